What follows belongs to an exercise in optimizing a design on an open flow for small area; a production flow would make more cautious choices. Where RTL was checked, it was by simulation tests only, not by an equivalence proof against the original. The runs stand in the order in which they began. Some may have run side by side, so a run need not build on the results above it, and the first need not be the original design. The series may have gaps, and a smaller design here may also do less where the tests do not look. The RTL of run 3 was laid out without a check of its function. No driver is modelled on the clock port, so clocking that relies on it looks cheaper here than on a real chip.

$ cat flow/config.mk
export PLATFORM = sky130hd
export DESIGN_NAME = simon_says_top
export DESIGN_NICKNAME = simon_says_top
export VERILOG_FILES = /design/flow/design.v
export SDC_FILE = /design/flow/constraint.sdc
export NUM_CORES = 4
export LEC_CHECK = 0
export CAP_MARGIN = 20
export CORE_MARGIN = 2
export CORE_UTILIZATION = 40
export PLACE_DENSITY = 0.6
export SLEW_MARGIN = 20
$ cat flow/constraint.sdc
create_clock -name core_clock -period 10.0 [get_ports {clk}]
set_input_delay 2.0000 -clock core_clock [delete_from_list [all_inputs] [get_ports {clk}]]
set_output_delay 2.0000 -clock core_clock [all_outputs]
set_load 0.01 [all_outputs]
$ cat flow/design.v
module clock_divider(
    input clk,               
    input reset,             
    output reg clk_1Hz,      
    output reg clk_2Hz,      
    output reg clk_3Hz,      
    output reg clk_10Hz      
);
    reg [26:0] counter_1Hz;
    reg [25:0] counter_2Hz;
    reg [24:0] counter_3Hz;
    reg [23:0] counter_10Hz;
    localparam COUNT_1HZ = 5_000;        
    localparam COUNT_2HZ = 2_500;        
    localparam COUNT_3HZ = 1_666;        
    localparam COUNT_10HZ = 500;         
    always @(posedge clk or posedge reset) begin
        if (reset) begin
            counter_1Hz <= 0;
            clk_1Hz <= 0;
        end else begin
            if (counter_1Hz == COUNT_1HZ - 1) begin
                counter_1Hz <= 0;
                clk_1Hz <= ~clk_1Hz;
            end else begin
                counter_1Hz <= counter_1Hz + 1;
            end
        end
    end
    always @(posedge clk or posedge reset) begin
        if (reset) begin
            counter_2Hz <= 0;
            clk_2Hz <= 0;
        end else begin
            if (counter_2Hz == COUNT_2HZ - 1) begin
                counter_2Hz <= 0;
                clk_2Hz <= ~clk_2Hz;
            end else begin
                counter_2Hz <= counter_2Hz + 1;
            end
        end
    end
    always @(posedge clk or posedge reset) begin
        if (reset) begin
            counter_3Hz <= 0;
            clk_3Hz <= 0;
        end else begin
            if (counter_3Hz == COUNT_3HZ - 1) begin
                counter_3Hz <= 0;
                clk_3Hz <= ~clk_3Hz;
            end else begin
                counter_3Hz <= counter_3Hz + 1;
            end
        end
    end
    always @(posedge clk or posedge reset) begin
        if (reset) begin
            counter_10Hz <= 0;
            clk_10Hz <= 0;
        end else begin
            if (counter_10Hz == COUNT_10HZ - 1) begin
                counter_10Hz <= 0;
                clk_10Hz <= ~clk_10Hz;
            end else begin
                counter_10Hz <= counter_10Hz + 1;
            end
        end
    end
endmodule
`timescale 1ns / 1ps
module keypad_controller(
    input clk_100MHz,
    input reset,                           
    input [3:0] row,                       
    output reg [3:0] col,                  
    output reg [3:0] dec_out               
    );
    parameter LAG = 10;                    
	reg [19:0] scan_timer;                 
	reg [1:0] col_select;                  
	always @(posedge clk_100MHz or posedge reset)
		if (reset) begin
			scan_timer <= 0;
			col_select <= 0;
		end
		else if(scan_timer == 99) begin    
			scan_timer <= 0;
			col_select <= col_select + 1;
		end
		else
			scan_timer <= scan_timer + 1;
	always @(posedge clk_100MHz or posedge reset)
		if (reset) begin
			col <= 4'b1111;
			dec_out <= 4'b1111;
		end
		else
		case(col_select)
			2'b00 :	begin
					   col <= 4'b0111;
					   if(scan_timer == LAG)
						  case(row)
						      4'b0111 :	dec_out <= 4'b0001;	 
						      4'b1011 :	dec_out <= 4'b0100;	 
						      4'b1101 :	dec_out <= 4'b0111;	 
						      4'b1110 :	dec_out <= 4'b0000;	 
						  endcase
					end
			2'b01 :	begin
					   col <= 4'b1011;
					   if(scan_timer == LAG)
						  case(row)    		
						      4'b0111 :	dec_out <= 4'b0010;	 
						      4'b1011 :	dec_out <= 4'b0101;	 
						      4'b1101 :	dec_out <= 4'b1000;	 
					          4'b1110 : dec_out <= 4'b1111;	 
			              endcase
			        end 
			2'b10 :	begin       
					   col <= 4'b1101;
					   if(scan_timer == LAG)
						  case(row)    		       
						      4'b0111 :	dec_out <= 4'b0011;	 
						      4'b1011 :	dec_out <= 4'b0110;	 
						      4'b1101 :	dec_out <= 4'b1001;	 
						      4'b1110 : dec_out <= 4'b1110;	 
						  endcase      
					end
			2'b11 :	begin
					   col <= 4'b1110;
					   if(scan_timer == LAG)
						  case(row)    
						      4'b0111 :	dec_out <= 4'b1010;	 
						      4'b1011 :	dec_out <= 4'b1011;	 
						      4'b1101 :	dec_out <= 4'b1100;	 
						      4'b1110 :	dec_out <= 4'b1101;	 
						  endcase      
					end
		endcase
endmodule
module game_controller(
    input clk,                       
    input reset,                     
    input select,                    
    input [15:0] switches,           
    input [3:0] keypad_value,        
    input clk_1Hz,                   
    input clk_2Hz,                   
    input clk_3Hz,                   
    input clk_10Hz,                  
    output reg player_clk,           
    output reg [15:0] sequence_leds, 
    output reg [15:0] game_over_leds, 
    output reg [15:0] current_leds,  
    output reg [2:0] current_round,  
    output reg [2:0] highest_round,  
    output reg [31:0] display_value, 
    output reg [1:0] game_state,     
    output reg says_showing,         
    output reg says_sequence_complete,  
    output reg says_times_odd,       
    output reg sequence_complete,    
    output reg input_valid,          
    output reg input_correct,        
    output reg game_over,            
    output reg display_mode,          
    output reg [15:0] debug_switch_toggled,
    output reg [15:0] debug_expected_toggle,
    output reg [15:0] debug_led_sequence_current,
    output reg [15:0] debug_switches,
    output reg [15:0] debug_player_switches,
    output reg [5:0]  debug_sequence_position
);
    localparam STATE_INIT = 2'b00;
    localparam STATE_SHOW_SEQUENCE = 2'b01;
    localparam STATE_PLAYER_INPUT = 2'b10;
    localparam STATE_GAME_OVER = 2'b11;
    localparam KEY_NONE = 4'd15;   
    localparam MAX_SEQUENCE_LENGTH = 5;
    localparam MAX_ROUND = 4'd10;           
    reg [15:0] led_sequence[0:MAX_SEQUENCE_LENGTH-1];
    reg [3:0] key_sequence[0:MAX_SEQUENCE_LENGTH-1];
    reg [5:0] sequence_length;             
    reg [5:0] sequence_position;           
    reg [3:0] says_count;                  
    reg [3:0] max_says_count;              
    reg says_displayed;                    
    reg [15:0] player_switches;            
    reg [15:0] switch_toggled;             
    reg [15:0] expected_toggle;            
    reg [3:0] player_key;                  
    reg player_key_pressed;                
    reg player_input_required;             
    reg [1:0] input_type[0:MAX_SEQUENCE_LENGTH-1];  
    reg input_step_completed;              
    reg [31:0] random_value;
    reg select_pressed;                    
    reg select_debounce;                   
    reg [19:0] select_counter;             
    reg player_clk_prev;
    always @(*) begin
        case (current_round)
            3'd1, 3'd2: player_clk = clk_1Hz;    
            3'd3, 3'd4: player_clk = clk_2Hz;    
            3'd5, 3'd6: player_clk = clk_3Hz;    
            3'd7: player_clk = clk_10Hz;         
            default: player_clk = clk_1Hz;
        endcase
    end
    always @(posedge clk or posedge reset) begin
        if (reset) begin
            random_value <= 32'hABCDEF01;  
        end else begin
            random_value <= {random_value[30:0], random_value[31] ^ random_value[27] ^ random_value[23] ^ random_value[19]};
        end
    end
    always @(posedge clk) begin
        player_clk_prev <= player_clk;
    end
    always @(posedge clk) begin
        debug_switch_toggled <= switch_toggled;
        debug_expected_toggle <= expected_toggle;
        debug_led_sequence_current <= (sequence_position < MAX_SEQUENCE_LENGTH) ? led_sequence[sequence_position[2:0]] : 16'h0000;
        debug_switches <= switches;
        debug_player_switches <= player_switches;
        debug_sequence_position <= sequence_position;
    end
    function [31:0] keypad_to_display;
        input [3:0] key;
        begin
            case (key)
                4'h0: keypad_to_display = 32'h00300000;  
                4'h1: keypad_to_display = 32'h00310000;  
                4'h2: keypad_to_display = 32'h00320000;  
                4'h3: keypad_to_display = 32'h00330000;  
                4'h4: keypad_to_display = 32'h00340000;  
                4'h5: keypad_to_display = 32'h00350000;  
                4'h6: keypad_to_display = 32'h00360000;  
                4'h7: keypad_to_display = 32'h00370000;  
                4'h8: keypad_to_display = 32'h00380000;  
                4'h9: keypad_to_display = 32'h00390000;  
                4'hA: keypad_to_display = 32'h00410000;  
                4'hB: keypad_to_display = 32'h00420000;  
                4'hC: keypad_to_display = 32'h00430000;  
                4'hD: keypad_to_display = 32'h00440000;  
                4'hE: keypad_to_display = 32'h00450000;  
                4'hF: keypad_to_display = 32'h00460000;  
                default: keypad_to_display = 32'h00200000;  
            endcase
        end
    endfunction
    reg        v_input_valid;
    reg [15:0] v_switch_toggled;
    reg [15:0] v_expected_toggle;
    reg [15:0] v_player_switches;
    reg [2:0]  v_current_round;
    reg [2:0]  v_highest_round;
    reg [1:0]  v_game_state;
    reg [5:0]  v_sequence_length;
    reg        n_input_valid_set, n_input_valid;
    reg        n_switch_toggled_set;
    reg        n_game_state_set;
    reg [1:0]  n_game_state;
    reg [1:0]  v_type;                 
    reg [15:0] v_led_step;             
    always @(posedge clk or posedge reset) begin
        if (reset) begin
            game_state <= STATE_INIT;
            sequence_leds <= 0;
            game_over_leds <= 0;
            current_leds <= 0;
            current_round <= 1;
            highest_round <= 1;
            display_value <= 0;
            says_showing <= 0;
            says_sequence_complete <= 0;
            says_times_odd <= 0;
            sequence_complete <= 0;
            input_valid <= 0;
            input_correct <= 0;
            game_over <= 0;
            display_mode <= 0;
            sequence_position <= 0;
            says_count <= 0;
            max_says_count <= 1;  
            says_displayed <= 0;
            player_switches <= 0;
            switch_toggled <= 0;
            expected_toggle <= 0;
            player_key <= KEY_NONE;
            player_key_pressed <= 0;
            player_input_required <= 0;
            input_step_completed <= 0;
            select_pressed <= 0;
            select_debounce <= 0;
            select_counter <= 0;
            sequence_length <= 6'd1;
            input_type[0] <= 2'd1; input_type[1] <= 2'd2; input_type[2] <= 2'd1;
            input_type[3] <= 2'd2; input_type[4] <= 2'd1;
            led_sequence[0] <= 16'h0002; key_sequence[0] <= 4'h0;
            led_sequence[1] <= 16'h0000; key_sequence[1] <= 4'h2;
            led_sequence[2] <= 16'h0020; key_sequence[2] <= 4'h0;
            led_sequence[3] <= 16'h0000; key_sequence[3] <= 4'hB;
            led_sequence[4] <= 16'h0080; key_sequence[4] <= 4'h0;
        end else begin
            v_input_valid = input_valid;
            v_switch_toggled = switch_toggled;
            v_expected_toggle = expected_toggle;
            v_player_switches = player_switches;
            v_current_round = current_round;
            v_highest_round = highest_round;
            v_game_state = game_state;
            v_sequence_length = sequence_length;
            n_input_valid_set = 0; n_input_valid = 0;
            n_switch_toggled_set = 0;
            n_game_state_set = 0; n_game_state = 0;
            v_type = (sequence_position < MAX_SEQUENCE_LENGTH && sequence_position < sequence_length) ?
                     input_type[sequence_position[2:0]] : 2'd0;
            v_led_step = (sequence_position < MAX_SEQUENCE_LENGTH) ? led_sequence[sequence_position[2:0]] : 16'h0000;
            if (select && !select_pressed && !select_debounce) begin
                select_debounce <= 1;
                select_counter <= 0;
            end
            if (select_debounce) begin
                if (select_counter >= 200) begin  
                    select_debounce <= 0;
                    if (select) begin
                        display_mode <= ~display_mode;
                    end
                end else begin
                    select_counter <= select_counter + 1;
                end
            end
            select_pressed <= select;
            case (game_state)
                STATE_INIT: begin
                    current_leds <= 0;
                    says_showing <= 0;
                    says_sequence_complete <= 0;
                    says_times_odd <= 0;
                    sequence_complete <= 0;
                    n_input_valid_set = 1; n_input_valid = 0;
                    input_correct <= 0;
                    game_over <= 0;
                    sequence_position <= 0;
                    says_count <= 0;
                    says_displayed <= 0;
                    player_input_required <= 0;
                    v_player_switches = switches;  
                    player_key <= KEY_NONE;
                    player_key_pressed <= 0;
                    n_switch_toggled_set = 1;
                    v_expected_toggle = 0;
                    input_step_completed <= 0;
                    max_says_count <= ((random_value[3:0] % 5) * 2) + 1;  
                    n_game_state_set = 1; n_game_state = STATE_SHOW_SEQUENCE;
                end
                STATE_SHOW_SEQUENCE: begin
                    if (!says_displayed) begin
                        says_showing <= 1;
                        display_value <= 32'h53415953;  
                        if (player_clk && !player_clk_prev) begin
                            says_count <= says_count + 1;
                            if (says_count >= max_says_count) begin
                                says_displayed <= 1;
                                says_sequence_complete <= 1;
                                says_times_odd <= (says_count % 2 == 1);
                                says_showing <= 0;
                                display_value <= 0;
                                sequence_position <= 0;
                            end
                        end
                    end else begin
                        says_showing <= 0;
                        if (player_clk && !player_clk_prev) begin
                            if (sequence_position < sequence_length) begin
                                if (v_type == 1) begin
                                    current_leds <= v_led_step;
                                    display_value <= 0;
                                end else begin
                                    current_leds <= 0;
                                    display_value <= keypad_to_display((sequence_position < MAX_SEQUENCE_LENGTH) ? key_sequence[sequence_position[2:0]] : 4'h0);
                                end
                                sequence_position <= sequence_position + 1;
                            end else begin
                                current_leds <= 0;
                                display_value <= {29'd0, current_round};
                                sequence_complete <= 1;
                                n_game_state_set = 1; n_game_state = STATE_PLAYER_INPUT;
                                sequence_position <= 0;
                                player_input_required <= 1;
                                v_player_switches = switches;  
                                player_key <= KEY_NONE;
                                player_key_pressed <= 0;
                                n_switch_toggled_set = 1;
                                v_expected_toggle = 0;
                                input_step_completed <= 0;
                            end
                        end
                    end
                end
                STATE_PLAYER_INPUT: begin
                    if (player_input_required) begin
                        if (!says_sequence_complete || (says_sequence_complete && !says_times_odd)) begin
                            if ((switches != player_switches) || player_key_pressed) begin
                                game_over <= 1;
                                n_game_state_set = 1; n_game_state = STATE_GAME_OVER;
                            end
                        end else begin
                            v_input_valid = 1;
                            if (v_type == 1) begin
                                if (switches != player_switches && !input_step_completed) begin
                                    v_switch_toggled = switches ^ player_switches;
                                    v_expected_toggle = v_led_step;
                                    if (v_switch_toggled == v_led_step) begin
                                        input_correct <= 1;
                                        input_step_completed <= 1;
                                    end else begin
                                        input_correct <= 0;
                                        game_over <= 1;
                                        n_game_state_set = 1; n_game_state = STATE_GAME_OVER;
                                    end
                                    v_player_switches = switches;
                                end else if (input_step_completed && (switches == player_switches)) begin
                                    sequence_position <= sequence_position + 1;
                                    input_step_completed <= 0;
                                    n_switch_toggled_set = 1;  
                                    n_input_valid_set = 1; n_input_valid = 0;
                                    input_correct <= 0;
                                end
                            end else if (v_type == 2) begin
                                if (!player_key_pressed && !input_step_completed) begin
                                    player_key_pressed <= 1;
                                    player_key <= keypad_value;
                                    if (keypad_value == ((sequence_position < MAX_SEQUENCE_LENGTH) ? key_sequence[sequence_position[2:0]] : 4'h0)) begin
                                        input_correct <= 1;
                                        input_step_completed <= 1;
                                    end else if (switches != player_switches) begin
                                        input_correct <= 0;
                                        game_over <= 1;
                                        n_game_state_set = 1; n_game_state = STATE_GAME_OVER;
                                    end else begin
                                        input_correct <= 0;
                                        game_over <= 1;
                                        n_game_state_set = 1; n_game_state = STATE_GAME_OVER;
                                    end
                                end else if (input_step_completed && player_key_pressed) begin
                                    sequence_position <= sequence_position + 1;
                                    input_step_completed <= 0;
                                    player_key_pressed <= 0;
                                    n_input_valid_set = 1; n_input_valid = 0;
                                    input_correct <= 0;
                                end
                            end
                            if (sequence_position >= sequence_length && !game_over) begin
                                player_input_required <= 0;  
                                if (v_current_round < MAX_ROUND) begin
                                    v_current_round = v_current_round + 1;
                                    if (v_current_round >= v_highest_round) begin
                                        v_highest_round = v_current_round + 1;
                                    end
                                end
                                if(v_current_round >= MAX_SEQUENCE_LENGTH) begin 
                                    generate_new_sequence(MAX_SEQUENCE_LENGTH, random_value); 
                                end else if (v_current_round % 3 == 0) begin
                                    generate_new_sequence(v_current_round + 1, random_value);
                                end else begin
                                    extend_sequence(v_current_round);
                                end
                                v_game_state = STATE_INIT;
                            end
                        end
                    end
                end
                STATE_GAME_OVER: begin
                    if (clk_2Hz) begin
                        game_over_leds <= 16'hFFFF;
                    end else begin
                        game_over_leds <= 16'h0000;
                    end
                    current_leds <= game_over_leds;
                end
                default: begin n_game_state_set = 1; n_game_state = STATE_INIT; end
            endcase
            input_valid <= n_input_valid_set ? n_input_valid : v_input_valid;
            switch_toggled <= n_switch_toggled_set ? 16'h0000 : v_switch_toggled;
            expected_toggle <= v_expected_toggle;
            player_switches <= v_player_switches;
            current_round <= v_current_round;
            highest_round <= v_highest_round;
            game_state <= n_game_state_set ? n_game_state : v_game_state;
        end
    end
    task generate_new_sequence;
        input [3:0] round;
        input [31:0] seed;
        integer i;
        reg [31:0] temp_random;
        begin
            sequence_length <= {2'b00, round};
            temp_random = seed;
            for (i = 0; i < MAX_SEQUENCE_LENGTH; i = i + 1) begin
                if (round <= 3) begin
                    if (temp_random[31] == 1) begin
                        input_type[i] <= 2'd1;
                        led_sequence[i] <= 16'h0001 << (temp_random[3:0] % 16);  
                        key_sequence[i] <= 4'h0;  
                    end else begin
                        input_type[i] <= 2'd2;
                        led_sequence[i] <= 16'h0000;  
                        key_sequence[i] <= temp_random[3:0] % 16;  
                    end
                end else begin
                    if (i % 2 == 0) begin
                        input_type[i] <= 2'd1;
                        led_sequence[i] <= 16'h0001 << (temp_random[3:0] % 16);  
                        key_sequence[i] <= 4'h0;  
                    end else begin
                        input_type[i] <= 2'd2;
                        led_sequence[i] <= 16'h0000;  
                        key_sequence[i] <= temp_random[3:0] % 16;  
                    end
                end
                temp_random = {temp_random[30:0], temp_random[31] ^ temp_random[21] ^ temp_random[1] ^ temp_random[0]};
            end
        end
    endtask
    task extend_sequence;
        input [3:0] round; 
        reg [31:0] temp_random;
        begin
            temp_random = random_value;
            if (v_sequence_length < MAX_SEQUENCE_LENGTH) begin
                if (round > 3 && temp_random[31] == 1) begin
                    input_type[v_sequence_length[2:0]] <= 2'd2;
                    led_sequence[v_sequence_length[2:0]] <= 16'h0000;  
                    key_sequence[v_sequence_length[2:0]] <= temp_random[3:0] % 16;  
                end else begin
                    input_type[v_sequence_length[2:0]] <= 2'd1;
                    led_sequence[v_sequence_length[2:0]] <= 16'h0001 << (temp_random[3:0] % 16);  
                    key_sequence[v_sequence_length[2:0]] <= 4'h0;  
                end
            end
            v_sequence_length = v_sequence_length + 1;
            sequence_length <= v_sequence_length;
        end
    endtask
endmodule
module seven_segment_controller(
    input clk,                       
    input reset,                     
    input display_mode,              
    input [31:0] display_value,      
    input says_showing,              
    input [2:0] current_round,       
    input [2:0] highest_round,       
    output reg [6:0] seg,            
    output reg [3:0] an              
);
    localparam CHAR_0 = 7'b1000000;
    localparam CHAR_1 = 7'b1111001;
    localparam CHAR_2 = 7'b0100100;
    localparam CHAR_3 = 7'b0110000;
    localparam CHAR_4 = 7'b0011001;
    localparam CHAR_5 = 7'b0010010;
    localparam CHAR_6 = 7'b0000010;
    localparam CHAR_7 = 7'b1111000;
    localparam CHAR_8 = 7'b0000000;
    localparam CHAR_9 = 7'b0010000;
    localparam CHAR_A = 7'b0001000;
    localparam CHAR_B = 7'b0000011;
    localparam CHAR_C = 7'b1000110;
    localparam CHAR_D = 7'b0100001;
    localparam CHAR_E = 7'b0000110;
    localparam CHAR_F = 7'b0001110;
    localparam CHAR_G = 7'b0010000;  
    localparam CHAR_H = 7'b0001001;
    localparam CHAR_I = 7'b1111001;  
    localparam CHAR_J = 7'b1100001;
    localparam CHAR_K = 7'b0001010;
    localparam CHAR_L = 7'b1000111;
    localparam CHAR_M = 7'b0101010;  
    localparam CHAR_N = 7'b0101011;  
    localparam CHAR_O = 7'b1000000;  
    localparam CHAR_P = 7'b0001100;
    localparam CHAR_Q = 7'b0011000;
    localparam CHAR_R = 7'b0101111;  
    localparam CHAR_S = 7'b0010010;  
    localparam CHAR_T = 7'b0000111;
    localparam CHAR_U = 7'b1000001;
    localparam CHAR_V = 7'b1100011;  
    localparam CHAR_W = 7'b1010101;  
    localparam CHAR_X = 7'b0001001;  
    localparam CHAR_Y = 7'b0010001;
    localparam CHAR_Z = 7'b0100100;  
    localparam CHAR_BLANK = 7'b1111111;
    reg [16:0] refresh_counter;       
    reg [1:0] digit_select;           
    reg [7:0] ascii_to_display[3:0];  
    reg [6:0] segments[3:0];          
    always @(posedge clk or posedge reset) begin
        if (reset) begin
            refresh_counter <= 0;
            digit_select <= 0;
        end else begin
            refresh_counter <= refresh_counter + 1;
            if (refresh_counter >= 100) begin  
                refresh_counter <= 0;
                digit_select <= digit_select + 1;
            end
        end
    end
    always @(posedge clk or posedge reset) begin
        if (reset) begin
            ascii_to_display[0] <= 8'h00;
            ascii_to_display[1] <= 8'h00;
            ascii_to_display[2] <= 8'h00;
            ascii_to_display[3] <= 8'h00;
        end else begin
            if (display_mode == 0) begin  
                if (says_showing) begin
                    ascii_to_display[3] <= display_value[31:24];  
                    ascii_to_display[2] <= display_value[23:16];  
                    ascii_to_display[1] <= display_value[15:8];   
                    ascii_to_display[0] <= display_value[7:0];    
                end else if (display_value != 0) begin
                    if (display_value >= 32'h20 && display_value <= 32'h7A) begin  
                        ascii_to_display[3] <= 8'h00;
                        ascii_to_display[2] <= 8'h00;
                        ascii_to_display[1] <= 8'h00;
                        ascii_to_display[0] <= display_value[15:8];  
                    end else begin
                        ascii_to_display[3] <= 8'h00;
                        ascii_to_display[2] <= 8'h00;
                        ascii_to_display[1] <= 8'h00;
                        ascii_to_display[0] <= 8'h30 + display_value[3:0];  
                    end
                end else begin
                    ascii_to_display[3] <= 8'h00;
                    ascii_to_display[2] <= 8'h00;
                    ascii_to_display[1] <= 8'h00;
                    ascii_to_display[0] <= 8'h00;
                end
            end else begin  
                ascii_to_display[3] <= 8'h00;
                ascii_to_display[2] <= 8'h00;
                ascii_to_display[1] <= 8'h00;
                ascii_to_display[0] <= 8'h30 + highest_round;  
            end
        end
    end
    always @(*) begin
        for (integer i = 0; i < 4; i = i + 1) begin
            case (ascii_to_display[i])
                8'h00: segments[i] = CHAR_BLANK;
                8'h30: segments[i] = CHAR_0;
                8'h31: segments[i] = CHAR_1;
                8'h32: segments[i] = CHAR_2;
                8'h33: segments[i] = CHAR_3;
                8'h34: segments[i] = CHAR_4;
                8'h35: segments[i] = CHAR_5;
                8'h36: segments[i] = CHAR_6;
                8'h37: segments[i] = CHAR_7;
                8'h38: segments[i] = CHAR_8;
                8'h39: segments[i] = CHAR_9;
                8'h41, 8'h61: segments[i] = CHAR_A;  
                8'h42, 8'h62: segments[i] = CHAR_B;  
                8'h43, 8'h63: segments[i] = CHAR_C;  
                8'h44, 8'h64: segments[i] = CHAR_D;  
                8'h45, 8'h65: segments[i] = CHAR_E;  
                8'h46, 8'h66: segments[i] = CHAR_F;  
                8'h47, 8'h67: segments[i] = CHAR_G;  
                8'h48, 8'h68: segments[i] = CHAR_H;  
                8'h49, 8'h69: segments[i] = CHAR_I;  
                8'h4A, 8'h6A: segments[i] = CHAR_J;  
                8'h4B, 8'h6B: segments[i] = CHAR_K;  
                8'h4C, 8'h6C: segments[i] = CHAR_L;  
                8'h4D, 8'h6D: segments[i] = CHAR_M;  
                8'h4E, 8'h6E: segments[i] = CHAR_N;  
                8'h4F, 8'h6F: segments[i] = CHAR_O;  
                8'h50, 8'h70: segments[i] = CHAR_P;  
                8'h51, 8'h71: segments[i] = CHAR_Q;  
                8'h52, 8'h72: segments[i] = CHAR_R;  
                8'h53, 8'h73: segments[i] = CHAR_S;  
                8'h54, 8'h74: segments[i] = CHAR_T;  
                8'h55, 8'h75: segments[i] = CHAR_U;  
                8'h56, 8'h76: segments[i] = CHAR_V;  
                8'h57, 8'h77: segments[i] = CHAR_W;  
                8'h58, 8'h78: segments[i] = CHAR_X;  
                8'h59, 8'h79: segments[i] = CHAR_Y;  
                8'h5A, 8'h7A: segments[i] = CHAR_Z;  
                default: segments[i] = CHAR_BLANK;
            endcase
        end
    end
    always @(*) begin
        case (digit_select)
            2'b00: begin
                an = 4'b1110;   
                seg = segments[0];
            end
            2'b01: begin
                an = 4'b1101;   
                seg = segments[1];
            end
            2'b10: begin
                an = 4'b1011;   
                seg = segments[2];
            end
            2'b11: begin
                an = 4'b0111;   
                seg = segments[3];
            end
        endcase
    end
endmodule
module simon_says_top(
    input clk,               
    input reset,             
    input select,            
    input [15:0] switches,   
    input [3:0] rows,    
    output [3:0] cols,   
    output [15:0] leds,      
    output [6:0] seg,        
    output [3:0] an          
);
    wire [15:0] sequence_leds;
    wire [15:0] game_over_leds;
    wire [15:0] current_leds;
    wire [2:0] current_round;
    wire [2:0] highest_round;
    wire [3:0] keypad_value;       
    wire keypad_valid;             
    wire [31:0] display_value;
    wire [1:0] game_state;         
    wire says_showing;
    wire says_sequence_complete;
    wire says_times_odd;
    wire sequence_complete;
    wire input_valid;
    wire input_correct;
    wire game_over;
    wire display_mode;            
    wire [15:0] debug_switch_toggled;
    wire [15:0] debug_expected_toggle;
    wire [15:0] debug_led_sequence_current;
    wire [15:0] debug_switches;
    wire [15:0] debug_player_switches;
    wire [5:0]  debug_sequence_position;
    wire clk_1Hz, clk_2Hz, clk_3Hz, clk_10Hz;
    wire player_clk;  
    wire [3:0] w_dec;
    clock_divider clock_div (
        .clk(clk),
        .reset(reset),
        .clk_1Hz(clk_1Hz),
        .clk_2Hz(clk_2Hz),
        .clk_3Hz(clk_3Hz),
        .clk_10Hz(clk_10Hz)
    );
    keypad_controller keypad_ctrl (
        .clk_100MHz(clk),
        .reset(reset),
        .row(rows),
		.col(cols),
        .dec_out(w_dec)
    );
    game_controller game_ctrl (
        .clk(clk),
        .reset(reset),
        .select(select),
        .switches(switches),
        .keypad_value(w_dec),
        .clk_1Hz(clk_1Hz),
        .clk_2Hz(clk_2Hz),
        .clk_3Hz(clk_3Hz),
        .clk_10Hz(clk_10Hz),
        .player_clk(player_clk),
        .sequence_leds(sequence_leds),
        .game_over_leds(game_over_leds),
        .current_leds(current_leds),
        .current_round(current_round),
        .highest_round(highest_round),
        .display_value(display_value),
        .game_state(game_state),
        .says_showing(says_showing),
        .says_sequence_complete(says_sequence_complete),
        .says_times_odd(says_times_odd),
        .sequence_complete(sequence_complete),
        .input_valid(input_valid),
        .input_correct(input_correct),
        .game_over(game_over),
        .display_mode(display_mode),
        .debug_switch_toggled(debug_switch_toggled),
        .debug_expected_toggle(debug_expected_toggle),
        .debug_led_sequence_current(debug_led_sequence_current),
        .debug_switches(debug_switches),
        .debug_player_switches(debug_player_switches),
        .debug_sequence_position(debug_sequence_position)
    );
    seven_segment_controller seg_ctrl (
        .clk(clk),
        .reset(reset),
        .display_mode(display_mode),
        .display_value(display_value),
        .says_showing(says_showing),
        .current_round(current_round),
        .highest_round(highest_round),
        .seg(seg),
        .an(an)
    );
    assign leds = current_leds;
endmodule
$ cat flow/run.sh
#!/bin/bash
# synth_recipe.tcl (not shown) runs the flow's synth.tcl, then flattens the netlist and writes it again
# the make line also repeats each setting of config.mk as NAME=value (left out here)
make -C /OpenROAD-flow-scripts/flow DESIGN_CONFIG=/design/flow/config.mk WORK_HOME=/design/flow/orfs CLKGATE_MAP_FILE= SYNTH_SCRIPT=/design/flow/synth_recipe.tcl finish
==> flow_metrics.py, run 1 <==
metrics = {
    "worst_setup_path": {
        "cp_top_family": "flip-flops",
        "rr_startpoint": "game_ctrl.current_round[0]",
        "critical_path_buf_inv_count": 1,
        "cp-start-kind": "flip-flop",
        "setup.worst_path.end_class": "primary output",
        "rrSetupSlack_ns": 5.37,
        "cp_cell_sequence": "mux2_2, o221ai_1, o21ai_0, o21ai_0, a21oi_1, a21oi_1, clkdlybuf4s50_1",
        "slowest_stage": "dfrtp_1",
        "critPathMaxStageDelay_ns": 0.92,
        "arrival_ns": 3.07,
        "reg2reg_depth": 13,
        "worstSetupPathType": "flip-flop to primary output",
        "critPathMaxFanout": 33,
        "cp.required_ns": 8.00,
        "worstReg2RegEnd": "game_ctrl.led_sequence[0][12]",
    },
    "sta": {
        "slew-limit-headroom": 0.318,
        "hold_viol_final": 0,
        "period_share": 0.507,
        "fin_worst_skew_ns": 0.0213,
        "layout_setup_ws_ns": 4.93,
        "finalMaxSlewViolations": 0,
        "tightest_slew_ns": 1.02,
        "min_period_ns": 5.07,
        "rsz0062_at_grt": "false",
        "fmax_mhz": 197,
        "final.setup.tns_ns": 0,
        "fin_hold_ws_ns": 0.352,
        "setup_violations": 0,
    },
    "yosys": {
        "synth_common_cells": "369 x dfrtp_1, 259 x nand2_1, 172 x o21ai_0, 170 x nor2_1, 113 x xnor2_1",
        "syn_area_per_cell_um2": 9.71,
        "synth_cells": 2245,
        "synth_top_area_cell": "dfrtp_1",
        "yosys-top-cells-area": "dfrtp_1 42%, ha_1 5.6%, dfstp_2 4.9%",
        "syn_area_um2": 21800,
        "ys.flop_type": "dfrtp_1",
        "synth_edf_count": 0,
        "ys_types": 97,
        "yosys_warnings": 9,
        "yosysMostFrequentCell": "dfrtp_1",
        "synth_top_area_share": 0.423,
        "ys_async_sr_fraction": 0.998,
        "ys_ff_latch": 411,
        "synth_seq_area_share": 0.474,
    },
    "route": {
        "postRouteAntennaNets": 0,
        "drt_iter0_drc": 1274,
        "drcViolationCount": 0,
        "viasPerCell": 5.67,
        "routed_wl_mm": 55.8,
        "firstDrtPassIters": 6,
        "wl_per_cell_um": 18.6,
        "num_vias": 17000,
    },
    "global_routing": {
        "grt_max_degree": 179,
        "overflow": 0,
        "antenna_found_initial": 0,
        "grt_pass1_vias": 16800,
        "grt_first_pass_wirelength_mm": 91.6,
        "grt_util_all_layers": 0.200,
    },
    "clocking": {
        "cts_sinks": 411,
        "numCtsBuffers": 46,
        "htree_num_levels": 2,
        "cts_setup_buffers": 0,
        "cts_tree": "built",
        "ctsResizeCount": 0,
        "ctsHoldBuffers": 0,
        "clk_latency_ns": 0.58,
        "clkSlewWorstSetupHoldPaths_ns": 0.06,
        "cts-root-buf": "clkbuf_16",
        "clockBufferDepth": 3,
    },
    "outcome": {
        "status": "no timing/DRC/antenna violations",
    },
    "floorplan": {
        "core_um2": 53800,
        "die-area_um2": 56400,
        "die_w_um": 237,
        "row_count": 85,
        "start_util": 0.405,
        "io_pins": 54,
        "fp.dieH_um": 237,
    },
    "cells_and_area": {
        "fillers": 5072,
        "diodes": 0,
        "multi_input_area_um2": 10800,
        "layout-drive-gt1-share": 0.0896,
        "final_util": 0.456,
        "nets": 2394,
        "syn2layout_area_growth_pct": 12.5,
        "seqCellArea_um2": 10300,
    },
    "placement": {
        "port_buffers": 53,
        "pre_cts_ws_ns": 5.10,
        "dp_hpwl_mm": 37.8,
        "place_congestion": 0.928,
    },
    "worst_hold_path": {
        "hold_start": "game_ctrl.random_value[24]",
        "min_path_type": "flip-flop to flip-flop",
        "hold_end": "game_ctrl.random_value[25]",
        "min_path_cells": 0,
    },
    "job": {
        "maxCapViolations": 0,
    },
}
## cells by family after synthesis
logic type | Yosys count | share of synthesized area
and+or+nand+nor | 777 | 0.175
muxes | 46 | 0.0246
buffers and inverters | 191 | 0.0359
xor gates and xnor gates | 167 | 0.0671
other | 1 | 0.000172
DFF | 411 | 0.474
adders and majority gates | 98 | 0.0562
AOI/OAI and AO/OA | 554 | 0.167
## cells in the final DEF (no fill, tap or decap), drive strengths merged, types with 7 or more instances in the layout
master           n
a21o            17
a21oi           87
a22o            20
a22oi           25
a31oi           47
a32oi           35
and2            28
and3            38
and4            12
buf             20
clkbuf          69
clkdlybuf4s50   53
clkinv          11
conb            10
dfrtp          369
dfstp           41
ha              98
inv             87
mux2            27
mux2i           19
nand2          261
nand2b          20
nand3           82
nand4           29
nor2           172
nor2b           14
nor3            37
nor4            33
nor4b            7
o211ai          24
o21ai          175
o22ai           14
o31ai           46
o41ai            8
or2             14
or3              7
xnor2          113
xor2            54
## registers in the layout (all words and copies together), names as in the netlist, 16 cells and up
| name | cells |
|---|---|
| game_ctrl.led_sequence | 80 |
| clock_div.counter_1Hz | 27 |
| game_ctrl.select_counter | 20 |
| seg_ctrl.refresh_counter | 17 |
| game_ctrl.key_sequence | 20 |
| game_ctrl.current_leds | 16 |
| game_ctrl.player_switches | 16 |
| clock_div.counter_10Hz | 24 |
| clock_div.counter_3Hz | 25 |
| clock_div.counter_2Hz | 26 |
| game_ctrl.random_value | 32 |
| keypad_ctrl.scan_timer | 20 |
## worst register-to-register path, delay by kind of cell (launching register included)
kind | cells | cell delay, ns
AO/OA/AOI/OAI | 5 | 1.90
adder cells (fa/ha/maj) | 3 | 0.85
buffers and inverters | 1 | 0.18
flip-flops | 1 | 0.69
AND/OR/NAND/NOR | 4 | 0.94
## how the worst max path moves through the flow
stage / startpoint / to / slack [ns] / cells after the start
6_report: seg_ctrl.ascii_to_display[2][2] / seg[2] / 4.93 / 7
5_1_grt: seg_ctrl.ascii_to_display[2][2] / seg[2] / 4.69 / 7
4_1_cts: seg_ctrl.ascii_to_display[2][2] / seg[2] / 4.90 / 7
3_5_place_dp: switches[11] / game_ctrl.player_switches[13] / 5.10 / 9
3_3_place_gp: switches[11] / game_ctrl.player_switches[12] / 5.14 / 9
2_1_floorplan: reset / clock_div.clk_10Hz / 2.51 / 1
## per-layer routing
layer,part of all wire,routed length [um],track usage
met5,0,0,0
met4,0.024,1320,0.0577
met3,0.058,3220,0.0377
met2,0.46,25600,0.317
met1,0.46,25700,0.279
## cell type report
cell class,count,area share
Timing Repair Buffer,73,0.0288
Clock inverter,16,0.00694
Clock buffer,69,0.0558
Multi-Input combinational cell,1652,0.438
Tap cell,696,0.0355
Sequential cell,411,0.421
Inverter,89,0.0138
## stage by stage
stage	cells	area (um^2)
3_3_place_gp	2920	23000
3_5_place_dp	2920	23000
6_report	3006	24500
2_1_floorplan	2254	21800
4_1_cts	3005	24500
5_1_grt	3006	24500
Power of run 1 is not shown: the default activity estimate is doubtful for this run.
==> run 2: changes to the inputs <==
==> flow/design.v (replaced) <==
module clock_divider(
    input clk,
    input reset,
    output reg clk_1Hz,
    output reg clk_2Hz,
    output reg clk_3Hz,
    output reg clk_10Hz,
    output reg [6:0] st,         
    output st_zero,
    output st_lag
);
    reg [2:0] b;
    reg [2:0] a;
    reg [10:0] c3;
    wire st_end = (st[6] & st[5] & st[1] & st[0]);    
    wire b_end  = b[2];                                
    wire a_end  = a[2];                                
    wire t10    = st_end & b_end;
    wire t2     = t10 & a_end;
    wire c3_end = c3[10] & c3[9] & c3[7] & c3[0];      
    assign st_zero = (st == 7'd0);
    assign st_lag  = (st == 7'd10);
    always @(posedge clk or posedge reset) begin
        if (reset) begin
            st <= 0; b <= 0; a <= 0; c3 <= 0;
            clk_1Hz <= 0; clk_2Hz <= 0; clk_3Hz <= 0; clk_10Hz <= 0;
        end else begin
            st <= st_end ? 7'd0 : st + 7'd1;
            if (st_end) b <= b_end ? 3'd0 : b + 3'd1;
            if (t10) begin
                a <= a_end ? 3'd0 : a + 3'd1;
                clk_10Hz <= ~clk_10Hz;
            end
            if (t2) begin
                clk_2Hz <= ~clk_2Hz;
                if (clk_2Hz) clk_1Hz <= ~clk_1Hz;
            end
            c3 <= c3_end ? 11'd0 : c3 + 11'd1;
            if (c3_end) clk_3Hz <= ~clk_3Hz;
        end
    end
endmodule
`timescale 1ns / 1ps
module keypad_controller(
    input clk_100MHz,
    input reset,
    input st_zero,
    input st_lag,
    input [3:0] row,
    output [3:0] col,
    output reg [3:0] dec_out
    );
    reg [1:0] ci;
    reg first;
    assign col = first ? 4'b1111 : ~(4'b1000 >> ci);
    always @(posedge clk_100MHz or posedge reset)
        if (reset) begin
            ci <= 2'd3;
            first <= 1'b1;
            dec_out <= 4'b1111;
        end else begin
            first <= 1'b0;
            if (st_zero) ci <= ci + 2'd1;
            if (st_lag)
                case ({ci, row})
                    6'b00_0111: dec_out <= 4'h1;
                    6'b00_1011: dec_out <= 4'h4;
                    6'b00_1101: dec_out <= 4'h7;
                    6'b00_1110: dec_out <= 4'h0;
                    6'b01_0111: dec_out <= 4'h2;
                    6'b01_1011: dec_out <= 4'h5;
                    6'b01_1101: dec_out <= 4'h8;
                    6'b01_1110: dec_out <= 4'hF;
                    6'b10_0111: dec_out <= 4'h3;
                    6'b10_1011: dec_out <= 4'h6;
                    6'b10_1101: dec_out <= 4'h9;
                    6'b10_1110: dec_out <= 4'hE;
                    6'b11_0111: dec_out <= 4'hA;
                    6'b11_1011: dec_out <= 4'hB;
                    6'b11_1101: dec_out <= 4'hC;
                    6'b11_1110: dec_out <= 4'hD;
                    default: ;
                endcase
        end
endmodule
module game_controller(
    input clk,
    input reset,
    input select,
    input [15:0] switches,
    input [3:0] keypad_value,
    input clk_1Hz,
    input clk_2Hz,
    input clk_3Hz,
    input clk_10Hz,
    output [15:0] leds,
    output [3:0] disp_code,          
    output [2:0] highest_round,
    output reg display_mode
);
    localparam S_INIT = 2'd0, S_SHOW = 2'd1, S_INPUT = 2'd2, S_OVER = 2'd3;
    reg [1:0] gs;
    reg [2:0] cr;
    reg won, wr;
    reg [3:0] r0, r1, r2, r3, r4;
    reg k0, k4;
    reg [2:0] P;
    reg [3:0] D;
    reg ss, cmp;
    reg [15:0] ps;
    reg [31:0] rnd;
    reg pclk_prev;
    reg gol, la;
    reg sp, db;
    reg [7:0] scnt;
    reg pclk;
    always @(*) begin
        case (cr)
            3'd1, 3'd2: pclk = clk_1Hz;
            3'd3, 3'd4: pclk = clk_2Hz;
            3'd5, 3'd6: pclk = clk_3Hz;
            3'd7:       pclk = clk_10Hz;
            default:    pclk = clk_1Hz;
        endcase
    end
    wire edge_p = pclk & ~pclk_prev;
    reg [2:0] L;
    always @(*) begin
        case (cr)
            3'd0: L = 3'd1;
            3'd1: L = wr ? 3'd2 : 3'd1;
            3'd2: L = wr ? 3'd3 : 3'd2;
            3'd3: L = 3'd4;
            default: L = 3'd5;
        endcase
    end
    wire lt3 = ~cr[2] & ~(cr[1] & cr[0]);
    reg [3:0] rP;
    reg kP;
    always @(*) begin
        case (P)
            3'd0: begin rP = r0; kP = k0 & lt3; end
            3'd1: begin rP = r1; kP = ~lt3; end
            3'd2: begin rP = r2; kP = 1'b0; end
            3'd3: begin rP = r3; kP = 1'b1; end
            default: begin rP = r4; kP = k4 & (cr == 3'd4); end
        endcase
    end
    wire [15:0] onehot = 16'd1 << rP;
    wire Pvalid = (P < L);
    wire [2:0] Pn = P + 3'd1;
    wire says_done = D[3] & D[2];
    wire show_led = (gs == S_SHOW) & says_done & (P != 3'd7) & ~kP;
    assign leds = {16{la}} | (show_led ? onehot : 16'd0);
    wire [2:0] crm1 = cr - 3'd1;
    reg [3:0] gcode;
    always @(*) begin
        case (gs)
            S_INIT: gcode = (won && crm1 != 0) ? {1'b0, crm1} : 4'd8;
            S_SHOW:
                if (!says_done)
                    gcode = ss ? 4'd9 : ((won && crm1 != 0) ? {1'b0, crm1} : 4'd8);
                else if (P == 3'd7)
                    gcode = 4'd8;
                else
                    gcode = kP ? 4'd0 : 4'd8;
            default: gcode = (cr != 0) ? {1'b0, cr} : 4'd8;
        endcase
    end
    assign disp_code = gcode;
    assign highest_round = cr + {2'b0, won};
    wire [31:0] S = rnd;
    wire f1 = S[31] ^ S[21] ^ S[1] ^ S[0];
    wire f2 = S[30] ^ S[20] ^ S[0] ^ f1;
    wire f3 = S[29] ^ S[19] ^ f1 ^ f2;
    wire f4 = S[28] ^ S[18] ^ f2 ^ f3;
    wire [2:0] n = cr + 3'd1;
    wire gen = (n == 3'd0) | (n == 3'd3) | n[2] & (n[1] | n[0]);
    reg [3:0] says_max;
    always @(*) begin
        case (S[3:0] % 5)
            0: says_max = 4'd1;
            1: says_max = 4'd3;
            2: says_max = 4'd5;
            3: says_max = 4'd7;
            default: says_max = 4'd9;
        endcase
    end
    wire sw_diff = (switches != ps);
    wire sw_match = ((switches ^ ps) == onehot);
    wire key_match = (keypad_value == rP);
    always @(posedge clk) begin
        pclk_prev <= pclk;
        gol <= (gs == S_OVER) & clk_2Hz;
    end
    wire sel_start = select & ~sp & ~db;
    wire sel_end = scnt[7] & scnt[6] & scnt[3];      
    always @(posedge clk or posedge reset) begin
        if (reset) begin
            sp <= 0; db <= 0; display_mode <= 0;
        end else begin
            sp <= select;
            if (sel_start) db <= 1'b1;
            else if (db & sel_end) begin
                db <= 1'b0;
                if (select) display_mode <= ~display_mode;
            end
        end
    end
    always @(posedge clk) begin
        if (sel_start) scnt <= 8'd0;
        else if (db & ~sel_end) scnt <= scnt + 8'd1;
    end
    always @(posedge clk or posedge reset) begin
        if (reset) begin
            rnd <= 32'hABCDEF01;
            gs <= S_INIT;
            cr <= 3'd1;
            won <= 1'b0;
            wr <= 1'b0;
            r0 <= 4'd1;
            k0 <= 1'b0;
            la <= 1'b0;
        end else begin
            rnd <= {rnd[30:0], rnd[31] ^ rnd[27] ^ rnd[23] ^ rnd[19]};
            la <= gol;
            case (gs)
                S_INIT: gs <= S_SHOW;
                S_SHOW: if (says_done & edge_p & ~(Pn < L)) gs <= S_INPUT;
                S_INPUT:
                    if (!Pvalid) begin
                        gs <= S_INIT;
                        cr <= n;
                        won <= 1'b1;
                        if (n == 3'd0) wr <= 1'b1;
                        if (gen) r0 <= S[3:0];
                        if (n == 3'd0) k0 <= ~S[31];
                    end else if (!kP) begin
                        if (!cmp && sw_diff && !sw_match) gs <= S_OVER;
                    end else begin
                        if (!cmp && !key_match) gs <= S_OVER;
                    end
                default: ;
            endcase
        end
    end
    always @(posedge clk) begin
        case (gs)
            S_INIT: begin
                P <= 3'd7;
                D <= says_max;
                ss <= 1'b0;
            end
            S_SHOW:
                if (!says_done) begin
                    ss <= ~(edge_p & (D == 4'd0));
                    if (edge_p) D <= D - 4'd1;
                end else if (edge_p) begin
                    if (Pn < L) P <= Pn;
                    else begin
                        P <= 3'd0;
                        ps <= switches;
                        cmp <= 1'b0;
                    end
                end
            S_INPUT:
                if (!Pvalid) begin
                    if (gen) begin
                        r1 <= {S[2:0], f1};
                        r2 <= {S[1:0], f1, f2};
                        r3 <= {S[0], f1, f2, f3};
                        r4 <= {f1, f2, f3, f4};
                    end
                    if (n == 3'd1 || (n == 3'd2 && !wr)) r1 <= S[3:0];
                    if (n == 3'd2 && wr) r2 <= S[3:0];
                    if (n == 3'd4) begin r4 <= S[3:0]; k4 <= S[31]; end
                end else if (!kP) begin
                    if (!cmp) begin
                        if (sw_diff) begin
                            ps <= switches;
                            if (sw_match) cmp <= 1'b1;
                        end
                    end else if (!sw_diff) begin
                        P <= Pn;
                        cmp <= 1'b0;
                    end
                end else begin
                    if (!cmp) begin
                        if (key_match) cmp <= 1'b1;
                    end else begin
                        P <= Pn;
                        cmp <= 1'b0;
                    end
                end
            default: ;
        endcase
    end
endmodule
module seven_segment_controller(
    input clk,
    input reset,
    input display_mode,
    input [3:0] disp_code,
    input [2:0] highest_round,
    output reg [6:0] seg,
    output reg [3:0] an
);
    localparam CHAR_BLANK = 7'b1111111;
    reg [6:0] refresh_counter;
    reg [1:0] digit_select;
    reg [3:0] code;
    wire rc_end = refresh_counter[6] & refresh_counter[5] & refresh_counter[2];   
    always @(posedge clk or posedge reset) begin
        if (reset) begin
            refresh_counter <= 0;
            digit_select <= 0;
            code <= 4'd8;
        end else begin
            refresh_counter <= rc_end ? 7'd0 : refresh_counter + 7'd1;
            if (rc_end) digit_select <= digit_select + 2'd1;
            code <= display_mode ? {1'b0, highest_round} : disp_code;
        end
    end
    wire says = (code == 4'd9);
    reg [6:0] dig0;
    always @(*) begin
        case (code)
            4'd0: dig0 = 7'b1000000;
            4'd1: dig0 = 7'b1111001;
            4'd2: dig0 = 7'b0100100;
            4'd3: dig0 = 7'b0110000;
            4'd4: dig0 = 7'b0011001;
            4'd5: dig0 = 7'b0010010;
            4'd6: dig0 = 7'b0000010;
            4'd7: dig0 = 7'b1111000;
            4'd9: dig0 = 7'b0010010;    
            default: dig0 = CHAR_BLANK;
        endcase
    end
    always @(*) begin
        case (digit_select)
            2'b00: begin an = 4'b1110; seg = dig0; end
            2'b01: begin an = 4'b1101; seg = says ? 7'b0010001 : CHAR_BLANK; end   
            2'b10: begin an = 4'b1011; seg = says ? 7'b0001000 : CHAR_BLANK; end   
            2'b11: begin an = 4'b0111; seg = says ? 7'b0010010 : CHAR_BLANK; end   
        endcase
    end
endmodule
module simon_says_top(
    input clk,               
    input reset,             
    input select,            
    input [15:0] switches,   
    input [3:0] rows,        
    output [3:0] cols,       
    output [15:0] leds,      
    output [6:0] seg,        
    output [3:0] an          
);
    wire clk_1Hz, clk_2Hz, clk_3Hz, clk_10Hz;
    wire [6:0] st;
    wire st_zero, st_lag;
    wire [3:0] w_dec;
    wire [3:0] disp_code;
    wire [2:0] highest_round;
    wire display_mode;
    clock_divider clock_div (
        .clk(clk),
        .reset(reset),
        .clk_1Hz(clk_1Hz),
        .clk_2Hz(clk_2Hz),
        .clk_3Hz(clk_3Hz),
        .clk_10Hz(clk_10Hz),
        .st(st),
        .st_zero(st_zero),
        .st_lag(st_lag)
    );
    keypad_controller keypad_ctrl (
        .clk_100MHz(clk),
        .reset(reset),
        .st_zero(st_zero),
        .st_lag(st_lag),
        .row(rows),
        .col(cols),
        .dec_out(w_dec)
    );
    game_controller game_ctrl (
        .clk(clk),
        .reset(reset),
        .select(select),
        .switches(switches),
        .keypad_value(w_dec),
        .clk_1Hz(clk_1Hz),
        .clk_2Hz(clk_2Hz),
        .clk_3Hz(clk_3Hz),
        .clk_10Hz(clk_10Hz),
        .leds(leds),
        .disp_code(disp_code),
        .highest_round(highest_round),
        .display_mode(display_mode)
    );
    seven_segment_controller seg_ctrl (
        .clk(clk),
        .reset(reset),
        .display_mode(display_mode),
        .disp_code(disp_code),
        .highest_round(highest_round),
        .seg(seg),
        .an(an)
    );
endmodule
==> run 2 against run 1 <==
Net effect:
- synthesized cell count fell by 63%
- worst setup slack lost 1.2 ns
- register-to-register slack improved by 0.13 ns
- global-route usage down 4.1 points
- critical path depth grew 3
- first-iteration DRC count shrank 78%
- final cell count down 61%
- sequential share of layout area shrank 1.8 points
- non-clock buffer count is 18 lower
- die area fell by 61%
- count of clock-buffer cells in the layout down 52
==> flow_metrics.py, run 2 <==
metrics = {
    "outcome": {
        "status": "no timing/DRC/antenna violations",
    },
    "worst_setup_path": {
        "slowest_stage": "o21bai_1",
        "critPathMaxFanout": 9,
        "reg2reg_depth": 12,
        "rrSetupSlack_ns": 5.50,
        "rr_startpoint": "game_ctrl.P[0]",
        "worstReg2RegEnd": "game_ctrl.gs[1]",
        "setup.worst_path.end_class": "primary output",
        "arrival_ns": 4.32,
        "cpMostUsedCell": "o21bai_1",
        "cp_cell_sequence": "inv_1, ha_1, nor3_2, o21bai_1, nor2_1, nor3_1, nor3b_1, nand3_1, o21bai_1, clkdlybuf4s50_1",
        "cp-start-kind": "flip-flop",
        "critPathMaxStageDelay_ns": 0.83,
        "cp.required_ns": 8.00,
        "worstSetupPathType": "flip-flop to primary output",
    },
    "cells_and_area": {
        "seqCellArea_um2": 3900,
        "nets": 959,
        "largest-register": "game_ctrl.rnd",
        "largest_reg_flops": 32,
        "layout_common_cells": "94 x nand2_1, 68 x dfrtp_1, 64 x o21ai_0",
        "largestRegisters": "game_ctrl.rnd: 32 flops, game_ctrl.ps: 16 flops, clock_div.c3: 11 flops",
        "fillers": 1910,
        "layout-drive-gt1-share": 0.0930,
        "diodes": 0,
        "multi_input_area_um2": 4100,
        "final_common_cell": "nand2_1",
        "syn2layout_area_growth_pct": 16.9,
    },
    "route": {
        "wl_per_cell_um": 14.5,
        "drt_iter0_drc": 275,
        "viasPerCell": 5.18,
        "drcViolationCount": 0,
        "postRouteAntennaNets": 0,
        "routed_wl_mm": 16.9,
        "num_vias": 6018,
        "firstDrtPassIters": 5,
    },
    "global_routing": {
        "grt_first_pass_wirelength_mm": 28.0,
        "grt_pass1_vias": 5702,
        "antenna_found_initial": 0,
        "grt_max_degree": 55,
        "overflow": 0,
        "grt_util_all_layers": 0.159,
    },
    "clocking": {
        "ctsHoldBuffers": 0,
        "cts_tree": "built",
        "clk_latency_ns": 0.43,
        "cts-root-buf": "clkbuf_16",
        "ctsResizeCount": 0,
        "clockBufferDepth": 2,
        "clkSlewWorstSetupHoldPaths_ns": 0.07,
        "cts_sinks": 148,
        "htree_num_levels": 4,
        "numCtsBuffers": 17,
        "cts_setup_buffers": 0,
    },
    "worst_hold_path": {
        "hold_end": "game_ctrl.la",
        "min_path_cells": 0,
        "hold_start": "game_ctrl.gol",
        "min_path_type": "flip-flop to flip-flop",
    },
    "placement": {
        "dp_hpwl_mm": 12.2,
        "place_congestion": 0.815,
        "pre_cts_ws_ns": 4.12,
        "port_buffers": 53,
    },
    "floorplan": {
        "core_um2": 20300,
        "fp.dieH_um": 148,
        "start_util": 0.408,
        "row_count": 52,
        "die_w_um": 148,
        "die-area_um2": 21900,
        "io_pins": 54,
    },
    "yosys": {
        "synth_top_area_share": 0.206,
        "ys_types": 66,
        "synth_fa_ha_area_frac": 0.0861,
        "ys.flop_type": "dfrtp_1",
        "yosys-top-cells-area": "dfrtp_1 21%, edfxtp_1 15%, dfstp_2 8.9%",
        "ys_ff_latch": 148,
        "synth_seq_area_share": 0.471,
        "synthSimpleGateAreaFrac": 0.164,
        "yosysMostFrequentCell": "nand2_1",
        "synth-xor-area-share": 0.0730,
        "synth_top_family_by_area": "simple AND/OR/NAND/NOR gates",
        "yosys_warnings": 4,
        "synth_common_cells": "94 x nand2_1, 68 x dfrtp_1, 64 x o21ai_0, 57 x ha_1, 55 x nor2_1",
        "syn_area_per_cell_um2": 9.96,
        "synthMuxAreaShare": 0.0267,
        "ys_async_sr_fraction": 0.649,
        "synth_top_area_cell": "dfrtp_1",
        "synth-compound-area-share": 0.146,
        "syn_area_um2": 8280,
        "synth_cells": 831,
        "synth_edf_count": 42,
    },
    "sta": {
        "tightest_slew_ns": 1.07,
        "layout_setup_ws_ns": 3.68,
        "finalMaxSlewViolations": 0,
        "fin_hold_ws_ns": 0.333,
        "setup_violations": 0,
        "fin_worst_skew_ns": 0.00687,
        "min_period_ns": 6.32,
        "final.setup.tns_ns": 0,
        "rsz0062_at_grt": "false",
        "period_share": 0.632,
        "slew-limit-headroom": 0.285,
        "fmax_mhz": 158,
        "hold_viol_final": 0,
    },
    "job": {
        "maxCapViolations": 0,
    },
}
-- run 2: final cells by class --
cell class / instances / area share
Timing Repair Buffer: 55 / 0.0564
Clock inverter: 15 / 0.0213
Sequential cell: 148 / 0.403
Tap cell: 270 / 0.0349
Clock buffer: 17 / 0.0440
Multi-Input combinational cell: 615 / 0.424
Inverter: 42 / 0.0165
-- run 2: critical path, delay by kind of cell, from the launching register on --
| family | cells | cell delay (ns) |
|---|---|---|
| AO/OA/AOI/OAI | 2 | 1.04 |
| adder cells (fa/ha/maj) | 1 | 0.29 |
| buffers and inverters | 2 | 0.68 |
| flip-flops | 1 | 0.45 |
| AND/OR/NAND/NOR | 5 | 1.42 |
-- run 2: layer usage --
| metal | vias to the layer above | GRT usage | part of all wire |
|---|---|---|---|
| met5 | - | 0 | 0 |
| met4 | 0 | 0.0562 | 0.016 |
| met3 | 22 | 0.0358 | 0.033 |
| met2 | 96 | 0.255 | 0.47 |
| met1 | 2858 | 0.214 | 0.48 |
| li1 | 3042 | - | - |
-- run 2: worst max path at each step --
stage | cells past startpoint | start | endpoint
6_report | 10 | game_ctrl.P[0] | leds[1]
2_1_floorplan | 1 | reset | clock_div.a[0]
3_3_place_gp | 10 | game_ctrl.P[0] | leds[0]
4_1_cts | 10 | game_ctrl.P[0] | leds[1]
5_1_grt | 10 | game_ctrl.P[1] | leds[10]
3_5_place_dp | 10 | game_ctrl.P[0] | leds[1]
-- run 2: cells by family after synthesis --
group	after synthesis
compound gates	193
flops	148
simple gates	277
xor+xnor	69
other cells	1
mux	18
fa+ha+maj	57
buf+inv	68
-- run 2: through the flow --
step                      instances  instance area (um^2)   util
after CTS                      1162                  9680  0.477
after floorplan                 831                  8280      -
after detailed placement       1130                  9050  0.446
after global routing           1162                  9680  0.477
after global placement         1130                  9050  0.446
final                          1162                  9680  0.477
Power of run 2 is not shown: the default activity estimate is doubtful for this run.
==> run 3: changes to the inputs <==
--- a/flow/design.v
+++ b/flow/design.v
@@ -2,40 +2,44 @@
     input clk,
     input reset,
-    output reg clk_1Hz,
-    output reg clk_2Hz,
-    output reg clk_3Hz,
-    output reg clk_10Hz,
-    output reg [6:0] st,         
-    output st_zero,
-    output st_lag
+    output clk_1Hz,
+    output clk_2Hz,
+    output clk_3Hz,
+    output clk_10Hz,
+    output st_zero,              
+    output st_lag                
 );
+    reg [6:0] st;                
     reg [2:0] b;
     reg [2:0] a;
-    reg [10:0] c3;
-    wire st_end = (st[6] & st[5] & st[1] & st[0]);    
-    wire b_end  = b[2];                                
-    wire a_end  = a[2];                                
-    wire t10    = st_end & b_end;
-    wire t2     = t10 & a_end;
-    wire c3_end = c3[10] & c3[9] & c3[7] & c3[0];      
-    assign st_zero = (st == 7'd0);
-    assign st_lag  = (st == 7'd10);
+    reg t2, t1;
+    reg [10:0] c3;               
+    reg t3;
+    wire st_end = ~st[0] & ~st[1] & st[2] & st[3] & st[4] & ~st[5];           
+    assign st_zero = ~st[1] & ~st[2] & st[3] & st[4] & st[5] & ~st[6];        
+    assign st_lag  = ~st[0] & ~st[2] & ~st[3] & st[4] & ~st[5];               
+    wire c3_end = c3[0] & c3[1] & c3[2] & ~c3[3] & c3[4] & c3[5] & ~c3[6]
+                  & c3[7] & c3[8] & c3[9];                                    
+    wire b_end = b[2];
+    wire a_end = a[2];
+    wire a_step = st_end & b_end;
+    wire t2_step = a_step & a_end;
+    assign clk_10Hz = t2 ^ a[0];
+    assign clk_2Hz = t2;
+    assign clk_1Hz = t1;
+    assign clk_3Hz = t3;
     always @(posedge clk or posedge reset) begin
         if (reset) begin
-            st <= 0; b <= 0; a <= 0; c3 <= 0;
-            clk_1Hz <= 0; clk_2Hz <= 0; clk_3Hz <= 0; clk_10Hz <= 0;
+            st <= 7'b0111000; b <= 0; a <= 0; t2 <= 0; t1 <= 0;
+            c3 <= 11'b11101101110; t3 <= 0;
         end else begin
-            st <= st_end ? 7'd0 : st + 7'd1;
+            st <= {st[5:0], ~(st[6] ^ st[0]) ^ st_end};
             if (st_end) b <= b_end ? 3'd0 : b + 3'd1;
-            if (t10) begin
-                a <= a_end ? 3'd0 : a + 3'd1;
-                clk_10Hz <= ~clk_10Hz;
+            if (a_step) a <= a_end ? 3'd0 : a + 3'd1;
+            if (t2_step) begin
+                t2 <= ~t2;
+                if (t2) t1 <= ~t1;
             end
-            if (t2) begin
-                clk_2Hz <= ~clk_2Hz;
-                if (clk_2Hz) clk_1Hz <= ~clk_1Hz;
-            end
-            c3 <= c3_end ? 11'd0 : c3 + 11'd1;
-            if (c3_end) clk_3Hz <= ~clk_3Hz;
+            c3 <= {c3[9:0], ~(c3[10] ^ c3[1]) ^ c3_end};
+            if (c3_end) t3 <= ~t3;
         end
     end
@@ -150,5 +154,5 @@
     wire Pvalid = (P < L);
     wire [2:0] Pn = P + 3'd1;
-    wire says_done = D[3] & D[2];
+    wire says_done = D[0] & D[1];
     wire show_led = (gs == S_SHOW) & says_done & (P != 3'd7) & ~kP;
     assign leds = {16{la}} | (show_led ? onehot : 16'd0);
@@ -177,23 +181,24 @@
     wire [2:0] n = cr + 3'd1;
     wire gen = (n == 3'd0) | (n == 3'd3) | n[2] & (n[1] | n[0]);
-    reg [3:0] says_max;
+    reg [3:0] says_load;
     always @(*) begin
-        case (S[3:0] % 5)
-            0: says_max = 4'd1;
-            1: says_max = 4'd3;
-            2: says_max = 4'd5;
-            3: says_max = 4'd7;
-            default: says_max = 4'd9;
+        case (S[3:0])
+            4'd0, 4'd5, 4'd10, 4'd15: says_load = 4'd4;
+            4'd1, 4'd6, 4'd11:        says_load = 4'd5;
+            4'd2, 4'd7, 4'd12:        says_load = 4'd1;
+            4'd3, 4'd8, 4'd13:        says_load = 4'd8;
+            default:                  says_load = 4'd14;
         endcase
     end
+    wire d_last = D[0] & D[3];
     wire sw_diff = (switches != ps);
     wire sw_match = ((switches ^ ps) == onehot);
     wire key_match = (keypad_value == rP);
-    always @(posedge clk) begin
-        pclk_prev <= pclk;
-        gol <= (gs == S_OVER) & clk_2Hz;
-    end
+    always @(posedge clk) pclk_prev <= pclk;
+    always @(posedge clk or posedge reset)
+        if (reset) gol <= 1'b0;
+        else gol <= (gs == S_OVER) & clk_2Hz;
     wire sel_start = select & ~sp & ~db;
-    wire sel_end = scnt[7] & scnt[6] & scnt[3];      
+    wire sel_end = scnt[0] & ~scnt[1] & ~scnt[2] & ~scnt[3] & ~scnt[4] & ~scnt[5] & scnt[6];
     always @(posedge clk or posedge reset) begin
         if (reset) begin
@@ -208,8 +213,6 @@
         end
     end
-    always @(posedge clk) begin
-        if (sel_start) scnt <= 8'd0;
-        else if (db & ~sel_end) scnt <= scnt + 8'd1;
-    end
+    always @(posedge clk)
+        scnt <= db ? {scnt[6:0], ~(scnt[7] ^ scnt[2])} : 8'd0;
     always @(posedge clk or posedge reset) begin
         if (reset) begin
@@ -249,11 +252,11 @@
             S_INIT: begin
                 P <= 3'd7;
-                D <= says_max;
+                D <= says_load;
                 ss <= 1'b0;
             end
             S_SHOW:
                 if (!says_done) begin
-                    ss <= ~(edge_p & (D == 4'd0));
-                    if (edge_p) D <= D - 4'd1;
+                    ss <= ~(edge_p & d_last);
+                    if (edge_p) D <= {D[2:0], ~(D[3] ^ D[0])};
                 end else if (edge_p) begin
                     if (Pn < L) P <= Pn;
@@ -310,12 +313,13 @@
     reg [1:0] digit_select;
     reg [3:0] code;
-    wire rc_end = refresh_counter[6] & refresh_counter[5] & refresh_counter[2];   
+    wire rc_end = ~refresh_counter[0] & ~refresh_counter[1] & ~refresh_counter[2]
+                  & ~refresh_counter[3] & ~refresh_counter[4];               
     always @(posedge clk or posedge reset) begin
         if (reset) begin
-            refresh_counter <= 0;
+            refresh_counter <= 7'b1000001;
             digit_select <= 0;
             code <= 4'd8;
         end else begin
-            refresh_counter <= rc_end ? 7'd0 : refresh_counter + 7'd1;
+            refresh_counter <= {refresh_counter[5:0], ~(refresh_counter[6] ^ refresh_counter[2]) ^ rc_end};
             if (rc_end) digit_select <= digit_select + 2'd1;
             code <= display_mode ? {1'b0, highest_round} : disp_code;
@@ -359,5 +363,4 @@
 );
     wire clk_1Hz, clk_2Hz, clk_3Hz, clk_10Hz;
-    wire [6:0] st;
     wire st_zero, st_lag;
     wire [3:0] w_dec;
@@ -372,5 +375,4 @@
         .clk_3Hz(clk_3Hz),
         .clk_10Hz(clk_10Hz),
-        .st(st),
         .st_zero(st_zero),
         .st_lag(st_lag)
==> flow/flow/run.sh (new file) <==
#!/bin/bash
set -euo pipefail
sed 's|CLKGATE_MAP_FILE= |CLKGATE_MAP_FILE= ADDER_MAP_FILE= BUFFER_PORTS_ARGS="-buffer_cell sky130_fd_sc_hd__buf_1" CTS_ARGS="-sink_clustering_enable -repair_clock_nets -dont_use_dummy_load" |' standard.sh > standard_custom.sh
bash standard_custom.sh finish > flow_make.log 2>&1
==> flow/standard.sh (new file) <==
#!/bin/bash
# synth_recipe.tcl (not shown) runs the flow's synth.tcl, then flattens the netlist and writes it again
# the make line also repeats each setting of config.mk as NAME=value (left out here)
make -C /OpenROAD-flow-scripts/flow DESIGN_CONFIG=/design/flow/config.mk WORK_HOME=/design/flow/orfs CLKGATE_MAP_FILE= SYNTH_SCRIPT=/design/flow/synth_recipe.tcl "${@:-finish}"
--- a/flow/config.mk
+++ b/flow/config.mk
@@ -6,4 +6,5 @@
 export NUM_CORES = 4
 export LEC_CHECK = 0
+export ABC_AREA = 1
 export CAP_MARGIN = 20
 export CORE_MARGIN = 2
removed: flow/run.sh
==> run 3 against run 2 <==
Net effect:
- cell area decreased by 18%
- critical endpoint is now leds[5]
- die area decreased by 13%
- global-route usage increased by 0.098 points
- critical path depth unchanged
- sequential cell count decreased by 1
- non-clock buffer count unchanged
- register-to-register slack improved by 1.3 ns
- via count decreased by 12%
- worst setup slack improved by 1.5 ns
==> flow_metrics.py, run 3 <==
metrics = {
    "cells_and_area": {
        "seqCellArea_um2": 3890,
        "nets": 873,
        "multi_input_area_um2": 2690,
        "largest_reg_flops": 32,
        "largest-register": "game_ctrl.rnd",
        "diodes": 0,
        "largestRegisters": "game_ctrl.rnd: 32 flops, game_ctrl.ps: 16 flops, clock_div.c3: 11 flops",
        "layout_common_cells": "160 x nand2_1, 103 x inv_1, 81 x nor2_1",
        "final_common_cell": "nand2_1",
        "postLayoutCellArea_um2": 7940,
        "syn2layout_area_growth_pct": 11.3,
        "fillers": 1688,
        "layout-drive-gt1-share": 0.118,
    },
    "floorplan": {
        "core_um2": 17400,
        "die_w_um": 138,
        "io_pins": 54,
        "start_util": 0.411,
        "fp.dieH_um": 138,
        "die-area_um2": 18900,
        "row_count": 48,
    },
    "sta": {
        "setup_violations": 0,
        "slew-limit-headroom": 0.504,
        "finalMaxSlewViolations": 0,
        "min_period_ns": 4.79,
        "tightest_slew_ns": 0.739,
        "hold_viol_final": 0,
        "fmax_mhz": 209,
        "final.setup.tns_ns": 0,
        "period_share": 0.479,
        "layout_setup_ws_ns": 5.21,
        "fin_hold_ws_ns": 0.344,
        "fin_worst_skew_ns": 0.0236,
        "rsz0062_at_grt": "false",
    },
    "placement": {
        "dpl_cell_area_um2": 7520,
        "place_congestion": 0.843,
        "dp_hpwl_mm": 10.2,
        "port_buffers": 53,
        "pre_cts_ws_ns": 5.63,
    },
    "route": {
        "routed_wl_mm": 14.0,
        "drt_iter0_drc": 249,
        "num_vias": 5279,
        "wl_per_cell_um": 13.0,
        "postRouteAntennaNets": 0,
        "firstDrtPassIters": 5,
        "viasPerCell": 4.92,
        "drcViolationCount": 0,
    },
    "yosys": {
        "yosys_warnings": 4,
        "yosys-top-cells-area": "dfrtp_1 19%, edfxtp_1 18%, dfstp_2 15%",
        "syn_area_per_cell_um2": 9.01,
        "synth_common_cells": "160 x nand2_1, 104 x inv_1, 81 x nor2_1, 58 x o21ai_0, 55 x dfrtp_1",
        "synth_cells": 792,
        "syn_area_um2": 7140,
        "ys.flop_type": "dfrtp_1",
        "ys_ff_latch": 147,
        "synth_top_area_cell": "dfrtp_1",
        "ys_async_sr_fraction": 0.653,
        "synth_top_area_share": 0.193,
        "yosysMostFrequentCell": "nand2_1",
        "synth_seq_area_share": 0.546,
        "ys_types": 49,
        "synth_edf_count": 42,
    },
    "global_routing": {
        "grt_max_degree": 50,
        "antenna_found_initial": 0,
        "grt_pass1_vias": 4948,
        "grt_util_all_layers": 0.160,
        "grt_first_pass_wirelength_mm": 23.8,
        "overflow": 0,
    },
    "job": {
        "maxCapViolations": 0,
    },
    "clocking": {
        "cts_sinks": 147,
        "cts-root-buf": "clkbuf_16",
        "ctsHoldBuffers": 0,
        "clk_latency_ns": 0.42,
        "clkSlewWorstSetupHoldPaths_ns": 0.07,
        "clockBufferDepth": 2,
        "htree_num_levels": 4,
        "cts_tree": "built",
        "ctsResizeCount": 0,
        "numCtsBuffers": 17,
        "cts_setup_buffers": 0,
    },
    "worst_setup_path": {
        "worstSetupPathType": "flip-flop to primary output",
        "rrSetupSlack_ns": 6.85,
        "worstReg2RegEnd": "game_ctrl.r1[0]",
        "critical_path_buf_inv_count": 3,
        "arrival_ns": 2.79,
        "critPathMaxStageDelay_ns": 0.63,
        "rr_startpoint": "game_ctrl.cr[0]",
        "cp_cell_sequence": "nand2_1, inv_2, nor2_2, nand3_1, o311ai_0, and2_1, inv_1, nand4_1, o21ai_0, buf_1",
        "cp.required_ns": 8.00,
        "setup.worst_path.end_class": "primary output",
        "slowest_stage": "dfstp_2",
        "worst-path-stages": 10,
        "cp-start-kind": "flip-flop",
        "cp_top_family": "simple AND/OR/NAND/NOR gates",
        "reg2reg_depth": 14,
        "critPathMaxFanout": 16,
    },
    "worst_hold_path": {
        "min_path_cells": 0,
        "hold_end": "clock_div.c3[10]",
        "min_path_type": "flip-flop to flip-flop",
        "hold_start": "clock_div.c3[9]",
    },
    "outcome": {
        "status": "no timing/DRC/antenna violations",
    },
}
run 3: cell count changes in the layout (fill, tap and decap cells not counted), moves of 19 or more:
cell and delta:
nand2_1 +66, inv_1 +63, ha_1 -57, buf_1 +53
clkdlybuf4s50_1 -53, nor2_1 +26, nand4_1 +20, a21oi_1 -19
run 3: per-stage QoR:
step,instances,utilization
after floorplan,792,-
after global placement,1056,0.433
after detailed placement,1056,0.433
after CTS,1073,0.458
after global routing,1073,0.458
final,1073,0.458
run 3: cell type report:
type / instances / share of cell area
Clock buffer: 17 / 0.0536
Sequential cell: 147 / 0.490
Timing Repair Buffer: 55 / 0.0269
Tap cell: 225 / 0.0354
Multi-Input combinational cell: 515 / 0.339
Inverter: 114 / 0.0545
run 3: how the worst max path moves through the flow:
stage	slack, ns	from	endpoint
after floorplan	5.56	reset	clock_div.a[0]
after detailed placement	5.63	game_ctrl.cr[0]	leds[5]
final	5.21	game_ctrl.cr[0]	leds[5]
after CTS	5.19	game_ctrl.cr[0]	leds[5]
after global routing	4.92	game_ctrl.cr[0]	leds[13]
after global placement	5.75	game_ctrl.cr[0]	leds[3]
run 3: metal layers:
metal,vias up,global-route usage,wire length [um]
met5,-,0,0
met4,0,0.0515,129
met3,11,0.0372,689
met2,129,0.250,6380
met1,2452,0.221,6780
li1,2687,-,-
run 3: cell families (layout without fill, tap and decap cells):
kind of cell    after synthesis  in the layout  share of synthesized area
other cells                   1              1                   0.000525
flops                       147            147                      0.546
compound gates              113            113                     0.0950
buf+inv                     130            186                     0.0777
xor+xnor                     48             48                     0.0589
simple gates                353            353                      0.222
Power of run 3 is not shown: the default activity estimate is doubtful for this run.
==> run 4: changes to the inputs <==
--- a/flow/design.v
+++ b/flow/design.v
@@ -106,5 +106,6 @@
     reg [1:0] gs;
     reg [2:0] cr;
-    reg won, wr;
+    reg wr;
+    wire won = ~(cr == 3'd1) | wr;     
     reg [3:0] r0, r1, r2, r3, r4;
     reg k0, k4;
@@ -161,13 +162,13 @@
     always @(*) begin
         case (gs)
-            S_INIT: gcode = (won && crm1 != 0) ? {1'b0, crm1} : 4'd8;
+            S_INIT: gcode = {crm1 == 3'd0, crm1};
             S_SHOW:
                 if (!says_done)
-                    gcode = ss ? 4'd9 : ((won && crm1 != 0) ? {1'b0, crm1} : 4'd8);
+                    gcode = ss ? 4'd9 : {crm1 == 3'd0, crm1};
                 else if (P == 3'd7)
                     gcode = 4'd8;
                 else
                     gcode = kP ? 4'd0 : 4'd8;
-            default: gcode = (cr != 0) ? {1'b0, cr} : 4'd8;
+            default: gcode = {cr == 3'd0, cr};
         endcase
     end
@@ -192,6 +193,8 @@
     end
     wire d_last = D[0] & D[3];
-    wire sw_diff = (switches != ps);
-    wire sw_match = ((switches ^ ps) == onehot);
+    wire [15:0] toggled = switches ^ ps;
+    wire sw_diff = |toggled;
+    wire sw_bad = |(toggled & ~onehot);
+    wire sw_match = ~sw_bad;
     wire key_match = (keypad_value == rP);
     always @(posedge clk) pclk_prev <= pclk;
@@ -220,5 +223,4 @@
             gs <= S_INIT;
             cr <= 3'd1;
-            won <= 1'b0;
             wr <= 1'b0;
             r0 <= 4'd1;
@@ -235,10 +237,9 @@
                         gs <= S_INIT;
                         cr <= n;
-                        won <= 1'b1;
                         if (n == 3'd0) wr <= 1'b1;
                         if (gen) r0 <= S[3:0];
                         if (n == 3'd0) k0 <= ~S[31];
                     end else if (!kP) begin
-                        if (!cmp && sw_diff && !sw_match) gs <= S_OVER;
+                        if (!cmp && sw_bad) gs <= S_OVER;
                     end else begin
                         if (!cmp && !key_match) gs <= S_OVER;
==> flow/flow/run.sh (replaced) <==
#!/bin/bash
set -euo pipefail
sed 's|CLKGATE_MAP_FILE= |CLKGATE_MAP_FILE= ADDER_MAP_FILE= BUFFER_PORTS_ARGS="-buffer_cell sky130_fd_sc_hd__buf_1" CTS_ARGS="-sink_clustering_enable -repair_clock_nets -dont_use_dummy_load -buf_list sky130_fd_sc_hd__clkbuf_8 -sink_clustering_size 30 -sink_clustering_max_diameter 150" |' standard.sh > standard_custom.sh
bash standard_custom.sh finish > flow_make.log 2>&1
==> run 4 against run 3 <==
Net effect:
- area after synthesis decreased by 5.3%
- worst setup slack got worse by 0.033 ns
- via count is 8.0% lower
- critical path depth decreased by 1
- clock skew grew 0.0063 ns
- non-clock buffer count is the same
- count of clock-buffer cells in the layout unchanged
- first-iteration DRC count rose by 30%
- sequential share of layout area grew 3.2 points
- still clean on timing, DRC and antenna
- utilization is 0.91 points lower
- largest cell class unchanged
==> flow_metrics.py, run 4 <==
metrics = {
    "yosys": {
        "ys_ff_latch": 146,
        "synth_edf_count": 42,
        "syn_area_per_cell_um2": 9.32,
        "yosysMostFrequentCell": "nand2_1",
        "syn_area_um2": 6760,
        "ys_types": 47,
        "synth_common_cells": "150 x nand2_1, 81 x inv_1, 65 x nor2_1, 61 x o21ai_0, 54 x dfrtp_1",
        "yosys-top-cells-area": "dfrtp_1 20%, edfxtp_1 19%, dfstp_2 16%",
        "yosys_warnings": 4,
        "synth_top_area_share": 0.200,
        "synth_seq_area_share": 0.573,
        "synth_cells": 725,
        "synth_top_area_cell": "dfrtp_1",
        "ys_async_sr_fraction": 0.651,
        "ys.flop_type": "dfrtp_1",
    },
    "floorplan": {
        "die-area_um2": 17900,
        "fp.dieH_um": 134,
        "row_count": 47,
        "start_util": 0.409,
        "die_w_um": 134,
        "io_pins": 54,
        "core_um2": 16500,
    },
    "cells_and_area": {
        "largest_reg_flops": 32,
        "largest-register": "game_ctrl.rnd",
        "largestRegisters": "game_ctrl.rnd: 32 flops, game_ctrl.ps: 16 flops, clock_div.c3: 11 flops",
        "fillers": 1650,
        "nets": 809,
        "postLayoutCellArea_um2": 7410,
        "syn2layout_area_growth_pct": 9.71,
        "diodes": 0,
        "layout_common_cells": "150 x nand2_1, 80 x inv_1, 65 x nor2_1",
        "fin_cells": 1004,
        "multi_input_area_um2": 2470,
        "final_common_cell": "nand2_1",
        "layout-drive-gt1-share": 0.120,
        "seqCellArea_um2": 3870,
    },
    "placement": {
        "dp_hpwl_mm": 9.49,
        "dp.cells": 987,
        "place_congestion": 0.850,
        "port_buffers": 53,
        "dpl_cell_area_um2": 7180,
        "pre_cts_ws_ns": 5.61,
    },
    "sta": {
        "period_share": 0.482,
        "final.setup.tns_ns": 0,
        "min_period_ns": 4.82,
        "fmax_mhz": 208,
        "hold_viol_final": 0,
        "rsz0062_at_grt": "false",
        "finalMaxSlewViolations": 0,
        "setup_violations": 0,
        "fin_worst_skew_ns": 0.0299,
        "layout_setup_ws_ns": 5.18,
        "tightest_slew_ns": 0.879,
        "slew-limit-headroom": 0.414,
    },
    "worst_setup_path": {
        "worst-path-stages": 9,
        "critPathMaxStageDelay_ns": 0.61,
        "cp.required_ns": 8.00,
        "cp_top_family": "simple AND/OR/NAND/NOR gates",
        "setup.worst_path.end_class": "primary output",
        "cp_cell_sequence": "nand2_1, nand2_1, inv_2, a31oi_1, o31ai_1, nand2_1, nand4_1, o21ai_0, buf_1",
        "arrival_ns": 2.82,
        "critPathMaxFanout": 16,
        "cp-start-kind": "flip-flop",
        "cpMostUsedCell": "nand2_1",
        "slowest_stage": "dfstp_2",
        "reg2reg_depth": 13,
        "critical_path_buf_inv_count": 2,
        "worstSetupPathType": "flip-flop to primary output",
    },
    "clocking": {
        "cts_setup_buffers": 0,
        "clkSlewWorstSetupHoldPaths_ns": 0.08,
        "clockBufferDepth": 2,
        "numCtsBuffers": 17,
        "ctsHoldBuffers": 0,
        "cts_tree": "built",
        "clk_latency_ns": 0.43,
        "cts-root-buf": "clkbuf_8",
        "htree_num_levels": 4,
        "cts_sinks": 146,
        "ctsResizeCount": 0,
    },
    "global_routing": {
        "antenna_found_initial": 0,
        "grt_first_pass_wirelength_mm": 21.4,
        "grt_max_degree": 73,
        "overflow": 0,
        "grt_pass1_vias": 4547,
        "grt_util_all_layers": 0.150,
    },
    "worst_hold_path": {
        "min_path_cells": 0,
        "min_path_type": "flip-flop to flip-flop",
    },
    "outcome": {
        "status": "no timing/DRC/antenna violations",
    },
    "route": {
        "postRouteAntennaNets": 0,
        "routed_wl_mm": 12.8,
        "drcViolationCount": 0,
        "firstDrtPassIters": 5,
        "wl_per_cell_um": 12.8,
        "viasPerCell": 4.84,
        "num_vias": 4855,
        "drt_iter0_drc": 324,
    },
    "job": {
        "maxCapViolations": 0,
    },
}
run 4: changes by cell type after synthesis, moves of 4 or more:
cell | previous run | this run
buf_6 | 7 | 1
a21oi_1 | 20 | 16
nor2_1 | 81 | 65
xor2_1 | 22 | 34
nand2_1 | 160 | 150
xnor2_1 | 26 | 14
nand4_1 | 28 | 19
inv_1 | 104 | 81
run 4: routing by layer:
layer,share of wire,track usage,wire length [um],up-vias
met2,0.45,0.235,5790,101
met5,0,0,0,-
met4,0.0045,0.0449,58,0
li1,-,-,-,2504
met1,0.50,0.205,6420,2245
met3,0.044,0.0393,562,5
run 4: cell type report:
type | instances | area share
Tap cell | 220 | 0.0371
Clock buffer | 17 | 0.0316
Multi-Input combinational cell | 474 | 0.333
Sequential cell | 146 | 0.522
Inverter | 92 | 0.0469
Timing Repair Buffer | 55 | 0.0289
run 4: cell families after synthesis:
logic type	share of synthesized area
adder cells (fa/ha/maj)	0.00148
AND/OR/NAND/NOR	0.206
XOR/XNOR	0.0622
flip-flops	0.573
buffers and inverters	0.0622
other	0.000555
AO/OA/AOI/OAI	0.0946
run 4: path summary, 6_finish.rpt:
check	startpoint	endpoint	slack [ns]
max	game_ctrl.cr[0]	leds[10]	5.18
min	game_ctrl.gol	game_ctrl.la	0.33
max reg2reg	game_ctrl.cr[0]	game_ctrl.r1[1]	6.92
min reg2reg	game_ctrl.gol	game_ctrl.la	0.33
max in group asynchronous	reset	clock_div.t1	7.30
min in group asynchronous	reset	seg_ctrl.refresh_counter[2]	1.50
run 4: metrics by stage:
stage / util / hold slack, ns
final: 0.448 / 0.333
after global routing: 0.448 / 0.342
after CTS: 0.448 / 0.334
after detailed placement: 0.434 / 0.335
after global placement: 0.434 / 0.332
after floorplan: - / 0.331
Power of run 4 is not shown: the default activity estimate is doubtful for this run.
==> run 5: changes to the inputs <==
==> flow/flow/run.sh (replaced) <==
#!/bin/bash
set -euo pipefail
sed 's|CLKGATE_MAP_FILE= |CLKGATE_MAP_FILE= ADDER_MAP_FILE= BUFFER_PORTS_ARGS="-buffer_cell sky130_fd_sc_hd__buf_1" CTS_ARGS="-repair_clock_nets -dont_use_dummy_load -buf_list sky130_fd_sc_hd__clkbuf_8" |' standard.sh > standard_custom.sh
bash standard_custom.sh finish > flow_make.log 2>&1
==> run 5 against run 4 <==
Net effect:
- die area unchanged
- area after synthesis unchanged
- final cell count unchanged
- via count unchanged
- register-to-register slack about the same
- largest cell class unchanged
- non-clock buffer count unchanged
- critical path type unchanged
- critical endpoint unchanged
- hold slack unchanged
- cell area unchanged
- sequential cell count unchanged
- global-route usage unchanged
==> flow_metrics.py, run 5 <==
metrics = {
    "worst_setup_path": {
        "slowest_stage": "dfstp_2",
        "critical_path_buf_inv_count": 2,
        "cpMostUsedCell": "nand2_1",
        "worstReg2RegEnd": "game_ctrl.r1[1]",
        "rr_startpoint": "game_ctrl.cr[0]",
        "cp-start-kind": "flip-flop",
        "critPathMaxStageDelay_ns": 0.61,
        "worstSetupPathType": "flip-flop to primary output",
        "critPathMaxFanout": 16,
        "rrSetupSlack_ns": 6.92,
        "setup.worst_path.end_class": "primary output",
        "critPathLaunch": "game_ctrl.cr[0]",
        "reg2reg_depth": 13,
        "cp_cell_sequence": "nand2_1, nand2_1, inv_2, a31oi_1, o31ai_1, nand2_1, nand4_1, o21ai_0, buf_1",
        "cp.required_ns": 8.00,
        "cp_top_family": "simple AND/OR/NAND/NOR gates",
        "arrival_ns": 2.82,
    },
    "clocking": {
        "cts-root-buf": "clkbuf_8",
        "ctsResizeCount": 0,
        "cts_sinks": 146,
        "clockBufferDepth": 2,
        "ctsHoldBuffers": 0,
        "cts_setup_buffers": 0,
        "cts_tree": "built",
        "htree_num_levels": 4,
        "numCtsBuffers": 17,
        "clk_latency_ns": 0.43,
        "clkSlewWorstSetupHoldPaths_ns": 0.08,
    },
    "worst_hold_path": {
        "hold_start": "game_ctrl.gol",
        "min_path_cells": 0,
        "min_path_type": "flip-flop to flip-flop",
        "hold_end": "game_ctrl.la",
    },
    "job": {
        "maxCapViolations": 0,
    },
    "floorplan": {
        "row_count": 47,
        "die_w_um": 134,
        "start_util": 0.409,
        "core_um2": 16500,
        "die-area_um2": 17900,
        "io_pins": 54,
        "fp.dieH_um": 134,
    },
    "sta": {
        "finalMaxSlewViolations": 0,
        "final.setup.tns_ns": 0,
        "min_period_ns": 4.82,
        "period_share": 0.482,
        "fin_worst_skew_ns": 0.0299,
        "tightest_slew_ns": 0.879,
        "setup_violations": 0,
        "fmax_mhz": 208,
        "slew-limit-headroom": 0.414,
        "hold_viol_final": 0,
        "rsz0062_at_grt": "false",
    },
    "global_routing": {
        "grt_pass1_vias": 4547,
        "grt_max_degree": 73,
        "grt_first_pass_wirelength_mm": 21.4,
        "antenna_found_initial": 0,
        "overflow": 0,
        "grt_util_all_layers": 0.150,
    },
    "yosys": {
        "yosysMostFrequentCell": "nand2_1",
        "synthSimpleGateAreaFrac": 0.206,
        "synth-compound-area-share": 0.0946,
        "synth_fa_ha_area_frac": 0.00148,
        "synth-xor-area-share": 0.0622,
        "ys.flop_type": "dfrtp_1",
        "synth_top_family_by_area": "simple AND/OR/NAND/NOR gates",
        "yosys-top-cells-area": "dfrtp_1 20%, edfxtp_1 19%, dfstp_2 16%",
        "yosys_warnings": 4,
        "synth_top_area_cell": "dfrtp_1",
        "synth_common_cells": "150 x nand2_1, 81 x inv_1, 65 x nor2_1, 61 x o21ai_0, 54 x dfrtp_1",
        "synth_cells": 725,
        "synthMuxAreaShare": 0,
        "syn_area_um2": 6760,
        "ys_types": 47,
        "ys_async_sr_fraction": 0.651,
        "synth_top_area_share": 0.200,
        "synth_seq_area_share": 0.573,
        "syn_area_per_cell_um2": 9.32,
        "ys_ff_latch": 146,
        "synth_edf_count": 42,
    },
    "cells_and_area": {
        "largestRegisters": "game_ctrl.rnd: 32 flops, game_ctrl.ps: 16 flops, clock_div.c3: 11 flops",
        "final_util": 0.448,
        "fillers": 1650,
        "largest-register": "game_ctrl.rnd",
        "nets": 809,
        "diodes": 0,
        "layout-drive-gt1-share": 0.120,
        "largest_reg_flops": 32,
        "layout_common_cells": "150 x nand2_1, 80 x inv_1, 65 x nor2_1",
        "syn2layout_area_growth_pct": 9.71,
        "final_common_cell": "nand2_1",
    },
    "placement": {
        "dp_hpwl_mm": 9.49,
        "port_buffers": 53,
        "place_congestion": 0.850,
    },
    "route": {
        "firstDrtPassIters": 5,
        "num_vias": 4855,
        "routed_wl_mm": 12.8,
        "postRouteAntennaNets": 0,
        "viasPerCell": 4.84,
        "drcViolationCount": 0,
        "drt_iter0_drc": 324,
        "wl_per_cell_um": 12.8,
    },
    "outcome": {
        "status": "no timing/DRC/antenna violations",
    },
}
[run 5: cell counts after synthesis]
Identical to the previous run, type by type.
[run 5: final cells by class]
class	instances	area, um^2	share of cell area
multi-input combinational	474	2470	0.333
clock buffer	17	234	0.0316
tap	220	275	0.0371
sequential	146	3870	0.522
timing repair buffer	55	214	0.0289
inverter	92	348	0.0469
[run 5: cells by family after synthesis]
family	count (synthesis)
xor+xnor	48
fa+ha+maj	1
flops	146
other cells	1
buf+inv	105
simple gates	312
compound gates	112
[run 5: through the flow]
step / worst slack, ns / std cells / hold WS (ns) / cell area, um^2
5_1_grt: 4.86 / 1004 / 0.342 / 7410
3_5_place_dp: 5.61 / 987 / 0.335 / 7180
4_1_cts: 5.11 / 1004 / 0.334 / 7410
2_1_floorplan: 5.59 / 725 / 0.331 / 6760
6_report: 5.18 / 1004 / 0.333 / 7410
3_3_place_gp: 5.72 / 987 / 0.332 / 7180
[run 5: worst max-delay path by stage]
stage / slack, ns / cells past startpoint / to
6_report: 5.18 / 9 / leds[10]
5_1_grt: 4.86 / 9 / leds[10]
4_1_cts: 5.11 / 9 / leds[10]
3_5_place_dp: 5.61 / 9 / leds[10]
3_3_place_gp: 5.72 / 9 / leds[10]
2_1_floorplan: 5.59 / 1 / clock_div.a[0]
[run 5: layer usage]
layer  global-route usage  part of all wire
met1                0.205              0.50
met2                0.235              0.45
met4               0.0449            0.0045
met5                    0                 0
met3               0.0393             0.044
Power of run 5 is not shown: the default activity estimate is doubtful for this run.
==> run 6: changes to the inputs <==
==> flow/flow/run.sh (replaced) <==
#!/bin/bash
set -euo pipefail
sed 's|CLKGATE_MAP_FILE= |CLKGATE_MAP_FILE= ADDER_MAP_FILE= BUFFER_PORTS_ARGS="-buffer_cell sky130_fd_sc_hd__buf_1" CTS_ARGS="-sink_clustering_enable -repair_clock_nets -dont_use_dummy_load -buf_list sky130_fd_sc_hd__clkbuf_8 -sink_clustering_size 40 -sink_clustering_max_diameter 400" |' standard.sh > standard_custom.sh
bash standard_custom.sh finish > flow_make.log 2>&1
==> run 6 against run 5 <==
Net effect:
- critical endpoint unchanged
- die area did not move
- utilization did not move
- critical path depth did not move
- clock skew did not move
- area after synthesis did not move
- wire length did not move
- worst setup slack did not move
- cell area did not move
- synthesized cell count did not move
==> flow_metrics.py, run 6 <==
metrics = {
    "outcome": {
        "status": "no timing/DRC/antenna violations",
    },
    "route": {
        "drcViolationCount": 0,
        "drt_iter0_drc": 324,
        "num_vias": 4855,
        "routed_wl_mm": 12.8,
        "postRouteAntennaNets": 0,
        "firstDrtPassIters": 5,
        "wl_per_cell_um": 12.8,
        "viasPerCell": 4.84,
    },
    "yosys": {
        "ys_ff_latch": 146,
        "synth_fa_ha_area_frac": 0.00148,
        "synth_top_family_by_area": "simple AND/OR/NAND/NOR gates",
        "syn_area_per_cell_um2": 9.32,
        "ys.flop_type": "dfrtp_1",
        "yosys-top-cells-area": "dfrtp_1 20%, edfxtp_1 19%, dfstp_2 16%",
        "yosys_warnings": 4,
        "yosysMostFrequentCell": "nand2_1",
        "synth_cells": 725,
        "synth_edf_count": 42,
        "ys_types": 47,
        "synthMuxAreaShare": 0,
        "synthSimpleGateAreaFrac": 0.206,
        "synth_top_area_share": 0.200,
        "ys_async_sr_fraction": 0.651,
        "syn_area_um2": 6760,
        "synth-compound-area-share": 0.0946,
        "synth_top_area_cell": "dfrtp_1",
        "synth_seq_area_share": 0.573,
        "synth-xor-area-share": 0.0622,
        "synth_common_cells": "150 x nand2_1, 81 x inv_1, 65 x nor2_1, 61 x o21ai_0, 54 x dfrtp_1",
    },
    "sta": {
        "fin_worst_skew_ns": 0.0299,
        "fin_hold_ws_ns": 0.333,
        "period_share": 0.482,
        "finalMaxSlewViolations": 0,
        "hold_viol_final": 0,
        "slew-limit-headroom": 0.414,
        "fmax_mhz": 208,
        "tightest_slew_ns": 0.879,
        "rsz0062_at_grt": "false",
        "final.setup.tns_ns": 0,
        "setup_violations": 0,
        "min_period_ns": 4.82,
    },
    "cells_and_area": {
        "multi_input_area_um2": 2470,
        "postLayoutCellArea_um2": 7410,
        "seqCellArea_um2": 3870,
        "layout-drive-gt1-share": 0.120,
        "diodes": 0,
        "syn2layout_area_growth_pct": 9.71,
        "largest-register": "game_ctrl.rnd",
        "largest_reg_flops": 32,
        "final_common_cell": "nand2_1",
        "nets": 809,
        "fillers": 1650,
        "layout_common_cells": "150 x nand2_1, 80 x inv_1, 65 x nor2_1",
        "largestRegisters": "game_ctrl.rnd: 32 flops, game_ctrl.ps: 16 flops, clock_div.c3: 11 flops",
    },
    "clocking": {
        "htree_num_levels": 4,
        "ctsHoldBuffers": 0,
        "numCtsBuffers": 17,
        "cts_tree": "built",
        "cts_setup_buffers": 0,
        "clk_latency_ns": 0.43,
        "ctsResizeCount": 0,
        "cts_sinks": 146,
        "clockBufferDepth": 2,
        "clkSlewWorstSetupHoldPaths_ns": 0.08,
        "cts-root-buf": "clkbuf_8",
    },
    "worst_setup_path": {
        "critical_path_buf_inv_count": 2,
        "setup.worst_path.end_class": "primary output",
        "worstSetupPathType": "flip-flop to primary output",
        "cp.required_ns": 8.00,
        "critPathMaxStageDelay_ns": 0.61,
        "cp-start-kind": "flip-flop",
        "cpMostUsedCell": "nand2_1",
        "cp_cell_sequence": "nand2_1, nand2_1, inv_2, a31oi_1, o31ai_1, nand2_1, nand4_1, o21ai_0, buf_1",
        "critPathMaxFanout": 16,
        "arrival_ns": 2.82,
        "cp_top_family": "simple AND/OR/NAND/NOR gates",
        "slowest_stage": "dfstp_2",
    },
    "floorplan": {
        "core_um2": 16500,
        "io_pins": 54,
        "fp.dieH_um": 134,
        "die_w_um": 134,
        "start_util": 0.409,
        "row_count": 47,
        "die-area_um2": 17900,
    },
    "global_routing": {
        "overflow": 0,
        "grt_first_pass_wirelength_mm": 21.4,
        "antenna_found_initial": 0,
        "grt_pass1_vias": 4547,
        "grt_util_all_layers": 0.150,
        "grt_max_degree": 73,
    },
    "job": {
        "maxCapViolations": 0,
    },
    "placement": {
        "dpl_cell_area_um2": 7180,
        "dp_hpwl_mm": 9.49,
        "port_buffers": 53,
        "place_congestion": 0.850,
    },
    "worst_hold_path": {
        "min_path_type": "flip-flop to flip-flop",
    },
}
run 6: logic make-up after synthesis:
kind of cell	count (synthesis)
flip-flops	146
other	1
buffers and inverters	105
AND/OR/NAND/NOR	312
AO/OA/AOI/OAI	112
XOR/XNOR	48
adder cells (fa/ha/maj)	1
run 6: worst paths after layout:
| check | start | cells after the start | slack, ns | endpoint |
|---|---|---|---|---|
| setup reg to reg | game_ctrl.cr[0] | 13 | 6.92 | game_ctrl.r1[1] |
| max in group asynchronous | reset | 3 | 7.30 | clock_div.t1 |
| setup / recovery | game_ctrl.cr[0] | 9 | 5.18 | leds[10] |
| hold reg to reg | game_ctrl.gol | 0 | 0.33 | game_ctrl.la |
| hold / removal | game_ctrl.gol | 0 | 0.33 | game_ctrl.la |
| min in group asynchronous | reset | 2 | 1.50 | seg_ctrl.refresh_counter[2] |
run 6: final cells by class:
cell class | count | share of cell area
Sequential cell | 146 | 0.522
Inverter | 92 | 0.0469
Timing Repair Buffer | 55 | 0.0289
Tap cell | 220 | 0.0371
Multi-Input combinational cell | 474 | 0.333
Clock buffer | 17 | 0.0316
run 6: per-stage QoR:
| step | utilization | setup WS [ns] | std cells |
|---|---|---|---|
| CTS | 0.448 | 5.11 | 1004 |
| floorplan | - | 5.59 | 725 |
| finish | 0.448 | 5.18 | 1004 |
| global route | 0.448 | 4.86 | 1004 |
| global placement | 0.434 | 5.72 | 987 |
| detailed placement | 0.434 | 5.61 | 987 |
run 6: layer usage:
layer / up-vias / GRT usage / wire length [um]
met2: 101 / 0.235 / 5790
li1: 2504 / - / -
met3: 5 / 0.0393 / 562
met1: 2245 / 0.205 / 6420
met5: - / 0 / 0
met4: 0 / 0.0449 / 58
Power of run 6 is not shown: the default activity estimate is doubtful for this run.
==> run 7: changes to the inputs <==
==> flow/flow/run.sh (replaced) <==
#!/bin/bash
# Own layout flow: the standard layout (standard.sh) with three changes.
#  1. Synthesis runs with ORFS's adder extraction off (ADDER_MAP_FILE empty):
#     extract_fa turns XOR/AND pairs found anywhere (decoders included) into
#     half-adder cells that abc can no longer optimise.
#  2. After the standard synthesis the combinational cells of the netlist are
#     turned back into logic and mapped again by abc with a stronger area
#     script (&deepsyn, then amap).  Flip-flop instances are not touched: same
#     cells, same names, as the standard synthesis made them.
#  3. Ports are buffered with buf_1 and the clock tree is built from clkbuf_8
#     without dummy loads.
# Each tool writes its full output to a log file in this folder.
set -euo pipefail
WORK=$(pwd)
YOSYS=$FLOW_HOME/../tools/install/yosys/bin/yosys
LIB=$FLOW_HOME/platforms/sky130hd/lib/sky130_fd_sc_hd__tt_025C_1v80.lib
RES=$WORK/orfs/results/sky130hd/simon_says_top/base

sed 's|CLKGATE_MAP_FILE= |CLKGATE_MAP_FILE= ADDER_MAP_FILE= BUFFER_PORTS_ARGS="-buffer_cell sky130_fd_sc_hd__buf_1" CTS_ARGS="-sink_clustering_enable -repair_clock_nets -dont_use_dummy_load -buf_list sky130_fd_sc_hd__clkbuf_8" |' standard.sh > standard_custom.sh
grep -q 'ADDER_MAP_FILE= ' standard_custom.sh

# 1. standard synthesis (adder extraction off)
bash standard_custom.sh synth > make_synth.log 2>&1

# 2. re-map the combinational logic
cp $RES/1_2_yosys.v $WORK/1_2_yosys_standard.v
python3 flow/comb_cells.py $LIB $WORK/comb_cells.v > comb_cells.log 2>&1
DONT_USE=$(cat flow/dont_use.txt)
cat > $WORK/reopt.ys <<EOS
read_liberty -lib $LIB
read_verilog $WORK/1_2_yosys_standard.v
hierarchy -top $FLOW_TOP
techmap -map $WORK/comb_cells.v
techmap
opt -purge
abc -liberty $LIB $DONT_USE -script $WORK/flow/reopt.abc
opt_clean -purge
hilomap -singleton -hicell sky130_fd_sc_hd__conb_1 HI -locell sky130_fd_sc_hd__conb_1 LO
insbuf -buf sky130_fd_sc_hd__buf_4 A X
splitnets
opt_clean -purge
check -assert -mapped
stat -liberty $LIB
write_verilog -noattr -nohex -nodec $WORK/1_2_yosys_reopt.v
EOS
$YOSYS -s $WORK/reopt.ys > reopt_yosys.log 2>&1
cp $WORK/1_2_yosys_reopt.v $RES/1_2_yosys.v
rm -f $RES/1_synth.odb

# 3. the rest of the layout
bash standard_custom.sh finish > make_finish.log 2>&1
==> flow/flow/comb_cells.py (new file) <==
# Writes a Verilog model (assign of its liberty function) for every
# combinational cell of a liberty file: python3 comb_cells.py LIB OUT.v
import re,sys
lib=open(sys.argv[1]).read()
# split cells
out=[]
for m in re.finditer(r'\n\s*cell\s*\(\s*"?([\w]+)"?\s*\)\s*\{',lib):
    name=m.group(1); start=m.end()
    # find matching brace
    depth=1;i=start
    while depth:
        c=lib[i]
        if c=='{':depth+=1
        elif c=='}':depth-=1
        i+=1
    body=lib[start:i]
    if re.search(r'\b(ff|latch|statetable)\s*\(',body): continue
    pins=[]
    for pm in re.finditer(r'\n\s*pin\s*\(\s*"?(\w+)"?\s*\)\s*\{',body):
        ps=pm.end(); d=1; j=ps
        while d:
            c=body[j]
            if c=='{':d+=1
            elif c=='}':d-=1
            j+=1
        pb=body[ps:j]
        dirm=re.search(r'direction\s*:\s*"?(\w+)"?',pb)
        fm=re.search(r'\bfunction\s*:\s*"([^"]*)"',pb)
        pins.append((pm.group(1),dirm.group(1) if dirm else None,fm.group(1) if fm else None))
    outs=[p for p in pins if p[1]=='output' and p[2]]
    ins=[p[0] for p in pins if p[1]=='input']
    if not outs or any(p[1]=='output' and not p[2] for p in pins) or any(p[1]=='inout' for p in pins): continue
    def conv(f):
        f=f.replace('!','~').replace('+','|')
        f=re.sub(r'\)\s*\(',')&(',f)
        f=re.sub(r'(\w)\s+(?=[\w(~])',r'\1&',f)
        f=re.sub(r'\)\s+(?=[\w(~])',')&',f)
        return f
    ports=ins+[p[0] for p in outs]
    s=f"module {name}({', '.join(ports)});\n"
    for p in ins: s+=f"  input {p};\n"
    for p in outs: s+=f"  output {p[0]};\n  assign {p[0]} = {conv(p[2])};\n"
    s+="endmodule\n"
    out.append(s)
open(sys.argv[2],'w').write(''.join(out))
==> flow/flow/dont_use.txt (new file) <==
-dont_use sky130_fd_sc_hd__lpflow_bleeder_1 -dont_use sky130_fd_sc_hd__lpflow_clkbufkapwr_1 -dont_use sky130_fd_sc_hd__lpflow_clkbufkapwr_16 -dont_use sky130_fd_sc_hd__lpflow_clkbufkapwr_2 -dont_use sky130_fd_sc_hd__lpflow_clkbufkapwr_4 -dont_use sky130_fd_sc_hd__lpflow_clkbufkapwr_8 -dont_use sky130_fd_sc_hd__lpflow_clkinvkapwr_1 -dont_use sky130_fd_sc_hd__lpflow_clkinvkapwr_16 -dont_use sky130_fd_sc_hd__lpflow_clkinvkapwr_2 -dont_use sky130_fd_sc_hd__lpflow_clkinvkapwr_4 -dont_use sky130_fd_sc_hd__lpflow_clkinvkapwr_8 -dont_use sky130_fd_sc_hd__lpflow_decapkapwr_12 -dont_use sky130_fd_sc_hd__lpflow_decapkapwr_3 -dont_use sky130_fd_sc_hd__lpflow_decapkapwr_4 -dont_use sky130_fd_sc_hd__lpflow_decapkapwr_6 -dont_use sky130_fd_sc_hd__lpflow_decapkapwr_8 -dont_use sky130_fd_sc_hd__lpflow_inputiso0n_1 -dont_use sky130_fd_sc_hd__lpflow_inputiso0p_1 -dont_use sky130_fd_sc_hd__lpflow_inputiso1n_1 -dont_use sky130_fd_sc_hd__lpflow_inputiso1p_1 -dont_use sky130_fd_sc_hd__lpflow_inputisolatch_1 -dont_use sky130_fd_sc_hd__lpflow_isobufsrc_1 -dont_use sky130_fd_sc_hd__lpflow_isobufsrc_16 -dont_use sky130_fd_sc_hd__lpflow_isobufsrc_2 -dont_use sky130_fd_sc_hd__lpflow_isobufsrc_4 -dont_use sky130_fd_sc_hd__lpflow_isobufsrc_8 -dont_use sky130_fd_sc_hd__lpflow_isobufsrckapwr_16 -dont_use sky130_fd_sc_hd__lpflow_lsbuf_lh_hl_isowell_tap_1 -dont_use sky130_fd_sc_hd__lpflow_lsbuf_lh_hl_isowell_tap_2 -dont_use sky130_fd_sc_hd__lpflow_lsbuf_lh_hl_isowell_tap_4 -dont_use sky130_fd_sc_hd__lpflow_lsbuf_lh_isowell_4 -dont_use sky130_fd_sc_hd__lpflow_lsbuf_lh_isowell_tap_1 -dont_use sky130_fd_sc_hd__lpflow_lsbuf_lh_isowell_tap_2 -dont_use sky130_fd_sc_hd__lpflow_lsbuf_lh_isowell_tap_4 -dont_use sky130_fd_sc_hd__probe_p_8 -dont_use sky130_fd_sc_hd__probec_p_8 
==> flow/flow/reopt.abc (new file) <==
strash; &get -n; &deepsyn -T 30; &put; dch -f; amap; topo
==> run 7 against run 6 <==
Net effect:
- first-iteration DRC count is 3.4% lower
- die area shrank 9.9%
- critical path type unchanged
- global-route usage up 1.3 points
- wire length decreased by 4.7%
- highest routed layer unchanged
- area after synthesis fell by 10%
- hold slack better by 0.021 ns
==> flow_metrics.py, run 7 <==
metrics = {
    "worst_setup_path": {
        "arrival_ns": 3.21,
        "cp.required_ns": 8.00,
        "critPathMaxFanout": 9,
        "worstSetupPathType": "flip-flop to primary output",
        "reg2reg_depth": 14,
        "cp-start-kind": "flip-flop",
        "rr_startpoint": "game_ctrl.cr[0]",
        "worstReg2RegEnd": "game_ctrl.ps[11]",
        "rrSetupSlack_ns": 6.72,
        "setup.worst_path.end_class": "primary output",
    },
    "outcome": {
        "status": "no timing/DRC/antenna violations",
    },
    "cells_and_area": {
        "largest-register": "game_ctrl.rnd",
        "largestRegisters": "game_ctrl.rnd: 32 flops, game_ctrl.ps: 16 flops, clock_div.c3: 11 flops",
        "final_util": 0.449,
        "fin_cells": 865,
        "fillers": 1421,
        "final_common_cell": "nor2_1",
        "nets": 702,
        "layout_common_cells": "131 x nor2_1, 74 x clkinv_1, 66 x a21oi_1",
        "syn2layout_area_growth_pct": 11.3,
        "largest_reg_flops": 32,
        "layout-drive-gt1-share": 0.0901,
        "diodes": 0,
    },
    "yosys": {
        "synth_cells": 605,
        "syn_area_um2": 6070,
        "syn_area_per_cell_um2": 10.0,
        "yosys_warnings": 4,
    },
    "sta": {
        "period_share": 0.521,
        "min_period_ns": 5.21,
        "fmax_mhz": 192,
        "final.setup.tns_ns": 0,
        "hold_viol_final": 0,
        "setup_violations": 0,
        "rsz0062_at_grt": "false",
        "tightest_slew_ns": 0.920,
        "layout_setup_ws_ns": 4.79,
        "fin_worst_skew_ns": 0.0316,
        "finalMaxSlewViolations": 0,
        "slew-limit-headroom": 0.382,
    },
    "global_routing": {
        "overflow": 0,
        "grt_util_all_layers": 0.163,
        "grt_pass1_vias": 4409,
        "antenna_found_initial": 0,
        "grt_first_pass_wirelength_mm": 20.9,
        "grt_max_degree": 52,
    },
    "clocking": {
        "clk_latency_ns": 0.44,
        "ctsResizeCount": 0,
        "cts_sinks": 146,
        "ctsHoldBuffers": 0,
        "htree_num_levels": 4,
        "cts_setup_buffers": 0,
        "cts_tree": "built",
        "cts-root-buf": "clkbuf_8",
        "clockBufferDepth": 2,
        "clkSlewWorstSetupHoldPaths_ns": 0.08,
        "numCtsBuffers": 17,
    },
    "floorplan": {
        "fp.dieH_um": 127,
        "io_pins": 54,
        "start_util": 0.404,
        "row_count": 45,
        "die_w_um": 127,
        "die-area_um2": 16200,
        "core_um2": 15000,
    },
    "job": {
        "maxCapViolations": 0,
    },
    "route": {
        "routed_wl_mm": 12.2,
        "firstDrtPassIters": 6,
        "viasPerCell": 5.20,
        "num_vias": 4501,
        "drcViolationCount": 0,
        "postRouteAntennaNets": 0,
        "drt_iter0_drc": 313,
        "wl_per_cell_um": 14.1,
    },
    "worst_hold_path": {
        "hold_start": "game_ctrl.rnd[8]",
        "min_path_type": "flip-flop to flip-flop",
        "hold_end": "game_ctrl.rnd[9]",
        "min_path_cells": 0,
    },
    "placement": {
        "dp.cells": 848,
        "dp_hpwl_mm": 9.07,
        "port_buffers": 53,
        "pre_cts_ws_ns": 5.22,
        "place_congestion": 0.905,
    },
}
run 7: layout make-up:
cell class | count | area, um^2 | area share
multi-input combinational | 384 | 1920 | 0.284
clock buffer | 17 | 234 | 0.0346
tap | 188 | 235 | 0.0348
timing repair buffer | 55 | 214 | 0.0317
inverter | 75 | 283 | 0.0419
sequential | 146 | 3870 | 0.573
run 7: through the flow:
| stage | area (um^2) | hold WS, ns |
|---|---|---|
| after floorplan | 6070 | 0.331 |
| after global placement | 6520 | 0.338 |
| after detailed placement | 6520 | 0.338 |
| after CTS | 6750 | 0.356 |
| after global routing | 6750 | 0.349 |
| final | 6750 | 0.353 |
run 7: how the worst max path moves through the flow:
stage / from / endpoint / slack, ns / cells past startpoint
detailed placement: game_ctrl.gs[0] / leds[8] / 5.22 / 8
floorplan: game_ctrl.P[0] / leds[10] / 5.72 / 9
finish: game_ctrl.gs[0] / leds[12] / 4.79 / 8
global placement: game_ctrl.gs[0] / leds[12] / 5.38 / 8
CTS: game_ctrl.gs[0] / leds[8] / 4.79 / 8
global route: game_ctrl.gs[0] / leds[4] / 4.37 / 8
run 7: metal layers:
| metal | routed length, um | up-vias | global-route usage |
|---|---|---|---|
| met5 | 0 | - | 0 |
| met4 | 206 | 0 | 0.0666 |
| met3 | 533 | 17 | 0.0410 |
| met2 | 5760 | 116 | 0.255 |
| met1 | 5720 | 2108 | 0.219 |
| li1 | - | 2260 | - |
run 7: critical path, stage by stage (launching register included):
cell	delay (ns)
dfrtp_1	0.43
clkinv_1	0.14
nor2_1	0.17
clkinv_1	0.20
nor3_1	0.79
nand3_1	0.27
or3_1	0.42
o21ai_0	0.20
buf_1	0.17
Power of run 7 is not shown: the default activity estimate is doubtful for this run.
==> run 8: changes to the inputs <==
--- a/flow/flow/run.sh
+++ b/flow/flow/run.sh
@@ -17,5 +17,5 @@
 RES=$WORK/orfs/results/sky130hd/simon_says_top/base
 
-sed 's|CLKGATE_MAP_FILE= |CLKGATE_MAP_FILE= ADDER_MAP_FILE= BUFFER_PORTS_ARGS="-buffer_cell sky130_fd_sc_hd__buf_1" CTS_ARGS="-sink_clustering_enable -repair_clock_nets -dont_use_dummy_load -buf_list sky130_fd_sc_hd__clkbuf_8" |' standard.sh > standard_custom.sh
+sed 's|CLKGATE_MAP_FILE= |CLKGATE_MAP_FILE= ADDER_MAP_FILE= BUFFER_PORTS_ARGS="-buffer_cell sky130_fd_sc_hd__buf_1" CTS_ARGS="-sink_clustering_enable -repair_clock_nets -dont_use_dummy_load -buf_list sky130_fd_sc_hd__clkbuf_4 sky130_fd_sc_hd__clkbuf_8" |' standard.sh > standard_custom.sh
 grep -q 'ADDER_MAP_FILE= ' standard_custom.sh
 
==> run 8 against run 7 <==
Net effect:
- the flow now stops in 4_1_cts
- synthesized cell count unchanged
- area after synthesis unchanged
==> flow_metrics.py, run 8 <==
metrics = {
    "floorplan": {
        "fp.dieH_um": 127,
        "row_count": 45,
        "io_pins": 54,
        "start_util": 0.404,
        "die_w_um": 127,
    },
    "placement": {
        "place_congestion": 0.905,
        "dp_hpwl_mm": 9.07,
        "port_buffers": 53,
        "dp.cells": 848,
    },
    "yosys": {
        "yosys_warnings": 4,
        "syn_area_per_cell_um2": 10.0,
        "syn_area_um2": 6070,
        "synth_cells": 605,
    },
    "outcome": {
        "firstError": "[ERROR STA-0564] clock_tree_synthesis positional arguments not supported.",
        "status": "stopped before the end",
        "stop_stage": "4_1_cts",
    },
}
## run 8: worst max-delay path by stage
stage / startpoint / end / slack (ns) / cells past startpoint
2_1_floorplan: game_ctrl.P[0] / leds[10] / 5.72 / 9
3_3_place_gp: game_ctrl.gs[0] / leds[12] / 5.38 / 8
3_5_place_dp: game_ctrl.gs[0] / leds[8] / 5.22 / 8
## run 8: through the flow
step / instance area, um^2 / utilization / setup WS [ns]
3_5_place_dp: 6520 / 0.434 / 5.22
2_1_floorplan: 6070 / - / 5.72
3_3_place_gp: 6520 / 0.434 / 5.38
==> run 9: changes to the inputs <==
--- a/flow/design.v
+++ b/flow/design.v
@@ -110,7 +110,9 @@
     reg [3:0] r0, r1, r2, r3, r4;
     reg k0, k4;
-    reg [2:0] P;
-    reg [3:0] D;
-    reg ss, cmp;
+    reg [3:0] Q;
+    reg sd, ss;
+    wire [3:0] D = Q;
+    wire [2:0] P = Q[2:0];
+    wire cmp = Q[3];
     reg [15:0] ps;
     reg [31:0] rnd;
@@ -155,5 +157,5 @@
     wire Pvalid = (P < L);
     wire [2:0] Pn = P + 3'd1;
-    wire says_done = D[0] & D[1];
+    wire says_done = sd;
     wire show_led = (gs == S_SHOW) & says_done & (P != 3'd7) & ~kP;
     assign leds = {16{la}} | (show_led ? onehot : 16'd0);
@@ -252,6 +254,6 @@
         case (gs)
             S_INIT: begin
-                P <= 3'd7;
-                D <= says_load;
+                Q <= says_load;
+                sd <= 1'b0;
                 ss <= 1'b0;
             end
@@ -259,11 +261,16 @@
                 if (!says_done) begin
                     ss <= ~(edge_p & d_last);
-                    if (edge_p) D <= {D[2:0], ~(D[3] ^ D[0])};
+                    if (edge_p) begin
+                        if (d_last) begin
+                            sd <= 1'b1;
+                            Q <= 4'b0111;
+                        end else
+                            Q <= {D[2:0], ~(D[3] ^ D[0])};
+                    end
                 end else if (edge_p) begin
-                    if (Pn < L) P <= Pn;
+                    if (Pn < L) Q[2:0] <= Pn;
                     else begin
-                        P <= 3'd0;
+                        Q <= 4'b0000;
                         ps <= switches;
-                        cmp <= 1'b0;
                     end
                 end
@@ -283,16 +290,14 @@
                         if (sw_diff) begin
                             ps <= switches;
-                            if (sw_match) cmp <= 1'b1;
+                            if (sw_match) Q[3] <= 1'b1;
                         end
                     end else if (!sw_diff) begin
-                        P <= Pn;
-                        cmp <= 1'b0;
+                        Q <= {1'b0, Pn};
                     end
                 end else begin
                     if (!cmp) begin
-                        if (key_match) cmp <= 1'b1;
+                        if (key_match) Q[3] <= 1'b1;
                     end else begin
-                        P <= Pn;
-                        cmp <= 1'b0;
+                        Q <= {1'b0, Pn};
                     end
                 end
--- a/flow/flow/run.sh
+++ b/flow/flow/run.sh
@@ -6,5 +6,6 @@
 #  2. After the standard synthesis the combinational cells of the netlist are
 #     turned back into logic and mapped again by abc with a stronger area
-#     script (&deepsyn, then amap).  Flip-flop instances are not touched: same
+#     script (&deepsyn, then amap), four times with different seeds; the
+#     smallest result is kept.  Flip-flop instances are not touched: same
 #     cells, same names, as the standard synthesis made them.
 #  3. Ports are buffered with buf_1 and the clock tree is built from clkbuf_8
@@ -17,5 +18,5 @@
 RES=$WORK/orfs/results/sky130hd/simon_says_top/base
 
-sed 's|CLKGATE_MAP_FILE= |CLKGATE_MAP_FILE= ADDER_MAP_FILE= BUFFER_PORTS_ARGS="-buffer_cell sky130_fd_sc_hd__buf_1" CTS_ARGS="-sink_clustering_enable -repair_clock_nets -dont_use_dummy_load -buf_list sky130_fd_sc_hd__clkbuf_4 sky130_fd_sc_hd__clkbuf_8" |' standard.sh > standard_custom.sh
+sed 's|CLKGATE_MAP_FILE= |CLKGATE_MAP_FILE= ADDER_MAP_FILE= BUFFER_PORTS_ARGS="-buffer_cell sky130_fd_sc_hd__buf_1" CTS_ARGS="-sink_clustering_enable -repair_clock_nets -dont_use_dummy_load -buf_list sky130_fd_sc_hd__clkbuf_8" |' standard.sh > standard_custom.sh
 grep -q 'ADDER_MAP_FILE= ' standard_custom.sh
 
@@ -27,5 +28,7 @@
 python3 flow/comb_cells.py $LIB $WORK/comb_cells.v > comb_cells.log 2>&1
 DONT_USE=$(cat flow/dont_use.txt)
-cat > $WORK/reopt.ys <<EOS
+for SEED in 1 2 3 4; do
+sed "s/@SEED@/$SEED/" flow/reopt.abc > $WORK/reopt_$SEED.abc
+cat > $WORK/reopt_$SEED.ys <<EOS
 read_liberty -lib $LIB
 read_verilog $WORK/1_2_yosys_standard.v
@@ -34,5 +37,5 @@
 techmap
 opt -purge
-abc -liberty $LIB $DONT_USE -script $WORK/flow/reopt.abc
+abc -liberty $LIB $DONT_USE -script $WORK/reopt_$SEED.abc
 opt_clean -purge
 hilomap -singleton -hicell sky130_fd_sc_hd__conb_1 HI -locell sky130_fd_sc_hd__conb_1 LO
@@ -41,8 +44,19 @@
 opt_clean -purge
 check -assert -mapped
-stat -liberty $LIB
-write_verilog -noattr -nohex -nodec $WORK/1_2_yosys_reopt.v
+tee -o $WORK/reopt_$SEED.stat stat -liberty $LIB
+write_verilog -noattr -nohex -nodec $WORK/1_2_yosys_reopt_$SEED.v
 EOS
-$YOSYS -s $WORK/reopt.ys > reopt_yosys.log 2>&1
+$YOSYS -s $WORK/reopt_$SEED.ys > reopt_yosys_$SEED.log 2>&1 &
+done
+wait
+# keep the smallest of the four abc runs (they differ only in &deepsyn's seed)
+BEST=$(for SEED in 1 2 3 4; do
+  if [[ -s $WORK/1_2_yosys_reopt_$SEED.v ]]; then
+    echo "$(sed -n "s/.*Chip area for module .*: //p" $WORK/reopt_$SEED.stat) $SEED"
+  fi
+done | sort -g | head -1 | cut -d' ' -f2)
+echo "best seed $BEST" > reopt_choice.log
+cat $WORK/reopt_*.stat | grep "Chip area" >> reopt_choice.log
+cp $WORK/1_2_yosys_reopt_$BEST.v $WORK/1_2_yosys_reopt.v
 cp $WORK/1_2_yosys_reopt.v $RES/1_2_yosys.v
 rm -f $RES/1_synth.odb
==> flow/flow/reopt.abc (replaced) <==
strash; &get -n; &deepsyn -T 40 -S @SEED@; &put; dch -f; amap; topo
==> run 9 against run 8 <==
Net effect:
- the run now finishes clean
- synthesized cell count did not move
- area after synthesis decreased by 1.3%
==> flow_metrics.py, run 9 <==
metrics = {
    "route": {
        "wl_met1_mm": 6.00,
        "postRouteAntennaNets": 0,
        "drcViolationCount": 0,
        "dr_wl_met3_um": 683,
        "routed_wl_mm": 12.9,
        "wl_met2_mm": 6.08,
        "num_vias": 4562,
        "drt_iter0_drc": 309,
        "viasPerCell": 5.30,
        "firstDrtPassIters": 5,
        "wl_per_cell_um": 15.0,
        "highest_layer": "met4",
    },
    "cells_and_area": {
        "layout-drive-gt1-share": 0.0888,
        "nets": 701,
        "syn2layout_area_growth_pct": 11.2,
        "final_common_cell": "nor2_1",
        "layout_common_cells": "136 x nor2_1, 69 x clkinv_1, 59 x a21oi_1",
        "largest_reg_flops": 32,
        "diodes": 0,
        "largestRegisters": "game_ctrl.rnd: 32 flops, game_ctrl.ps: 16 flops, clock_div.c3: 11 flops",
        "fillers": 1403,
        "largest-register": "game_ctrl.rnd",
    },
    "floorplan": {
        "io_pins": 54,
        "start_util": 0.410,
        "fp.dieH_um": 126,
        "row_count": 44,
        "core_um2": 14600,
        "die_w_um": 126,
        "die-area_um2": 16000,
    },
    "global_routing": {
        "grt_max_degree": 78,
        "overflow": 0,
        "grt_util_all_layers": 0.171,
        "grt_first_pass_wirelength_mm": 21.6,
        "grt_pass1_vias": 4351,
        "antenna_found_initial": 0,
    },
    "yosys": {
        "syn_area_per_cell_um2": 9.90,
        "yosys_warnings": 4,
        "synth_cells": 605,
        "syn_area_um2": 5990,
    },
    "placement": {
        "place_congestion": 0.954,
        "dp_hpwl_mm": 9.62,
        "port_buffers": 53,
    },
    "sta": {
        "tightest_slew_ns": 0.934,
        "min_period_ns": 4.88,
        "finalMaxSlewViolations": 0,
        "fmax_mhz": 205,
        "hold_viol_final": 0,
        "slew-limit-headroom": 0.378,
        "rsz0062_at_grt": "false",
        "period_share": 0.488,
        "setup_violations": 0,
        "final.setup.tns_ns": 0,
        "fin_worst_skew_ns": 0.0302,
    },
    "clocking": {
        "clk_latency_ns": 0.44,
        "numCtsBuffers": 17,
        "cts-root-buf": "clkbuf_8",
        "htree_num_levels": 4,
        "cts_sinks": 143,
        "cts_tree": "built",
        "clkSlewWorstSetupHoldPaths_ns": 0.08,
        "clockBufferDepth": 2,
        "ctsResizeCount": 0,
        "ctsHoldBuffers": 0,
        "cts_setup_buffers": 0,
    },
    "worst_setup_path": {
        "arrival_ns": 2.88,
        "setup.worst_path.end_class": "primary output",
        "cp-start-kind": "flip-flop",
        "critPathMaxFanout": 8,
        "worstSetupPathType": "flip-flop to primary output",
        "cp.required_ns": 8.00,
    },
    "outcome": {
        "status": "no timing/DRC/antenna violations",
    },
    "worst_hold_path": {
        "min_path_type": "flip-flop to flip-flop",
    },
    "job": {
        "maxCapViolations": 0,
    },
}
## run 9: worst max-delay path, cell delays in order, from the launching register on
cell and delay (ns):
dfstp_2 0.55, clkinv_1 0.17, nor2_1 0.43, clkinv_1 0.28, nand4_1 0.18, a31oi_1 0.13, clkinv_1 0.16, nand4_1 0.16
o21ai_0 0.22, buf_1 0.17
## run 9: path summary, 6_finish.rpt
kind                             startpoint  cells after the start          endpoint  slack, ns
max                         game_ctrl.cr[0]                      9           leds[7]       5.12
min                        game_ctrl.rnd[4]                      0  game_ctrl.rnd[5]       0.35
max reg2reg                 game_ctrl.gs[1]                      8   game_ctrl.r3[3]       6.82
min reg2reg                game_ctrl.rnd[4]                      0  game_ctrl.rnd[5]       0.35
max in group asynchronous             reset                      3      game_ctrl.la       7.30
min in group asynchronous             reset                      2   clock_div.c3[0]       1.46
## run 9: cell type report
class | instances | area (um^2) | share of cell area
repair buffers | 54 | 206 | 0.0310
multi-input cells | 392 | 1950 | 0.292
flip-flops and latches | 143 | 3780 | 0.568
well taps | 184 | 230 | 0.0346
inverters | 70 | 264 | 0.0396
clock buffers | 17 | 234 | 0.0351
## run 9: metrics by stage
stage / std cells / setup slack [ns] / util / instance area [um^2] / hold WS, ns
finish: 860 / 5.12 / 0.457 / 6660 / 0.349
global route: 860 / 4.85 / 0.457 / 6660 / 0.356
CTS: 860 / 5.13 / 0.457 / 6660 / 0.351
detailed placement: 843 / 5.63 / 0.440 / 6430 / 0.340
global placement: 843 / 5.65 / 0.440 / 6430 / 0.334
floorplan: 605 / 6.18 / - / 5990 / 0.331
## run 9: per-layer routing
metal  vias up  global-route usage
met1      2164               0.234
met2       130               0.268
met4         0              0.0588
met5         -                   0
met3        12              0.0426
li1       2256                   -
Power of run 9 is not shown: the default activity estimate is doubtful for this run.
==> run 10: changes to the inputs <==
--- a/flow/flow/run.sh
+++ b/flow/flow/run.sh
@@ -9,6 +9,7 @@
 #     smallest result is kept.  Flip-flop instances are not touched: same
 #     cells, same names, as the standard synthesis made them.
-#  3. Ports are buffered with buf_1 and the clock tree is built from clkbuf_8
-#     without dummy loads.
+#  3. Ports are buffered with buf_1 and the clock tree is built from clkbuf_4
+#     without dummy loads; clock buffers whose loads would see a slow edge
+#     are then upsized to clkbuf_8 (flow/resize_clk.tcl).
 # Each tool writes its full output to a log file in this folder.
 set -euo pipefail
@@ -18,5 +19,7 @@
 RES=$WORK/orfs/results/sky130hd/simon_says_top/base
 
-sed 's|CLKGATE_MAP_FILE= |CLKGATE_MAP_FILE= ADDER_MAP_FILE= BUFFER_PORTS_ARGS="-buffer_cell sky130_fd_sc_hd__buf_1" CTS_ARGS="-sink_clustering_enable -repair_clock_nets -dont_use_dummy_load -buf_list sky130_fd_sc_hd__clkbuf_8" |' standard.sh > standard_custom.sh
+sed 's|CLKGATE_MAP_FILE= |CLKGATE_MAP_FILE= ADDER_MAP_FILE= BUFFER_PORTS_ARGS="-buffer_cell sky130_fd_sc_hd__buf_1" CTS_ARGS="-sink_clustering_enable -repair_clock_nets -dont_use_dummy_load -buf_list sky130_fd_sc_hd__clkbuf_4" |' standard.sh > standard_custom.sh
+sed -i "s|CLKGATE_MAP_FILE= |CLKGATE_MAP_FILE= POST_CTS_TCL=$WORK/flow/resize_clk.tcl |" standard_custom.sh
+grep -q 'POST_CTS_TCL=' standard_custom.sh
 grep -q 'ADDER_MAP_FILE= ' standard_custom.sh
 
==> flow/flow/resize_clk.tcl (new file) <==
# Clock tree leaf sizing: the tree is built from clkbuf_4; every clock buffer
# whose worst load pin slew (placement estimate) is over the limit below is
# replaced by clkbuf_8, then placement is legalised again.
set clk_slew_limit 0.105
estimate_parasitics -placement
set upsized 0
foreach inst [get_cells *] {
  if {[get_property $inst ref_name] ne "sky130_fd_sc_hd__clkbuf_4"} { continue }
  set out [get_pins -of_objects $inst -filter "direction == output"]
  set worst 0
  foreach p [get_pins -of_objects [get_nets -of_objects $out] -filter "direction == input"] {
    set s [get_property $p slew_max]
    if {$s > $worst} { set worst $s }
  }
  if {$worst > $clk_slew_limit} {
    replace_cell $inst [get_lib_cells */sky130_fd_sc_hd__clkbuf_8]
    incr upsized
  }
}
puts "clock buffers upsized to clkbuf_8: $upsized"
if {$upsized > 0} {
  detailed_placement
  check_placement -verbose
}
==> run 10 against run 9 <==
Net effect:
- still clean on timing, DRC and antenna
- hold slack worse by 0.0031 ns
- critical path depth is the same
- area after synthesis is the same
- count of clock-buffer cells in the layout did not move
- largest cell class unchanged
==> flow_metrics.py, run 10 <==
metrics = {
    "placement": {
        "dp_hpwl_mm": 9.62,
        "port_buffers": 53,
        "place_congestion": 0.954,
    },
    "route": {
        "num_vias": 4528,
        "viasPerCell": 5.27,
        "drt_iter0_drc": 288,
        "firstDrtPassIters": 5,
        "postRouteAntennaNets": 0,
        "routed_wl_mm": 12.9,
        "wl_per_cell_um": 15.0,
        "drcViolationCount": 0,
    },
    "cells_and_area": {
        "nets": 701,
        "diodes": 0,
        "syn2layout_area_growth_pct": 10.2,
        "final_common_cell": "nor2_1",
        "layout_common_cells": "136 x nor2_1, 69 x clkinv_1, 59 x a21oi_1",
        "largest-register": "game_ctrl.rnd",
        "largestRegisters": "game_ctrl.rnd: 32 flops, game_ctrl.ps: 16 flops, clock_div.c3: 11 flops",
        "largest_reg_flops": 32,
        "layout-drive-gt1-share": 0.0888,
    },
    "sta": {
        "final.setup.tns_ns": 0,
        "slew-limit-headroom": 0.377,
        "fmax_mhz": 204,
        "tightest_slew_ns": 0.934,
        "finalMaxSlewViolations": 0,
        "fin_worst_skew_ns": 0.0341,
        "setup_violations": 0,
        "rsz0062_at_grt": "false",
        "min_period_ns": 4.90,
        "period_share": 0.490,
        "hold_viol_final": 0,
    },
    "worst_setup_path": {
        "rrSetupSlack_ns": 6.79,
        "rr_startpoint": "game_ctrl.cr[0]",
        "cp-start-kind": "flip-flop",
        "setup.worst_path.end_class": "primary output",
        "reg2reg_depth": 9,
        "arrival_ns": 2.90,
        "cp.required_ns": 8.00,
        "critPathMaxFanout": 8,
        "worstSetupPathType": "flip-flop to primary output",
        "worstReg2RegEnd": "game_ctrl.ps[14]",
    },
    "global_routing": {
        "overflow": 0,
        "grt_max_degree": 78,
        "grt_util_all_layers": 0.170,
        "grt_first_pass_wirelength_mm": 21.6,
        "antenna_found_initial": 0,
        "grt_pass1_vias": 4372,
    },
    "yosys": {
        "yosys_warnings": 4,
        "syn_area_per_cell_um2": 9.90,
        "synth_cells": 605,
        "syn_area_um2": 5990,
    },
    "worst_hold_path": {
        "hold_end": "clock_div.st[3]",
        "hold_start": "clock_div.st[2]",
        "min_path_type": "flip-flop to flip-flop",
        "min_path_cells": 0,
    },
    "floorplan": {
        "start_util": 0.410,
        "io_pins": 54,
        "die_w_um": 126,
        "row_count": 44,
        "fp.dieH_um": 126,
        "die-area_um2": 16000,
        "core_um2": 14600,
    },
    "clocking": {
        "cts_tree": "built",
        "clk_latency_ns": 0.43,
        "clkSlewWorstSetupHoldPaths_ns": 0.10,
        "cts_sinks": 143,
    },
    "job": {
        "maxCapViolations": 0,
    },
    "outcome": {
        "status": "no timing/DRC/antenna violations",
    },
}
## run 10: critical path, stage by stage, from the launching register on
cell	delay (ns)
dfstp_2	0.56
clkinv_1	0.17
nor2_1	0.44
clkinv_1	0.28
nand4_1	0.17
a31oi_1	0.13
clkinv_1	0.16
nand4_1	0.16
o21ai_0	0.22
buf_1	0.17
## run 10: area by class of cell
cell class,count,area [um^2]
Clock buffer,17,171
Sequential cell,143,3780
Fill cell,1406,7990
Inverter,70,264
Tap cell,184,230
Timing Repair Buffer,54,206
Multi-Input combinational cell,392,1950
## run 10: routing by layer
layer  vias up  wire length [um]  global-route usage
li1       2255                 -                   -
met1      2143              6080               0.233
met2       121              6020               0.268
met3         9               630              0.0409
met4         0               172              0.0556
met5         -                 0                   0
## run 10: stage by stage
stage               instances  hold slack [ns]  setup slack [ns]  utilization  area (um^2)
floorplan                 605            0.331              6.18            -         5990
global placement          843            0.334              5.65        0.440         6430
detailed placement        843            0.340              5.63        0.440         6430
global route              860            0.354              4.84        0.452         6600
finish                    860            0.345              5.10        0.452         6600
## run 10: how the worst max path moves through the flow
stage / from / to / slack, ns
finish: game_ctrl.cr[0] / leds[7] / 5.10
global route: game_ctrl.cr[0] / leds[9] / 4.84
detailed placement: game_ctrl.cr[0] / leds[3] / 5.63
global placement: game_ctrl.cr[0] / leds[3] / 5.65
floorplan: game_ctrl.cr[0] / leds[0] / 6.18
Power of run 10 is not shown: the default activity estimate is doubtful for this run.
==> run 11: changes to the inputs <==
--- a/flow/config.mk
+++ b/flow/config.mk
@@ -9,5 +9,5 @@
 export CAP_MARGIN = 20
 export CORE_MARGIN = 2
-export CORE_UTILIZATION = 40
-export PLACE_DENSITY = 0.6
+export CORE_UTILIZATION = 60
+export PLACE_DENSITY = 0.75
 export SLEW_MARGIN = 20
==> run 11 against run 10 <==
Net effect:
- fmax increased by 2.9%
- global-route usage is 5.8 points higher
- non-clock buffer count unchanged
- sequential share of layout area increased by 0.73 points
- first-iteration DRC count up 26%
- worst setup slack gained 0.14 ns
- synthesized cell count unchanged
- die area shrank 32%
- critical path type unchanged
- highest routed layer unchanged
==> flow_metrics.py, run 11 <==
metrics = {
    "worst_setup_path": {
        "cp.required_ns": 8.00,
        "reg2reg_depth": 8,
        "rrSetupSlack_ns": 6.86,
        "cp-start-kind": "flip-flop",
        "worstSetupPathType": "flip-flop to primary output",
        "arrival_ns": 2.76,
        "rr_startpoint": "game_ctrl.gs[1]",
        "worstReg2RegEnd": "game_ctrl.r3[1]",
        "critPathMaxFanout": 8,
        "setup.worst_path.end_class": "primary output",
    },
    "global_routing": {
        "antenna_found_initial": 0,
        "overflow": 0,
        "grt_max_degree": 55,
        "grt_first_pass_wirelength_mm": 19.6,
        "grt_util_all_layers": 0.229,
        "grt_pass1_vias": 4215,
    },
    "cells_and_area": {
        "seqCellArea_um2": 3780,
        "layout_common_cells": "136 x nor2_1, 69 x clkinv_1, 59 x a21oi_1",
        "syn2layout_area_growth_pct": 8.80,
        "multi_input_area_um2": 1950,
        "fillers": 770,
        "layout-drive-gt1-share": 0.0888,
        "largest-register": "game_ctrl.rnd",
        "diodes": 0,
        "nets": 701,
        "largestRegisters": "game_ctrl.rnd: 32 flops, game_ctrl.ps: 16 flops, clock_div.c3: 11 flops",
        "final_common_cell": "nor2_1",
        "largest_reg_flops": 32,
    },
    "sta": {
        "min_period_ns": 4.76,
        "fmax_mhz": 210,
        "slew-limit-headroom": 0.524,
        "finalMaxSlewViolations": 0,
        "final.setup.tns_ns": 0,
        "setup_violations": 0,
        "hold_viol_final": 0,
        "fin_worst_skew_ns": 0.0372,
        "tightest_slew_ns": 0.713,
        "rsz0062_at_grt": "false",
        "period_share": 0.476,
    },
    "route": {
        "viasPerCell": 5.70,
        "drcViolationCount": 0,
        "firstDrtPassIters": 8,
        "routed_wl_mm": 11.9,
        "wl_per_cell_um": 14.8,
        "drt_iter0_drc": 364,
        "postRouteAntennaNets": 0,
        "num_vias": 4609,
    },
    "clocking": {
        "cts_sinks": 143,
        "clk_latency_ns": 0.42,
        "cts_tree": "built",
        "clkSlewWorstSetupHoldPaths_ns": 0.09,
    },
    "placement": {
        "place_congestion": 0.955,
        "dp_hpwl_mm": 8.93,
        "port_buffers": 53,
    },
    "worst_hold_path": {
        "min_path_type": "flip-flop to flip-flop",
        "hold_end": "game_ctrl.rnd[9]",
        "min_path_cells": 0,
        "hold_start": "game_ctrl.rnd[8]",
    },
    "floorplan": {
        "fp.dieH_um": 104,
        "core_um2": 9730,
        "start_util": 0.615,
        "row_count": 36,
        "die-area_um2": 10800,
        "die_w_um": 104,
        "io_pins": 54,
    },
    "outcome": {
        "status": "no timing/DRC/antenna violations",
    },
    "yosys": {
        "syn_area_per_cell_um2": 9.90,
        "syn_area_um2": 5990,
        "yosys_warnings": 4,
        "synth_cells": 605,
    },
    "job": {
        "maxCapViolations": 0,
    },
}
## run 11: final cells by class
cell class	count	area share
sequential	143	0.580
multi-input combinational	392	0.299
inverter	70	0.0405
timing repair buffer	54	0.0317
tap	133	0.0255
clock buffer	17	0.0234
## run 11: critical path, cell delays in order (launching register included)
cell      delay [ns]
dfstp_2         0.56
clkinv_1        0.16
nor2_1          0.37
clkinv_1        0.22
nand4_1         0.14
a31oi_1         0.15
clkinv_1        0.18
nand4_1         0.17
o21ai_0         0.23
buf_1           0.18
## run 11: through the flow
step           cells  hold WS [ns]  setup WS, ns  utilization  instance area (um^2)
2_1_floorplan    605         0.331          6.18            -                  5990
3_3_place_gp     792         0.334          5.80        0.654                  6360
3_5_place_dp     792         0.339          5.75        0.654                  6360
5_1_grt          809         0.350          5.01        0.670                  6520
6_report         809         0.349          5.24        0.670                  6520
## run 11: how the worst max path moves through the flow
| stage | start | to | slack, ns | cells past startpoint |
|---|---|---|---|---|
| floorplan | game_ctrl.cr[0] | leds[0] | 6.18 | 8 |
| global placement | game_ctrl.cr[0] | leds[0] | 5.80 | 9 |
| detailed placement | game_ctrl.cr[0] | leds[12] | 5.75 | 9 |
| global route | game_ctrl.cr[0] | leds[14] | 5.01 | 9 |
| finish | game_ctrl.cr[0] | leds[12] | 5.24 | 9 |
## run 11: metal layers
metal	vias to the layer above	wire, um	global-route usage
met3	21	671	0.0658
met4	0	189	0.0705
li1	2273	-	-
met2	156	5810	0.372
met1	2159	5260	0.301
met5	-	0	0
Power of run 11 is not shown: the default activity estimate is doubtful for this run.
==> run 12: changes to the inputs <==
--- a/flow/config.mk
+++ b/flow/config.mk
@@ -9,5 +9,5 @@
 export CAP_MARGIN = 20
 export CORE_MARGIN = 2
-export CORE_UTILIZATION = 60
-export PLACE_DENSITY = 0.75
+export CORE_UTILIZATION = 75
+export PLACE_DENSITY = 0.9
 export SLEW_MARGIN = 20
==> run 12 against run 11 <==
Net effect:
- via count rose by 7.3%
- global-route usage is 11 points higher
- area after synthesis unchanged
- first-iteration DRC count increased by 46%
- register-to-register slack got worse by 0.06 ns
- fmax fell by 0.96%
- sequential share of layout area rose by 0.29 points
- cell area fell by 0.50%
- sequential cell count did not move
==> flow_metrics.py, run 12 <==
metrics = {
    "placement": {
        "port_buffers": 53,
        "dpl_cell_area_um2": 6320,
        "place_congestion": 1.01,
        "dp_hpwl_mm": 9.68,
        "pre_cts_ws_ns": 5.70,
    },
    "global_routing": {
        "antenna_found_initial": 0,
        "grt_pass1_vias": 4739,
        "grt_first_pass_wirelength_mm": 22.0,
        "grt_util_all_layers": 0.336,
        "grt_max_degree": 65,
        "overflow": 0,
    },
    "sta": {
        "tightest_slew_ns": 0.743,
        "hold_viol_final": 0,
        "layout_setup_ws_ns": 5.19,
        "fin_worst_skew_ns": 0.0358,
        "fmax_mhz": 208,
        "final.setup.tns_ns": 0,
        "rsz0062_at_grt": "false",
        "setup_violations": 0,
        "period_share": 0.481,
        "slew-limit-headroom": 0.505,
        "finalMaxSlewViolations": 0,
        "min_period_ns": 4.81,
    },
    "floorplan": {
        "die_w_um": 93.4,
        "die-area_um2": 8720,
        "start_util": 0.775,
        "row_count": 32,
        "io_pins": 54,
        "fp.dieH_um": 93.4,
        "core_um2": 7730,
    },
    "worst_setup_path": {
        "arrival_ns": 2.81,
        "rrSetupSlack_ns": 6.80,
        "critPathMaxFanout": 6,
        "worstReg2RegEnd": "game_ctrl.r3[2]",
        "rr_startpoint": "game_ctrl.gs[1]",
        "cp-start-kind": "flip-flop",
        "reg2reg_depth": 8,
        "cp.required_ns": 8.00,
        "critPathLaunch": "game_ctrl.Q[0]",
        "setup.worst_path.end_class": "primary output",
        "worstSetupPathType": "flip-flop to primary output",
        "endpoint": "leds[13]",
    },
    "cells_and_area": {
        "diodes": 0,
        "largest_reg_flops": 32,
        "fillers": 444,
        "layout-drive-gt1-share": 0.0888,
        "final_common_cell": "nor2_1",
        "layout_common_cells": "136 x nor2_1, 69 x clkinv_1, 59 x a21oi_1",
        "syn2layout_area_growth_pct": 8.25,
        "final_util": 0.839,
        "postLayoutCellArea_um2": 6480,
        "largest-register": "game_ctrl.rnd",
        "largestRegisters": "game_ctrl.rnd: 32 flops, game_ctrl.ps: 16 flops, clock_div.c3: 11 flops",
        "multi_input_area_um2": 1950,
        "nets": 701,
        "seqCellArea_um2": 3780,
    },
    "route": {
        "drt_iter0_drc": 532,
        "wl_per_cell_um": 17.8,
        "postRouteAntennaNets": 0,
        "firstDrtPassIters": 8,
        "routed_wl_mm": 13.9,
        "num_vias": 4946,
        "drcViolationCount": 0,
        "viasPerCell": 6.36,
    },
    "clocking": {
        "cts_sinks": 143,
        "cts_tree": "built",
        "clk_latency_ns": 0.43,
        "clkSlewWorstSetupHoldPaths_ns": 0.10,
    },
    "yosys": {
        "yosys_warnings": 4,
        "syn_area_um2": 5990,
        "syn_area_per_cell_um2": 9.90,
        "synth_cells": 605,
    },
    "job": {
        "maxCapViolations": 0,
    },
    "outcome": {
        "status": "no timing/DRC/antenna violations",
    },
    "worst_hold_path": {
        "min_path_type": "flip-flop to flip-flop",
    },
}
[run 12: critical path, stage by stage (launching register included)]
cell	delay, ns
edfxtp_1	0.45
clkinv_1	0.17
nor2_1	0.22
clkinv_1	0.20
nor2_1	0.14
nor4_1	0.07
o22ai_1	0.48
clkinv_1	0.23
nand4_1	0.21
o21ai_0	0.10
buf_1	0.15
[run 12: how the worst min path moves through the flow]
stage	startpoint	end	slack, ns	depth (start not counted)
2_1_floorplan	game_ctrl.gol	game_ctrl.la	0.33	0
3_3_place_gp	game_ctrl.rnd[26]	game_ctrl.rnd[27]	0.34	0
3_5_place_dp	seg_ctrl.refresh_counter[5]	seg_ctrl.refresh_counter[6]	0.34	0
5_1_grt	game_ctrl.gol	game_ctrl.la	0.33	0
6_report	game_ctrl.gol	game_ctrl.la	0.32	0
[run 12: routing by layer]
| metal | vias up | share of wire | track usage |
|---|---|---|---|
| li1 | 2257 | - | - |
| met2 | 286 | 0.51 | 0.581 |
| met1 | 2333 | 0.38 | 0.404 |
| met4 | 0 | 0.034 | 0.141 |
| met5 | - | 0 | 0 |
| met3 | 70 | 0.079 | 0.0830 |
[run 12: layout make-up]
cell class              instances  share of cell area
clock buffers                  17              0.0245
well taps                     102              0.0197
inverters                      70              0.0407
flip-flops and latches        143               0.583
repair buffers                 54              0.0318
multi-input cells             392               0.300
[run 12: through the flow]
step                cells  hold slack, ns
global route          778           0.326
global placement      761           0.335
finish                778           0.322
floorplan             605           0.331
detailed placement    761           0.337
Power of run 12 is not shown: the default activity estimate is doubtful for this run.
==> run 13: changes to the inputs <==
--- a/flow/design.v
+++ b/flow/design.v
@@ -104,5 +104,8 @@
 );
     localparam S_INIT = 2'd0, S_SHOW = 2'd1, S_INPUT = 2'd2, S_OVER = 2'd3;
-    reg [1:0] gs;
+    localparam P_INIT = 3'b000, P_SHOW1 = 3'b001, P_SAYS = 3'b011, P_STEPS = 3'b010,
+               P_INPUT = 3'b100, P_OVER = 3'b101;
+    reg [2:0] ph;
+    wire [1:0] gs = ph[2] ? (ph[0] ? S_OVER : S_INPUT) : ((ph[1] | ph[0]) ? S_SHOW : S_INIT);
     reg [2:0] cr;
     reg wr;
@@ -111,5 +114,6 @@
     reg k0, k4;
     reg [3:0] Q;
-    reg sd, ss;
+    wire sd = (ph == P_STEPS);
+    wire ss = (ph == P_SAYS);
     wire [3:0] D = Q;
     wire [2:0] P = Q[2:0];
@@ -223,5 +227,5 @@
         if (reset) begin
             rnd <= 32'hABCDEF01;
-            gs <= S_INIT;
+            ph <= P_INIT;
             cr <= 3'd1;
             wr <= 1'b0;
@@ -233,9 +237,13 @@
             la <= gol;
             case (gs)
-                S_INIT: gs <= S_SHOW;
-                S_SHOW: if (says_done & edge_p & ~(Pn < L)) gs <= S_INPUT;
+                S_INIT: ph <= P_SHOW1;
+                S_SHOW:
+                    if (!says_done) begin
+                        if (edge_p & d_last) ph <= P_STEPS;
+                        else ph <= P_SAYS;
+                    end else if (edge_p & ~(Pn < L)) ph <= P_INPUT;
                 S_INPUT:
                     if (!Pvalid) begin
-                        gs <= S_INIT;
+                        ph <= P_INIT;
                         cr <= n;
                         if (n == 3'd0) wr <= 1'b1;
@@ -243,7 +251,7 @@
                         if (n == 3'd0) k0 <= ~S[31];
                     end else if (!kP) begin
-                        if (!cmp && sw_bad) gs <= S_OVER;
+                        if (!cmp && sw_bad) ph <= P_OVER;
                     end else begin
-                        if (!cmp && !key_match) gs <= S_OVER;
+                        if (!cmp && !key_match) ph <= P_OVER;
                     end
                 default: ;
@@ -255,13 +263,9 @@
             S_INIT: begin
                 Q <= says_load;
-                sd <= 1'b0;
-                ss <= 1'b0;
             end
             S_SHOW:
                 if (!says_done) begin
-                    ss <= ~(edge_p & d_last);
                     if (edge_p) begin
                         if (d_last) begin
-                            sd <= 1'b1;
                             Q <= 4'b0111;
                         end else
--- a/flow/config.mk
+++ b/flow/config.mk
@@ -9,5 +9,5 @@
 export CAP_MARGIN = 20
 export CORE_MARGIN = 2
-export CORE_UTILIZATION = 75
-export PLACE_DENSITY = 0.9
+export CORE_UTILIZATION = 60
+export PLACE_DENSITY = 0.75
 export SLEW_MARGIN = 20
==> run 13 against run 12 <==
Net effect:
- synthesized cell count shrank 0.17%
- register-to-register slack got worse by 0.20 ns
- fmax is 6.4% lower
- sequential share of layout area shrank 0.81 points
- highest routed layer unchanged
- still clean
- largest cell class unchanged
==> flow_metrics.py, run 13 <==
metrics = {
    "clocking": {
        "cts_tree": "built",
        "clkSlewWorstSetupHoldPaths_ns": 0.09,
        "clk_latency_ns": 0.41,
        "cts_sinks": 142,
    },
    "floorplan": {
        "die_w_um": 104,
        "core_um2": 9680,
        "io_pins": 54,
        "die-area_um2": 10700,
        "row_count": 36,
        "start_util": 0.615,
        "fp.dieH_um": 104,
    },
    "global_routing": {
        "grt_max_degree": 74,
        "grt_util_all_layers": 0.246,
        "grt_first_pass_wirelength_mm": 20.9,
        "grt_pass1_vias": 4436,
        "overflow": 0,
        "antenna_found_initial": 0,
    },
    "worst_setup_path": {
        "rrSetupSlack_ns": 6.60,
        "reg2reg_depth": 9,
        "worstReg2RegEnd": "game_ctrl.r3[1]",
        "endpoint": "leds[12]",
        "worstSetupPathType": "flip-flop to primary output",
        "critPathMaxFanout": 8,
        "critPathMaxStageDelay_ns": 0.49,
        "slowest_stage": "edfxtp_1",
        "rr_startpoint": "game_ctrl.cr[2]",
        "cp.required_ns": 8.00,
        "arrival_ns": 3.14,
        "cpMostUsedCell": "clkinv_1",
        "cp-start-kind": "flip-flop",
        "setup.worst_path.end_class": "primary output",
        "critPathLaunch": "game_ctrl.Q[0]",
        "cp_cell_sequence": "clkinv_1, nor2_1, clkinv_1, nor2_1, nor4_1, o22ai_1, clkinv_1, or3_1, o21ai_0, buf_1",
    },
    "cells_and_area": {
        "largestRegisters": "game_ctrl.rnd: 32 flops, game_ctrl.ps: 16 flops, clock_div.c3: 11 flops",
        "largest_reg_flops": 32,
        "nets": 701,
        "final_util": 0.672,
        "layout-drive-gt1-share": 0.0917,
        "layout_common_cells": "120 x nor2_1, 75 x clkinv_1, 60 x a21oi_1",
        "syn2layout_area_growth_pct": 9.30,
        "final_common_cell": "nor2_1",
        "postLayoutCellArea_um2": 6510,
        "largest-register": "game_ctrl.rnd",
        "diodes": 0,
    },
    "placement": {
        "dp_hpwl_mm": 9.45,
        "place_congestion": 0.971,
        "dpl_cell_area_um2": 6350,
        "port_buffers": 53,
        "pre_cts_ws_ns": 5.34,
    },
    "yosys": {
        "synth_cells": 604,
        "syn_area_um2": 5960,
        "yosys_warnings": 4,
        "syn_area_per_cell_um2": 9.86,
    },
    "worst_hold_path": {
        "min_path_type": "flip-flop to flip-flop",
    },
    "sta": {
        "finalMaxSlewViolations": 0,
        "fin_worst_skew_ns": 0.0289,
        "tightest_slew_ns": 0.867,
        "setup_violations": 0,
        "slew-limit-headroom": 0.422,
        "rsz0062_at_grt": "false",
        "hold_viol_final": 0,
        "final.setup.tns_ns": 0,
        "min_period_ns": 5.14,
        "layout_setup_ws_ns": 4.86,
        "fmax_mhz": 195,
        "period_share": 0.514,
    },
    "route": {
        "num_vias": 4615,
        "drt_iter0_drc": 395,
        "wl_per_cell_um": 15.5,
        "firstDrtPassIters": 5,
        "postRouteAntennaNets": 0,
        "drcViolationCount": 0,
        "routed_wl_mm": 12.5,
        "viasPerCell": 5.70,
    },
    "job": {
        "maxCapViolations": 0,
    },
    "outcome": {
        "status": "no timing/DRC/antenna violations",
    },
}
run 13: cell types whose count changed in the layout (fill, tap and decap cells not counted), sizes merged, moves of 4 or more:
cell    delta
nand4      -7
or3        +4
clkinv     +6
nor4       +5
nor2      -16
nor3       +5
or4        -4
run 13: area by class of cell:
class                      instances  area [um^2]
multi-input combinational        386         1940
fill                             797         3170
inverter                          76          287
tap                              133          166
timing repair buffer              55          214
sequential                       142         3740
clock buffer                      17          165
run 13: critical path, delay by kind of cell, from the launching register on:
family / cells / cell delay [ns]
DFF: 1 / 0.49
buffers and inverters: 4 / 0.78
and+or+nand+nor: 4 / 0.88
AOI/OAI and AO/OA: 2 / 0.57
run 13: worst min path at each step:
| stage | startpoint | to | slack, ns | depth (start not counted) |
|---|---|---|---|---|
| 5_1_grt | clock_div.st[4] | clock_div.st[5] | 0.34 | 0 |
| 6_report | game_ctrl.rnd[12] | game_ctrl.rnd[13] | 0.34 | 0 |
| 3_3_place_gp | game_ctrl.gol | game_ctrl.la | 0.33 | 0 |
| 2_1_floorplan | game_ctrl.gol | game_ctrl.la | 0.33 | 0 |
| 3_5_place_dp | game_ctrl.rnd[7] | game_ctrl.rnd[8] | 0.34 | 0 |
run 13: routing by layer:
layer | wire length (um) | GRT usage | vias to the layer above
met2 | 5960 | 0.394 | 138
met3 | 641 | 0.0648 | 19
li1 | - | - | 2272
met1 | 5670 | 0.331 | 2186
met4 | 248 | 0.0849 | 0
met5 | 0 | 0 | -
run 13: per-stage QoR:
step	instances	hold WS [ns]
global placement	792	0.333
finish	809	0.342
detailed placement	792	0.337
floorplan	604	0.331
global route	809	0.344
Power of run 13 is not shown: the default activity estimate is doubtful for this run.
==> run 14: changes to the inputs <==
--- a/flow/flow/run.sh
+++ b/flow/flow/run.sh
@@ -6,6 +6,6 @@
 #  2. After the standard synthesis the combinational cells of the netlist are
 #     turned back into logic and mapped again by abc with a stronger area
-#     script (&deepsyn, then amap), four times with different seeds; the
-#     smallest result is kept.  Flip-flop instances are not touched: same
+#     script (two rounds of &deepsyn and amap), four times with different
+#     seeds; the smallest result is kept.  Flip-flop instances are not touched: same
 #     cells, same names, as the standard synthesis made them.
 #  3. Ports are buffered with buf_1 and the clock tree is built from clkbuf_4
@@ -32,5 +32,5 @@
 DONT_USE=$(cat flow/dont_use.txt)
 for SEED in 1 2 3 4; do
-sed "s/@SEED@/$SEED/" flow/reopt.abc > $WORK/reopt_$SEED.abc
+sed "s/@SEED@/$SEED/; s/@SEED2@/$((SEED + 4))/" flow/reopt.abc > $WORK/reopt_$SEED.abc
 cat > $WORK/reopt_$SEED.ys <<EOS
 read_liberty -lib $LIB
==> flow/flow/reopt.abc (replaced) <==
strash; &get -n; &deepsyn -T 30 -S @SEED@; &put; dch -f; amap; strash; &get -n; &deepsyn -T 30 -S @SEED2@; &put; dch -f; amap; topo
==> run 14 against run 13 <==
Net effect:
- still clean on timing, DRC and antenna
- utilization down 0.12 points
- count of clock-buffer cells in the layout unchanged
- synthesized cell count down 1.7%
- highest routed layer unchanged
- area after synthesis down 0.17%
- final cell count down 1.2%
- worst setup slack better by 0.095 ns
- hold slack worse by 0.011 ns
- critical path type unchanged
- sequential share of layout area up 0.10 points
==> flow_metrics.py, run 14 <==
metrics = {
    "floorplan": {
        "row_count": 36,
        "fp.dieH_um": 104,
        "die_w_um": 104,
        "start_util": 0.614,
        "die-area_um2": 10700,
        "io_pins": 54,
        "core_um2": 9680,
    },
    "job": {
        "maxCapViolations": 0,
    },
    "global_routing": {
        "grt_first_pass_wirelength_mm": 20.0,
        "grt_max_degree": 51,
        "grt_pass1_vias": 4344,
        "antenna_found_initial": 0,
        "overflow": 0,
        "grt_util_all_layers": 0.234,
    },
    "route": {
        "num_vias": 4585,
        "routed_wl_mm": 11.7,
        "drcViolationCount": 0,
        "drt_iter0_drc": 352,
        "postRouteAntennaNets": 0,
        "wl_per_cell_um": 14.6,
        "viasPerCell": 5.74,
        "firstDrtPassIters": 5,
    },
    "worst_setup_path": {
        "cpMostUsedCell": "nor2_1",
        "rrSetupSlack_ns": 6.86,
        "arrival_ns": 3.04,
        "critPathMaxStageDelay_ns": 0.57,
        "worstSetupPathType": "flip-flop to primary output",
        "slowest_stage": "dfstp_2",
        "rr_startpoint": "game_ctrl.cr[0]",
        "cp_cell_sequence": "clkinv_1, nor2_1, nor2_1, nand3_1, a31oi_1, nand3b_1, or3_1, o21ai_0, buf_1",
        "critPathMaxFanout": 8,
        "critPathLaunch": "game_ctrl.cr[0]",
        "setup.worst_path.end_class": "primary output",
        "cp-start-kind": "flip-flop",
        "cp.required_ns": 8.00,
    },
    "yosys": {
        "syn_area_per_cell_um2": 10.0,
        "yosys_warnings": 4,
        "syn_area_um2": 5950,
        "synth_cells": 594,
    },
    "worst_hold_path": {
        "min_path_type": "flip-flop to flip-flop",
        "hold_start": "game_ctrl.rnd[14]",
    },
    "sta": {
        "tightest_slew_ns": 0.841,
        "fmax_mhz": 198,
        "slew-limit-headroom": 0.437,
        "hold_viol_final": 0,
        "rsz0062_at_grt": "false",
        "setup_violations": 0,
        "period_share": 0.504,
        "finalMaxSlewViolations": 0,
        "fin_worst_skew_ns": 0.0322,
        "min_period_ns": 5.04,
        "final.setup.tns_ns": 0,
    },
    "cells_and_area": {
        "largest-register": "game_ctrl.rnd",
        "largestRegisters": "game_ctrl.rnd: 32 flops, game_ctrl.ps: 16 flops, clock_div.c3: 11 flops",
        "syn2layout_area_growth_pct": 9.30,
        "fin_cells": 799,
        "layout-drive-gt1-share": 0.0916,
        "seqCellArea_um2": 3740,
        "fillers": 793,
        "nets": 691,
        "final_common_cell": "nor2_1",
        "layout_common_cells": "109 x nor2_1, 72 x clkinv_1, 60 x a21oi_1",
        "diodes": 0,
        "multi_input_area_um2": 1930,
        "largest_reg_flops": 32,
    },
    "clocking": {
        "clkSlewWorstSetupHoldPaths_ns": 0.10,
        "cts_sinks": 142,
        "cts_tree": "built",
        "clk_latency_ns": 0.42,
    },
    "placement": {
        "port_buffers": 53,
        "dp.cells": 782,
        "dp_hpwl_mm": 8.64,
        "place_congestion": 1.03,
    },
    "outcome": {
        "status": "no timing/DRC/antenna violations",
    },
}
run 14: worst max-delay path: cells and delay by family (launching register included):
kind | cells | cell delay [ns]
AOI/OAI and AO/OA | 2 | 0.39
buffers and inverters | 2 | 0.37
DFF | 1 | 0.57
and+or+nand+nor | 5 | 1.32
run 14: area by class of cell:
class / count / area share
sequential: 142 / 0.576
multi-input combinational: 379 / 0.297
inverter: 73 / 0.0423
timing repair buffer: 55 / 0.0329
clock buffer: 17 / 0.0264
tap: 133 / 0.0256
run 14: path summary, 6_finish.rpt:
kind | cells past startpoint | endpoint
max | 9 | leds[6]
min in group asynchronous | 2 | game_ctrl.rnd[30]
max in group asynchronous | 3 | clock_div.st[4]
max reg2reg | 8 | game_ctrl.ps[4]
min reg2reg | 0 | game_ctrl.rnd[15]
min | 0 | game_ctrl.rnd[15]
run 14: per-stage QoR:
step           hold slack, ns  setup slack, ns  area, um^2   util
2_1_floorplan           0.331             5.77        5950      -
3_3_place_gp            0.333             5.53        6330  0.654
3_5_place_dp            0.336             5.43        6330  0.654
5_1_grt                 0.323             4.63        6500  0.671
6_report                0.331             4.96        6500  0.671
run 14: routing by layer:
metal	GRT usage	part of all wire
met5	0	0
met4	0.0714	0.018
met3	0.0686	0.066
met2	0.370	0.46
met1	0.318	0.45
Power of run 14 is not shown: the default activity estimate is doubtful for this run.
==> run 15: changes to the inputs <==
--- a/flow/design.v
+++ b/flow/design.v
@@ -51,4 +51,5 @@
     input st_zero,
     input st_lag,
+    input first,
     input [3:0] row,
     output [3:0] col,
@@ -56,13 +57,10 @@
     );
     reg [1:0] ci;
-    reg first;
     assign col = first ? 4'b1111 : ~(4'b1000 >> ci);
     always @(posedge clk_100MHz or posedge reset)
         if (reset) begin
             ci <= 2'd3;
-            first <= 1'b1;
             dec_out <= 4'b1111;
         end else begin
-            first <= 1'b0;
             if (st_zero) ci <= ci + 2'd1;
             if (st_lag)
@@ -101,5 +99,6 @@
     output [3:0] disp_code,          
     output [2:0] highest_round,
-    output reg display_mode
+    output reg display_mode,
+    output first_cycle               
 );
     localparam S_INIT = 2'd0, S_SHOW = 2'd1, S_INPUT = 2'd2, S_OVER = 2'd3;
@@ -114,4 +113,5 @@
     reg k0, k4;
     reg [3:0] Q;
+    assign first_cycle = (ph == P_INIT) & ~won;
     wire sd = (ph == P_STEPS);
     wire ss = (ph == P_SAYS);
@@ -373,5 +373,5 @@
 );
     wire clk_1Hz, clk_2Hz, clk_3Hz, clk_10Hz;
-    wire st_zero, st_lag;
+    wire st_zero, st_lag, first_cycle;
     wire [3:0] w_dec;
     wire [3:0] disp_code;
@@ -393,4 +393,5 @@
         .st_zero(st_zero),
         .st_lag(st_lag),
+        .first(first_cycle),
         .row(rows),
         .col(cols),
@@ -410,5 +411,6 @@
         .disp_code(disp_code),
         .highest_round(highest_round),
-        .display_mode(display_mode)
+        .display_mode(display_mode),
+        .first_cycle(first_cycle)
     );
     seven_segment_controller seg_ctrl (
==> run 15 against run 14 <==
Net effect:
- highest routed layer unchanged
- final cell count fell by 0.75%
- register-to-register slack got worse by 0.78 ns
- hold slack better by 0.020 ns
==> flow_metrics.py, run 15 <==
metrics = {
    "outcome": {
        "status": "no timing/DRC/antenna violations",
    },
    "cells_and_area": {
        "largest_reg_flops": 32,
        "largestRegisters": "game_ctrl.rnd: 32 flops, game_ctrl.ps: 16 flops, clock_div.c3: 11 flops",
        "syn2layout_area_growth_pct": 9.01,
        "layout-drive-gt1-share": 0.0909,
        "diodes": 0,
        "fillers": 792,
        "seqCellArea_um2": 3720,
        "multi_input_area_um2": 1960,
        "nets": 685,
        "final_common_cell": "nor2_1",
        "layout_common_cells": "119 x nor2_1, 67 x clkinv_1, 61 x a21oi_1",
        "largest-register": "game_ctrl.rnd",
    },
    "worst_setup_path": {
        "cp-start-kind": "flip-flop",
        "setup.worst_path.end_class": "primary output",
        "critPathLaunch": "game_ctrl.Q[0]",
        "rr_startpoint": "game_ctrl.cr[0]",
        "cp_top_family": "compound AO/OA/AOI/OAI gates",
        "worstReg2RegEnd": "game_ctrl.ps[2]",
        "worstSetupPathType": "flip-flop to primary output",
        "cpMostUsedCell": "clkinv_1",
        "critPathMaxStageDelay_ns": 0.49,
        "arrival_ns": 3.29,
        "rrSetupSlack_ns": 6.08,
        "slowest_stage": "edfxtp_1",
        "cp_cell_sequence": "clkinv_1, and3_1, a2111oi_0, nor2_1, a21oi_1, clkinv_1, or3_1, o21ai_0, buf_1",
        "critPathMaxFanout": 10,
        "reg2reg_depth": 11,
        "worst-path-stages": 9,
        "cp.required_ns": 8.00,
        "critical_path_buf_inv_count": 3,
    },
    "sta": {
        "hold_viol_final": 0,
        "rsz0062_at_grt": "false",
        "fmax_mhz": 189,
        "fin_worst_skew_ns": 0.0333,
        "fin_hold_ws_ns": 0.350,
        "finalMaxSlewViolations": 0,
        "final.setup.tns_ns": 0,
        "tightest_slew_ns": 0.821,
        "min_period_ns": 5.29,
        "setup_violations": 0,
        "period_share": 0.529,
        "slew-limit-headroom": 0.447,
    },
    "job": {
        "maxCapViolations": 0,
    },
    "worst_hold_path": {
        "hold_end": "game_ctrl.rnd[23]",
        "min_path_type": "flip-flop to flip-flop",
        "hold_start": "game_ctrl.rnd[22]",
        "min_path_cells": 0,
    },
    "floorplan": {
        "die-area_um2": 10700,
        "core_um2": 9680,
        "row_count": 36,
        "start_util": 0.613,
        "fp.dieH_um": 103,
        "die_w_um": 103,
        "io_pins": 54,
    },
    "route": {
        "postRouteAntennaNets": 0,
        "num_vias": 4592,
        "routed_wl_mm": 12.2,
        "drt_iter0_drc": 329,
        "viasPerCell": 5.79,
        "firstDrtPassIters": 5,
        "drcViolationCount": 0,
        "wl_per_cell_um": 15.4,
    },
    "yosys": {
        "synth_cells": 588,
        "syn_area_um2": 5930,
        "syn_area_per_cell_um2": 10.1,
        "yosys_warnings": 4,
    },
    "placement": {
        "dp_hpwl_mm": 9.13,
        "place_congestion": 0.960,
        "port_buffers": 53,
    },
    "clocking": {
        "clk_latency_ns": 0.42,
        "clkSlewWorstSetupHoldPaths_ns": 0.09,
        "cts_sinks": 141,
        "cts_tree": "built",
    },
    "global_routing": {
        "grt_max_degree": 50,
        "antenna_found_initial": 0,
        "grt_util_all_layers": 0.246,
        "grt_pass1_vias": 4188,
        "overflow": 0,
        "grt_first_pass_wirelength_mm": 19.6,
    },
}
[run 15: cell type report]
cell class	count	area share
Clock buffer	17	0.0236
Inverter	68	0.0397
Multi-Input combinational cell	379	0.303
Sequential cell	141	0.575
Tap cell	133	0.0257
Timing Repair Buffer	55	0.0331
[run 15: per-stage QoR]
step	utilization	setup WS, ns	cell area [um^2]	std cells
2_1_floorplan	-	5.59	5930	588
3_3_place_gp	0.652	5.26	6310	776
3_5_place_dp	0.652	5.15	6310	776
5_1_grt	0.668	4.24	6470	793
6_report	0.668	4.71	6470	793
[run 15: how the worst max path moves through the flow]
stage,end,slack (ns)
finish,leds[3],4.71
floorplan,leds[0],5.59
global placement,leds[3],5.26
detailed placement,leds[1],5.15
global route,leds[1],4.24
[run 15: metal layers]
metal / track usage / share of wire / vias to the layer above
li1: - / - / 2243
met1: 0.332 / 0.45 / 2164
met2: 0.376 / 0.47 / 162
met3: 0.0719 / 0.064 / 23
met4: 0.106 / 0.020 / 0
met5: 0 / 0 / -
Power of run 15 is not shown: the default activity estimate is doubtful for this run.

re-timing with driven ports:
No port has a modelled driver above. Below, the same layouts with a new extraction and two added sets of constraints. Step 1 sets driving cells, clkbuf_16 on the clock port and buf_2 on the other inputs (assumed; they add their load-dependent delay and slew). Step 2, shift: input delay + t, output delay - t, t = (earliest + latest rising clock arrival at the registers) / 2. This alone moves slack from input paths to output paths. Three values: no drivers, after step 1, after step 2; two values: the first two.
| run | shift t [ns] | setup slack, ns | hold slack, ns | clock arrival spread, ns |
|---|---|---|---|---|
| run 1 | 0.633 | 4.930 / 4.870 / 5.092 | 0.352 / 0.352 / 0.352 | 0.022 / 0.022 |
| run 2 | 0.468 | 3.682 / 3.637 / 4.105 | 0.333 / 0.333 / 0.333 | 0.007 / 0.007 |
| run 3 | 0.448 | 5.213 / 5.172 / 5.620 | 0.344 / 0.344 / 0.344 | 0.024 / 0.024 |
| run 4 | 0.455 | 5.181 / 5.146 / 5.601 | 0.333 / 0.333 / 0.333 | 0.031 / 0.031 |
| run 5 | 0.455 | 5.181 / 5.146 / 5.601 | 0.333 / 0.333 / 0.333 | 0.031 / 0.031 |
| run 6 | 0.455 | 5.181 / 5.146 / 5.601 | 0.333 / 0.333 / 0.333 | 0.031 / 0.031 |
| run 7 | 0.466 | 4.795 / 4.756 / 5.222 | 0.353 / 0.353 / 0.353 | 0.035 / 0.035 |
| run 9 | 0.462 | 5.115 / 5.082 / 5.544 | 0.349 / 0.349 / 0.349 | 0.034 / 0.034 |
| run 10 | 0.450 | 5.101 / 5.067 / 5.517 | 0.345 / 0.345 / 0.345 | 0.034 / 0.035 |
| run 11 | 0.429 | 5.241 / 5.210 / 5.640 | 0.349 / 0.349 / 0.349 | 0.037 / 0.037 |
| run 12 | 0.442 | 5.195 / 5.160 / 5.602 | 0.322 / 0.322 / 0.322 | 0.036 / 0.036 |
| run 13 | 0.426 | 4.864 / 4.828 / 5.254 | 0.342 / 0.342 / 0.342 | 0.037 / 0.036 |
| run 14 | 0.442 | 4.959 / 4.924 / 5.365 | 0.331 / 0.331 / 0.331 | 0.034 / 0.033 |
| run 15 | 0.441 | 4.710 / 4.674 / 5.115 | 0.350 / 0.350 / 0.350 | 0.033 / 0.034 |
After both steps setup and hold are still met in every run listed.
